What follows belongs to an exercise in optimizing a design on an open flow for small area; a production flow would make more cautious choices. In this exercise RTL edits were held to simulation tests only and were not proved equivalent to the original. Runs are listed by start time; runs that overlapped did not see each other's results, and the first one shown may already differ from the original design. The series may have gaps, and a smaller design here may also do less where the tests do not look.

**design/flow/design.v**
```verilog
`resetall
`timescale 1ns / 1ps
module adv_timer_apb_if #(
  parameter APB_ADDR_WIDTH = 12
) (
  input  logic                      HCLK,
  input  logic                      HRESETn,
  input  logic [APB_ADDR_WIDTH-1:0] PADDR,
  input  logic               [31:0] PWDATA,
  input  logic                      PWRITE,
  input  logic                      PSEL,
  input  logic                      PENABLE,
  output logic               [31:0] PRDATA,
  output logic                      PREADY,
  output logic                      PSLVERR,
  output logic               [3:0]  events_en_o,
  output logic               [3:0]  events_sel_0_o,
  output logic               [3:0]  events_sel_1_o,
  output logic               [3:0]  events_sel_2_o,
  output logic               [3:0]  events_sel_3_o,
  input  logic              [15:0]  timer0_counter_i,
  input  logic              [15:0]  timer1_counter_i,
  input  logic              [15:0]  timer2_counter_i,
  input  logic              [15:0]  timer3_counter_i,
  output logic                      timer0_start_o,
  output logic                      timer0_stop_o,
  output logic                      timer0_update_o,
  output logic                      timer0_arm_o,
  output logic                      timer0_rst_o,
  output logic                      timer0_saw_o,
  output logic                [2:0] timer0_in_mode_o,
  output logic                [7:0] timer0_in_sel_o,
  output logic                      timer0_in_clk_o,
  output logic                [7:0] timer0_presc_o,
  output logic               [15:0] timer0_th_hi_o,
  output logic               [15:0] timer0_th_low_o,
  output logic                [2:0] timer0_ch0_mode_o,
  output logic                [1:0] timer0_ch0_flt_o,
  output logic               [15:0] timer0_ch0_th_o,
  output logic               [15:0] timer0_ch0_lut_o,
  output logic                [2:0] timer0_ch1_mode_o,
  output logic                [1:0] timer0_ch1_flt_o,
  output logic               [15:0] timer0_ch1_th_o,
  output logic               [15:0] timer0_ch1_lut_o,
  output logic                [2:0] timer0_ch2_mode_o,
  output logic                [1:0] timer0_ch2_flt_o,
  output logic               [15:0] timer0_ch2_th_o,
  output logic               [15:0] timer0_ch2_lut_o,
  output logic                [2:0] timer0_ch3_mode_o,
  output logic                [1:0] timer0_ch3_flt_o,
  output logic               [15:0] timer0_ch3_th_o,
  output logic               [15:0] timer0_ch3_lut_o,
  output logic                      timer1_start_o,
  output logic                      timer1_stop_o,
  output logic                      timer1_update_o,
  output logic                      timer1_arm_o,
  output logic                      timer1_rst_o,
  output logic                      timer1_saw_o,
  output logic                [2:0] timer1_in_mode_o,
  output logic                [7:0] timer1_in_sel_o,
  output logic                      timer1_in_clk_o,
  output logic                [7:0] timer1_presc_o,
  output logic               [15:0] timer1_th_hi_o,
  output logic               [15:0] timer1_th_low_o,
  output logic                [2:0] timer1_ch0_mode_o,
  output logic                [1:0] timer1_ch0_flt_o,
  output logic               [15:0] timer1_ch0_th_o,
  output logic               [15:0] timer1_ch0_lut_o,
  output logic                [2:0] timer1_ch1_mode_o,
  output logic                [1:0] timer1_ch1_flt_o,
  output logic               [15:0] timer1_ch1_th_o,
  output logic               [15:0] timer1_ch1_lut_o,
  output logic                [2:0] timer1_ch2_mode_o,
  output logic                [1:0] timer1_ch2_flt_o,
  output logic               [15:0] timer1_ch2_th_o,
  output logic               [15:0] timer1_ch2_lut_o,
  output logic                [2:0] timer1_ch3_mode_o,
  output logic                [1:0] timer1_ch3_flt_o,
  output logic               [15:0] timer1_ch3_th_o,
  output logic               [15:0] timer1_ch3_lut_o,
  output logic                      timer2_start_o,
  output logic                      timer2_stop_o,
  output logic                      timer2_update_o,
  output logic                      timer2_arm_o,
  output logic                      timer2_rst_o,
  output logic                      timer2_saw_o,
  output logic                [2:0] timer2_in_mode_o,
  output logic                [7:0] timer2_in_sel_o,
  output logic                      timer2_in_clk_o,
  output logic                [7:0] timer2_presc_o,
  output logic               [15:0] timer2_th_hi_o,
  output logic               [15:0] timer2_th_low_o,
  output logic                [2:0] timer2_ch0_mode_o,
  output logic                [1:0] timer2_ch0_flt_o,
  output logic               [15:0] timer2_ch0_th_o,
  output logic               [15:0] timer2_ch0_lut_o,
  output logic                [2:0] timer2_ch1_mode_o,
  output logic                [1:0] timer2_ch1_flt_o,
  output logic               [15:0] timer2_ch1_th_o,
  output logic               [15:0] timer2_ch1_lut_o,
  output logic                [2:0] timer2_ch2_mode_o,
  output logic                [1:0] timer2_ch2_flt_o,
  output logic               [15:0] timer2_ch2_th_o,
  output logic               [15:0] timer2_ch2_lut_o,
  output logic                [2:0] timer2_ch3_mode_o,
  output logic                [1:0] timer2_ch3_flt_o,
  output logic               [15:0] timer2_ch3_th_o,
  output logic               [15:0] timer2_ch3_lut_o,
  output logic                      timer3_start_o,
  output logic                      timer3_stop_o,
  output logic                      timer3_update_o,
  output logic                      timer3_arm_o,
  output logic                      timer3_rst_o,
  output logic                      timer3_saw_o,
  output logic                [2:0] timer3_in_mode_o,
  output logic                [7:0] timer3_in_sel_o,
  output logic                      timer3_in_clk_o,
  output logic                [7:0] timer3_presc_o,
  output logic               [15:0] timer3_th_hi_o,
  output logic               [15:0] timer3_th_low_o,
  output logic                [2:0] timer3_ch0_mode_o,
  output logic                [1:0] timer3_ch0_flt_o,
  output logic               [15:0] timer3_ch0_th_o,
  output logic               [15:0] timer3_ch0_lut_o,
  output logic                [2:0] timer3_ch1_mode_o,
  output logic                [1:0] timer3_ch1_flt_o,
  output logic               [15:0] timer3_ch1_th_o,
  output logic               [15:0] timer3_ch1_lut_o,
  output logic                [2:0] timer3_ch2_mode_o,
  output logic                [1:0] timer3_ch2_flt_o,
  output logic               [15:0] timer3_ch2_th_o,
  output logic               [15:0] timer3_ch2_lut_o,
  output logic                [2:0] timer3_ch3_mode_o,
  output logic                [1:0] timer3_ch3_flt_o,
  output logic               [15:0] timer3_ch3_th_o,
  output logic               [15:0] timer3_ch3_lut_o,
  output logic                      timer0_clk_en_o,
  output logic                      timer1_clk_en_o,
  output logic                      timer2_clk_en_o,
  output logic                      timer3_clk_en_o
);
  logic        s_timer1_apb_in_clk;
  logic        s_timer2_apb_in_clk;
  logic        s_timer3_apb_in_clk;
  logic        s_timer1_apb_start;
  logic        s_timer1_apb_stop;
  logic        s_timer2_apb_start;
  logic        s_timer2_apb_stop;
  logic        s_timer3_apb_start;
  logic        s_timer3_apb_stop;
  logic [31:0] r_timer0_th;
  logic  [7:0] r_timer0_presc;
  logic  [7:0] r_timer0_in_sel;
  logic        r_timer0_in_clk;
  logic  [2:0] r_timer0_in_mode;
  logic        r_timer0_start;
  logic        r_timer0_stop;
  logic        r_timer0_update;
  logic        r_timer0_arm;
  logic        r_timer0_rst;
  logic        r_timer0_saw;
  logic [15:0] r_timer0_ch0_th;
  logic  [2:0] r_timer0_ch0_mode;
  logic [15:0] r_timer0_ch0_lut;
  logic  [1:0] r_timer0_ch0_flt;
  logic [15:0] r_timer0_ch1_th;
  logic  [2:0] r_timer0_ch1_mode;
  logic [15:0] r_timer0_ch1_lut;
  logic  [1:0] r_timer0_ch1_flt;
  logic [15:0] r_timer0_ch2_th;
  logic  [2:0] r_timer0_ch2_mode;
  logic [15:0] r_timer0_ch2_lut;
  logic  [1:0] r_timer0_ch2_flt;
  logic [15:0] r_timer0_ch3_th;
  logic  [2:0] r_timer0_ch3_mode;
  logic [15:0] r_timer0_ch3_lut;
  logic  [1:0] r_timer0_ch3_flt;
  logic [31:0] r_timer1_th;
  logic  [7:0] r_timer1_presc;
  logic  [7:0] r_timer1_in_sel;
  logic        r_timer1_in_clk;
  logic  [2:0] r_timer1_in_mode;
  logic        r_timer1_start;
  logic        r_timer1_stop;
  logic        r_timer1_update;
  logic        r_timer1_arm;
  logic        r_timer1_rst;
  logic        r_timer1_saw;
  logic [15:0] r_timer1_ch0_th;
  logic  [2:0] r_timer1_ch0_mode;
  logic [15:0] r_timer1_ch0_lut;
  logic  [1:0] r_timer1_ch0_flt;
  logic [15:0] r_timer1_ch1_th;
  logic  [2:0] r_timer1_ch1_mode;
  logic [15:0] r_timer1_ch1_lut;
  logic  [1:0] r_timer1_ch1_flt;
  logic [15:0] r_timer1_ch2_th;
  logic  [2:0] r_timer1_ch2_mode;
  logic [15:0] r_timer1_ch2_lut;
  logic  [1:0] r_timer1_ch2_flt;
  logic [15:0] r_timer1_ch3_th;
  logic  [2:0] r_timer1_ch3_mode;
  logic [15:0] r_timer1_ch3_lut;
  logic  [1:0] r_timer1_ch3_flt;
  logic [31:0] r_timer2_th;
  logic  [7:0] r_timer2_presc;
  logic  [7:0] r_timer2_in_sel;
  logic        r_timer2_in_clk;
  logic  [2:0] r_timer2_in_mode;
  logic        r_timer2_start;
  logic        r_timer2_stop;
  logic        r_timer2_update;
  logic        r_timer2_arm;
  logic        r_timer2_rst;
  logic        r_timer2_saw;
  logic [15:0] r_timer2_ch0_th;
  logic  [2:0] r_timer2_ch0_mode;
  logic [15:0] r_timer2_ch0_lut;
  logic  [1:0] r_timer2_ch0_flt;
  logic [15:0] r_timer2_ch1_th;
  logic  [2:0] r_timer2_ch1_mode;
  logic [15:0] r_timer2_ch1_lut;
  logic  [1:0] r_timer2_ch1_flt;
  logic [15:0] r_timer2_ch2_th;
  logic  [2:0] r_timer2_ch2_mode;
  logic [15:0] r_timer2_ch2_lut;
  logic  [1:0] r_timer2_ch2_flt;
  logic [15:0] r_timer2_ch3_th;
  logic  [2:0] r_timer2_ch3_mode;
  logic [15:0] r_timer2_ch3_lut;
  logic  [1:0] r_timer2_ch3_flt;
  logic [31:0] r_timer3_th;
  logic  [7:0] r_timer3_presc;
  logic  [7:0] r_timer3_in_sel;
  logic        r_timer3_in_clk;
  logic  [2:0] r_timer3_in_mode;
  logic        r_timer3_start;
  logic        r_timer3_stop;
  logic        r_timer3_update;
  logic        r_timer3_arm;
  logic        r_timer3_rst;
  logic        r_timer3_saw;
  logic [15:0] r_timer3_ch0_th;
  logic  [2:0] r_timer3_ch0_mode;
  logic [15:0] r_timer3_ch0_lut;
  logic  [1:0] r_timer3_ch0_flt;
  logic [15:0] r_timer3_ch1_th;
  logic  [2:0] r_timer3_ch1_mode;
  logic [15:0] r_timer3_ch1_lut;
  logic  [1:0] r_timer3_ch1_flt;
  logic [15:0] r_timer3_ch2_th;
  logic  [2:0] r_timer3_ch2_mode;
  logic [15:0] r_timer3_ch2_lut;
  logic  [1:0] r_timer3_ch2_flt;
  logic [15:0] r_timer3_ch3_th;
  logic  [2:0] r_timer3_ch3_mode;
  logic [15:0] r_timer3_ch3_lut;
  logic  [1:0] r_timer3_ch3_flt;
  logic  [3:0] r_event_sel_0; 
  logic  [3:0] r_event_sel_1; 
  logic  [3:0] r_event_sel_2; 
  logic  [3:0] r_event_sel_3; 
  logic  [3:0] r_event_en   ; 
  logic  [3:0] r_clk_en;
  logic  [7:0] s_apb_addr;
  assign events_en_o    = r_event_en;
  assign events_sel_0_o = r_event_sel_0;
  assign events_sel_1_o = r_event_sel_1;
  assign events_sel_2_o = r_event_sel_2;
  assign events_sel_3_o = r_event_sel_3;
  assign timer0_start_o     = r_timer0_start;
  assign timer0_stop_o      = r_timer0_stop;
  assign timer0_update_o    = r_timer0_update;
  assign timer0_rst_o       = r_timer0_rst;
  assign timer0_arm_o       = r_timer0_arm;
  assign timer0_saw_o       = r_timer0_saw;
  assign timer0_in_mode_o   = r_timer0_in_mode;
  assign timer0_in_sel_o    = r_timer0_in_sel;
  assign timer0_in_clk_o    = r_timer0_in_clk;
  assign timer0_presc_o     = r_timer0_presc;
  assign timer0_th_hi_o     = r_timer0_th[31:16];
  assign timer0_th_low_o    = r_timer0_th[15:0];
  assign timer0_ch0_mode_o  = r_timer0_ch0_mode;
  assign timer0_ch0_flt_o   = r_timer0_ch0_flt;
  assign timer0_ch0_th_o    = r_timer0_ch0_th;
  assign timer0_ch0_lut_o   = r_timer0_ch0_lut;
  assign timer0_ch1_mode_o  = r_timer0_ch1_mode;
  assign timer0_ch1_flt_o   = r_timer0_ch1_flt;
  assign timer0_ch1_th_o    = r_timer0_ch1_th;
  assign timer0_ch1_lut_o   = r_timer0_ch1_lut;
  assign timer0_ch2_mode_o  = r_timer0_ch2_mode;
  assign timer0_ch2_flt_o   = r_timer0_ch2_flt;
  assign timer0_ch2_th_o    = r_timer0_ch2_th;
  assign timer0_ch2_lut_o   = r_timer0_ch2_lut;
  assign timer0_ch3_mode_o  = r_timer0_ch3_mode;
  assign timer0_ch3_flt_o   = r_timer0_ch3_flt;
  assign timer0_ch3_th_o    = r_timer0_ch3_th;
  assign timer0_ch3_lut_o   = r_timer0_ch3_lut;
  assign timer1_start_o     = r_timer1_start;
  assign timer1_stop_o      = r_timer1_stop;
  assign timer1_update_o    = r_timer1_update;
  assign timer1_rst_o       = r_timer1_rst;
  assign timer1_arm_o       = r_timer1_arm;
  assign timer1_saw_o       = r_timer1_saw;
  assign timer1_in_mode_o   = r_timer1_in_mode;
  assign timer1_in_sel_o    = r_timer1_in_sel;
  assign timer1_in_clk_o    = r_timer1_in_clk;
  assign timer1_presc_o     = r_timer1_presc;
  assign timer1_th_hi_o     = r_timer1_th[31:16];
  assign timer1_th_low_o    = r_timer1_th[15:0];
  assign timer1_ch0_mode_o  = r_timer1_ch0_mode;
  assign timer1_ch0_flt_o   = r_timer1_ch0_flt;
  assign timer1_ch0_th_o    = r_timer1_ch0_th;
  assign timer1_ch0_lut_o   = r_timer1_ch0_lut;
  assign timer1_ch1_mode_o  = r_timer1_ch1_mode;
  assign timer1_ch1_flt_o   = r_timer1_ch1_flt;
  assign timer1_ch1_th_o    = r_timer1_ch1_th;
  assign timer1_ch1_lut_o   = r_timer1_ch1_lut;
  assign timer1_ch2_mode_o  = r_timer1_ch2_mode;
  assign timer1_ch2_flt_o   = r_timer1_ch2_flt;
  assign timer1_ch2_th_o    = r_timer1_ch2_th;
  assign timer1_ch2_lut_o   = r_timer1_ch2_lut;
  assign timer1_ch3_mode_o  = r_timer1_ch3_mode;
  assign timer1_ch3_flt_o   = r_timer1_ch3_flt;
  assign timer1_ch3_th_o    = r_timer1_ch3_th;
  assign timer1_ch3_lut_o   = r_timer1_ch3_lut;
  assign timer2_start_o     = r_timer2_start;
  assign timer2_stop_o      = r_timer2_stop;
  assign timer2_update_o    = r_timer2_update;
  assign timer2_rst_o       = r_timer2_rst;
  assign timer2_arm_o       = r_timer2_arm;
  assign timer2_saw_o       = r_timer2_saw;
  assign timer2_in_mode_o   = r_timer2_in_mode;
  assign timer2_in_sel_o    = r_timer2_in_sel;
  assign timer2_in_clk_o    = r_timer2_in_clk;
  assign timer2_presc_o     = r_timer2_presc;
  assign timer2_th_hi_o     = r_timer2_th[31:16];
  assign timer2_th_low_o    = r_timer2_th[15:0];
  assign timer2_ch0_mode_o  = r_timer2_ch0_mode;
  assign timer2_ch0_flt_o   = r_timer2_ch0_flt;
  assign timer2_ch0_th_o    = r_timer2_ch0_th;
  assign timer2_ch0_lut_o   = r_timer2_ch0_lut;
  assign timer2_ch1_mode_o  = r_timer2_ch1_mode;
  assign timer2_ch1_flt_o   = r_timer2_ch1_flt;
  assign timer2_ch1_th_o    = r_timer2_ch1_th;
  assign timer2_ch1_lut_o   = r_timer2_ch1_lut;
  assign timer2_ch2_mode_o  = r_timer2_ch2_mode;
  assign timer2_ch2_flt_o   = r_timer2_ch2_flt;
  assign timer2_ch2_th_o    = r_timer2_ch2_th;
  assign timer2_ch2_lut_o   = r_timer2_ch2_lut;
  assign timer2_ch3_mode_o  = r_timer2_ch3_mode;
  assign timer2_ch3_flt_o   = r_timer2_ch3_flt;
  assign timer2_ch3_th_o    = r_timer2_ch3_th;
  assign timer2_ch3_lut_o   = r_timer2_ch3_lut;
  assign timer3_start_o     = r_timer3_start;
  assign timer3_stop_o      = r_timer3_stop;
  assign timer3_update_o    = r_timer3_update;
  assign timer3_rst_o       = r_timer3_rst;
  assign timer3_arm_o       = r_timer3_arm;
  assign timer3_saw_o       = r_timer3_saw;
  assign timer3_in_mode_o   = r_timer3_in_mode;
  assign timer3_in_sel_o    = r_timer3_in_sel;
  assign timer3_in_clk_o    = r_timer3_in_clk;
  assign timer3_presc_o     = r_timer3_presc;
  assign timer3_th_hi_o     = r_timer3_th[31:16];
  assign timer3_th_low_o    = r_timer3_th[15:0];
  assign timer3_ch0_mode_o  = r_timer3_ch0_mode;
  assign timer3_ch0_flt_o   = r_timer3_ch0_flt;
  assign timer3_ch0_th_o    = r_timer3_ch0_th;
  assign timer3_ch0_lut_o   = r_timer3_ch0_lut;
  assign timer3_ch1_mode_o  = r_timer3_ch1_mode;
  assign timer3_ch1_flt_o   = r_timer3_ch1_flt;
  assign timer3_ch1_th_o    = r_timer3_ch1_th;
  assign timer3_ch1_lut_o   = r_timer3_ch1_lut;
  assign timer3_ch2_mode_o  = r_timer3_ch2_mode;
  assign timer3_ch2_flt_o   = r_timer3_ch2_flt;
  assign timer3_ch2_th_o    = r_timer3_ch2_th;
  assign timer3_ch2_lut_o   = r_timer3_ch2_lut;
  assign timer3_ch3_mode_o  = r_timer3_ch3_mode;
  assign timer3_ch3_flt_o   = r_timer3_ch3_flt;
  assign timer3_ch3_th_o    = r_timer3_ch3_th;
  assign timer3_ch3_lut_o   = r_timer3_ch3_lut;
  assign timer0_clk_en_o    = r_clk_en[0];
  assign timer1_clk_en_o    = r_clk_en[1];
  assign timer2_clk_en_o    = r_clk_en[2];
  assign timer3_clk_en_o    = r_clk_en[3];
  assign s_apb_addr = PADDR[9:2];
  always_ff @(posedge HCLK, negedge HRESETn) 
  begin
    if(~HRESETn) 
    begin
      r_timer0_th       <=  'h0;
      r_timer0_in_sel   <=  'h0;
      r_timer0_in_clk   <=  'h0;
      r_timer0_in_mode  <=  'h0;
      r_timer0_presc    <=  'h0;
      r_timer0_start    <= 1'b0;
      r_timer0_stop     <= 1'b0;
      r_timer0_update   <= 1'b0;
      r_timer0_arm      <= 1'b0;
      r_timer0_rst      <= 1'b0;
      r_timer0_saw      <= 1'b1;
      r_timer0_ch0_th   <=  'h0;
      r_timer0_ch0_mode <=  'h0;
      r_timer0_ch0_lut  <=  'h0;
      r_timer0_ch0_flt  <=  'h0;
      r_timer0_ch1_th   <=  'h0;
      r_timer0_ch1_mode <=  'h0;
      r_timer0_ch1_lut  <=  'h0;
      r_timer0_ch1_flt  <=  'h0;
      r_timer0_ch2_th   <=  'h0;
      r_timer0_ch2_mode <=  'h0;
      r_timer0_ch2_lut  <=  'h0;
      r_timer0_ch2_flt  <=  'h0;
      r_timer0_ch3_th   <=  'h0;
      r_timer0_ch3_mode <=  'h0;
      r_timer0_ch3_lut  <=  'h0;
      r_timer0_ch3_flt  <=  'h0;
      r_timer1_th       <=  'h0;
      r_timer1_in_sel   <=  'h0;
      r_timer1_in_clk   <=  'h0;
      r_timer1_in_mode  <=  'h0;
      r_timer1_presc    <=  'h0;
      r_timer1_start    <= 1'b0;
      r_timer1_stop     <= 1'b0;
      r_timer1_update   <= 1'b0;
      r_timer1_rst      <= 1'b0;
      r_timer1_arm      <= 1'b0;
      r_timer1_saw      <= 1'b1;
      r_timer1_ch0_th   <=  'h0;
      r_timer1_ch0_mode <=  'h0;
      r_timer1_ch0_lut  <=  'h0;
      r_timer1_ch0_flt  <=  'h0;
      r_timer1_ch1_th   <=  'h0;
      r_timer1_ch1_mode <=  'h0;
      r_timer1_ch1_lut  <=  'h0;
      r_timer1_ch1_flt  <=  'h0;
      r_timer1_ch2_th   <=  'h0;
      r_timer1_ch2_mode <=  'h0;
      r_timer1_ch2_lut  <=  'h0;
      r_timer1_ch2_flt  <=  'h0;
      r_timer1_ch3_th   <=  'h0;
      r_timer1_ch3_mode <=  'h0;
      r_timer1_ch3_lut  <=  'h0;
      r_timer1_ch3_flt  <=  'h0;
      r_timer2_th       <=  'h0;
      r_timer2_in_sel   <=  'h0;
      r_timer2_in_clk   <=  'h0;
      r_timer2_in_mode  <=  'h0;
      r_timer2_presc    <=  'h0;
      r_timer2_start    <= 1'b0;
      r_timer2_stop     <= 1'b0;
      r_timer2_update   <= 1'b0;
      r_timer2_rst      <= 1'b0;
      r_timer2_arm      <= 1'b0;
      r_timer2_saw      <= 1'b1;
      r_timer2_ch0_th   <=  'h0;
      r_timer2_ch0_mode <=  'h0;
      r_timer2_ch0_lut  <=  'h0;
      r_timer2_ch0_flt  <=  'h0;
      r_timer2_ch1_th   <=  'h0;
      r_timer2_ch1_mode <=  'h0;
      r_timer2_ch1_lut  <=  'h0;
      r_timer2_ch1_flt  <=  'h0;
      r_timer2_ch2_th   <=  'h0;
      r_timer2_ch2_mode <=  'h0;
      r_timer2_ch2_lut  <=  'h0;
      r_timer2_ch2_flt  <=  'h0;
      r_timer2_ch3_th   <=  'h0;
      r_timer2_ch3_mode <=  'h0;
      r_timer2_ch3_lut  <=  'h0;
      r_timer2_ch3_flt  <=  'h0;
      r_timer3_th       <=  'h0;
      r_timer3_in_sel   <=  'h0;
      r_timer3_in_clk   <=  'h0;
      r_timer3_in_mode  <=  'h0;
      r_timer3_presc    <=  'h0;
      r_timer3_start    <= 1'b0;
      r_timer3_stop     <= 1'b0;
      r_timer3_update   <= 1'b0;
      r_timer3_rst      <= 1'b0;
      r_timer3_arm      <= 1'b0;
      r_timer3_saw      <= 1'b1;
      r_timer3_ch0_th   <=  'h0;
      r_timer3_ch0_mode <=  'h0;
      r_timer3_ch0_lut  <=  'h0;
      r_timer3_ch0_flt  <=  'h0;
      r_timer3_ch1_th   <=  'h0;
      r_timer3_ch1_mode <=  'h0;
      r_timer3_ch1_lut  <=  'h0;
      r_timer3_ch1_flt  <=  'h0;
      r_timer3_ch2_th   <=  'h0;
      r_timer3_ch2_mode <=  'h0;
      r_timer3_ch2_lut  <=  'h0;
      r_timer3_ch2_flt  <=  'h0;
      r_timer3_ch3_th   <=  'h0;
      r_timer3_ch3_mode <=  'h0;
      r_timer3_ch3_lut  <=  'h0;
      r_timer3_ch3_flt  <=  'h0;
      r_event_sel_0     <=  'h0; 
      r_event_sel_1     <=  'h0; 
      r_event_sel_2     <=  'h0; 
      r_event_sel_3     <=  'h0; 
      r_event_en        <=  'h0; 
      r_clk_en          <=  'h0;
    end
    else
    begin
      if (PSEL && PENABLE && PWRITE)
      begin
        case (s_apb_addr)
          8'b00000010:
            r_timer0_th <= PWDATA;
          8'b00000000:
          begin
            r_timer0_start  <= PWDATA[0];
            r_timer0_stop   <= PWDATA[1];
            r_timer0_update <= PWDATA[2];
            r_timer0_rst    <= PWDATA[3];
            r_timer0_arm    <= PWDATA[4];
          end
          8'b00000001:
          begin
            r_timer0_in_sel <= PWDATA[7:0];
            r_timer0_in_mode<= PWDATA[10:8];
            r_timer0_in_clk <= PWDATA[11];
            r_timer0_saw    <= PWDATA[12];
            r_timer0_presc  <= PWDATA[23:16];
          end
          8'b00000011:
          begin
            r_timer0_ch0_th   <= PWDATA[15:0];
            r_timer0_ch0_mode <= PWDATA[18:16];
          end
          8'b00000111:
          begin
            r_timer0_ch0_lut  <= PWDATA[15:0];
            r_timer0_ch0_flt  <= PWDATA[17:16];
          end
          8'b00000100:
          begin
            r_timer0_ch1_th   <= PWDATA[15:0];
            r_timer0_ch1_mode <= PWDATA[18:16];
          end
          8'b00001000:
          begin
            r_timer0_ch1_lut  <= PWDATA[15:0];
            r_timer0_ch1_flt  <= PWDATA[17:16];
          end
          8'b00000101:
          begin
            r_timer0_ch2_th   <= PWDATA[15:0];
            r_timer0_ch2_mode <= PWDATA[18:16];
          end
          8'b00001001:
          begin
            r_timer0_ch2_lut  <= PWDATA[15:0];
            r_timer0_ch2_flt  <= PWDATA[17:16];
          end
          8'b00000110:
          begin
            r_timer0_ch3_th   <= PWDATA[15:0];
            r_timer0_ch3_mode <= PWDATA[18:16];
          end
          8'b00001010:
          begin
            r_timer0_ch3_lut  <= PWDATA[15:0];
            r_timer0_ch3_flt  <= PWDATA[17:16];
          end
          8'b00010010:
            r_timer1_th <= PWDATA;
          8'b00010000:
          begin
            r_timer1_start  <= PWDATA[0];
            r_timer1_stop   <= PWDATA[1];
            r_timer1_update <= PWDATA[2];
            r_timer1_rst    <= PWDATA[3];
            r_timer1_arm    <= PWDATA[4];
          end
          8'b00010001:
          begin
            r_timer1_in_sel <= PWDATA[7:0];
            r_timer1_in_mode<= PWDATA[10:8];
            r_timer1_in_clk <= PWDATA[11];
            r_timer1_saw    <= PWDATA[12];
            r_timer1_presc  <= PWDATA[23:16];
          end
          8'b00010011:
          begin
            r_timer1_ch0_th   <= PWDATA[15:0];
            r_timer1_ch0_mode <= PWDATA[18:16];
          end
          8'b00010111:
          begin
            r_timer1_ch0_lut  <= PWDATA[15:0];
            r_timer1_ch0_flt  <= PWDATA[17:16];
          end
          8'b00010100:
          begin
            r_timer1_ch1_th   <= PWDATA[15:0];
            r_timer1_ch1_mode <= PWDATA[18:16];
          end
          8'b00011000:
          begin
            r_timer1_ch1_lut  <= PWDATA[15:0];
            r_timer1_ch1_flt  <= PWDATA[17:16];
          end
          8'b00010101:
          begin
            r_timer1_ch2_th   <= PWDATA[15:0];
            r_timer1_ch2_mode <= PWDATA[18:16];
          end
          8'b00011001:
          begin
            r_timer1_ch2_lut  <= PWDATA[15:0];
            r_timer1_ch2_flt  <= PWDATA[17:16];
          end
          8'b00010110:
          begin
            r_timer1_ch3_th   <= PWDATA[15:0];
            r_timer1_ch3_mode <= PWDATA[18:16];
          end
          8'b00011010:
          begin
            r_timer1_ch3_lut  <= PWDATA[15:0];
            r_timer1_ch3_flt  <= PWDATA[17:16];
          end
          8'b00100010:
            r_timer2_th <= PWDATA;
          8'b00100000:
          begin
            r_timer2_start  <= PWDATA[0];
            r_timer2_stop   <= PWDATA[1];
            r_timer2_update <= PWDATA[2];
            r_timer2_rst    <= PWDATA[3];
            r_timer2_arm    <= PWDATA[4];
          end
          8'b00100001:
          begin
            r_timer2_in_sel <= PWDATA[7:0];
            r_timer2_in_mode<= PWDATA[10:8];
            r_timer2_in_clk <= PWDATA[11];
            r_timer2_saw    <= PWDATA[12];
            r_timer2_presc  <= PWDATA[23:16];
          end
          8'b00100011:
          begin
            r_timer2_ch0_th   <= PWDATA[15:0];
            r_timer2_ch0_mode <= PWDATA[18:16];
          end
          8'b00100111:
          begin
            r_timer2_ch0_lut  <= PWDATA[15:0];
            r_timer2_ch0_flt  <= PWDATA[17:16];
          end
          8'b00100100:
          begin
            r_timer2_ch1_th   <= PWDATA[15:0];
            r_timer2_ch1_mode <= PWDATA[18:16];
          end
          8'b00101000:
          begin
            r_timer2_ch1_lut  <= PWDATA[15:0];
            r_timer2_ch1_flt  <= PWDATA[17:16];
          end
          8'b00100101:
          begin
            r_timer2_ch2_th   <= PWDATA[15:0];
            r_timer2_ch2_mode <= PWDATA[18:16];
          end
          8'b00101001:
          begin
            r_timer2_ch2_lut  <= PWDATA[15:0];
            r_timer2_ch2_flt  <= PWDATA[17:16];
          end
          8'b00100110:
          begin
            r_timer2_ch3_th   <= PWDATA[15:0];
            r_timer2_ch3_mode <= PWDATA[18:16];
          end
          8'b00101010:
          begin
            r_timer2_ch3_lut  <= PWDATA[15:0];
            r_timer2_ch3_flt  <= PWDATA[17:16];
          end
          8'b00110010:
            r_timer3_th <= PWDATA;
          8'b00110000:
          begin
            r_timer3_start  <= PWDATA[0];
            r_timer3_stop   <= PWDATA[1];
            r_timer3_update <= PWDATA[2];
            r_timer3_rst    <= PWDATA[3];
            r_timer3_arm    <= PWDATA[4];
          end
          8'b00110001:
          begin
            r_timer3_in_sel <= PWDATA[7:0];
            r_timer3_in_mode<= PWDATA[10:8];
            r_timer3_in_clk <= PWDATA[11];
            r_timer3_saw    <= PWDATA[12];
            r_timer3_presc  <= PWDATA[23:16];
          end
          8'b00110011:
          begin
            r_timer3_ch0_th   <= PWDATA[15:0];
            r_timer3_ch0_mode <= PWDATA[18:16];
          end
          8'b00110111:
          begin
            r_timer3_ch0_lut  <= PWDATA[15:0];
            r_timer3_ch0_flt  <= PWDATA[17:16];
          end
          8'b00110100:
          begin
            r_timer3_ch1_th   <= PWDATA[15:0];
            r_timer3_ch1_mode <= PWDATA[18:16];
          end
          8'b00111000:
          begin
            r_timer3_ch1_lut  <= PWDATA[15:0];
            r_timer3_ch1_flt  <= PWDATA[17:16];
          end
          8'b00110101:
          begin
            r_timer3_ch2_th   <= PWDATA[15:0];
            r_timer3_ch2_mode <= PWDATA[18:16];
          end
          8'b00111001:
          begin
            r_timer3_ch2_lut  <= PWDATA[15:0];
            r_timer3_ch2_flt  <= PWDATA[17:16];
          end
          8'b00110110:
          begin
            r_timer3_ch3_th   <= PWDATA[15:0];
            r_timer3_ch3_mode <= PWDATA[18:16];
          end
          8'b00111010:
          begin
            r_timer3_ch3_lut  <= PWDATA[15:0];
            r_timer3_ch3_flt  <= PWDATA[17:16];
          end
          8'b01000000:
          begin
            r_event_sel_0 <= PWDATA[3:0];
            r_event_sel_1 <= PWDATA[7:4];
            r_event_sel_2 <= PWDATA[11:8];
            r_event_sel_3 <= PWDATA[15:12];
            r_event_en    <= PWDATA[19:16];
          end
          8'b01000001:
          begin
            r_clk_en <= PWDATA[3:0];
          end
        endcase  
      end
      else
      begin
        r_timer0_start  <= 1'b0;
        r_timer0_stop   <= 1'b0;
        r_timer0_rst    <= 1'b0;
        r_timer0_update <= 1'b0;
        r_timer0_arm    <= 1'b0;
        r_timer1_start  <= 1'b0;
        r_timer1_stop   <= 1'b0;
        r_timer1_rst    <= 1'b0;
        r_timer1_update <= 1'b0;
        r_timer1_arm    <= 1'b0;
        r_timer2_start  <= 1'b0;
        r_timer2_stop   <= 1'b0;
        r_timer2_rst    <= 1'b0;
        r_timer2_update <= 1'b0;
        r_timer2_arm    <= 1'b0;
        r_timer3_start  <= 1'b0;
        r_timer3_stop   <= 1'b0;
        r_timer3_rst    <= 1'b0;
        r_timer3_update <= 1'b0;
        r_timer3_arm    <= 1'b0;
      end
    end
  end
  always_comb
  begin
    case (s_apb_addr)
    8'b00000010:
        PRDATA = r_timer0_th;
    8'b00010010:
        PRDATA = r_timer1_th;
    8'b00100010:
        PRDATA = r_timer2_th;
    8'b00110010:
        PRDATA = r_timer3_th;
    8'b00000001:
      PRDATA = {8'h0,r_timer0_presc,3'h0,r_timer0_saw,r_timer0_in_clk,r_timer0_in_mode,r_timer0_in_sel};
    8'b00000011:
      PRDATA = {13'h0,r_timer0_ch0_mode,r_timer0_ch0_th};
    8'b00000111:
      PRDATA = {14'h0,r_timer0_ch0_flt,r_timer0_ch0_lut};
    8'b00000100:
      PRDATA = {13'h0,r_timer0_ch1_mode,r_timer0_ch1_th};
    8'b00001000:
      PRDATA = {14'h0,r_timer0_ch1_flt,r_timer0_ch1_lut};
    8'b00000101:
      PRDATA = {13'h0,r_timer0_ch2_mode,r_timer0_ch2_th};
    8'b00001001:
      PRDATA = {14'h0,r_timer0_ch2_flt,r_timer0_ch2_lut};
    8'b00000110:
      PRDATA = {13'h0,r_timer0_ch3_mode,r_timer0_ch3_th};
    8'b00001010:
      PRDATA = {14'h0,r_timer0_ch3_flt,r_timer0_ch3_lut};
    8'b00010001:
      PRDATA = {8'h0,r_timer1_presc,3'h0,r_timer1_saw,r_timer1_in_clk,r_timer1_in_mode,r_timer1_in_sel};
    8'b00010011:
      PRDATA = {13'h0,r_timer1_ch0_mode,r_timer1_ch0_th};
    8'b00010111:
      PRDATA = {14'h0,r_timer1_ch0_flt,r_timer1_ch0_lut};
    8'b00010100:
      PRDATA = {13'h0,r_timer1_ch1_mode,r_timer1_ch1_th};
    8'b00011000:
      PRDATA = {14'h0,r_timer1_ch1_flt,r_timer1_ch1_lut};
    8'b00010101:
      PRDATA = {13'h0,r_timer1_ch2_mode,r_timer1_ch2_th};
    8'b00011001:
      PRDATA = {14'h0,r_timer1_ch2_flt,r_timer1_ch2_lut};
    8'b00010110:
      PRDATA = {13'h0,r_timer1_ch3_mode,r_timer1_ch3_th};
    8'b00011010:
      PRDATA = {14'h0,r_timer1_ch3_flt,r_timer1_ch3_lut};
    8'b00100001:
      PRDATA = {8'h0,r_timer2_presc,3'h0,r_timer2_saw,r_timer2_in_clk,r_timer2_in_mode,r_timer2_in_sel};
    8'b00100011:
      PRDATA = {13'h0,r_timer2_ch0_mode,r_timer2_ch0_th};
    8'b00100111:
      PRDATA = {14'h0,r_timer2_ch0_flt,r_timer2_ch0_lut};
    8'b00100100:
      PRDATA = {13'h0,r_timer2_ch1_mode,r_timer2_ch1_th};
    8'b00101000:
      PRDATA = {14'h0,r_timer2_ch1_flt,r_timer2_ch1_lut};
    8'b00100101:
      PRDATA = {13'h0,r_timer2_ch2_mode,r_timer2_ch2_th};
    8'b00101001:
      PRDATA = {14'h0,r_timer2_ch2_flt,r_timer2_ch2_lut};
    8'b00100110:
      PRDATA = {13'h0,r_timer2_ch3_mode,r_timer2_ch3_th};
    8'b00101010:
      PRDATA = {14'h0,r_timer2_ch3_flt,r_timer2_ch3_lut};
    8'b00110001:
      PRDATA = {8'h0,r_timer3_presc,3'h0,r_timer3_saw,r_timer3_in_clk,r_timer3_in_mode,r_timer3_in_sel};
    8'b00110011:
      PRDATA = {13'h0,r_timer3_ch0_mode,r_timer3_ch0_th};
    8'b00110111:
      PRDATA = {14'h0,r_timer3_ch0_flt,r_timer3_ch0_lut};
    8'b00110100:
      PRDATA = {13'h0,r_timer3_ch1_mode,r_timer3_ch1_th};
    8'b00111000:
      PRDATA = {14'h0,r_timer3_ch1_flt,r_timer3_ch1_lut};
    8'b00110101:
      PRDATA = {13'h0,r_timer3_ch2_mode,r_timer3_ch2_th};
    8'b00111001:
      PRDATA = {14'h0,r_timer3_ch2_flt,r_timer3_ch2_lut};
    8'b00110110:
      PRDATA = {13'h0,r_timer3_ch3_mode,r_timer3_ch3_th};
    8'b00111010:
      PRDATA = {14'h0,r_timer3_ch3_flt,r_timer3_ch3_lut};
    8'b00001011:
      PRDATA = {16'h0,timer0_counter_i};
    8'b00011011:
      PRDATA = {16'h0,timer1_counter_i};
    8'b00101011:
      PRDATA = {16'h0,timer2_counter_i};
    8'b00111011:
      PRDATA = {16'h0,timer3_counter_i};
    8'b01000000:
      PRDATA = {12'h0,r_event_en,r_event_sel_3,r_event_sel_2,r_event_sel_1,r_event_sel_0};
    8'b01000001:
      PRDATA = {28'h0,r_clk_en};
      default:
          PRDATA = 'h0;
      endcase
    end
    assign PREADY  = 1'b1;
    assign PSLVERR = 1'b0;
 endmodule  
`resetall
`resetall
`timescale 1ns / 1ps
module comparator #(
  parameter NUM_BITS = 16
) (
  input  logic                clk_i,
  input  logic                rstn_i,
  input  logic                clk_en_i,
  input  logic                ctrl_active_i,
  input  logic                ctrl_update_i,
  input  logic                ctrl_rst_i,
  input  logic [NUM_BITS-1:0] cfg_comp_i,
  input  logic          [2:0] cfg_comp_op_i,
  input  logic                timer_end_i,
  input  logic                timer_valid_i,
  input  logic                timer_sawtooth_i,
  input  logic [NUM_BITS-1:0] timer_count_i,
  output logic                result_o
);
  logic [NUM_BITS-1:0] r_comp;
  logic          [2:0] r_comp_op; 
  logic                r_value;
  logic                r_active;
  logic                r_is_2nd_event;
  logic                s_match;
  logic                s_2nd_event;
  assign s_match = timer_valid_i & (r_comp == timer_count_i);
  assign s_2nd_event = timer_sawtooth_i ? timer_end_i : s_match;
  assign result_o = r_value;  
  always_ff @(posedge clk_i or negedge rstn_i) begin : proc_r_comp
    if(~rstn_i) begin
      r_comp    <= 0;
      r_comp_op <= 0;
    end else if (clk_en_i) begin
      if (ctrl_update_i)  
      begin
        r_comp    <= cfg_comp_i;
        r_comp_op <= cfg_comp_op_i; 
      end
    end
  end
  always_ff @(posedge clk_i or negedge rstn_i) begin : proc_r_value
    if(~rstn_i) begin
      r_value <= 0;
      r_is_2nd_event <= 1'b0;
    end else if (clk_en_i) begin
      if  (ctrl_rst_i)
      begin
        r_value <= 1'b0;
        r_is_2nd_event <= 1'b0;
      end
      else if (timer_valid_i && ctrl_active_i)
      begin
        case(r_comp_op)
          3'b000:
            r_value <= s_match ? 1'b1 : r_value;
          3'b001:
          begin
            if(timer_sawtooth_i)
            begin
              if(s_match)
                r_value <= ~r_value;
              else if(s_2nd_event)
                r_value <= 1'b0;
            end
            else
            begin
              if(s_match && !r_is_2nd_event)
              begin
                r_value <= ~r_value;
                r_is_2nd_event <= 1'b1;
              end
              else if(s_match && r_is_2nd_event)
              begin
                r_value <= 1'b0;
                r_is_2nd_event <= 1'b0;
              end
            end
          end
          3'b010:
          begin
            if(timer_sawtooth_i)
            begin
              if(s_match)
                r_value <= 1'b1;
              else if(s_2nd_event)
                r_value <= 1'b0;
            end
            else
            begin
              if(s_match && !r_is_2nd_event)
              begin
                r_value <= 1'b1;
                r_is_2nd_event <= 1'b1;
              end
              else if(s_match && r_is_2nd_event)
              begin
                r_value <= 1'b0;
                r_is_2nd_event <= 1'b0;
              end
            end
          end
          3'b011:
            r_value <= s_match ? ~r_value : r_value;
          3'b100:
            r_value <= s_match ? 1'b0 : r_value;
          3'b101:
          begin
            if(timer_sawtooth_i)
            begin
              if(s_match)
                r_value <= ~r_value;
              else if(s_2nd_event)
                r_value <= 1'b1;
            end
            else
            begin
              if(s_match && !r_is_2nd_event)
              begin
                r_value <= ~r_value;
                r_is_2nd_event <= 1'b1;
              end
              else if(s_match && r_is_2nd_event)
              begin
                r_value <= 1'b1;
                r_is_2nd_event <= 1'b0;
              end
            end
          end
          3'b110:
          begin
            if(timer_sawtooth_i)
            begin
              if(s_match)
                r_value <= 1'b0;
              else if(s_2nd_event)
                r_value <= 1'b1;
            end
            else
            begin
              if(s_match && !r_is_2nd_event)
              begin
                r_value <= 1'b0;
                r_is_2nd_event <= 1'b1;
              end
              else if(s_match && r_is_2nd_event)
              begin
                r_value <= 1'b1;
                r_is_2nd_event <= 1'b0;
              end
            end
          end
          default:
          begin
            r_value        <= r_value;
            r_is_2nd_event <= 1'b0;
          end
        endcase  
      end
    end
  end
endmodule  
`resetall
`resetall
`timescale 1ns / 1ps
module input_stage #(
  parameter EXTSIG_NUM = 32
) (
  input  logic                  clk_i,
  input  logic                  rstn_i,
  input  logic                clk_en_i,
  input  logic                  ctrl_active_i,
  input  logic                  ctrl_update_i,
  input  logic                  ctrl_arm_i,
  input  logic                  cnt_end_i,
  input  logic            [7:0] cfg_sel_i,
  input  logic                  cfg_sel_clk_i,
  input  logic            [2:0] cfg_mode_i,
  input  logic                  ls_clk_i,
  input  logic [EXTSIG_NUM-1:0] signal_i,
  output logic                  event_o
);
  logic s_rise;
  logic s_rise_ls_clk;
  logic s_fall;
  logic s_int_evnt;
  logic s_event;
  logic                r_active;
  logic                r_event;
  logic                r_oldval;
  logic                s_int_sig;
  logic          [7:0] r_sel; 
  logic          [2:0] r_mode;
  logic                r_armed;
  logic          [2:0] r_ls_clk_sync;
  assign s_rise = ~r_oldval &  s_int_sig;
  assign s_fall =  r_oldval & ~s_int_sig;
  assign s_rise_ls_clk = ~r_ls_clk_sync[2] & r_ls_clk_sync[1];
  always_ff @(posedge clk_i or negedge rstn_i) begin : proc_r_ls_clk_sync
    if(~rstn_i) begin
      r_ls_clk_sync <= 'h0;
    end else if (clk_en_i) begin
      r_ls_clk_sync <= {r_ls_clk_sync[1:0],ls_clk_i};
    end
  end
  always_ff @(posedge clk_i or negedge rstn_i) begin : proc_r_mode
    if(~rstn_i) begin
      r_mode    <= 0;
      r_sel     <= 0;
    end else if (clk_en_i) begin
      if (ctrl_update_i)
      begin
        r_mode    <= cfg_mode_i;
        r_sel     <= cfg_sel_i; 
      end
    end
  end
  always_comb begin : proc_event_o
    if(cfg_sel_clk_i)
      event_o = s_int_evnt & s_rise_ls_clk;
    else
      event_o = s_int_evnt;
  end
  always_comb begin : proc_s_int_evnt
    case (r_mode)
      3'b000:
        s_int_evnt = 1'b1;          
      3'b001:
        s_int_evnt = ~s_int_sig;
      3'b010:
        s_int_evnt = s_int_sig;
      3'b011:
        s_int_evnt = s_rise;
      3'b100:
        s_int_evnt = s_fall;
      3'b101:
        s_int_evnt = s_rise | s_fall;
      3'b110:
      begin
        if(r_armed)
          s_int_evnt = s_rise ? 1'b1 : r_event;
        else
          s_int_evnt = 1'b0;
      end
      3'b111:
      begin
        if(r_armed)
          s_int_evnt = s_fall ? 1'b1 : r_event;
        else
          s_int_evnt = 1'b0;
      end
    endcase  
  end
  always_comb begin : proc_int_sig
    s_int_sig = 0;
    for (int i=0;i<EXTSIG_NUM;i++)
    begin
      if (r_sel == i)
        s_int_sig = signal_i[i];
    end
  end
  always_ff @(posedge clk_i or negedge rstn_i) begin : proc_r_event
    if(~rstn_i) begin
      r_event <= 1'b0;
      r_armed <= 1'b0;
    end else if (clk_en_i) begin
      if (r_armed)
        r_event <= s_int_evnt;
      else if(cnt_end_i)
        r_event <= 1'b0;
      if (ctrl_arm_i)
        r_armed <= 1'b1;
      else if(cnt_end_i)
        r_armed <= 1'b0;
    end
  end
  always_ff @(posedge clk_i or negedge rstn_i) begin : proc_r_sync
    if(~rstn_i) begin
      r_oldval <= 0;
    end else if (clk_en_i) begin
      if (ctrl_active_i)
      begin
        if (!cfg_sel_clk_i || (cfg_sel_clk_i && s_rise_ls_clk))
          r_oldval <= s_int_sig;
      end
    end
  end
endmodule  
`resetall
`resetall
`timescale 1ns / 1ps
module  prescaler (
  input  logic                clk_i,
  input  logic                rstn_i,
  input  logic                clk_en_i,
  input  logic                ctrl_active_i,
  input  logic                ctrl_update_i,
  input  logic                ctrl_rst_i,
  input  logic          [7:0] cfg_presc_i,
  input  logic                event_i,
  output logic                event_o
);
  logic   [7:0] r_presc;
  logic   [7:0] r_counter;
  always_ff @(posedge clk_i or negedge rstn_i) begin : proc_r_presc
    if(~rstn_i) begin
      r_presc <= 0;
    end else if (clk_en_i) begin
      if ( ctrl_update_i )  
      begin
        r_presc <= cfg_presc_i;
      end
    end
  end
  always_ff @(posedge clk_i or negedge rstn_i) begin : proc_r_counter
    if(~rstn_i) begin
      r_counter <= 0;
      event_o <= 0;
    end else if (clk_en_i) begin
      if (ctrl_rst_i)
      begin
        r_counter <= 0;
        event_o   <= 0;
      end
      else if (ctrl_active_i)
      begin
        if (event_i)
        begin
          if(r_presc == 0)
          begin
            event_o <= 1'b1;
          end
          else
          begin
            if (r_counter == r_presc)
            begin
              event_o   <= 1'b1;
              r_counter <= 0;
            end
            else
            begin
              event_o   <= 1'b0;
              r_counter <= r_counter + 1;
            end
          end
        end
        else
        begin
          event_o <= 1'b0;
        end
      end
      else
      begin
        r_counter <= 0;
        event_o   <= 0;
      end
    end
  end
endmodule  
`resetall
`resetall
`timescale 1ns / 1ps
module timer_cntrl (
  input  logic       clk_i,
  input  logic       rstn_i,
  input  logic                clk_en_i,
  input  logic       cfg_start_i,
  input  logic       cfg_stop_i,
  input  logic       cfg_rst_i,
  input  logic       cfg_update_i,
  input  logic       cfg_arm_i,
  output logic       ctrl_cnt_upd_o,
  output logic       ctrl_all_upd_o,
  output logic       ctrl_active_o,
  output logic       ctrl_rst_o,
  output logic       ctrl_arm_o,
  input  logic       cnt_update_i,
  output logic [7:0] status_o
);
  logic r_active;
  logic r_pending;
  assign ctrl_arm_o = cfg_arm_i;
  assign status_o = {6'h0,r_pending};
  assign ctrl_active_o = r_active;
  always_comb begin : proc_sm
    if (cfg_start_i && !r_active)
    begin
      ctrl_rst_o     = 1'b1;
      ctrl_cnt_upd_o = 1'b1;
      ctrl_all_upd_o = 1'b1;
    end
    else
    begin
      ctrl_rst_o     = cfg_rst_i;
      ctrl_cnt_upd_o = cfg_update_i;
      ctrl_all_upd_o = cnt_update_i;      
    end
  end
  always_ff @(posedge clk_i or negedge rstn_i) begin : proc_r_active
    if(~rstn_i) begin
      r_active <= 0;
      r_pending <= 0;
    end else if (clk_en_i) begin
      if (cfg_start_i)
        r_active <= 1;
      else if (cfg_stop_i)
        r_active <= 0;
      if (cnt_update_i && !cfg_update_i)
      begin
        r_pending <= 0;
      end
      else if(cfg_update_i)
      begin
        r_pending <= 1;
      end
    end
  end
endmodule
`resetall
`resetall
`timescale 1ns / 1ps
module up_down_counter #(
  parameter NUM_BITS = 16
) (
  input  logic                clk_i,
  input  logic                rstn_i,
  input  logic                clk_en_i,
  input  logic                cfg_sawtooth_i,
  input  logic [NUM_BITS-1:0] cfg_start_i,
  input  logic [NUM_BITS-1:0] cfg_end_i,
  input  logic                ctrl_update_i,
  input  logic                ctrl_rst_i,
  input  logic                ctrl_active_i,
  input  logic                counter_event_i,
  output logic                counter_end_o,
  output logic                counter_saw_o,
  output logic                counter_evt_o,
  output logic [NUM_BITS-1:0] counter_o
);
  logic [NUM_BITS-1:0] r_counter;
  logic [NUM_BITS-1:0] r_start;
  logic [NUM_BITS-1:0] r_end;
  logic [NUM_BITS-1:0] s_counter;
  logic [NUM_BITS-1:0] s_start;
  logic [NUM_BITS-1:0] s_end;
  logic                r_direction;  
  logic                r_sawtooth;  
  logic                r_event;
  logic                s_direction;  
  logic                s_sawtooth; 
  logic                s_is_update; 
  logic                s_do_update; 
  logic                s_pending_update; 
  logic                r_pending_update; 
  assign counter_o     = r_counter;
  assign counter_saw_o = r_sawtooth;
  assign counter_evt_o = ctrl_active_i & r_event;
  assign counter_end_o = ctrl_active_i & r_event & s_is_update;
  assign s_is_update = r_sawtooth ? (r_counter == r_end) : (r_direction && (r_counter == r_start-1));
  always_ff @(posedge clk_i or negedge rstn_i) begin : proc_r_event
    if(~rstn_i) begin
      r_event <= 0;
      r_pending_update <= 0;
    end else if (clk_en_i) begin
      r_pending_update <= s_pending_update;
      if (ctrl_active_i)
        r_event <= counter_event_i;
    end
  end
  always_comb begin : proc_s_do_update
    s_pending_update = r_pending_update;
    s_do_update      = 0;
    if (ctrl_update_i || r_pending_update)
    begin
      if(ctrl_update_i && !ctrl_active_i)
      begin
        s_pending_update = 0;
        s_do_update      = 1;
      end
      else if(s_is_update)
      begin
        s_pending_update = 0;
        s_do_update      = counter_event_i;
      end
      else
      begin
        s_pending_update = 1;
        s_do_update      = 0;
      end
    end
    else if(ctrl_rst_i)
    begin
        s_pending_update = 0;
        s_do_update      = 1;
    end
  end
  always_comb begin : proc_s_counter
    s_counter   = r_counter;
    s_start     = r_start;
    s_sawtooth  = r_sawtooth;
    s_end       = r_end;
    s_direction = r_direction;
    if(s_do_update)
    begin
      s_counter   = cfg_start_i;
      s_start     = cfg_start_i;
      s_sawtooth  = cfg_sawtooth_i;
      s_end       = cfg_end_i;
      s_direction = 1'b0;
    end
    else if(counter_event_i && ctrl_active_i)
    begin
      if (!r_direction && (r_counter == r_end))
      begin
        if (r_sawtooth)
        begin
          s_counter   = r_start;
          s_direction = 1'b0;
        end
        else 
        begin
          s_counter    = r_counter - 1;
          s_direction  = 1'b1;
        end
      end
      else if (r_direction && (r_counter == r_start))
      begin
        s_counter    = r_counter + 1;
        s_direction  = 1'b0;
      end
      else
      begin
        if (r_direction)
          s_counter  = r_counter - 1;
        else
          s_counter  = r_counter + 1;
      end
    end
  end
  always_ff @(posedge clk_i or negedge rstn_i) begin : proc_r_counter
    if(~rstn_i) begin
      r_counter   <= 0;
      r_start     <= 0;
      r_end       <= 0;
      r_direction <= 0;
      r_sawtooth  <= 1'b1;
    end else if (clk_en_i) begin
      if (s_do_update || (counter_event_i && ctrl_active_i))
      begin
        r_counter   <= s_counter;
        r_direction <= s_direction;
      end
      if (s_do_update)
      begin
        r_start     <= s_start    ;
        r_end       <= s_end      ;
        r_sawtooth  <= s_sawtooth ;       
      end
    end
  end
endmodule
`resetall
`resetall
`timescale 1ns / 1ps
module timer_module #(
  parameter NUM_BITS = 16,
  parameter N_EXTSIG = 32
) (
  input  logic        clk_i,
  input  logic            rstn_i,
  input  logic            clk_en_i,
  input  logic                cfg_start_i,
  input  logic                cfg_stop_i,
  input  logic                cfg_rst_i,
  input  logic                cfg_update_i,
  input  logic                cfg_arm_i,
  input  logic          [7:0] cfg_sel_i,
  input  logic                cfg_sel_clk_i,
  input  logic          [2:0] cfg_mode_i,
  input  logic          [7:0] cfg_presc_i,
  input  logic                cfg_sawtooth_i,
  input  logic [NUM_BITS-1:0] cfg_cnt_start_i,
  input  logic [NUM_BITS-1:0] cfg_cnt_end_i,
  input  logic [NUM_BITS-1:0] cfg_comp_ch0_i,
  input  logic          [2:0] cfg_comp_op_ch0_i,
  input  logic [NUM_BITS-1:0] cfg_comp_ch1_i,
  input  logic          [2:0] cfg_comp_op_ch1_i,
  input  logic [NUM_BITS-1:0] cfg_comp_ch2_i,
  input  logic          [2:0] cfg_comp_op_ch2_i,
  input  logic [NUM_BITS-1:0] cfg_comp_ch3_i,
  input  logic          [2:0] cfg_comp_op_ch3_i,
  input  logic                ls_clk_i,
  input  logic [N_EXTSIG-1:0] signal_i,
  output logic [NUM_BITS-1:0] counter_o,
  output logic          [3:0] pwm_o,
  output logic          [7:0] status_o
);
  logic s_ctrl_update_cnt;
  logic s_ctrl_update_all;
  logic s_ctrl_active;
  logic s_ctrl_rst;
  logic s_ctrl_arm;
  logic s_cnt_update;  
  logic s_in_evt;
  logic s_presc_evt;
  logic s_cnt_end;
  logic s_cnt_saw;
  logic s_cnt_evt;
  logic [NUM_BITS-1:0] s_cnt;
  assign counter_o = s_cnt;
  timer_cntrl u_controller
  (
    .clk_i          ( clk_i      ),
    .rstn_i         ( rstn_i     ),
    .clk_en_i         ( clk_en_i          ),
    .cfg_start_i    ( cfg_start_i       ),
    .cfg_stop_i     ( cfg_stop_i        ),
    .cfg_rst_i      ( cfg_rst_i         ),
    .cfg_update_i   ( cfg_update_i      ),
    .cfg_arm_i      ( cfg_arm_i         ),
    .ctrl_cnt_upd_o ( s_ctrl_update_cnt ),
    .ctrl_all_upd_o ( s_ctrl_update_all ),
    .ctrl_active_o  ( s_ctrl_active     ),
    .ctrl_rst_o     ( s_ctrl_rst        ),
    .ctrl_arm_o     ( s_ctrl_arm        ),
    .cnt_update_i   ( s_cnt_evt         ),
    .status_o       ( status_o          )
  );
  input_stage #(
    .EXTSIG_NUM(N_EXTSIG)
  ) u_in_stage (
    .clk_i         ( clk_i             ),
    .rstn_i        ( rstn_i            ),
    .clk_en_i         ( clk_en_i          ),
    .ctrl_update_i ( s_ctrl_update_all ),
    .ctrl_active_i ( s_ctrl_active     ),
    .ctrl_arm_i    ( s_ctrl_arm        ),
    .cnt_end_i     ( s_cnt_end         ),
    .cfg_sel_i     ( cfg_sel_i         ),
    .cfg_sel_clk_i ( cfg_sel_clk_i     ),
    .cfg_mode_i    ( cfg_mode_i        ),
    .ls_clk_i      ( ls_clk_i          ),
    .signal_i      ( signal_i          ),
    .event_o       ( s_in_evt          )
  );
  prescaler u_prescaler
  (
    .clk_i         ( clk_i             ),
    .rstn_i        ( rstn_i            ),
    .clk_en_i         ( clk_en_i          ),
    .ctrl_update_i ( s_ctrl_update_all ),
    .ctrl_active_i ( s_ctrl_active     ),
    .ctrl_rst_i    ( s_ctrl_rst        ),
    .cfg_presc_i   ( cfg_presc_i       ),
    .event_i       ( s_in_evt          ),
    .event_o       ( s_presc_evt       )
  );
  up_down_counter u_counter
  (
    .clk_i           ( clk_i             ),
    .rstn_i          ( rstn_i            ),
    .clk_en_i         ( clk_en_i          ),
    .ctrl_update_i   ( s_ctrl_update_cnt ),
    .ctrl_rst_i      ( s_ctrl_rst        ),
    .ctrl_active_i   ( s_ctrl_active     ),
    .cfg_sawtooth_i  ( cfg_sawtooth_i    ),
    .cfg_start_i     ( cfg_cnt_start_i   ),
    .cfg_end_i       ( cfg_cnt_end_i     ),
    .counter_event_i ( s_presc_evt       ),
    .counter_end_o   ( s_cnt_end         ),
    .counter_saw_o   ( s_cnt_saw         ),
    .counter_evt_o   ( s_cnt_evt         ),
    .counter_o       ( s_cnt             )
  );
  comparator u_comp_ch0
  (
    .clk_i            ( clk_i             ),
    .rstn_i           ( rstn_i            ),
    .clk_en_i         ( clk_en_i          ),
    .ctrl_update_i    ( s_ctrl_update_all ),
    .ctrl_active_i    ( s_ctrl_active     ),
    .ctrl_rst_i       ( s_ctrl_rst        ),
    .timer_end_i      ( s_cnt_end         ),
    .timer_valid_i    ( s_cnt_evt         ),
    .timer_sawtooth_i ( s_cnt_saw         ),
    .timer_count_i    ( s_cnt             ),
    .cfg_comp_op_i    ( cfg_comp_op_ch0_i ),
    .cfg_comp_i       ( cfg_comp_ch0_i    ),
    .result_o         ( pwm_o[0]          )
  );
  comparator u_comp_ch1
  (
    .clk_i             ( clk_i          ),
    .rstn_i            ( rstn_i         ),
    .clk_en_i         ( clk_en_i          ),
    .ctrl_update_i     ( s_ctrl_update_all ),
    .ctrl_active_i     ( s_ctrl_active     ),
    .ctrl_rst_i        ( s_ctrl_rst        ),
    .timer_end_i       ( s_cnt_end      ),
    .timer_valid_i     ( s_cnt_evt      ),
    .timer_sawtooth_i  ( s_cnt_saw      ),
    .timer_count_i     ( s_cnt          ),
    .cfg_comp_op_i     ( cfg_comp_op_ch1_i ),
    .cfg_comp_i        ( cfg_comp_ch1_i    ),
    .result_o          ( pwm_o[1]   )
  );
  comparator u_comp_ch2
  (
    .clk_i             ( clk_i          ),
    .rstn_i            ( rstn_i         ),
    .clk_en_i         ( clk_en_i          ),
    .ctrl_update_i     ( s_ctrl_update_all ),
    .ctrl_active_i     ( s_ctrl_active     ),
    .ctrl_rst_i        ( s_ctrl_rst        ),
    .timer_end_i       ( s_cnt_end      ),
    .timer_valid_i     ( s_cnt_evt      ),
    .timer_sawtooth_i  ( s_cnt_saw      ),
    .timer_count_i     ( s_cnt          ),
    .cfg_comp_op_i     ( cfg_comp_op_ch2_i ),
    .cfg_comp_i        ( cfg_comp_ch2_i    ),
    .result_o          ( pwm_o[2]   )
  );
  comparator u_comp_ch3
  (
    .clk_i             ( clk_i          ),
    .rstn_i            ( rstn_i         ),
    .clk_en_i         ( clk_en_i          ),
    .ctrl_update_i     ( s_ctrl_update_all ),
    .ctrl_active_i     ( s_ctrl_active     ),
    .ctrl_rst_i        ( s_ctrl_rst        ),
    .timer_end_i       ( s_cnt_end      ),
    .timer_valid_i     ( s_cnt_evt      ),
    .timer_sawtooth_i  ( s_cnt_saw      ),
    .timer_count_i     ( s_cnt          ),
    .cfg_comp_op_i     ( cfg_comp_op_ch3_i ),
    .cfg_comp_i        ( cfg_comp_ch3_i    ),
    .result_o          ( pwm_o[3]   )
  );
endmodule  
`resetall
`resetall
`timescale 1ns / 1ps
module apb_adv_timer #(
  parameter APB_ADDR_WIDTH = 12,
  parameter EXTSIG_NUM     = 32,
  parameter TIMER_NBITS    = 16
) (
  input  logic                      HCLK,
  input  logic                      HRESETn,
  input  logic [APB_ADDR_WIDTH-1:0] PADDR,
  input  logic               [31:0] PWDATA,
  input  logic                      PWRITE,
  input  logic                      PSEL,
  input  logic                      PENABLE,
  output logic               [31:0] PRDATA,
  output logic                      PREADY,
  output logic                      PSLVERR,
  input  logic                      dft_cg_enable_i,
  input  logic                      low_speed_clk_i,
  input  logic     [EXTSIG_NUM-1:0] ext_sig_i,
  output logic                [3:0] events_o, 
  output logic                [3:0] ch_0_o, 
  output logic                [3:0] ch_1_o, 
  output logic                [3:0] ch_2_o, 
  output logic                [3:0] ch_3_o
);
  localparam N_TIMEREXTSIG = EXTSIG_NUM+16;
  logic                      s_timer0_apb_start;
  logic                      s_timer0_apb_stop;
  logic                      s_timer0_apb_arm;
  logic                      s_timer0_apb_update;
  logic                      s_timer0_apb_rst;
  logic                      s_timer0_apb_saw;
  logic                [7:0] s_timer0_apb_in_sel;
  logic                [2:0] s_timer0_apb_in_mode;
  logic                [7:0] s_timer0_apb_presc;
  logic               [15:0] s_timer0_apb_th_hi;
  logic               [15:0] s_timer0_apb_th_low;
  logic                [2:0] s_timer0_apb_ch0_mode;
  logic                [1:0] s_timer0_apb_ch0_flt;
  logic               [15:0] s_timer0_apb_ch0_th;
  logic               [15:0] s_timer0_apb_ch0_lut;
  logic                [2:0] s_timer0_apb_ch1_mode;
  logic                [1:0] s_timer0_apb_ch1_flt;
  logic               [15:0] s_timer0_apb_ch1_th;
  logic               [15:0] s_timer0_apb_ch1_lut;
  logic                [2:0] s_timer0_apb_ch2_mode;
  logic                [1:0] s_timer0_apb_ch2_flt;
  logic               [15:0] s_timer0_apb_ch2_th;
  logic               [15:0] s_timer0_apb_ch2_lut;
  logic                [2:0] s_timer0_apb_ch3_mode;
  logic                [1:0] s_timer0_apb_ch3_flt;
  logic               [15:0] s_timer0_apb_ch3_th;
  logic               [15:0] s_timer0_apb_ch3_lut;
  logic                      s_timer1_apb_start;
  logic                      s_timer1_apb_stop;
  logic                      s_timer1_apb_arm;
  logic                      s_timer1_apb_update;
  logic                      s_timer1_apb_rst;
  logic                      s_timer1_apb_saw;
  logic                [7:0] s_timer1_apb_in_sel;
  logic                [2:0] s_timer1_apb_in_mode;
  logic                [7:0] s_timer1_apb_presc;
  logic               [15:0] s_timer1_apb_th_hi;
  logic               [15:0] s_timer1_apb_th_low;
  logic                [2:0] s_timer1_apb_ch0_mode;
  logic                [1:0] s_timer1_apb_ch0_flt;
  logic               [15:0] s_timer1_apb_ch0_th;
  logic               [15:0] s_timer1_apb_ch0_lut;
  logic                [2:0] s_timer1_apb_ch1_mode;
  logic                [1:0] s_timer1_apb_ch1_flt;
  logic               [15:0] s_timer1_apb_ch1_th;
  logic               [15:0] s_timer1_apb_ch1_lut;
  logic                [2:0] s_timer1_apb_ch2_mode;
  logic                [1:0] s_timer1_apb_ch2_flt;
  logic               [15:0] s_timer1_apb_ch2_th;
  logic               [15:0] s_timer1_apb_ch2_lut;
  logic                [2:0] s_timer1_apb_ch3_mode;
  logic                [1:0] s_timer1_apb_ch3_flt;
  logic               [15:0] s_timer1_apb_ch3_th;
  logic               [15:0] s_timer1_apb_ch3_lut;
  logic                      s_timer2_apb_start;
  logic                      s_timer2_apb_stop;
  logic                      s_timer2_apb_arm;
  logic                      s_timer2_apb_update;
  logic                      s_timer2_apb_rst;
  logic                      s_timer2_apb_saw;
  logic                [7:0] s_timer2_apb_in_sel;
  logic                [2:0] s_timer2_apb_in_mode;
  logic                [7:0] s_timer2_apb_presc;
  logic               [15:0] s_timer2_apb_th_hi;
  logic               [15:0] s_timer2_apb_th_low;
  logic                [2:0] s_timer2_apb_ch0_mode;
  logic                [1:0] s_timer2_apb_ch0_flt;
  logic               [15:0] s_timer2_apb_ch0_th;
  logic               [15:0] s_timer2_apb_ch0_lut;
  logic                [2:0] s_timer2_apb_ch1_mode;
  logic                [1:0] s_timer2_apb_ch1_flt;
  logic               [15:0] s_timer2_apb_ch1_th;
  logic               [15:0] s_timer2_apb_ch1_lut;
  logic                [2:0] s_timer2_apb_ch2_mode;
  logic                [1:0] s_timer2_apb_ch2_flt;
  logic               [15:0] s_timer2_apb_ch2_th;
  logic               [15:0] s_timer2_apb_ch2_lut;
  logic                [2:0] s_timer2_apb_ch3_mode;
  logic                [1:0] s_timer2_apb_ch3_flt;
  logic               [15:0] s_timer2_apb_ch3_th;
  logic               [15:0] s_timer2_apb_ch3_lut;
  logic                      s_timer3_apb_start;
  logic                      s_timer3_apb_stop;
  logic                      s_timer3_apb_arm;
  logic                      s_timer3_apb_update;
  logic                      s_timer3_apb_rst;
  logic                      s_timer3_apb_saw;
  logic                [7:0] s_timer3_apb_in_sel;
  logic                [2:0] s_timer3_apb_in_mode;
  logic                [7:0] s_timer3_apb_presc;
  logic               [15:0] s_timer3_apb_th_hi;
  logic               [15:0] s_timer3_apb_th_low;
  logic                [2:0] s_timer3_apb_ch0_mode;
  logic                [1:0] s_timer3_apb_ch0_flt;
  logic               [15:0] s_timer3_apb_ch0_th;
  logic               [15:0] s_timer3_apb_ch0_lut;
  logic                [2:0] s_timer3_apb_ch1_mode;
  logic                [1:0] s_timer3_apb_ch1_flt;
  logic               [15:0] s_timer3_apb_ch1_th;
  logic               [15:0] s_timer3_apb_ch1_lut;
  logic                [2:0] s_timer3_apb_ch2_mode;
  logic                [1:0] s_timer3_apb_ch2_flt;
  logic               [15:0] s_timer3_apb_ch2_th;
  logic               [15:0] s_timer3_apb_ch2_lut;
  logic                [2:0] s_timer3_apb_ch3_mode;
  logic                [1:0] s_timer3_apb_ch3_flt;
  logic               [15:0] s_timer3_apb_ch3_th;
  logic               [15:0] s_timer3_apb_ch3_lut;
  logic                [3:0] s_event_en;
  logic                [3:0] s_event_sel_0;
  logic                [3:0] s_event_sel_1;
  logic                [3:0] s_event_sel_2;
  logic                [3:0] s_event_sel_3;
  logic                      s_timer0_apb_in_clk;
  logic                      s_timer1_apb_in_clk;
  logic                      s_timer2_apb_in_clk;
  logic                      s_timer3_apb_in_clk;
  logic               [15:0] s_timer0_counter;
  logic               [15:0] s_timer1_counter;
  logic               [15:0] s_timer2_counter;
  logic               [15:0] s_timer3_counter;
  logic                      s_timer0_clk_en;
  logic                      s_timer1_clk_en;
  logic                      s_timer2_clk_en;
  logic                      s_timer3_clk_en;
  logic                      s_clk_en_timer0;
  logic                      s_clk_en_timer1;
  logic                      s_clk_en_timer2;
  logic                      s_clk_en_timer3;
  adv_timer_apb_if #(
    .APB_ADDR_WIDTH          ( APB_ADDR_WIDTH        )
  ) u_apb_if (
    .HCLK                    ( HCLK                  ),
    .HRESETn                 ( HRESETn               ),
    .PADDR                   ( PADDR                 ),
    .PWDATA                  ( PWDATA                ),
    .PWRITE                  ( PWRITE                ),
    .PSEL                    ( PSEL                  ),
    .PENABLE                 ( PENABLE               ),
    .PRDATA                  ( PRDATA                ),
    .PREADY                  ( PREADY                ),
    .PSLVERR                 ( PSLVERR               ),
    .events_en_o             ( s_event_en            ),
    .events_sel_0_o          ( s_event_sel_0         ),
    .events_sel_1_o          ( s_event_sel_1         ),
    .events_sel_2_o          ( s_event_sel_2         ),
    .events_sel_3_o          ( s_event_sel_3         ),
    .timer0_start_o          ( s_timer0_apb_start    ),
    .timer0_stop_o           ( s_timer0_apb_stop     ),
    .timer0_arm_o            ( s_timer0_apb_arm      ),
    .timer0_update_o         ( s_timer0_apb_update   ),
    .timer0_rst_o            ( s_timer0_apb_rst      ),
    .timer0_saw_o            ( s_timer0_apb_saw      ),
    .timer0_in_sel_o         ( s_timer0_apb_in_sel   ),
    .timer0_in_clk_o         ( s_timer0_apb_in_clk   ),
    .timer0_in_mode_o        ( s_timer0_apb_in_mode  ),
    .timer0_presc_o          ( s_timer0_apb_presc    ),
    .timer0_th_hi_o          ( s_timer0_apb_th_hi    ),
    .timer0_th_low_o         ( s_timer0_apb_th_low   ),
    .timer0_ch0_mode_o       ( s_timer0_apb_ch0_mode ),
    .timer0_ch0_flt_o        ( s_timer0_apb_ch0_flt  ),
    .timer0_ch0_th_o         ( s_timer0_apb_ch0_th   ),
    .timer0_ch0_lut_o        ( s_timer0_apb_ch0_lut  ),
    .timer0_ch1_mode_o       ( s_timer0_apb_ch1_mode ),
    .timer0_ch1_flt_o        ( s_timer0_apb_ch1_flt  ),
    .timer0_ch1_th_o         ( s_timer0_apb_ch1_th   ),
    .timer0_ch1_lut_o        ( s_timer0_apb_ch1_lut  ),
    .timer0_ch2_mode_o       ( s_timer0_apb_ch2_mode ),
    .timer0_ch2_flt_o        ( s_timer0_apb_ch2_flt  ),
    .timer0_ch2_th_o         ( s_timer0_apb_ch2_th   ),
    .timer0_ch2_lut_o        ( s_timer0_apb_ch2_lut  ),
    .timer0_ch3_mode_o       ( s_timer0_apb_ch3_mode ),
    .timer0_ch3_flt_o        ( s_timer0_apb_ch3_flt  ),
    .timer0_ch3_th_o         ( s_timer0_apb_ch3_th   ),
    .timer0_ch3_lut_o        ( s_timer0_apb_ch3_lut  ),
    .timer0_counter_i        ( s_timer0_counter      ),
    .timer1_start_o          ( s_timer1_apb_start    ),
    .timer1_stop_o           ( s_timer1_apb_stop     ),
    .timer1_arm_o            ( s_timer1_apb_arm      ),
    .timer1_update_o         ( s_timer1_apb_update   ),
    .timer1_rst_o            ( s_timer1_apb_rst      ),
    .timer1_saw_o            ( s_timer1_apb_saw      ),
    .timer1_in_sel_o         ( s_timer1_apb_in_sel   ),
    .timer1_in_clk_o         ( s_timer1_apb_in_clk   ),
    .timer1_in_mode_o        ( s_timer1_apb_in_mode  ),
    .timer1_presc_o          ( s_timer1_apb_presc    ),
    .timer1_th_hi_o          ( s_timer1_apb_th_hi    ),
    .timer1_th_low_o         ( s_timer1_apb_th_low   ),
    .timer1_ch0_mode_o       ( s_timer1_apb_ch0_mode ),
    .timer1_ch0_flt_o        ( s_timer1_apb_ch0_flt  ),
    .timer1_ch0_th_o         ( s_timer1_apb_ch0_th   ),
    .timer1_ch0_lut_o        ( s_timer1_apb_ch0_lut  ),
    .timer1_ch1_mode_o       ( s_timer1_apb_ch1_mode ),
    .timer1_ch1_flt_o        ( s_timer1_apb_ch1_flt  ),
    .timer1_ch1_th_o         ( s_timer1_apb_ch1_th   ),
    .timer1_ch1_lut_o        ( s_timer1_apb_ch1_lut  ),
    .timer1_ch2_mode_o       ( s_timer1_apb_ch2_mode ),
    .timer1_ch2_flt_o        ( s_timer1_apb_ch2_flt  ),
    .timer1_ch2_th_o         ( s_timer1_apb_ch2_th   ),
    .timer1_ch2_lut_o        ( s_timer1_apb_ch2_lut  ),
    .timer1_ch3_mode_o       ( s_timer1_apb_ch3_mode ),
    .timer1_ch3_flt_o        ( s_timer1_apb_ch3_flt  ),
    .timer1_ch3_th_o         ( s_timer1_apb_ch3_th   ),
    .timer1_ch3_lut_o        ( s_timer1_apb_ch3_lut  ),
    .timer1_counter_i        ( s_timer1_counter      ),
    .timer2_start_o          ( s_timer2_apb_start    ),
    .timer2_stop_o           ( s_timer2_apb_stop     ),
    .timer2_arm_o            ( s_timer2_apb_arm      ),
    .timer2_update_o         ( s_timer2_apb_update   ),
    .timer2_rst_o            ( s_timer2_apb_rst      ),
    .timer2_saw_o            ( s_timer2_apb_saw      ),
    .timer2_in_sel_o         ( s_timer2_apb_in_sel   ),
    .timer2_in_clk_o         ( s_timer2_apb_in_clk   ),
    .timer2_in_mode_o        ( s_timer2_apb_in_mode  ),
    .timer2_presc_o          ( s_timer2_apb_presc    ),
    .timer2_th_hi_o          ( s_timer2_apb_th_hi    ),
    .timer2_th_low_o         ( s_timer2_apb_th_low   ),
    .timer2_ch0_mode_o       ( s_timer2_apb_ch0_mode ),
    .timer2_ch0_flt_o        ( s_timer2_apb_ch0_flt  ),
    .timer2_ch0_th_o         ( s_timer2_apb_ch0_th   ),
    .timer2_ch0_lut_o        ( s_timer2_apb_ch0_lut  ),
    .timer2_ch1_mode_o       ( s_timer2_apb_ch1_mode ),
    .timer2_ch1_flt_o        ( s_timer2_apb_ch1_flt  ),
    .timer2_ch1_th_o         ( s_timer2_apb_ch1_th   ),
    .timer2_ch1_lut_o        ( s_timer2_apb_ch1_lut  ),
    .timer2_ch2_mode_o       ( s_timer2_apb_ch2_mode ),
    .timer2_ch2_flt_o        ( s_timer2_apb_ch2_flt  ),
    .timer2_ch2_th_o         ( s_timer2_apb_ch2_th   ),
    .timer2_ch2_lut_o        ( s_timer2_apb_ch2_lut  ),
    .timer2_ch3_mode_o       ( s_timer2_apb_ch3_mode ),
    .timer2_ch3_flt_o        ( s_timer2_apb_ch3_flt  ),
    .timer2_ch3_th_o         ( s_timer2_apb_ch3_th   ),
    .timer2_ch3_lut_o        ( s_timer2_apb_ch3_lut  ),
    .timer2_counter_i        ( s_timer2_counter      ),
    .timer3_start_o          ( s_timer3_apb_start    ),
    .timer3_stop_o           ( s_timer3_apb_stop     ),
    .timer3_arm_o            ( s_timer3_apb_arm      ),
    .timer3_update_o         ( s_timer3_apb_update   ),
    .timer3_rst_o            ( s_timer3_apb_rst      ),
    .timer3_saw_o            ( s_timer3_apb_saw      ),
    .timer3_in_sel_o         ( s_timer3_apb_in_sel   ),
    .timer3_in_clk_o         ( s_timer3_apb_in_clk   ),
    .timer3_in_mode_o        ( s_timer3_apb_in_mode  ),
    .timer3_presc_o          ( s_timer3_apb_presc    ),
    .timer3_th_hi_o          ( s_timer3_apb_th_hi    ),
    .timer3_th_low_o         ( s_timer3_apb_th_low   ),
    .timer3_ch0_mode_o       ( s_timer3_apb_ch0_mode ),
    .timer3_ch0_flt_o        ( s_timer3_apb_ch0_flt  ),
    .timer3_ch0_th_o         ( s_timer3_apb_ch0_th   ),
    .timer3_ch0_lut_o        ( s_timer3_apb_ch0_lut  ),
    .timer3_ch1_mode_o       ( s_timer3_apb_ch1_mode ),
    .timer3_ch1_flt_o        ( s_timer3_apb_ch1_flt  ),
    .timer3_ch1_th_o         ( s_timer3_apb_ch1_th   ),
    .timer3_ch1_lut_o        ( s_timer3_apb_ch1_lut  ),
    .timer3_ch2_mode_o       ( s_timer3_apb_ch2_mode ),
    .timer3_ch2_flt_o        ( s_timer3_apb_ch2_flt  ),
    .timer3_ch2_th_o         ( s_timer3_apb_ch2_th   ),
    .timer3_ch2_lut_o        ( s_timer3_apb_ch2_lut  ),
    .timer3_ch3_mode_o       ( s_timer3_apb_ch3_mode ),
    .timer3_ch3_flt_o        ( s_timer3_apb_ch3_flt  ),
    .timer3_ch3_th_o         ( s_timer3_apb_ch3_th   ),
    .timer3_ch3_lut_o        ( s_timer3_apb_ch3_lut  ),
    .timer3_counter_i        ( s_timer3_counter      ),
    .timer0_clk_en_o         ( s_timer0_clk_en       ),
    .timer1_clk_en_o         ( s_timer1_clk_en       ),
    .timer2_clk_en_o         ( s_timer2_clk_en       ),
    .timer3_clk_en_o         ( s_timer3_clk_en       )
  );
  logic [7:0] s_timer0_status;
  logic [N_TIMEREXTSIG-1:0] s_timer0_signal;
  assign s_timer0_signal = {ch_3_o,ch_2_o,ch_1_o,ch_0_o,ext_sig_i};
  assign s_clk_en_timer0 = s_timer0_clk_en | dft_cg_enable_i;
  timer_module #(
    .NUM_BITS(TIMER_NBITS),
    .N_EXTSIG(N_TIMEREXTSIG)
  ) u_tim0 (
    .clk_i            ( HCLK                  ),
    .clk_en_i         ( s_clk_en_timer0        ),
    .rstn_i           ( HRESETn               ),
    .cfg_start_i      ( s_timer0_apb_start    ),
    .cfg_stop_i       ( s_timer0_apb_stop     ),
    .cfg_rst_i        ( s_timer0_apb_rst      ),
    .cfg_update_i     ( s_timer0_apb_update   ),
    .cfg_arm_i        ( s_timer0_apb_arm      ),
    .cfg_sel_i        ( s_timer0_apb_in_sel   ),
    .cfg_sel_clk_i    ( s_timer0_apb_in_clk   ),
    .cfg_mode_i       ( s_timer0_apb_in_mode  ),
    .cfg_presc_i      ( s_timer0_apb_presc    ),
    .cfg_sawtooth_i   ( s_timer0_apb_saw      ),
    .cfg_cnt_start_i  ( s_timer0_apb_th_low   ),
    .cfg_cnt_end_i    ( s_timer0_apb_th_hi    ),
    .cfg_comp_ch0_i   ( s_timer0_apb_ch0_th   ),
    .cfg_comp_op_ch0_i( s_timer0_apb_ch0_mode ),
    .cfg_comp_ch1_i   ( s_timer0_apb_ch1_th   ),
    .cfg_comp_op_ch1_i( s_timer0_apb_ch1_mode ),
    .cfg_comp_ch2_i   ( s_timer0_apb_ch2_th   ),
    .cfg_comp_op_ch2_i( s_timer0_apb_ch2_mode ),
    .cfg_comp_ch3_i   ( s_timer0_apb_ch3_th   ),
    .cfg_comp_op_ch3_i( s_timer0_apb_ch3_mode ),
    .ls_clk_i         ( low_speed_clk_i       ),
    .signal_i         ( s_timer0_signal       ),
    .counter_o        ( s_timer0_counter      ),
    .pwm_o            ( ch_0_o                ),
    .status_o         ( s_timer0_status       )
  );
  logic [7:0] s_timer1_status;
  logic [N_TIMEREXTSIG-1:0] s_timer1_signal;
  assign s_timer1_signal = {ch_3_o,ch_2_o,ch_1_o,ch_0_o,ext_sig_i};
  assign s_clk_en_timer1 = s_timer1_clk_en | dft_cg_enable_i;
  timer_module #(
    .NUM_BITS(TIMER_NBITS),
    .N_EXTSIG(N_TIMEREXTSIG)
  ) u_tim1 (
    .clk_i            ( HCLK                  ),
    .clk_en_i         ( s_clk_en_timer1        ),
    .rstn_i           ( HRESETn               ),
    .cfg_start_i      ( s_timer1_apb_start    ),
    .cfg_stop_i       ( s_timer1_apb_stop     ),
    .cfg_rst_i        ( s_timer1_apb_rst      ),
    .cfg_update_i     ( s_timer1_apb_update   ),
    .cfg_arm_i        ( s_timer1_apb_arm      ),
    .cfg_sel_i        ( s_timer1_apb_in_sel   ),
    .cfg_sel_clk_i    ( s_timer1_apb_in_clk   ),
    .cfg_mode_i       ( s_timer1_apb_in_mode  ),
    .cfg_presc_i      ( s_timer1_apb_presc    ),
    .cfg_sawtooth_i   ( s_timer1_apb_saw      ),
    .cfg_cnt_start_i  ( s_timer1_apb_th_low   ),
    .cfg_cnt_end_i    ( s_timer1_apb_th_hi    ),
    .cfg_comp_ch0_i   ( s_timer1_apb_ch0_th   ),
    .cfg_comp_op_ch0_i( s_timer1_apb_ch0_mode ),
    .cfg_comp_ch1_i   ( s_timer1_apb_ch1_th   ),
    .cfg_comp_op_ch1_i( s_timer1_apb_ch1_mode ),
    .cfg_comp_ch2_i   ( s_timer1_apb_ch2_th   ),
    .cfg_comp_op_ch2_i( s_timer1_apb_ch2_mode ),
    .cfg_comp_ch3_i   ( s_timer1_apb_ch3_th   ),
    .cfg_comp_op_ch3_i( s_timer1_apb_ch3_mode ),
    .ls_clk_i         ( low_speed_clk_i       ),
    .signal_i         ( s_timer1_signal       ),
    .counter_o        ( s_timer1_counter      ),
    .pwm_o            ( ch_1_o                ),
    .status_o         ( s_timer1_status       )
  );
  logic [7:0] s_timer2_status;
  logic [N_TIMEREXTSIG-1:0] s_timer2_signal;
  assign s_timer2_signal = {ch_3_o,ch_2_o,ch_1_o,ch_0_o,ext_sig_i};
  assign s_clk_en_timer2 = s_timer2_clk_en | dft_cg_enable_i;
  timer_module #(
    .NUM_BITS(TIMER_NBITS),
    .N_EXTSIG(N_TIMEREXTSIG)
  ) u_tim2 (
    .clk_i            ( HCLK                  ),
    .clk_en_i         ( s_clk_en_timer2        ),
    .rstn_i           ( HRESETn               ),
    .cfg_start_i      ( s_timer2_apb_start    ),
    .cfg_stop_i       ( s_timer2_apb_stop     ),
    .cfg_rst_i        ( s_timer2_apb_rst      ),
    .cfg_update_i     ( s_timer2_apb_update   ),
    .cfg_arm_i        ( s_timer2_apb_arm      ),
    .cfg_sel_i        ( s_timer2_apb_in_sel   ),
    .cfg_sel_clk_i    ( s_timer2_apb_in_clk   ),
    .cfg_mode_i       ( s_timer2_apb_in_mode  ),
    .cfg_presc_i      ( s_timer2_apb_presc    ),
    .cfg_sawtooth_i   ( s_timer2_apb_saw      ),
    .cfg_cnt_start_i  ( s_timer2_apb_th_low   ),
    .cfg_cnt_end_i    ( s_timer2_apb_th_hi    ),
    .cfg_comp_ch0_i   ( s_timer2_apb_ch0_th   ),
    .cfg_comp_op_ch0_i( s_timer2_apb_ch0_mode ),
    .cfg_comp_ch1_i   ( s_timer2_apb_ch1_th   ),
    .cfg_comp_op_ch1_i( s_timer2_apb_ch1_mode ),
    .cfg_comp_ch2_i   ( s_timer2_apb_ch2_th   ),
    .cfg_comp_op_ch2_i( s_timer2_apb_ch2_mode ),
    .cfg_comp_ch3_i   ( s_timer2_apb_ch3_th   ),
    .cfg_comp_op_ch3_i( s_timer2_apb_ch3_mode ),
    .ls_clk_i         ( low_speed_clk_i       ),
    .signal_i         ( s_timer2_signal       ),
    .counter_o        ( s_timer2_counter      ),
    .pwm_o            ( ch_2_o                ),
    .status_o         ( s_timer2_status       )
  );
  logic [7:0] s_timer3_status;
  logic [N_TIMEREXTSIG-1:0] s_timer3_signal;
  assign s_timer3_signal = {ch_3_o,ch_2_o,ch_1_o,ch_0_o,ext_sig_i};
  assign s_clk_en_timer3 = s_timer3_clk_en | dft_cg_enable_i;
  timer_module #(
    .NUM_BITS(TIMER_NBITS),
    .N_EXTSIG(N_TIMEREXTSIG)
  ) u_tim3 (
    .clk_i            ( HCLK                  ),
    .clk_en_i         ( s_clk_en_timer3        ),
    .rstn_i           ( HRESETn               ),
    .cfg_start_i      ( s_timer3_apb_start    ),
    .cfg_stop_i       ( s_timer3_apb_stop     ),
    .cfg_rst_i        ( s_timer3_apb_rst      ),
    .cfg_update_i     ( s_timer3_apb_update   ),
    .cfg_arm_i        ( s_timer3_apb_arm      ),
    .cfg_sel_i        ( s_timer3_apb_in_sel   ),
    .cfg_sel_clk_i    ( s_timer3_apb_in_clk   ),
    .cfg_mode_i       ( s_timer3_apb_in_mode  ),
    .cfg_presc_i      ( s_timer3_apb_presc    ),
    .cfg_sawtooth_i   ( s_timer3_apb_saw      ),
    .cfg_cnt_start_i  ( s_timer3_apb_th_low   ),
    .cfg_cnt_end_i    ( s_timer3_apb_th_hi    ),
    .cfg_comp_ch0_i   ( s_timer3_apb_ch0_th   ),
    .cfg_comp_op_ch0_i( s_timer3_apb_ch0_mode ),
    .cfg_comp_ch1_i   ( s_timer3_apb_ch1_th   ),
    .cfg_comp_op_ch1_i( s_timer3_apb_ch1_mode ),
    .cfg_comp_ch2_i   ( s_timer3_apb_ch2_th   ),
    .cfg_comp_op_ch2_i( s_timer3_apb_ch2_mode ),
    .cfg_comp_ch3_i   ( s_timer3_apb_ch3_th   ),
    .cfg_comp_op_ch3_i( s_timer3_apb_ch3_mode ),
    .ls_clk_i         ( low_speed_clk_i       ),
    .signal_i         ( s_timer3_signal       ),
    .counter_o        ( s_timer3_counter      ),
    .pwm_o            ( ch_3_o                ),
    .status_o         ( s_timer3_status       )
  );
  logic [15:0] s_event_signals;
  logic  [1:0] r_event_sync_0;
  logic  [1:0] r_event_sync_1;
  logic  [1:0] r_event_sync_2;
  logic  [1:0] r_event_sync_3;
  assign s_event_signals = {ch_3_o,ch_2_o,ch_1_o,ch_0_o};
  assign events_o[0] = s_event_en[0] & r_event_sync_0[1] & ~r_event_sync_0[0];
  assign events_o[1] = s_event_en[1] & r_event_sync_1[1] & ~r_event_sync_1[0];
  assign events_o[2] = s_event_en[2] & r_event_sync_2[1] & ~r_event_sync_2[0];
  assign events_o[3] = s_event_en[3] & r_event_sync_3[1] & ~r_event_sync_3[0];
  always_ff @(posedge HCLK or negedge HRESETn) begin : proc_edgedet
    if(~HRESETn) begin
      r_event_sync_0 <= 0;
      r_event_sync_1 <= 0;
      r_event_sync_2 <= 0;
      r_event_sync_3 <= 0;
    end else begin
      if (s_event_en[0])
        r_event_sync_0 <= {s_event_signals[s_event_sel_0],r_event_sync_0[1]};
      if (s_event_en[1])
        r_event_sync_1 <= {s_event_signals[s_event_sel_1],r_event_sync_1[1]};
      if (s_event_en[2])
        r_event_sync_2 <= {s_event_signals[s_event_sel_2],r_event_sync_2[1]};
      if (s_event_en[3])
        r_event_sync_3 <= {s_event_signals[s_event_sel_3],r_event_sync_3[1]};
    end
  end
endmodule  
`resetall
```
**design/flow/run.sh**
```bash
#!/bin/bash
# synth_recipe.tcl (not shown) runs the flow's synth.tcl, then flattens the netlist and writes it again
# the make line also repeats each setting of config.mk as NAME=value (left out here)
make -C /OpenROAD-flow-scripts/flow DESIGN_CONFIG=/design/flow/config.mk WORK_HOME=/design/flow/orfs CLKGATE_MAP_FILE= SYNTH_SCRIPT=/design/flow/synth_recipe.tcl finish
```
**design/flow/config.mk**
```make
export PLATFORM = sky130hd
export DESIGN_NAME = apb_adv_timer
export DESIGN_NICKNAME = apb_adv_timer
export VERILOG_FILES = /design/flow/design.v
export SDC_FILE = /design/flow/constraint.sdc
export NUM_CORES = 4
export LEC_CHECK = 0
export CAP_MARGIN = 20
export CORE_MARGIN = 2
export CORE_UTILIZATION = 40
export SLEW_MARGIN = 20
```
**design/flow/constraint.sdc**
```tcl
create_clock -name core_clock -period 10.0 [get_ports {HCLK}]
set_input_delay 2.0000 -clock core_clock [delete_from_list [all_inputs] [get_ports {HCLK}]]
set_output_delay 2.0000 -clock core_clock [all_outputs]
set_load 0.01 [all_outputs]
```
==> results of run 1 <==
==> cell type report <==
class / instances / share of cell area, %
multi-input combinational: 5107 / 44.45
clock buffer: 243 / 5.382
antenna: 14 / 0.03800
tap: 2688 / 3.648
timing repair buffer: 352 / 3.276
inverter: 133 / 0.5415
sequential: 1540 / 41.81
clock inverter: 66 / 0.8604
==> stage by stage <==
stage / std cells / worst slack [ps]
2_1_floorplan: 7384 / 3957
5_1_grt: 10130 / 1127
6_report: 10140 / 963.1
3_5_place_dp: 9818 / 1235
4_1_cts: 10130 / 1216
3_3_place_gp: 9817 / 1264
==> critical path, cell delays in order <==
cell and delay, ps:
clkdlybuf4s50_1 480, nor2_1 100, nand3b_1 590, buf_4 310
nor2_2 50, buf_4 220, a22o_1 260, a221oi_1 560
nand4_1 410, nor4_1 870, buf_4 290, nand4_1 270
clkdlybuf4s50_1 570
==> cell usage after synthesis (29+ instances only) <==
master | count | area (um^2)
and2_1 | 32 | 200.2
xnor2_1 | 265 | 2321
a22o_1 | 107 | 937.2
nand2_1 | 414 | 1554
a31oi_1 | 39 | 244.0
nor2b_1 | 47 | 294.0
clkbuf_1 | 482 | 1809
or4_1 | 31 | 232.7
o21ai_0 | 238 | 1191
dfrtp_1 | 1532 | 38340
nor3_1 | 101 | 505.5
a222oi_1 | 39 | 390.4
o31ai_1 | 33 | 247.7
buf_1 | 70 | 262.8
nand3b_1 | 36 | 270.3
nor4_1 | 118 | 738.2
and3_1 | 48 | 300.3
nand3_1 | 187 | 935.9
a21oi_1 | 174 | 870.8
nand2b_1 | 64 | 400.4
a22oi_1 | 212 | 1592
mux4_2 | 29 | 653.1
nand4_1 | 140 | 875.8
mux2i_1 | 93 | 930.9
o211ai_1 | 44 | 330.3
nor2_1 | 317 | 1190
inv_1 | 130 | 488.0
mux2_2 | 1328 | 14950
xor2_1 | 270 | 2365
a221oi_1 | 113 | 989.7
o22ai_1 | 49 | 306.5
==> state kept, by name, summed over array words and instances (netlist names), 32 cells and up <==
register              cells
u_apb_if.r_timer0_th     32
u_apb_if.r_timer3_th     32
u_apb_if.r_timer2_th     32
u_apb_if.r_timer1_th     32
==> worst max path at each step <==
stage | cells past startpoint | endpoint | start
global placement | 13 | PRDATA[2] | PADDR[8]
floorplan | 9 | PRDATA[22] | PADDR[9]
finish | 13 | PRDATA[2] | PADDR[9]
global route | 13 | PRDATA[2] | PADDR[8]
detailed placement | 13 | PRDATA[2] | PADDR[9]
CTS | 13 | PRDATA[2] | PADDR[9]
==> per-layer routing <==
layer | track usage (%) | part of all wire (%) | up-vias
li1 | - | - | 27150
met1 | 44.01 | 41 | 34530
met2 | 45.63 | 42 | 3682
met3 | 7.762 | 10 | 827
met4 | 18.57 | 6.7 | 6
met5 | 0 | 0.011 | -
==> cells by family after synthesis <==
kind of cell / share of synthesized area [%]
adder cells (fa/ha/maj): 0.3654
AND/OR/NAND/NOR: 10.76
other: 0.009138
AO/OA/AOI/OAI: 12.14
multiplexers: 20.50
XOR/XNOR: 5.729
flip-flops: 46.90
buffers and inverters: 3.594
==> key figures, run 1 <==
Min path
  • Worst hold start: u_tim2.u_in_stage.r_ls_clk_sync[0]$_DFFE_PN0N_
  • Hold crit path type: reg2reg
  • Hold path endpoint: u_tim2.u_in_stage.r_ls_clk_sync[0]$_DFFE_PN0N_
  • Hold Path Depth: 2

Place
  • Final GP Congestion: 0.9841
  • Final HPWL DP: 240.3 mm
  • Buffers on Ports: 130
  • Post-DP Area: 86360 um^2

Worst setup path
  • Reg2Reg Capture Point: u_tim2.u_prescaler.r_counter[4]$_DFFE_PN0P_
  • Reg-to-reg slack, setup: 4700 ps
  • Critical Path End Type: output port
  • Setup crit start kind: input port
  • Crit path kind: in2out
  • CP required: 8000 ps
  • Worst Path Max Fanout: 13
  • Crit path DAT: 7040 ps
  • Reg2reg start: u_tim2.u_in_stage.r_sel[0]$_DFFE_PN0P_
  • R2r worst-path depth: 16

Global route
  • Initial antenna violation count: 17
  • Tot GR Track Use: 31.97%
  • First-pass GRT wire length: 481.9 mm
  • Vias in the first global route: 62880
  • Largest net degree at the start of global routing: 175
  • Total grt overflow: 0

Synth
  • Ys flop type: dfrtp_1
  • Yosys warnings: 7
  • Post-synth ARST share: 100.0%
  • Cells after Synth: 7384
  • Post-synth EDFFs: 0
  • Number of synthesized register bits: 1540
  • Syn_nets: 7491
  • Seq/Total Area, Yosys: 46.90%
  • Syn avg cell area: 11.13 um^2
  • Unique masters post-synth: 102
  • Mapped cell area: 82190 um^2

Cells and area
  • FF+latch area: 38550 um^2
  • Filler cell count: 18900
  • Commonest non-fill, non-tap cell in the layout: dfrtp_1
  • Area of the multi-input gates: 40980 um^2
  • Area Overhead vs Synth: 12.18%
  • Util after Layout: 45.11%
  • Final instance area: 92200 um^2
  • Most frequent cells in the layout: dfrtp_1 (1532), mux2_2 (1328), nand2_1 (405)
  • Nets: 7411
  • Layout cell share with drive strength beyond 1: 27.43%

CTS
  • Clk buf depth: 3
  • TritonCTS Sinks: 1540
  • CTS H-tree lvls: 4
  • Root Driver: clkbuf_16
  • Post-cts gate resize count: 0
  • CTS Buf Count: 170
  • Clk pin slew, worst setup/hold paths: 60 ps
  • CTS tree: yes
  • Post-CTS Hold Buffers: 0
  • Skew-Pair Late Insertion Delay: 860 ps
  • Postcts setup bufs: 0

Job
  • Max cap viols: 0

Drt
  • Remaining DRCs: 0
  • Initial drt markers: 9039
  • First-pass DRT Iterations: 7
  • Vias post-DR: 66190
  • Aggregate routed wire length: 341.5 mm
  • Final antenna-violating net count: 0
  • Via density: 6.526
  • Wirelength per Cell: 33.67 um

STA
  • Worst Max-Slew Pin Slew: 1245 ps
  • RSZ-0062 raised after global routing: no
  • Final period utilization: 90.37%
  • Max frequency: 110.7 MHz
  • Worst hold slack: 465.8 ps
  • Final setup TNS: 0 ps
  • Clk_skew: 53.56 ps
  • Final Hold Fails: 0
  • Final setup vio count: 0
  • Slew Viols, Final: 0
  • Rel. slew slack: 16.78%
  • Min cycle time layout: 9037 ps

Die
  • Initial core utilization: 40.21%
  • Die H: 457.3 um
  • Core area: 204400 um^2
  • # IOs: 137
  • Row cnt: 166
  • Die X: 457.3 um
  • Die Footprint: 209100 um^2

Outcome
  • Status: finished clean
Power of run 1 is not shown: the default activity estimate is doubtful for this run.
==> run 2: changes to the inputs <==
==> design/flow/design.v (replaced) <==
`resetall
`timescale 1ns / 1ps
module adv_timer_apb_if #(
  parameter APB_ADDR_WIDTH = 12
) (
  input  logic                      HCLK,
  input  logic                      HRESETn,
  input  logic [APB_ADDR_WIDTH-1:0] PADDR,
  input  logic               [31:0] PWDATA,
  input  logic                      PWRITE,
  input  logic                      PSEL,
  input  logic                      PENABLE,
  output logic               [31:0] PRDATA,
  output logic                      PREADY,
  output logic                      PSLVERR,
  output logic               [3:0]  events_en_o,
  output logic              [15:0]  events_sel_o,    
  input  logic              [63:0]  counter_i,       
  output logic               [3:0]  start_o,
  output logic               [3:0]  stop_o,
  output logic               [3:0]  update_o,
  output logic               [3:0]  arm_o,
  output logic               [3:0]  rst_o,
  output logic               [3:0]  saw_o,
  output logic              [31:0]  in_sel_o,        
  output logic               [3:0]  in_clk_o,
  output logic              [11:0]  in_mode_o,       
  output logic              [31:0]  presc_o,         
  output logic             [127:0]  th_o,            
  output logic             [255:0]  ch_th_o,         
  output logic              [47:0]  ch_mode_o,       
  output logic               [3:0]  clk_en_o
);
  logic [7:0] s_apb_addr;
  logic       s_write;
  assign s_apb_addr = PADDR[9:2];
  assign s_write    = PSEL & PENABLE & PWRITE;
  logic       r_cmd_valid;
  logic [1:0] r_cmd_timer;
  logic [4:0] r_cmd;
  always_ff @(posedge HCLK or negedge HRESETn) begin : proc_cmd_valid
    if (~HRESETn)
      r_cmd_valid <= 1'b0;
    else
      r_cmd_valid <= s_write && (s_apb_addr[7:6] == 2'b00) && (s_apb_addr[3:0] == 4'd0);
  end
  always_ff @(posedge HCLK) begin : proc_cmd
    r_cmd_timer <= s_apb_addr[5:4];
    r_cmd       <= PWDATA[4:0];
  end
  logic [3:0] r_event_en;
  logic [15:0] r_event_sel;
  logic [3:0] r_clk_en;
  logic [127:0] r_th;
  logic [31:0]  r_presc;
  logic [31:0]  r_in_sel;
  logic [3:0]       r_in_clk;
  logic [11:0]  r_in_mode;
  logic [3:0]       r_saw;
  logic [255:0] r_ch_th;
  logic [47:0]  r_ch_mode;
  logic [287:0] r_ch_lut;      
  logic [15:0]  r_ch_lut_valid;  
  genvar t, c;
  generate
    for (t = 0; t < 4; t++) begin : g_tim
      logic s_sel;
      assign s_sel = s_write && (s_apb_addr[7:4] == {2'b00, t[1:0]});
      always_ff @(posedge HCLK or negedge HRESETn) begin : proc_regs
        if (~HRESETn) begin
          r_th[t*32 +: 32]      <= '0;
          r_presc[t*8 +: 8]   <= '0;
          r_in_sel[t*8 +: 8]  <= '0;
          r_in_clk[t]  <= 1'b0;
          r_in_mode[t*3 +: 3] <= '0;
          r_saw[t]     <= 1'b1;
        end else begin
          if (s_sel && s_apb_addr[3:0] == 4'd2)
            r_th[t*32 +: 32] <= PWDATA;
          if (s_sel && s_apb_addr[3:0] == 4'd1) begin
            r_in_sel[t*8 +: 8]  <= PWDATA[7:0];
            r_in_mode[t*3 +: 3] <= PWDATA[10:8];
            r_in_clk[t]  <= PWDATA[11];
            r_saw[t]     <= PWDATA[12];
            r_presc[t*8 +: 8]   <= PWDATA[23:16];
          end
        end
      end
      for (c = 0; c < 4; c++) begin : g_ch
        always_ff @(posedge HCLK or negedge HRESETn) begin : proc_ch
          if (~HRESETn) begin
            r_ch_th[(4*t+c)*16 +: 16]        <= '0;
            r_ch_mode[(4*t+c)*3 +: 3]      <= '0;
            r_ch_lut_valid[4*t+c] <= 1'b0;
          end else begin
            if (s_sel && s_apb_addr[3:0] == 4'd3 + c) begin
              r_ch_th[(4*t+c)*16 +: 16]   <= PWDATA[15:0];
              r_ch_mode[(4*t+c)*3 +: 3] <= PWDATA[18:16];
            end
            if (s_sel && s_apb_addr[3:0] == 4'd7 + c)
              r_ch_lut_valid[4*t+c] <= 1'b1;
          end
        end
        always_ff @(posedge HCLK) begin : proc_lut
          if (s_sel && s_apb_addr[3:0] == 4'd7 + c)
            r_ch_lut[(4*t+c)*18 +: 18] <= PWDATA[17:0];
        end
              end
      assign start_o[t]  = r_cmd_valid && (r_cmd_timer == t) && r_cmd[0];
      assign stop_o[t]   = r_cmd_valid && (r_cmd_timer == t) && r_cmd[1];
      assign update_o[t] = r_cmd_valid && (r_cmd_timer == t) && r_cmd[2];
      assign rst_o[t]    = r_cmd_valid && (r_cmd_timer == t) && r_cmd[3];
      assign arm_o[t]    = r_cmd_valid && (r_cmd_timer == t) && r_cmd[4];
    end
  endgenerate
  always_ff @(posedge HCLK or negedge HRESETn) begin : proc_glob
    if (~HRESETn) begin
      r_event_sel <= '0;
      r_event_en  <= '0;
      r_clk_en    <= '0;
    end else begin
      if (s_write && s_apb_addr == 8'h40) begin
        r_event_sel <= PWDATA[15:0];
        r_event_en  <= PWDATA[19:16];
      end
      if (s_write && s_apb_addr == 8'h41)
        r_clk_en <= PWDATA[3:0];
    end
  end
  assign th_o      = r_th;
  assign presc_o   = r_presc;
  assign in_sel_o  = r_in_sel;
  assign in_clk_o  = r_in_clk;
  assign in_mode_o = r_in_mode;
  assign saw_o     = r_saw;
  assign ch_th_o   = r_ch_th;
  assign ch_mode_o = r_ch_mode;
  assign events_en_o  = r_event_en;
  assign events_sel_o = r_event_sel;
  assign clk_en_o     = r_clk_en;
  always_comb begin : proc_rdata
    PRDATA = '0;
    for (int i = 0; i < 4; i++) begin
      if (s_apb_addr == {2'b00, i[1:0], 4'd1})
        PRDATA = PRDATA | {8'h0, r_presc[i*8 +: 8], 3'h0, r_saw[i], r_in_clk[i], r_in_mode[i*3 +: 3], r_in_sel[i*8 +: 8]};
      if (s_apb_addr == {2'b00, i[1:0], 4'd2})
        PRDATA = PRDATA | r_th[i*32 +: 32];
      for (int j = 0; j < 4; j++) begin
        if (s_apb_addr == {2'b00, i[1:0], 4'd3 + j[3:0]})
          PRDATA = PRDATA | {13'h0, r_ch_mode[(4*i+j)*3 +: 3], r_ch_th[(4*i+j)*16 +: 16]};
        if (s_apb_addr == {2'b00, i[1:0], 4'd7 + j[3:0]} && r_ch_lut_valid[4*i+j])
          PRDATA = PRDATA | {14'h0, r_ch_lut[(4*i+j)*18 +: 18]};
      end
      if (s_apb_addr == {2'b00, i[1:0], 4'd11})
        PRDATA = PRDATA | {16'h0, counter_i[i*16 +: 16]};
    end
    if (s_apb_addr == 8'h40)
      PRDATA = PRDATA | {12'h0, r_event_en, r_event_sel};
    if (s_apb_addr == 8'h41)
      PRDATA = PRDATA | {28'h0, r_clk_en};
  end
  assign PREADY  = 1'b1;
  assign PSLVERR = 1'b0;
endmodule  
`resetall
`resetall
`timescale 1ns / 1ps
module comparator #(
  parameter NUM_BITS = 16
) (
  input  logic                clk_i,
  input  logic                rstn_i,
  input  logic                clk_en_i,
  input  logic                ctrl_active_i,
  input  logic                ctrl_update_i,
  input  logic                ctrl_rst_i,
  input  logic [NUM_BITS-1:0] cfg_comp_i,
  input  logic          [2:0] cfg_comp_op_i,
  input  logic                timer_end_i,
  input  logic                timer_valid_i,
  input  logic                timer_sawtooth_i,
  input  logic [NUM_BITS-1:0] timer_count_i,
  output logic                result_o
);
  logic [NUM_BITS-1:0] r_comp;
  logic          [2:0] r_comp_op;
  logic                r_value;
  logic                r_is_2nd_event;
  logic                s_match;
  logic                s_step;
  logic                s_two_evt;    
  logic                s_first_val;  
  logic                s_second_val; 
  logic                s_value;
  logic                s_is_2nd;
  assign s_match = (r_comp == timer_count_i);
  assign s_step  = timer_valid_i & ctrl_active_i;
  assign result_o = r_value;
  always_ff @(posedge clk_i) begin : proc_r_comp
    if (clk_en_i && ctrl_update_i) begin
      r_comp    <= cfg_comp_i;
      r_comp_op <= cfg_comp_op_i;
    end
  end
  always_comb begin : proc_next
    s_two_evt    = 1'b0;
    s_first_val  = r_value;
    s_second_val = r_value;
    case (r_comp_op)
      3'b000:    s_first_val = 1'b1;
      3'b001: begin s_two_evt = 1'b1; s_first_val = ~r_value; s_second_val = 1'b0; end
      3'b010: begin s_two_evt = 1'b1; s_first_val = 1'b1;     s_second_val = 1'b0; end
      3'b011:    s_first_val = ~r_value;
      3'b100:    s_first_val = 1'b0;
      3'b101: begin s_two_evt = 1'b1; s_first_val = ~r_value; s_second_val = 1'b1; end
      3'b110: begin s_two_evt = 1'b1; s_first_val = 1'b0;     s_second_val = 1'b1; end
      default:    ;
    endcase
    s_value  = r_value;
    s_is_2nd = r_is_2nd_event;
    if (r_comp_op == 3'b111)
      s_is_2nd = 1'b0;
    else if (s_two_evt && !timer_sawtooth_i) begin
      if (s_match) begin
        s_value  = r_is_2nd_event ? s_second_val : s_first_val;
        s_is_2nd = ~r_is_2nd_event;
      end
    end else begin
      if (s_match)
        s_value = s_first_val;
      else if (s_two_evt && timer_end_i)
        s_value = s_second_val;
    end
  end
  always_ff @(posedge clk_i or negedge rstn_i) begin : proc_r_value
    if(~rstn_i) begin
      r_value <= 1'b0;
    end else if (clk_en_i) begin
      if (ctrl_rst_i)
        r_value <= 1'b0;
      else if (s_step)
        r_value <= s_value;
    end
  end
  always_ff @(posedge clk_i) begin : proc_r_is_2nd
    if (clk_en_i) begin
      if (ctrl_rst_i)
        r_is_2nd_event <= 1'b0;
      else if (s_step)
        r_is_2nd_event <= s_is_2nd;
    end
  end
endmodule  
`resetall
`resetall
`timescale 1ns / 1ps
module input_stage #(
  parameter EXTSIG_NUM = 32
) (
  input  logic                  clk_i,
  input  logic                  rstn_i,
  input  logic                clk_en_i,
  input  logic                  ctrl_active_i,
  input  logic                  ctrl_update_i,
  input  logic                  ctrl_arm_i,
  input  logic                  cnt_end_i,
  input  logic            [7:0] cfg_sel_i,
  input  logic                  cfg_sel_clk_i,
  input  logic            [2:0] cfg_mode_i,
  input  logic                  ls_clk_i,
  input  logic [EXTSIG_NUM-1:0] signal_i,
  output logic                  event_o
);
  logic s_rise;
  logic s_rise_ls_clk;
  logic s_fall;
  logic s_int_evnt;
  logic s_event;
  logic                r_active;
  logic                r_event;
  logic                r_oldval;
  logic                s_int_sig;
  logic          [5:0] r_sel;    
  logic          [2:0] r_mode;
  logic                r_armed;
  logic          [2:0] r_ls_clk_sync;
  assign s_rise = ~r_oldval &  s_int_sig;
  assign s_fall =  r_oldval & ~s_int_sig;
  assign s_rise_ls_clk = ~r_ls_clk_sync[2] & r_ls_clk_sync[1];
  always_ff @(posedge clk_i or negedge rstn_i) begin : proc_r_ls_clk_sync
    if(~rstn_i) begin
      r_ls_clk_sync <= 'h0;
    end else if (clk_en_i) begin
      r_ls_clk_sync <= {r_ls_clk_sync[1:0],ls_clk_i};
    end
  end
  always_ff @(posedge clk_i or negedge rstn_i) begin : proc_r_mode
    if(~rstn_i) begin
      r_mode    <= 0;
    end else if (clk_en_i) begin
      if (ctrl_update_i)
        r_mode    <= cfg_mode_i;
    end
  end
  always_ff @(posedge clk_i) begin : proc_r_sel
    if (clk_en_i && ctrl_update_i)
      r_sel <= {cfg_sel_i[5:4] | {2{|cfg_sel_i[7:6]}}, cfg_sel_i[3:0]};
  end
  always_comb begin : proc_event_o
    if(cfg_sel_clk_i)
      event_o = s_int_evnt & s_rise_ls_clk;
    else
      event_o = s_int_evnt;
  end
  always_comb begin : proc_s_int_evnt
    case (r_mode)
      3'b000:
        s_int_evnt = 1'b1;          
      3'b001:
        s_int_evnt = ~s_int_sig;
      3'b010:
        s_int_evnt = s_int_sig;
      3'b011:
        s_int_evnt = s_rise;
      3'b100:
        s_int_evnt = s_fall;
      3'b101:
        s_int_evnt = s_rise | s_fall;
      3'b110:
      begin
        if(r_armed)
          s_int_evnt = s_rise ? 1'b1 : r_event;
        else
          s_int_evnt = 1'b0;
      end
      3'b111:
      begin
        if(r_armed)
          s_int_evnt = s_fall ? 1'b1 : r_event;
        else
          s_int_evnt = 1'b0;
      end
    endcase  
  end
  logic [63:0] s_sig_pad;
  assign s_sig_pad = {{(64-EXTSIG_NUM){1'b0}}, signal_i};
  assign s_int_sig = s_sig_pad[r_sel];
  always_ff @(posedge clk_i or negedge rstn_i) begin : proc_r_event
    if(~rstn_i) begin
      r_event <= 1'b0;
      r_armed <= 1'b0;
    end else if (clk_en_i) begin
      if (r_armed)
        r_event <= s_int_evnt;
      else if(cnt_end_i)
        r_event <= 1'b0;
      if (ctrl_arm_i)
        r_armed <= 1'b1;
      else if(cnt_end_i)
        r_armed <= 1'b0;
    end
  end
  always_ff @(posedge clk_i or negedge rstn_i) begin : proc_r_sync
    if(~rstn_i) begin
      r_oldval <= 0;
    end else if (clk_en_i) begin
      if (ctrl_active_i)
      begin
        if (!cfg_sel_clk_i || (cfg_sel_clk_i && s_rise_ls_clk))
          r_oldval <= s_int_sig;
      end
    end
  end
endmodule  
`resetall
`resetall
`timescale 1ns / 1ps
module  prescaler (
  input  logic                clk_i,
  input  logic                rstn_i,
  input  logic                clk_en_i,
  input  logic                ctrl_active_i,
  input  logic                ctrl_update_i,
  input  logic                ctrl_rst_i,
  input  logic          [7:0] cfg_presc_i,
  input  logic                event_i,
  output logic                event_o
);
  logic   [7:0] r_presc;
  logic   [7:0] r_counter;
  always_ff @(posedge clk_i) begin : proc_r_presc
    if (clk_en_i && ctrl_update_i)
      r_presc <= cfg_presc_i;
  end
  always_ff @(posedge clk_i) begin : proc_r_counter
    if (clk_en_i) begin
      if (ctrl_rst_i)
        r_counter <= 0;
      else if (ctrl_active_i && event_i && (r_presc != 0))
      begin
        if (r_counter == r_presc)
          r_counter <= 0;
        else
          r_counter <= r_counter + 1;
      end
    end
  end
  always_ff @(posedge clk_i) begin : proc_event_o
    if (clk_en_i) begin
      if (ctrl_rst_i || !ctrl_active_i || !event_i)
        event_o <= 1'b0;
      else
        event_o <= (r_presc == 0) || (r_counter == r_presc);
    end
  end
endmodule  
`resetall
`resetall
`timescale 1ns / 1ps
module timer_cntrl (
  input  logic       clk_i,
  input  logic       rstn_i,
  input  logic                clk_en_i,
  input  logic       cfg_start_i,
  input  logic       cfg_stop_i,
  input  logic       cfg_rst_i,
  input  logic       cfg_update_i,
  input  logic       cfg_arm_i,
  output logic       ctrl_cnt_upd_o,
  output logic       ctrl_all_upd_o,
  output logic       ctrl_active_o,
  output logic       ctrl_rst_o,
  output logic       ctrl_arm_o,
  input  logic       cnt_update_i,
  output logic [7:0] status_o
);
  logic r_active;
  logic r_pending;
  assign ctrl_arm_o = cfg_arm_i;
  assign status_o = {6'h0,r_pending};
  assign ctrl_active_o = r_active;
  always_comb begin : proc_sm
    if (cfg_start_i && !r_active)
    begin
      ctrl_rst_o     = 1'b1;
      ctrl_cnt_upd_o = 1'b1;
      ctrl_all_upd_o = 1'b1;
    end
    else
    begin
      ctrl_rst_o     = cfg_rst_i;
      ctrl_cnt_upd_o = cfg_update_i;
      ctrl_all_upd_o = cnt_update_i;      
    end
  end
  always_ff @(posedge clk_i or negedge rstn_i) begin : proc_r_active
    if(~rstn_i) begin
      r_active <= 0;
      r_pending <= 0;
    end else if (clk_en_i) begin
      if (cfg_start_i)
        r_active <= 1;
      else if (cfg_stop_i)
        r_active <= 0;
      if (cnt_update_i && !cfg_update_i)
      begin
        r_pending <= 0;
      end
      else if(cfg_update_i)
      begin
        r_pending <= 1;
      end
    end
  end
endmodule
`resetall
`resetall
`timescale 1ns / 1ps
module up_down_counter #(
  parameter NUM_BITS = 16
) (
  input  logic                clk_i,
  input  logic                rstn_i,
  input  logic                clk_en_i,
  input  logic                cfg_sawtooth_i,
  input  logic [NUM_BITS-1:0] cfg_start_i,
  input  logic [NUM_BITS-1:0] cfg_end_i,
  input  logic                ctrl_update_i,
  input  logic                ctrl_rst_i,
  input  logic                ctrl_active_i,
  input  logic                counter_event_i,
  output logic                counter_end_o,
  output logic                counter_saw_o,
  output logic                counter_evt_o,
  output logic [NUM_BITS-1:0] counter_o
);
  logic [NUM_BITS-1:0] r_counter;
  logic [NUM_BITS-1:0] r_start;
  logic [NUM_BITS-1:0] r_end;
  logic [NUM_BITS-1:0] s_counter;
  logic                r_direction;  
  logic                r_sawtooth;  
  logic                r_event;
  logic                s_direction;  
  logic                s_is_update; 
  logic                s_do_update; 
  logic                s_pending_update; 
  logic                r_pending_update; 
  assign counter_o     = r_counter;
  assign counter_saw_o = r_sawtooth;
  assign counter_evt_o = ctrl_active_i & r_event;
  assign counter_end_o = ctrl_active_i & r_event & s_is_update;
  logic [NUM_BITS-1:0] s_cnt_inc;
  logic [NUM_BITS-1:0] s_cnt_dec;
  logic                s_cnt_carry;
  assign {s_cnt_carry, s_cnt_inc} = {1'b0, r_counter} + 1;
  assign s_cnt_dec = r_counter - 1;
  assign s_is_update = r_sawtooth ? (r_counter == r_end) : (r_direction && !s_cnt_carry && (s_cnt_inc == r_start));
  always_ff @(posedge clk_i or negedge rstn_i) begin : proc_r_event
    if(~rstn_i) begin
      r_event <= 0;
      r_pending_update <= 0;
    end else if (clk_en_i) begin
      r_pending_update <= s_pending_update;
      if (ctrl_active_i)
        r_event <= counter_event_i;
    end
  end
  always_comb begin : proc_s_do_update
    s_pending_update = r_pending_update;
    s_do_update      = 0;
    if (ctrl_update_i || r_pending_update)
    begin
      if(ctrl_update_i && !ctrl_active_i)
      begin
        s_pending_update = 0;
        s_do_update      = 1;
      end
      else if(s_is_update)
      begin
        s_pending_update = 0;
        s_do_update      = counter_event_i;
      end
      else
      begin
        s_pending_update = 1;
        s_do_update      = 0;
      end
    end
    else if(ctrl_rst_i)
    begin
        s_pending_update = 0;
        s_do_update      = 1;
    end
  end
  always_comb begin : proc_s_counter
    s_counter   = r_counter;
    s_direction = r_direction;
    if(s_do_update)
    begin
      s_counter   = cfg_start_i;
      s_direction = 1'b0;
    end
    else if (!r_direction && (r_counter == r_end))
    begin
      if (r_sawtooth)
      begin
        s_counter   = r_start;
        s_direction = 1'b0;
      end
      else
      begin
        s_counter    = s_cnt_dec;
        s_direction  = 1'b1;
      end
    end
    else if (r_direction && (r_counter == r_start))
    begin
      s_counter    = s_cnt_inc;
      s_direction  = 1'b0;
    end
    else
    begin
      if (r_direction)
        s_counter  = s_cnt_dec;
      else
        s_counter  = s_cnt_inc;
    end
  end
  always_ff @(posedge clk_i or negedge rstn_i) begin : proc_r_counter
    if(~rstn_i) begin
      r_counter   <= 0;
    end else if (clk_en_i) begin
      if (s_do_update || (counter_event_i && ctrl_active_i))
        r_counter   <= s_counter;
    end
  end
  always_ff @(posedge clk_i) begin : proc_r_bounds
    if (clk_en_i) begin
      if (s_do_update || (counter_event_i && ctrl_active_i))
        r_direction <= s_direction;
      if (s_do_update)
      begin
        r_start     <= cfg_start_i;
        r_end       <= cfg_end_i;
        r_sawtooth  <= cfg_sawtooth_i;
      end
    end
  end
endmodule
`resetall
`resetall
`timescale 1ns / 1ps
module timer_module #(
  parameter NUM_BITS = 16,
  parameter N_EXTSIG = 32
) (
  input  logic        clk_i,
  input  logic            rstn_i,
  input  logic            clk_en_i,
  input  logic                cfg_start_i,
  input  logic                cfg_stop_i,
  input  logic                cfg_rst_i,
  input  logic                cfg_update_i,
  input  logic                cfg_arm_i,
  input  logic          [7:0] cfg_sel_i,
  input  logic                cfg_sel_clk_i,
  input  logic          [2:0] cfg_mode_i,
  input  logic          [7:0] cfg_presc_i,
  input  logic                cfg_sawtooth_i,
  input  logic [NUM_BITS-1:0] cfg_cnt_start_i,
  input  logic [NUM_BITS-1:0] cfg_cnt_end_i,
  input  logic [NUM_BITS-1:0] cfg_comp_ch0_i,
  input  logic          [2:0] cfg_comp_op_ch0_i,
  input  logic [NUM_BITS-1:0] cfg_comp_ch1_i,
  input  logic          [2:0] cfg_comp_op_ch1_i,
  input  logic [NUM_BITS-1:0] cfg_comp_ch2_i,
  input  logic          [2:0] cfg_comp_op_ch2_i,
  input  logic [NUM_BITS-1:0] cfg_comp_ch3_i,
  input  logic          [2:0] cfg_comp_op_ch3_i,
  input  logic                ls_clk_i,
  input  logic [N_EXTSIG-1:0] signal_i,
  output logic [NUM_BITS-1:0] counter_o,
  output logic          [3:0] pwm_o,
  output logic          [7:0] status_o
);
  logic s_ctrl_update_cnt;
  logic s_ctrl_update_all;
  logic s_ctrl_active;
  logic s_ctrl_rst;
  logic s_ctrl_arm;
  logic s_cnt_update;  
  logic s_in_evt;
  logic s_presc_evt;
  logic s_cnt_end;
  logic s_cnt_saw;
  logic s_cnt_evt;
  logic [NUM_BITS-1:0] s_cnt;
  assign counter_o = s_cnt;
  timer_cntrl u_controller
  (
    .clk_i          ( clk_i      ),
    .rstn_i         ( rstn_i     ),
    .clk_en_i         ( clk_en_i          ),
    .cfg_start_i    ( cfg_start_i       ),
    .cfg_stop_i     ( cfg_stop_i        ),
    .cfg_rst_i      ( cfg_rst_i         ),
    .cfg_update_i   ( cfg_update_i      ),
    .cfg_arm_i      ( cfg_arm_i         ),
    .ctrl_cnt_upd_o ( s_ctrl_update_cnt ),
    .ctrl_all_upd_o ( s_ctrl_update_all ),
    .ctrl_active_o  ( s_ctrl_active     ),
    .ctrl_rst_o     ( s_ctrl_rst        ),
    .ctrl_arm_o     ( s_ctrl_arm        ),
    .cnt_update_i   ( s_cnt_evt         ),
    .status_o       ( status_o          )
  );
  input_stage #(
    .EXTSIG_NUM(N_EXTSIG)
  ) u_in_stage (
    .clk_i         ( clk_i             ),
    .rstn_i        ( rstn_i            ),
    .clk_en_i         ( clk_en_i          ),
    .ctrl_update_i ( s_ctrl_update_all ),
    .ctrl_active_i ( s_ctrl_active     ),
    .ctrl_arm_i    ( s_ctrl_arm        ),
    .cnt_end_i     ( s_cnt_end         ),
    .cfg_sel_i     ( cfg_sel_i         ),
    .cfg_sel_clk_i ( cfg_sel_clk_i     ),
    .cfg_mode_i    ( cfg_mode_i        ),
    .ls_clk_i      ( ls_clk_i          ),
    .signal_i      ( signal_i          ),
    .event_o       ( s_in_evt          )
  );
  prescaler u_prescaler
  (
    .clk_i         ( clk_i             ),
    .rstn_i        ( rstn_i            ),
    .clk_en_i         ( clk_en_i          ),
    .ctrl_update_i ( s_ctrl_update_all ),
    .ctrl_active_i ( s_ctrl_active     ),
    .ctrl_rst_i    ( s_ctrl_rst        ),
    .cfg_presc_i   ( cfg_presc_i       ),
    .event_i       ( s_in_evt          ),
    .event_o       ( s_presc_evt       )
  );
  up_down_counter u_counter
  (
    .clk_i           ( clk_i             ),
    .rstn_i          ( rstn_i            ),
    .clk_en_i         ( clk_en_i          ),
    .ctrl_update_i   ( s_ctrl_update_cnt ),
    .ctrl_rst_i      ( s_ctrl_rst        ),
    .ctrl_active_i   ( s_ctrl_active     ),
    .cfg_sawtooth_i  ( cfg_sawtooth_i    ),
    .cfg_start_i     ( cfg_cnt_start_i   ),
    .cfg_end_i       ( cfg_cnt_end_i     ),
    .counter_event_i ( s_presc_evt       ),
    .counter_end_o   ( s_cnt_end         ),
    .counter_saw_o   ( s_cnt_saw         ),
    .counter_evt_o   ( s_cnt_evt         ),
    .counter_o       ( s_cnt             )
  );
  comparator u_comp_ch0
  (
    .clk_i            ( clk_i             ),
    .rstn_i           ( rstn_i            ),
    .clk_en_i         ( clk_en_i          ),
    .ctrl_update_i    ( s_ctrl_update_all ),
    .ctrl_active_i    ( s_ctrl_active     ),
    .ctrl_rst_i       ( s_ctrl_rst        ),
    .timer_end_i      ( s_cnt_end         ),
    .timer_valid_i    ( s_cnt_evt         ),
    .timer_sawtooth_i ( s_cnt_saw         ),
    .timer_count_i    ( s_cnt             ),
    .cfg_comp_op_i    ( cfg_comp_op_ch0_i ),
    .cfg_comp_i       ( cfg_comp_ch0_i    ),
    .result_o         ( pwm_o[0]          )
  );
  comparator u_comp_ch1
  (
    .clk_i             ( clk_i          ),
    .rstn_i            ( rstn_i         ),
    .clk_en_i         ( clk_en_i          ),
    .ctrl_update_i     ( s_ctrl_update_all ),
    .ctrl_active_i     ( s_ctrl_active     ),
    .ctrl_rst_i        ( s_ctrl_rst        ),
    .timer_end_i       ( s_cnt_end      ),
    .timer_valid_i     ( s_cnt_evt      ),
    .timer_sawtooth_i  ( s_cnt_saw      ),
    .timer_count_i     ( s_cnt          ),
    .cfg_comp_op_i     ( cfg_comp_op_ch1_i ),
    .cfg_comp_i        ( cfg_comp_ch1_i    ),
    .result_o          ( pwm_o[1]   )
  );
  comparator u_comp_ch2
  (
    .clk_i             ( clk_i          ),
    .rstn_i            ( rstn_i         ),
    .clk_en_i         ( clk_en_i          ),
    .ctrl_update_i     ( s_ctrl_update_all ),
    .ctrl_active_i     ( s_ctrl_active     ),
    .ctrl_rst_i        ( s_ctrl_rst        ),
    .timer_end_i       ( s_cnt_end      ),
    .timer_valid_i     ( s_cnt_evt      ),
    .timer_sawtooth_i  ( s_cnt_saw      ),
    .timer_count_i     ( s_cnt          ),
    .cfg_comp_op_i     ( cfg_comp_op_ch2_i ),
    .cfg_comp_i        ( cfg_comp_ch2_i    ),
    .result_o          ( pwm_o[2]   )
  );
  comparator u_comp_ch3
  (
    .clk_i             ( clk_i          ),
    .rstn_i            ( rstn_i         ),
    .clk_en_i         ( clk_en_i          ),
    .ctrl_update_i     ( s_ctrl_update_all ),
    .ctrl_active_i     ( s_ctrl_active     ),
    .ctrl_rst_i        ( s_ctrl_rst        ),
    .timer_end_i       ( s_cnt_end      ),
    .timer_valid_i     ( s_cnt_evt      ),
    .timer_sawtooth_i  ( s_cnt_saw      ),
    .timer_count_i     ( s_cnt          ),
    .cfg_comp_op_i     ( cfg_comp_op_ch3_i ),
    .cfg_comp_i        ( cfg_comp_ch3_i    ),
    .result_o          ( pwm_o[3]   )
  );
endmodule  
`resetall
`resetall
`timescale 1ns / 1ps
module apb_adv_timer #(
  parameter APB_ADDR_WIDTH = 12,   
  parameter EXTSIG_NUM     = 32,
  parameter TIMER_NBITS    = 16
) (
  input  logic                      HCLK,
  input  logic                      HRESETn,
  input  logic [APB_ADDR_WIDTH-1:0] PADDR,
  input  logic               [31:0] PWDATA,
  input  logic                      PWRITE,
  input  logic                      PSEL,
  input  logic                      PENABLE,
  output logic               [31:0] PRDATA,
  output logic                      PREADY,
  output logic                      PSLVERR,
  input  logic                      dft_cg_enable_i,
  input  logic                      low_speed_clk_i,
  input  logic     [EXTSIG_NUM-1:0] ext_sig_i,
  output logic                [3:0] events_o,
  output logic                [3:0] ch_0_o,
  output logic                [3:0] ch_1_o,
  output logic                [3:0] ch_2_o,
  output logic                [3:0] ch_3_o
);
  localparam N_TIMEREXTSIG = EXTSIG_NUM+16;
  logic   [3:0] s_event_en;
  logic  [15:0] s_event_sel;
  logic   [3:0] s_start;
  logic   [3:0] s_stop;
  logic   [3:0] s_update;
  logic   [3:0] s_arm;
  logic   [3:0] s_rst;
  logic   [3:0] s_saw;
  logic  [31:0] s_in_sel;
  logic   [3:0] s_in_clk;
  logic  [11:0] s_in_mode;
  logic  [31:0] s_presc;
  logic [127:0] s_th;
  logic [255:0] s_ch_th;
  logic  [47:0] s_ch_mode;
  logic   [3:0] s_clk_en;
  logic  [63:0] s_counter;
  logic  [15:0] s_pwm;
  logic [N_TIMEREXTSIG-1:0] s_timer_signal;
  assign ch_0_o = s_pwm[3:0];
  assign ch_1_o = s_pwm[7:4];
  assign ch_2_o = s_pwm[11:8];
  assign ch_3_o = s_pwm[15:12];
  assign s_timer_signal = {s_pwm, ext_sig_i};
  adv_timer_apb_if #(
    .APB_ADDR_WIDTH ( APB_ADDR_WIDTH )
  ) u_apb_if (
    .HCLK           ( HCLK         ),
    .HRESETn        ( HRESETn      ),
    .PADDR          ( PADDR        ),
    .PWDATA         ( PWDATA       ),
    .PWRITE         ( PWRITE       ),
    .PSEL           ( PSEL         ),
    .PENABLE        ( PENABLE      ),
    .PRDATA         ( PRDATA       ),
    .PREADY         ( PREADY       ),
    .PSLVERR        ( PSLVERR      ),
    .events_en_o    ( s_event_en   ),
    .events_sel_o   ( s_event_sel  ),
    .counter_i      ( s_counter    ),
    .start_o        ( s_start      ),
    .stop_o         ( s_stop       ),
    .update_o       ( s_update     ),
    .arm_o          ( s_arm        ),
    .rst_o          ( s_rst        ),
    .saw_o          ( s_saw        ),
    .in_sel_o       ( s_in_sel     ),
    .in_clk_o       ( s_in_clk     ),
    .in_mode_o      ( s_in_mode    ),
    .presc_o        ( s_presc      ),
    .th_o           ( s_th         ),
    .ch_th_o        ( s_ch_th      ),
    .ch_mode_o      ( s_ch_mode    ),
    .clk_en_o       ( s_clk_en     )
  );
  genvar t;
  generate
    for (t = 0; t < 4; t++) begin : g_tim
      timer_module #(
        .NUM_BITS ( TIMER_NBITS   ),
        .N_EXTSIG ( N_TIMEREXTSIG )
      ) u_tim (
        .clk_i             ( HCLK                             ),
        .clk_en_i          ( s_clk_en[t] | dft_cg_enable_i    ),
        .rstn_i            ( HRESETn                          ),
        .cfg_start_i       ( s_start[t]                       ),
        .cfg_stop_i        ( s_stop[t]                        ),
        .cfg_rst_i         ( s_rst[t]                         ),
        .cfg_update_i      ( s_update[t]                      ),
        .cfg_arm_i         ( s_arm[t]                         ),
        .cfg_sel_i         ( s_in_sel[t*8 +: 8]               ),
        .cfg_sel_clk_i     ( s_in_clk[t]                      ),
        .cfg_mode_i        ( s_in_mode[t*3 +: 3]              ),
        .cfg_presc_i       ( s_presc[t*8 +: 8]                ),
        .cfg_sawtooth_i    ( s_saw[t]                         ),
        .cfg_cnt_start_i   ( s_th[t*32 +: 16]                 ),
        .cfg_cnt_end_i     ( s_th[t*32+16 +: 16]              ),
        .cfg_comp_ch0_i    ( s_ch_th[(4*t+0)*16 +: 16]        ),
        .cfg_comp_op_ch0_i ( s_ch_mode[(4*t+0)*3 +: 3]        ),
        .cfg_comp_ch1_i    ( s_ch_th[(4*t+1)*16 +: 16]        ),
        .cfg_comp_op_ch1_i ( s_ch_mode[(4*t+1)*3 +: 3]        ),
        .cfg_comp_ch2_i    ( s_ch_th[(4*t+2)*16 +: 16]        ),
        .cfg_comp_op_ch2_i ( s_ch_mode[(4*t+2)*3 +: 3]        ),
        .cfg_comp_ch3_i    ( s_ch_th[(4*t+3)*16 +: 16]        ),
        .cfg_comp_op_ch3_i ( s_ch_mode[(4*t+3)*3 +: 3]        ),
        .ls_clk_i          ( low_speed_clk_i                  ),
        .signal_i          ( s_timer_signal                   ),
        .counter_o         ( s_counter[t*16 +: 16]            ),
        .pwm_o             ( s_pwm[t*4 +: 4]                  ),
        .status_o          (                                  )
      );
    end
  endgenerate
  logic [7:0] r_event_sync;    
  genvar e;
  generate
    for (e = 0; e < 4; e++) begin : g_evt
      assign events_o[e] = s_event_en[e] & r_event_sync[2*e+1] & ~r_event_sync[2*e];
      always_ff @(posedge HCLK or negedge HRESETn) begin : proc_edgedet
        if (~HRESETn)
          r_event_sync[2*e +: 2] <= 2'b00;
        else if (s_event_en[e])
          r_event_sync[2*e +: 2] <= {s_pwm[s_event_sel[e*4 +: 4]], r_event_sync[2*e+1]};
      end
    end
  endgenerate
endmodule  
`resetall
==> run 2 against run 1 <==
Compared with the run above: setup slack better by 250 ps; critical path depth unchanged; clock skew shrank 25 ps; clock-buffer cell count is 2 higher; global-route usage shrank 2.2 points; maximum frequency is 2.8% higher; still clean on timing, DRC and antenna; synthesized area shrank 11%; worst hold slack got worse by 6.7 ps; first-iteration DRC count fell by 9.5%.
==> key figures, run 2 <==
STA
  • Final setup vio count: 0
  • Clk_skew: 29.03 ps
  • Worst hold slack: 459.1 ps
  • Slew Viols, Final: 0
  • Min cycle time layout: 8791 ps
  • Worst Max-Slew Pin Slew: 1211 ps
  • RSZ-0062 raised after global routing: no
  • Final Hold Fails: 0
  • Final setup TNS: 0 ps
  • Final period utilization: 87.91%
  • Rel. slew slack: 19.15%
  • Max frequency: 113.8 MHz

Drt
  • Final antenna-violating net count: 0
  • Vias post-DR: 53480
  • Initial drt markers: 8179
  • Wirelength per Cell: 33.80 um
  • Aggregate routed wire length: 281.8 mm
  • Via density: 6.414
  • Remaining DRCs: 0
  • First-pass DRT Iterations: 9

Min path
  • Worst hold start: u_apb_if.r_ch_lut_valid[5]$_DFFE_PN0P_
  • Hold crit path type: reg2reg

Synth
  • Mapped cell area: 73070 um^2
  • Number of synthesized register bits: 1536
  • XOR/XNOR share of the synthesized area: 6.569%
  • Leading cell types by count after synthesis: edfxtp_1 (836), dfrtp_1 (689), mux2_2 (579)
  • Post-synth EDFFs: 836
  • Syn_nets: 5816
  • Synth area leaders: edfxtp_1 (34%), dfrtp_1 (24%), mux2_2 (8.9%), xor2_1 (4.7%), mux4_2 (2.5%)
  • Most common cell in the netlist: edfxtp_1
  • Post-synthesis adder-cell area fraction: 0.5617%
  • Syn avg cell area: 12.79 um^2
  • Simple-gate share of the synthesized area: 9.446%
  • Cells after Synth: 5713
  • Post-synthesis mux area share: 12.42%
  • Post-synth ARST share: 45.12%
  • Yosys warnings: 7
  • Area share of the largest cell type after synthesis: 34.36%
  • Largest family of logic cells by synthesized area: multiplexers
  • Seq/Total Area, Yosys: 58.29%
  • Ys flop type: edfxtp_1
  • Unique masters post-synth: 91
  • Compound-Gate Fraction of Synth Area: 10.07%
  • Post-synth top area cell: edfxtp_1

CTS
  • Skew-Pair Late Insertion Delay: 830 ps
  • CTS H-tree lvls: 4
  • Post-CTS Hold Buffers: 0
  • CTS tree: yes
  • Postcts setup bufs: 0
  • Post-cts gate resize count: 0
  • Clk buf depth: 3
  • Root Driver: clkbuf_16
  • CTS Buf Count: 162
  • Clk pin slew, worst setup/hold paths: 60 ps
  • TritonCTS Sinks: 1536

Worst setup path
  • Worst path cell trace: clkdlybuf4s50_1 -> nor2_1 -> nand2_1 -> nor2_4 -> buf_12 -> a22oi_1 -> nand2_1 -> a221oi_1 -> nand3_1 -> nor4_1 -> buf_4 -> nand4_1 -> clkdlybuf4s50_1
  • CP Capture Point: PRDATA[7]
  • Reg2Reg Capture Point: g_tim[2].u_tim.u_prescaler.r_counter[7]$_SDFFCE_PP0P_
  • Reg2reg start: g_tim[2].u_tim.u_in_stage.r_sel[0]$_DFFE_PP_
  • Reg-to-reg slack, setup: 5120 ps
  • Critical path origin: PADDR[7]
  • R2r worst-path depth: 12
  • Crit path DAT: 6790 ps
  • Crit path kind: in2out
  • CP required: 8000 ps
  • Critical Path End Type: output port
  • Slowest Stage Delay on Critical Path: 760 ps
  • Slowest CP cell: nor4_1
  • Setup crit start kind: input port
  • Worst Path Max Fanout: 20

Job
  • Max cap viols: 0

Place
  • Final HPWL DP: 194.0 mm
  • Buffers on Ports: 130
  • Final GP Congestion: 0.9557
  • DP Cell Count: 8017

Global route
  • Total grt overflow: 0
  • Tot GR Track Use: 29.73%
  • Initial antenna violation count: 26
  • Largest net degree at the start of global routing: 166
  • Vias in the first global route: 49230
  • First-pass GRT wire length: 390.3 mm

Cells and area
  • Max reg flops: 288
  • FF+latch area: 42590 um^2
  • Most frequent cells in the layout: edfxtp_1 (836), dfrtp_1 (689), mux2_2 (579)
  • Util after Layout: 45.84%
  • Finished Layout Cells: 8338
  • Filler cell count: 16230
  • Area Overhead vs Synth: 13.64%
  • Layout cell share with drive strength beyond 1: 21.28%
  • Commonest non-fill, non-tap cell in the layout: edfxtp_1
  • Nets: 5917
  • Top reg by flops: u_apb_if.r_ch_lut
  • Area of the multi-input gates: 28830 um^2
  • Top flop regs: u_apb_if.r_ch_lut: 288 flops, u_apb_if.r_ch_th: 256 flops, u_apb_if.r_th: 128 flops

Die
  • Die X: 431.4 um
  • Die H: 431.4 um
  • # IOs: 137
  • Core area: 181100 um^2
  • Row cnt: 156
  • Die Footprint: 186100 um^2
  • Initial core utilization: 40.34%

Outcome
  • Status: finished clean
## run 2: changes by cell type in the layout (fill, tap and decap cells not counted), sizes merged, moves of 31 or more
cell,previous run,this run
mux4,29,80
nand3,187,108
mux2,1349,579
o21ai,243,193
xor2,270,390
nor2,320,271
nand2,414,383
edfxtp,0,836
dfrtp,1532,689
inv,138,75
nor3,102,53
a21oi,175,104
xnor2,265,158
## run 2: metal layers
layer | global-route usage, % | up-vias | share of wire (%)
met5 | 0 | - | 0.037
li1 | - | 21850 | -
met4 | 15.16 | 16 | 5.8
met2 | 42.09 | 3573 | 42
met1 | 41.95 | 27430 | 40
met3 | 7.714 | 612 | 12
## run 2: worst min path at each step
| stage | to | slack, ps | depth (start not counted) |
|---|---|---|---|
| 3_5_place_dp | u_apb_if.r_ch_lut_valid[5]$_DFFE_PN0P_ | 440 | 1 |
| 4_1_cts | u_apb_if.r_ch_lut_valid[5]$_DFFE_PN0P_ | 460 | 1 |
| 6_report | u_apb_if.r_ch_lut_valid[5]$_DFFE_PN0P_ | 460 | 1 |
| 3_3_place_gp | u_apb_if.r_ch_lut_valid[0]$_DFFE_PN0P_ | 440 | 1 |
| 2_1_floorplan | u_apb_if.r_ch_lut_valid[0]$_DFFE_PN0P_ | 430 | 1 |
| 5_1_grt | u_apb_if.r_ch_lut_valid[5]$_DFFE_PN0P_ | 470 | 1 |
## run 2: area by class of cell
class	count	share of cell area, %
antenna	13	0.03918
clock buffer	245	5.829
clock inverter	60	0.7098
inverter	64	0.2954
multi-input combinational	3707	34.72
sequential	1536	51.30
tap	2370	3.571
timing repair buffer	343	3.541
## run 2: kinds of logic (layout without fill, tap and decap cells)
family / after synthesis / count (layout)
adders and majority gates: 36 / 36
buffers and inverters: 470 / 712
and+or+nand+nor: 1366 / 1366
muxes: 734 / 734
other: 2 / 15
AOI/OAI and AO/OA: 1021 / 1021
DFF: 1536 / 1536
xor gates and xnor gates: 548 / 548
## run 2: metrics by stage
| step | area, um^2 | worst slack, ps |
|---|---|---|
| global placement | 77450 | 1338 |
| global route | 83010 | 1039 |
| detailed placement | 77480 | 1328 |
| finish | 83030 | 1209 |
| floorplan | 73070 | 2330 |
| CTS | 82910 | 1302 |
## run 2: critical path: cells and delay by family
kind | cells | cell delay, ps
compound gates | 2 | 700
buf+inv | 4 | 1670
simple gates | 7 | 2370
Power of run 2 is not shown: the default activity estimate is doubtful for this run.
==> run 3: changes to the inputs <==
--- a/design/flow/config.mk
+++ b/design/flow/config.mk
@@ -6,4 +6,6 @@
 export NUM_CORES = 4
 export LEC_CHECK = 0
+export ABC_AREA = 1
+export ABC_CLOCK_PERIOD_IN_PS = 10000
 export CAP_MARGIN = 20
 export CORE_MARGIN = 2
==> run 3 against run 2 <==
Compared with the run above: still clean on timing, DRC and antenna; die area is 2.0% higher; sequential cell count stayed put; non-clock buffer count is 5 lower; utilization is 0.17 points lower; synthesized area is 2.0% higher; synthesized cell count is 39% higher; global-route usage is 5.3 points higher; register-to-register slack better by 40 ps; setup slack worse by 180 ps; critical endpoint is now PRDATA[10].
==> key figures, run 3 <==
CTS
  • TritonCTS Sinks: 1536
  • Post-cts gate resize count: 0
  • CTS H-tree lvls: 4
  • Clk buf depth: 3
  • Skew-Pair Late Insertion Delay: 870 ps
  • CTS Buf Count: 164
  • Post-CTS Hold Buffers: 0
  • Postcts setup bufs: 0
  • Clk pin slew, worst setup/hold paths: 60 ps
  • Root Driver: clkbuf_16
  • CTS tree: yes

Drt
  • Vias post-DR: 63870
  • Initial drt markers: 9828
  • First-pass DRT Iterations: 8
  • Final antenna-violating net count: 0
  • Via density: 5.982
  • Wirelength per Cell: 31.85 um
  • Aggregate routed wire length: 340.1 mm
  • Remaining DRCs: 0

Cells and area
  • Nets: 8145
  • Layout cell share with drive strength beyond 1: 8.296%
  • Commonest non-fill, non-tap cell in the layout: nand2_1
  • Filler cell count: 17610
  • Top reg by flops: u_apb_if.r_ch_lut
  • Most frequent cells in the layout: nand2_1 (1916), o21ai_0 (930), edfxtp_1 (836)
  • Max reg flops: 288
  • Top flop regs: u_apb_if.r_ch_lut: 288 flops, u_apb_if.r_ch_th: 256 flops, u_apb_if.r_th: 128 flops
  • Util after Layout: 45.67%
  • Area Overhead vs Synth: 13.47%

Synth
  • Seq/Total Area, Yosys: 57.13%
  • Syn_nets: 8050
  • Number of synthesized register bits: 1536
  • Area share of the largest cell type after synthesis: 33.67%
  • Mapped cell area: 74550 um^2
  • Ys flop type: edfxtp_1
  • Leading cell types by count after synthesis: nand2_1 (1926), o21ai_0 (930), edfxtp_1 (836)
  • Syn avg cell area: 9.381 um^2
  • Post-synth EDFFs: 836
  • Unique masters post-synth: 67
  • Post-synth top area cell: edfxtp_1
  • Most common cell in the netlist: nand2_1
  • Post-synth ARST share: 45.12%
  • Synth area leaders: edfxtp_1 (34%), dfrtp_1 (23%), nand2_1 (9.7%), o21ai_0 (6.2%), xnor2_1 (3.8%)
  • Cells after Synth: 7947
  • Yosys warnings: 7

STA
  • Max frequency: 111.4 MHz
  • Slew Viols, Final: 0
  • RSZ-0062 raised after global routing: no
  • Clk_skew: 47.26 ps
  • Rel. slew slack: 13.72%
  • Worst Max-Slew Pin Slew: 1294 ps
  • Final setup TNS: 0 ps
  • Final Hold Fails: 0
  • Min cycle time layout: 8973 ps
  • Final period utilization: 89.73%
  • Final setup vio count: 0

Worst setup path
  • Setup crit start kind: input port
  • Worst Path Max Fanout: 15
  • Crit path DAT: 6970 ps
  • CP required: 8000 ps
  • Critical Path End Type: output port
  • Crit path kind: in2out

Die
  • Die Footprint: 189900 um^2
  • Die X: 435.7 um
  • # IOs: 137
  • Row cnt: 158
  • Die H: 435.7 um
  • Core area: 185200 um^2
  • Initial core utilization: 40.25%

Global route
  • Largest net degree at the start of global routing: 164
  • Initial antenna violation count: 42
  • Tot GR Track Use: 35.04%
  • First-pass GRT wire length: 465.6 mm
  • Total grt overflow: 0
  • Vias in the first global route: 58480

Outcome
  • Status: finished clean

Place
  • Buffers on Ports: 130
  • Final HPWL DP: 248.0 mm
  • Final GP Congestion: 1.083

Job
  • Max cap viols: 0

Min path
  • Hold crit path type: reg2reg
-- run 3: area by class of cell --
type / count / area (um^2) / area share [%]
Multi-Input combinational cell: 5383 / 27990 / 33.09
Tap cell: 2480 / 3103 / 3.668
Clock buffer: 243 / 4776 / 5.646
Timing Repair Buffer: 338 / 2953 / 3.491
Antenna cell: 12 / 30.03 / 0.03550
Clock inverter: 66 / 823.3 / 0.9732
Sequential cell: 1536 / 42590 / 50.35
Inverter: 619 / 2326 / 2.750
-- run 3: kinds of logic after synthesis --
| logic type | synth area share (%) |
|---|---|
| xor gates and xnor gates | 5.376 |
| DFF | 57.13 |
| buffers and inverters | 5.656 |
| other | 0.01007 |
| adders and majority gates | 0.3357 |
| AOI/OAI and AO/OA | 12.15 |
| and+or+nand+nor | 19.30 |
| muxes | 0.04028 |
-- run 3: worst paths after layout --
kind	from	endpoint	slack, ps	cells after the start
worst max-delay path	PADDR[7]	PRDATA[10]	1030	13
worst min-delay path	u_apb_if.r_ch_th[192]$_DFFE_PN0P_	g_tim[3].u_tim.u_comp_ch0.r_comp[0]$_DFFE_PP_	460	0
worst max register to register	g_tim[0].u_tim.u_counter.r_counter[0]$_DFFE_PN0P_	g_tim[0].u_tim.u_counter.r_end[10]$_DFFE_PP_	5160	17
worst min register to register	u_apb_if.r_ch_th[192]$_DFFE_PN0P_	g_tim[3].u_tim.u_comp_ch0.r_comp[0]$_DFFE_PP_	460	0
max in group asynchronous	HRESETn	u_apb_if.r_event_sel[6]$_DFFE_PN0P_	6760	3
min in group asynchronous	HRESETn	u_apb_if.r_th[78]$_DFFE_PN0P_	1110	1
-- run 3: worst max-delay path, stage by stage --
cell,delay (ps)
clkdlybuf4s50_1,810
inv_1,130
nand3_1,260
clkinv_1,480
nand2_1,170
inv_1,450
buf_4,360
a22o_1,390
a221oi_1,760
nand4_1,170
nor2_1,140
nand3_1,220
clkdlybuf4s50_1,560
-- run 3: stage by stage --
step           std cells  hold WS (ps)  setup WS [ps]  cell area [um^2]
3_3_place_gp       10350         452.2           1115             78870
3_5_place_dp       10350         453.3           1036             78880
4_1_cts            10660         467.5           1031             84480
2_1_floorplan       7947         437.5           2602             74550
5_1_grt            10670         477.2           1036             84570
6_report           10680         461.5           1027             84590
-- run 3: per-layer routing --
metal | share of wire [%] | GRT usage (%) | vias up
li1 | - | - | 27390
met1 | 38 | 44.80 | 31600
met2 | 42 | 50.86 | 3983
met3 | 12 | 10.10 | 883
met4 | 8.5 | 24.96 | 22
met5 | 0.040 | 0 | -
Power of run 3 is not shown: the default activity estimate is doubtful for this run.
==> run 4: changes to the inputs <==
==> design/flow/flow/run.sh (new file) <==
#!/bin/bash
# Own layout flow: the standard layout, except that the technology mapping
# of the combinational logic (the abc step of ORFS synthesis) uses a deeper
# area-oriented ABC script (flow/abc_deep.script). Registers, their names and
# cell types come out as in the standard synthesis, since abc only maps the
# logic between them. Everything after synthesis is the standard flow.
set -euo pipefail
W=$(pwd)
export MY_ABC_SCRIPT=$W/flow/abc_deep.script
sed "s#SYNTH_SCRIPT=[^ ]*#SYNTH_SCRIPT=$W/flow/my_synth.tcl#" standard.sh > my_standard.sh
bash my_standard.sh finish > $W/flow_make.log 2>&1 || { tail -50 $W/flow_make.log; exit 1; }
tail -5 $W/flow_make.log
==> design/flow/flow/abc_deep.script (new file) <==
strash
&get -n
&st
&deepsyn -T 60
&put
dch -f
amap
==> design/flow/flow/my_synth.tcl (new file) <==
# The standard synthesis (synth_recipe.tcl), with ORFS's abc call given a
# different ABC script. abc maps only the logic between the flip-flops.
proc abc {args} {
  set i [lsearch -exact $args -script]
  if { $i >= 0 } {
    lset args [expr { $i + 1 }] $::env(MY_ABC_SCRIPT)
  }
  puts "abc (own script): $args"
  yosys abc {*}$args
}
source [file dirname [file dirname [file normalize [info script]]]]/synth_recipe.tcl
==> design/flow/standard.sh (new file) <==
#!/bin/bash
# synth_recipe.tcl (not shown) runs the flow's synth.tcl, then flattens the netlist and writes it again
# the make line also repeats each setting of config.mk as NAME=value (left out here)
make -C /OpenROAD-flow-scripts/flow DESIGN_CONFIG=/design/flow/config.mk WORK_HOME=/design/flow/orfs CLKGATE_MAP_FILE= SYNTH_SCRIPT=/design/flow/synth_recipe.tcl "${@:-finish}"
--- a/design/flow/config.mk
+++ b/design/flow/config.mk
@@ -6,6 +6,4 @@
 export NUM_CORES = 4
 export LEC_CHECK = 0
-export ABC_AREA = 1
-export ABC_CLOCK_PERIOD_IN_PS = 10000
 export CAP_MARGIN = 20
 export CORE_MARGIN = 2
removed: design/flow/run.sh
==> run 4 against run 3 <==
Compared with the run above: worst hold slack lost 25 ps; non-clock buffer count fell by 8; die area shrank 8.0%; maximum frequency decreased by 5.1%; sequential cell count unchanged; wire length is 0.81% lower; synthesized area shrank 8.1%; sequential share of layout area up 3.1 points; utilization up 1.3 points; register-to-register slack worse by 2900 ps; setup slack worse by 480 ps; critical endpoint is now PRDATA[11]; largest cell class unchanged.
==> key figures, run 4 <==
Drt
  • Remaining DRCs: 0
  • Vias post-DR: 61220
  • Initial drt markers: 10930
  • Final antenna-violating net count: 0
  • Wirelength per Cell: 36.35 um
  • Via density: 6.596
  • Aggregate routed wire length: 337.3 mm
  • First-pass DRT Iterations: 7

Worst setup path
  • Crit path kind: in2out
  • R2r worst-path depth: 20
  • CP required: 8000 ps
  • Crit path DAT: 7450 ps
  • Worst Path Max Fanout: 17
  • Reg2Reg Capture Point: g_tim[0].u_tim.u_counter.r_counter[9]$_DFFE_PN0P_
  • Setup crit start kind: input port
  • Reg2reg start: g_tim[0].u_tim.u_counter.r_counter[3]$_DFFE_PN0P_
  • Critical Path End Type: output port
  • Reg-to-reg slack, setup: 2240 ps

STA
  • Final period utilization: 94.54%
  • Final setup TNS: 0 ps
  • Max frequency: 105.8 MHz
  • Clk_skew: 36.29 ps
  • RSZ-0062 raised after global routing: no
  • Final Hold Fails: 0
  • Rel. slew slack: 15.81%
  • Min cycle time layout: 9454 ps
  • Worst Max-Slew Pin Slew: 1263 ps
  • Final setup vio count: 0
  • Slew Viols, Final: 0

Outcome
  • Status: finished clean

Place
  • Final HPWL DP: 243.4 mm
  • Post-DP Area: 74270 um^2
  • Buffers on Ports: 130
  • Final GP Congestion: 1.083

Synth
  • Unique masters post-synth: 63
  • Post-synth top area cell: edfxtp_1
  • Number of synthesized register bits: 1536
  • Post-synth ARST share: 45.12%
  • Mapped cell area: 68500 um^2
  • Syn_nets: 6536
  • Most common cell in the netlist: clkinv_1
  • Synth area leaders: edfxtp_1 (37%), dfrtp_1 (25%), o22ai_1 (7.6%), clkinv_1 (5.7%), nor2_1 (4.5%)
  • Cells after Synth: 6433
  • Area share of the largest cell type after synthesis: 36.65%
  • Seq/Total Area, Yosys: 62.18%
  • Ys flop type: edfxtp_1
  • Yosys warnings: 7
  • Leading cell types by count after synthesis: clkinv_1 (1045), edfxtp_1 (836), nor2_1 (828)
  • Post-synth EDFFs: 836
  • Syn avg cell area: 10.65 um^2

CTS
  • TritonCTS Sinks: 1536
  • CTS H-tree lvls: 4
  • Post-CTS Hold Buffers: 0
  • Skew-Pair Late Insertion Delay: 850 ps
  • Post-cts gate resize count: 0
  • CTS tree: yes
  • Clk pin slew, worst setup/hold paths: 60 ps
  • CTS Buf Count: 163
  • Clk buf depth: 3
  • Root Driver: clkbuf_16
  • Postcts setup bufs: 0

Cells and area
  • Nets: 7013
  • Most frequent cells in the layout: clkinv_1 (1049), edfxtp_1 (836), o22ai_1 (827)
  • Commonest non-fill, non-tap cell in the layout: clkinv_1
  • Area Overhead vs Synth: 16.44%
  • Top reg by flops: u_apb_if.r_ch_lut
  • Layout cell share with drive strength beyond 1: 7.486%
  • Max reg flops: 288
  • Top flop regs: u_apb_if.r_ch_lut: 288 flops, u_apb_if.r_ch_th: 256 flops, u_apb_if.r_th: 128 flops
  • Final instance area: 79760 um^2

Die
  • Row cnt: 151
  • # IOs: 137
  • Die X: 417.8 um
  • Core area: 169700 um^2
  • Die Footprint: 174600 um^2
  • Initial core utilization: 40.37%
  • Die H: 417.8 um

Global route
  • Largest net degree at the start of global routing: 137
  • Tot GR Track Use: 38.00%
  • Initial antenna violation count: 37
  • First-pass GRT wire length: 456.7 mm
  • Vias in the first global route: 55320
  • Total grt overflow: 0

Job
  • Max cap viols: 0

Min path
  • Hold path endpoint: g_tim[1].u_tim.u_comp_ch1.r_comp[2]$_DFFE_PP_
  • Worst hold start: u_apb_if.r_ch_th[82]$_DFFE_PN0P_
  • Hold crit path type: reg2reg
  • Hold Path Depth: 0
[run 4: cell families (layout without fill, tap and decap cells)]
logic type | after synthesis | in the layout | share of synthesized area [%]
AOI/OAI and AO/OA | 2138 | 2138 | 20.74
xor gates and xnor gates | 5 | 5 | 0.06393
adders and majority gates | 20 | 20 | 0.3653
buffers and inverters | 1063 | 1683 | 5.924
DFF | 1536 | 1536 | 62.18
other | 2 | 12 | 0.01096
and+or+nand+nor | 1669 | 1669 | 10.72
[run 4: worst max-delay path by stage]
stage                         start  cells past startpoint                                       endpoint
floorplan           dft_cg_enable_i                      8  g_tim[1].u_tim.u_comp_ch1.r_value$_DFFE_PN0P_
global placement           PADDR[8]                     10                                      PRDATA[4]
detailed placement         PADDR[8]                     10                                      PRDATA[4]
CTS                        PADDR[8]                     10                                      PRDATA[4]
global route               PADDR[6]                     13                                     PRDATA[11]
finish                     PADDR[7]                     13                                     PRDATA[11]
[run 4: stage by stage]
stage	instances	hold slack [ps]	setup slack [ps]	utilization (%)
2_1_floorplan	6433	430.5	1990	-
3_3_place_gp	8961	433.9	650.8	43.77
3_5_place_dp	8962	436.5	979.7	43.78
4_1_cts	9270	447.2	980.2	46.96
5_1_grt	9273	454.2	685.2	47.00
6_report	9281	436.6	545.6	47.01
[run 4: layout make-up]
cell class / count / area [um^2]
Inverter: 1045 / 3926
Clock inverter: 96 / 998.5
Clock buffer: 212 / 4405
Multi-Input combinational cell: 3834 / 22170
Timing Repair Buffer: 330 / 2865
Tap cell: 2218 / 2775
Sequential cell: 1536 / 42590
Fill cell: 15750 / 89900
Antenna cell: 10 / 25.02
[run 4: routing by layer]
| metal | GRT usage [%] | vias to the layer above | share of wire, % |
|---|---|---|---|
| met1 | 50.59 | 30290 | 38 |
| met2 | 53.63 | 4621 | 41 |
| met3 | 10.62 | 971 | 13 |
| met4 | 26.18 | 22 | 8.5 |
| met5 | 0 | - | 0.040 |
| li1 | - | 25310 | - |
[run 4: worst max-delay path, stage by stage]
cell and delay [ps]:
clkdlybuf4s50_1 890, or3_1 220, or2_0 720, buf_4 270
nor3_2 50, buf_4 280, nand2_1 110, o21ai_0 80
a221oi_1 230, o2111ai_1 420, nor4b_1 1090, nand3_1 480
clkdlybuf4s50_1 610
Power of run 4 is not shown: the default activity estimate is doubtful for this run.
==> run 5: changes to the inputs <==
==> design/flow/run.sh (new file) <==
#!/bin/bash
# synth_recipe.tcl (not shown) runs the flow's synth.tcl, then flattens the netlist and writes it again
# the make line also repeats each setting of config.mk as NAME=value (left out here)
make -C /OpenROAD-flow-scripts/flow DESIGN_CONFIG=/design/flow/config.mk WORK_HOME=/design/flow/orfs CLKGATE_MAP_FILE= SYNTH_SCRIPT=/design/flow/synth_recipe.tcl finish
--- a/design/flow/config.mk
+++ b/design/flow/config.mk
@@ -6,6 +6,7 @@
 export NUM_CORES = 4
 export LEC_CHECK = 0
-export CAP_MARGIN = 20
+export CAP_MARGIN = 0
 export CORE_MARGIN = 2
 export CORE_UTILIZATION = 40
-export SLEW_MARGIN = 20
+export CTS_BUF_LIST = sky130_fd_sc_hd__clkbuf_4 sky130_fd_sc_hd__clkbuf_8
+export SLEW_MARGIN = 0
removed: design/flow/flow/run.sh
removed: design/flow/flow/abc_deep.script
removed: design/flow/flow/my_synth.tcl
removed: design/flow/standard.sh
==> run 5 against run 4 <==
Compared with the run above: via count is 12% lower; sequential share of layout area is 2.2 points lower; still clean; cell count is 8.4% lower; clock skew is 34 ps higher; register-to-register slack better by 2900 ps; utilization is 1.1 points lower; final area is 4.3% higher.
==> key figures, run 5 <==
Outcome
  • Status: finished clean

Synth
  • Synth area leaders: edfxtp_1 (34%), dfrtp_1 (24%), mux2_2 (8.9%), xor2_1 (4.7%), mux4_2 (2.5%)
  • Mapped cell area: 73070 um^2
  • Seq/Total Area, Yosys: 58.29%
  • Post-synth ARST share: 45.12%
  • Ys flop type: edfxtp_1
  • Number of synthesized register bits: 1536
  • Syn avg cell area: 12.79 um^2
  • Post-synth top area cell: edfxtp_1
  • Yosys warnings: 7
  • Syn_nets: 5816
  • Leading cell types by count after synthesis: edfxtp_1 (836), dfrtp_1 (689), mux2_2 (579)
  • Area share of the largest cell type after synthesis: 34.36%
  • Most common cell in the netlist: edfxtp_1
  • Cells after Synth: 5713
  • Post-synth EDFFs: 836
  • Unique masters post-synth: 91

Cells and area
  • Most frequent cells in the layout: edfxtp_1 (836), dfrtp_1 (689), mux2_2 (579)
  • Area Overhead vs Synth: 13.84%
  • Top flop regs: u_apb_if.r_ch_lut: 288 flops, u_apb_if.r_ch_th: 256 flops, u_apb_if.r_th: 128 flops
  • Util after Layout: 45.92%
  • Nets: 6027
  • Finished Layout Cells: 8502
  • Commonest non-fill, non-tap cell in the layout: edfxtp_1
  • Area of the multi-input gates: 28820 um^2
  • Filler cell count: 16380
  • Layout cell share with drive strength beyond 1: 24.18%
  • Top reg by flops: u_apb_if.r_ch_lut
  • Max reg flops: 288
  • FF+latch area: 42590 um^2

STA
  • Worst hold slack: 444.0 ps
  • Min cycle time layout: 9083 ps
  • Max frequency: 110.1 MHz
  • RSZ-0062 raised after global routing: no
  • Worst Max-Slew Pin Slew: 1309 ps
  • Final period utilization: 90.83%
  • Final setup vio count: 0
  • Slew Viols, Final: 0
  • Clk_skew: 70.37 ps
  • Rel. slew slack: 12.54%
  • Final Hold Fails: 0
  • Final setup TNS: 0 ps

Worst setup path
  • Crit path DAT: 7080 ps
  • Reg2reg start: g_tim[2].u_tim.u_in_stage.r_sel[0]$_DFFE_PP_
  • Slowest Stage Delay on Critical Path: 810 ps
  • Setup crit start kind: input port
  • Worst Path Max Fanout: 20
  • Slowest CP cell: nor4_1
  • CP required: 8000 ps
  • Crit path kind: in2out
  • Critical path origin: PADDR[7]
  • Worst path cell trace: clkdlybuf4s50_1 -> nor2_1 -> nand2_1 -> nor2_4 -> buf_12 -> a22oi_1 -> nand2_1 -> a221oi_1 -> nand3_1 -> nor4_1 -> buf_4 -> nand4_1 -> clkdlybuf4s50_1
  • Critical Path End Type: output port

CTS
  • Clk buf depth: 4
  • Postcts setup bufs: 0
  • Root Driver: clkbuf_8
  • Post-CTS Hold Buffers: 0
  • Post-cts gate resize count: 0
  • Clk pin slew, worst setup/hold paths: 60 ps
  • CTS H-tree lvls: 5
  • Skew-Pair Late Insertion Delay: 1040 ps
  • CTS Buf Count: 276
  • CTS tree: yes
  • TritonCTS Sinks: 1536

Drt
  • Aggregate routed wire length: 283.7 mm
  • Final antenna-violating net count: 0
  • Initial drt markers: 8447
  • Remaining DRCs: 0
  • Vias post-DR: 53980
  • Via density: 6.349
  • First-pass DRT Iterations: 9
  • Wirelength per Cell: 33.37 um

Die
  • Die H: 431.4 um
  • Core area: 181100 um^2
  • Die Footprint: 186100 um^2
  • Initial core utilization: 40.34%
  • Die X: 431.4 um
  • # IOs: 137
  • Row cnt: 156

Min path
  • Hold crit path type: reg2reg
  • Worst hold start: u_apb_if.r_ch_th[6]$_DFFE_PN0P_

Global route
  • Tot GR Track Use: 29.98%
  • Largest net degree at the start of global routing: 166
  • First-pass GRT wire length: 394.8 mm
  • Initial antenna violation count: 31
  • Total grt overflow: 0
  • Vias in the first global route: 50870

Place
  • Final HPWL DP: 193.9 mm
  • Final GP Congestion: 0.9557
  • Buffers on Ports: 130
  • DP Cell Count: 8016

Job
  • Max cap viols: 0
[run 5: cell types whose count changed in the layout (fill, tap and decap cells not counted), sizes merged, moves of 107 or more]
cell / before / now
a22oi: 97 / 204
mux2: 0 / 579
o22ai: 827 / 43
o21ai: 341 / 193
xnor2: 1 / 158
o221ai: 139 / 19
xor2: 4 / 390
nor3: 177 / 53
nor2: 828 / 271
clkinv: 1090 / 39
a21oi: 266 / 104
clkbuf: 212 / 423
[run 5: metal layers]
| layer | global-route usage, % | up-vias | share of wire (%) |
|---|---|---|---|
| met5 | 0 | - | 0.061 |
| met4 | 16.69 | 28 | 6.4 |
| met3 | 8.592 | 728 | 12 |
| met2 | 41.90 | 3553 | 41 |
| met1 | 41.68 | 27610 | 40 |
| li1 | - | 22060 | - |
[run 5: worst max-delay path, delay by kind of cell]
kind | cells | cell delay, ps
AO/OA/AOI/OAI | 2 | 780
AND/OR/NAND/NOR | 7 | 2570
buffers and inverters | 4 | 1700
[run 5: cell type report]
type | instances | area share (%)
inverter | 64 | 0.2948
tap | 2370 | 3.565
sequential | 1536 | 51.20
antenna | 7 | 0.02106
timing repair buffer | 339 | 3.400
clock inverter | 56 | 0.6197
clock buffer | 423 | 6.247
multi-input combinational | 3707 | 34.65
[run 5: cells by family (layout without fill, tap and decap cells)]
| family | after synthesis | in the layout | share of synthesized area [%] |
|---|---|---|---|
| flops | 1536 | 1536 | 58.29 |
| simple gates | 1366 | 1366 | 9.446 |
| compound gates | 1021 | 1021 | 10.07 |
| mux | 734 | 734 | 12.42 |
| xor+xnor | 548 | 548 | 6.569 |
| buf+inv | 470 | 882 | 2.639 |
| fa+ha+maj | 36 | 36 | 0.5617 |
| other cells | 2 | 9 | 0.01028 |
[run 5: worst paths after layout]
| kind | depth (start not counted) | slack, ps | to |
|---|---|---|---|
| hold / removal | 0 | 440 | g_tim[0].u_tim.u_comp_ch0.r_comp[6]$_DFFE_PP_ |
| hold reg to reg | 0 | 440 | g_tim[0].u_tim.u_comp_ch0.r_comp[6]$_DFFE_PP_ |
| max in group asynchronous | 3 | 6720 | g_tim[0].u_tim.u_in_stage.r_armed$_DFFE_PN0P_ |
| setup / recovery | 13 | 920 | PRDATA[7] |
| min in group asynchronous | 1 | 930 | u_apb_if.r_ch_th[241]$_DFFE_PN0P_ |
| setup reg to reg | 12 | 5150 | g_tim[2].u_tim.u_prescaler.r_counter[4]$_SDFFCE_PP0P_ |
[run 5: metrics by stage]
step	instance area, um^2	worst slack (ps)
floorplan	73070	2330
global placement	77450	1338
detailed placement	77450	1305
CTS	83160	1281
global route	83170	998.1
finish	83180	917.0
Power of run 5 is not shown: the default activity estimate is doubtful for this run.
==> run 6: changes to the inputs <==
--- a/design/flow/design.v
+++ b/design/flow/design.v
@@ -17,4 +17,5 @@
   output logic              [15:0]  events_sel_o,    
   input  logic              [63:0]  counter_i,       
+  input  logic               [3:0]  counter_valid_i, 
   output logic               [3:0]  start_o,
   output logic               [3:0]  stop_o,
@@ -152,5 +153,5 @@
           PRDATA = PRDATA | {14'h0, r_ch_lut[(4*i+j)*18 +: 18]};
       end
-      if (s_apb_addr == {2'b00, i[1:0], 4'd11})
+      if (s_apb_addr == {2'b00, i[1:0], 4'd11} && counter_valid_i[i])
         PRDATA = PRDATA | {16'h0, counter_i[i*16 +: 16]};
     end
@@ -493,5 +494,6 @@
   output logic                counter_saw_o,
   output logic                counter_evt_o,
-  output logic [NUM_BITS-1:0] counter_o
+  output logic [NUM_BITS-1:0] counter_o,
+  output logic                counter_valid_o
 );
   logic [NUM_BITS-1:0] r_counter;
@@ -513,8 +515,21 @@
   logic [NUM_BITS-1:0] s_cnt_inc;
   logic [NUM_BITS-1:0] s_cnt_dec;
-  logic                s_cnt_carry;
-  assign {s_cnt_carry, s_cnt_inc} = {1'b0, r_counter} + 1;
-  assign s_cnt_dec = r_counter - 1;
-  assign s_is_update = r_sawtooth ? (r_counter == r_end) : (r_direction && !s_cnt_carry && (s_cnt_inc == r_start));
+  logic                s_eq_end;
+  logic                s_eq_start;
+  logic                s_cnt_write;
+  logic                r_cnt_valid;
+  logic                r_upd_hit;
+  logic                s_upd_hit;
+  assign s_cnt_inc  = r_counter + 1;
+  assign s_cnt_dec  = r_counter - 1;
+  assign s_eq_end   = (r_counter == r_end);
+  assign s_eq_start = (r_counter == r_start);
+  assign counter_valid_o = r_cnt_valid;
+  assign s_is_update = r_sawtooth ? s_eq_end : r_upd_hit;
+  always_comb begin : proc_s_upd_hit
+    s_upd_hit = 1'b0;
+    if (!s_do_update && !r_direction && s_eq_end)
+      s_upd_hit = !r_sawtooth && s_eq_start && (r_start != '0);
+  end
   always_ff @(posedge clk_i or negedge rstn_i) begin : proc_r_event
     if(~rstn_i) begin
@@ -554,4 +569,5 @@
     end
   end
+  assign s_cnt_write = s_do_update || (counter_event_i && ctrl_active_i);
   always_comb begin : proc_s_counter
     s_counter   = r_counter;
@@ -562,5 +578,5 @@
       s_direction = 1'b0;
     end
-    else if (!r_direction && (r_counter == r_end))
+    else if (!r_direction && s_eq_end)
     begin
       if (r_sawtooth)
@@ -575,5 +591,5 @@
       end
     end
-    else if (r_direction && (r_counter == r_start))
+    else if (r_direction && s_eq_start)
     begin
       s_counter    = s_cnt_inc;
@@ -588,16 +604,18 @@
     end
   end
-  always_ff @(posedge clk_i or negedge rstn_i) begin : proc_r_counter
-    if(~rstn_i) begin
-      r_counter   <= 0;
-    end else if (clk_en_i) begin
-      if (s_do_update || (counter_event_i && ctrl_active_i))
-        r_counter   <= s_counter;
-    end
+  always_ff @(posedge clk_i or negedge rstn_i) begin : proc_r_cnt_valid
+    if(~rstn_i)
+      r_cnt_valid <= 1'b0;
+    else if (clk_en_i && s_do_update)
+      r_cnt_valid <= 1'b1;
   end
-  always_ff @(posedge clk_i) begin : proc_r_bounds
+  always_ff @(posedge clk_i) begin : proc_r_counter
     if (clk_en_i) begin
-      if (s_do_update || (counter_event_i && ctrl_active_i))
+      if (s_cnt_write)
+      begin
+        r_counter   <= s_counter;
         r_direction <= s_direction;
+        r_upd_hit   <= s_upd_hit;
+      end
       if (s_do_update)
       begin
@@ -642,4 +660,5 @@
   input  logic [N_EXTSIG-1:0] signal_i,
   output logic [NUM_BITS-1:0] counter_o,
+  output logic                counter_valid_o,
   output logic          [3:0] pwm_o,
   output logic          [7:0] status_o
@@ -720,5 +739,6 @@
     .counter_saw_o   ( s_cnt_saw         ),
     .counter_evt_o   ( s_cnt_evt         ),
-    .counter_o       ( s_cnt             )
+    .counter_o       ( s_cnt             ),
+    .counter_valid_o ( counter_valid_o   )
   );
   comparator u_comp_ch0
@@ -832,4 +852,5 @@
   logic   [3:0] s_clk_en;
   logic  [63:0] s_counter;
+  logic   [3:0] s_counter_valid;
   logic  [15:0] s_pwm;
   logic [N_TIMEREXTSIG-1:0] s_timer_signal;
@@ -855,4 +876,5 @@
     .events_sel_o   ( s_event_sel  ),
     .counter_i      ( s_counter    ),
+    .counter_valid_i( s_counter_valid ),
     .start_o        ( s_start      ),
     .stop_o         ( s_stop       ),
@@ -903,4 +925,5 @@
         .signal_i          ( s_timer_signal                   ),
         .counter_o         ( s_counter[t*16 +: 16]            ),
+        .counter_valid_o   ( s_counter_valid[t]               ),
         .pwm_o             ( s_pwm[t*4 +: 4]                  ),
         .status_o          (                                  )
==> design/flow/flow/run.sh (new file) <==
#!/bin/bash
# Own layout flow: the standard layout (standard.sh, same make targets and
# settings) with three changes:
#  - synthesis maps the combinational logic with a deeper, area-oriented ABC
#    script (flow/abc_deep.script); flip-flops, their names and cell types are
#    those of the standard synthesis, since abc only maps the logic between them;
#  - the port buffers are sky130_fd_sc_hd__buf_2 cells;
#  - clock tree synthesis uses clkbuf_8 buffers, 14-sink clusters and no
#    dummy loads.
# make's full output goes to flow_make.log; ORFS keeps each step's log under
# orfs/logs/.
set -euo pipefail
W=$(pwd)
export MY_ABC_SCRIPT=$W/flow/abc_deep.script
sed "s#SYNTH_SCRIPT=[^ ]*#SYNTH_SCRIPT=$W/flow/my_synth.tcl#" standard.sh > my_standard.sh
bash my_standard.sh \
  "BUFFER_PORTS_ARGS=-buffer_cell sky130_fd_sc_hd__buf_2" \
  "CTS_ARGS=-sink_clustering_enable -repair_clock_nets -dont_use_dummy_load -buf_list sky130_fd_sc_hd__clkbuf_8 -sink_clustering_size 14 -sink_clustering_max_diameter 60" \
  finish > $W/flow_make.log 2>&1 || { tail -50 $W/flow_make.log; exit 1; }
tail -5 $W/flow_make.log
==> design/flow/flow/abc_deep.script (new file) <==
strash
&get -n
&st
&deepsyn -T 60
&put
dch -f
amap
==> design/flow/flow/my_synth.tcl (new file) <==
# The standard synthesis (synth_recipe.tcl), with ORFS's abc call given a
# different ABC script. abc maps only the logic between the flip-flops.
proc abc {args} {
  set i [lsearch -exact $args -script]
  if { $i >= 0 } {
    lset args [expr { $i + 1 }] $::env(MY_ABC_SCRIPT)
  }
  puts "abc (own script): $args"
  yosys abc {*}$args
}
source [file dirname [file dirname [file normalize [info script]]]]/synth_recipe.tcl
==> design/flow/standard.sh (new file) <==
#!/bin/bash
# synth_recipe.tcl (not shown) runs the flow's synth.tcl, then flattens the netlist and writes it again
# the make line also repeats each setting of config.mk as NAME=value (left out here)
make -C /OpenROAD-flow-scripts/flow DESIGN_CONFIG=/design/flow/config.mk WORK_HOME=/design/flow/orfs CLKGATE_MAP_FILE= SYNTH_SCRIPT=/design/flow/synth_recipe.tcl "${@:-finish}"
==> design/flow/config.mk (replaced) <==
export PLATFORM = sky130hd
export DESIGN_NAME = apb_adv_timer
export DESIGN_NICKNAME = apb_adv_timer
export VERILOG_FILES = /design/flow/design.v
export SDC_FILE = /design/flow/constraint.sdc
export NUM_CORES = 4
export LEC_CHECK = 0
export CAP_MARGIN = 20
export CORE_MARGIN = 2
export CORE_UTILIZATION = 40
export SLEW_MARGIN = 20
removed: design/flow/run.sh
==> run 6 against run 5 <==
Compared with the run above: die area down 7.9%; final area fell by 10%; setup slack improved by 470 ps; worst hold slack worse by 19 ps; wire length is 18% higher; utilization shrank 1.3 points; register-to-register slack got worse by 1200 ps; global-route usage grew 8.6 points; cell count decreased by 2.2%; critical endpoint is now PRDATA[9]; largest cell class unchanged; highest routed layer unchanged.
==> key figures, run 6 <==
Synth
  • Mapped cell area: 67240 um^2
  • Most common cell in the netlist: edfxtp_1
  • Seq/Total Area, Yosys: 64.15%
  • Post-synth ARST share: 41.00%
  • Ys flop type: edfxtp_1
  • Leading cell types by count after synthesis: edfxtp_1 (904), nor2_1 (682), dfrtp_1 (629)
  • Yosys warnings: 7
  • Post-synth top area cell: edfxtp_1
  • Syn avg cell area: 11.92 um^2
  • Syn_nets: 5746
  • Post-synth EDFFs: 904
  • Synth area leaders: edfxtp_1 (40%), dfrtp_1 (23%), o22a_1 (6.1%), nor2_1 (3.8%), clkinv_1 (3.2%)
  • Cells after Synth: 5643
  • Unique masters post-synth: 62
  • Number of synthesized register bits: 1544
  • Area share of the largest cell type after synthesis: 40.37%

Global route
  • Initial antenna violation count: 46
  • First-pass GRT wire length: 448.4 mm
  • Total grt overflow: 0
  • Vias in the first global route: 52230
  • Tot GR Track Use: 38.56%
  • Largest net degree at the start of global routing: 160

CTS
  • Post-CTS Hold Buffers: 0
  • Postcts setup bufs: 0
  • CTS Buf Count: 149
  • CTS tree: yes
  • Post-cts gate resize count: 0
  • Root Driver: clkbuf_8
  • Clk buf depth: 3
  • TritonCTS Sinks: 1544
  • CTS H-tree lvls: 4
  • Clk pin slew, worst setup/hold paths: 100 ps
  • Skew-Pair Late Insertion Delay: 960 ps

Min path
  • Worst hold start: u_apb_if.r_ch_th[98]$_DFFE_PN0P_
  • Hold crit path type: reg2reg

Cells and area
  • Max reg flops: 288
  • Most frequent cells in the layout: edfxtp_1 (904), nor2_1 (644), dfrtp_1 (629)
  • Top reg by flops: u_apb_if.r_ch_lut
  • Nets: 6199
  • Commonest non-fill, non-tap cell in the layout: edfxtp_1
  • Filler cell count: 15650
  • Top flop regs: u_apb_if.r_ch_lut: 288 flops, u_apb_if.r_ch_th: 256 flops, u_apb_if.r_th: 128 flops
  • Layout cell share with drive strength beyond 1: 9.222%
  • Util after Layout: 44.64%
  • Area Overhead vs Synth: 10.90%

Drt
  • First-pass DRT Iterations: 8
  • Aggregate routed wire length: 335.3 mm
  • Vias post-DR: 57680
  • Wirelength per Cell: 40.33 um
  • Final antenna-violating net count: 0
  • Initial drt markers: 10450
  • Via density: 6.938
  • Remaining DRCs: 0

Worst setup path
  • Reg2reg start: g_tim[3].u_tim.u_counter.r_counter[11]$_DFFE_PP_
  • Crit path DAT: 6610 ps
  • Crit path kind: in2out
  • Worst Path Max Fanout: 14
  • CP required: 8000 ps
  • Critical Path End Type: output port
  • Critical path origin: PADDR[3]
  • Setup crit start kind: input port

STA
  • Rel. slew slack: 7.421%
  • RSZ-0062 raised after global routing: no
  • Final setup TNS: 0 ps
  • Clk_skew: 109.7 ps
  • Final period utilization: 86.12%
  • Final Hold Fails: 0
  • Worst Max-Slew Pin Slew: 1389 ps
  • Min cycle time layout: 8612 ps
  • Max frequency: 116.1 MHz
  • Final setup vio count: 0
  • Slew Viols, Final: 0

Place
  • Buffers on Ports: 130
  • Final GP Congestion: 1.057
  • Final HPWL DP: 237.7 mm

Die
  • # IOs: 137
  • Core area: 167000 um^2
  • Die X: 414.0 um
  • Die Footprint: 171400 um^2
  • Row cnt: 150
  • Die H: 414.0 um
  • Initial core utilization: 40.25%

Job
  • Max cap viols: 0

Outcome
  • Status: finished clean
[run 6: cell types whose count changed in the layout (fill, tap and decap cells not counted), moves of 83 or more]
| cell | before | now |
|---|---|---|
| a21oi_1 | 101 | 265 |
| mux2_2 | 579 | 0 |
| a222oi_1 | 27 | 110 |
| clkinv_1 | 13 | 577 |
| o22ai_1 | 43 | 195 |
| clkdlybuf4s50_1 | 111 | 0 |
| nor2_1 | 218 | 644 |
| xor2_1 | 390 | 1 |
| buf_2 | 16 | 126 |
| clkbuf_8 | 323 | 149 |
| nor3_1 | 52 | 162 |
| clkbuf_4 | 100 | 0 |
| o22a_1 | 5 | 468 |
| xnor2_1 | 158 | 1 |
[run 6: kinds of logic (layout without fill, tap and decap cells)]
| kind of cell | Yosys count | after routing | synth area share, % |
|---|---|---|---|
| AOI/OAI and AO/OA | 2014 | 2014 | 22.37 |
| xor gates and xnor gates | 2 | 2 | 0.02606 |
| and+or+nand+nor | 1464 | 1464 | 9.635 |
| adders and majority gates | 20 | 20 | 0.3722 |
| DFF | 1544 | 1544 | 64.15 |
| buffers and inverters | 597 | 1048 | 3.433 |
| other | 2 | 18 | 0.01117 |
[run 6: worst paths after layout]
check / to / slack [ps] / depth (start not counted)
max reg2reg: g_tim[3].u_tim.u_counter.r_counter[12]$_DFFE_PP_ / 4000 / 16
max: PRDATA[9] / 1390 / 10
max in group asynchronous: u_apb_if.r_ch_lut_valid[5]$_DFFE_PN0P_ / 7370 / 2
min in group asynchronous: u_apb_if.r_in_sel[21]$_DFFE_PN0P_ / 1080 / 1
min reg2reg: g_tim[1].u_tim.u_comp_ch2.r_comp[2]$_DFFE_PP_ / 420 / 0
min: g_tim[1].u_tim.u_comp_ch2.r_comp[2]$_DFFE_PP_ / 420 / 0
[run 6: worst max-delay path, cell delays in order]
cell and delay (ps):
buf_2 340, clkinv_1 530, nand4_1 910, nor3_2 90, buf_4 250, a221oi_1 760
o211ai_1 170, nor4b_1 790, nand4_1 460, buf_2 290
[run 6: cell type report]
cell class | count | area, um^2 | area share, %
multi-input cells | 3502 | 22250 | 29.85
well taps | 2204 | 2758 | 3.698
diodes | 16 | 40.04 | 0.05370
clock buffers | 149 | 2051 | 2.750
inverters | 579 | 2178 | 2.921
flip-flops and latches | 1544 | 43130 | 57.84
repair buffers | 320 | 2152 | 2.886
[run 6: through the flow]
step,std cells,cell area [um^2],worst slack (ps),hold WS [ps]
2_1_floorplan,5643,67250,2518,432.7
3_5_place_dp,8148,72420,1724,439.1
5_1_grt,8301,74530,1525,447.2
3_3_place_gp,8148,72410,1758,435.1
4_1_cts,8297,74470,1695,427.4
6_report,8314,74560,1388,424.5
[run 6: per-layer routing]
metal	global-route usage [%]	vias up	wire length [um]
li1	-	23110	-
met1	50.09	28980	123700
met2	54.21	4610	137400
met3	13.39	945	46580
met4	25.92	38	27350
met5	0	-	251
Power of run 6 is not shown: the default activity estimate is doubtful for this run.
==> run 7: changes to the inputs <==
--- a/design/flow/design.v
+++ b/design/flow/design.v
@@ -68,5 +68,5 @@
       logic s_sel;
       assign s_sel = s_write && (s_apb_addr[7:4] == {2'b00, t[1:0]});
-      always_ff @(posedge HCLK or negedge HRESETn) begin : proc_regs
+      always_ff @(posedge HCLK) begin : proc_regs
         if (~HRESETn) begin
           r_th[t*32 +: 32]      <= '0;
@@ -89,5 +89,5 @@
       end
       for (c = 0; c < 4; c++) begin : g_ch
-        always_ff @(posedge HCLK or negedge HRESETn) begin : proc_ch
+        always_ff @(posedge HCLK) begin : proc_ch
           if (~HRESETn) begin
             r_ch_th[(4*t+c)*16 +: 16]        <= '0;
@@ -115,5 +115,5 @@
     end
   endgenerate
-  always_ff @(posedge HCLK or negedge HRESETn) begin : proc_glob
+  always_ff @(posedge HCLK) begin : proc_glob
     if (~HRESETn) begin
       r_event_sel <= '0;
@@ -140,24 +140,31 @@
   assign events_sel_o = r_event_sel;
   assign clk_en_o     = r_clk_en;
+  logic [31:0] s_rdata;
+  always_comb begin : proc_rdata_rst
+    if (HRESETn)
+      PRDATA = s_rdata;
+    else
+      PRDATA = {19'h0, (s_apb_addr[7:6] == 2'b00) && (s_apb_addr[3:0] == 4'd1), 12'h0};
+  end
   always_comb begin : proc_rdata
-    PRDATA = '0;
+    s_rdata = '0;
     for (int i = 0; i < 4; i++) begin
       if (s_apb_addr == {2'b00, i[1:0], 4'd1})
-        PRDATA = PRDATA | {8'h0, r_presc[i*8 +: 8], 3'h0, r_saw[i], r_in_clk[i], r_in_mode[i*3 +: 3], r_in_sel[i*8 +: 8]};
+        s_rdata = s_rdata | {8'h0, r_presc[i*8 +: 8], 3'h0, r_saw[i], r_in_clk[i], r_in_mode[i*3 +: 3], r_in_sel[i*8 +: 8]};
       if (s_apb_addr == {2'b00, i[1:0], 4'd2})
-        PRDATA = PRDATA | r_th[i*32 +: 32];
+        s_rdata = s_rdata | r_th[i*32 +: 32];
       for (int j = 0; j < 4; j++) begin
         if (s_apb_addr == {2'b00, i[1:0], 4'd3 + j[3:0]})
-          PRDATA = PRDATA | {13'h0, r_ch_mode[(4*i+j)*3 +: 3], r_ch_th[(4*i+j)*16 +: 16]};
+          s_rdata = s_rdata | {13'h0, r_ch_mode[(4*i+j)*3 +: 3], r_ch_th[(4*i+j)*16 +: 16]};
         if (s_apb_addr == {2'b00, i[1:0], 4'd7 + j[3:0]} && r_ch_lut_valid[4*i+j])
-          PRDATA = PRDATA | {14'h0, r_ch_lut[(4*i+j)*18 +: 18]};
+          s_rdata = s_rdata | {14'h0, r_ch_lut[(4*i+j)*18 +: 18]};
       end
       if (s_apb_addr == {2'b00, i[1:0], 4'd11} && counter_valid_i[i])
-        PRDATA = PRDATA | {16'h0, counter_i[i*16 +: 16]};
+        s_rdata = s_rdata | {16'h0, counter_i[i*16 +: 16]};
     end
     if (s_apb_addr == 8'h40)
-      PRDATA = PRDATA | {12'h0, r_event_en, r_event_sel};
+      s_rdata = s_rdata | {12'h0, r_event_en, r_event_sel};
     if (s_apb_addr == 8'h41)
-      PRDATA = PRDATA | {28'h0, r_clk_en};
+      s_rdata = s_rdata | {28'h0, r_clk_en};
   end
   assign PREADY  = 1'b1;
@@ -289,5 +296,5 @@
   assign s_fall =  r_oldval & ~s_int_sig;
   assign s_rise_ls_clk = ~r_ls_clk_sync[2] & r_ls_clk_sync[1];
-  always_ff @(posedge clk_i or negedge rstn_i) begin : proc_r_ls_clk_sync
+  always_ff @(posedge clk_i) begin : proc_r_ls_clk_sync
     if(~rstn_i) begin
       r_ls_clk_sync <= 'h0;
@@ -296,5 +303,5 @@
     end
   end
-  always_ff @(posedge clk_i or negedge rstn_i) begin : proc_r_mode
+  always_ff @(posedge clk_i) begin : proc_r_mode
     if(~rstn_i) begin
       r_mode    <= 0;
@@ -347,5 +354,5 @@
   assign s_sig_pad = {{(64-EXTSIG_NUM){1'b0}}, signal_i};
   assign s_int_sig = s_sig_pad[r_sel];
-  always_ff @(posedge clk_i or negedge rstn_i) begin : proc_r_event
+  always_ff @(posedge clk_i) begin : proc_r_event
     if(~rstn_i) begin
       r_event <= 1'b0;
@@ -362,5 +369,5 @@
     end
   end
-  always_ff @(posedge clk_i or negedge rstn_i) begin : proc_r_sync
+  always_ff @(posedge clk_i) begin : proc_r_sync
     if(~rstn_i) begin
       r_oldval <= 0;
@@ -455,5 +462,5 @@
     end
   end
-  always_ff @(posedge clk_i or negedge rstn_i) begin : proc_r_active
+  always_ff @(posedge clk_i) begin : proc_r_active
     if(~rstn_i) begin
       r_active <= 0;
@@ -513,6 +520,4 @@
   assign counter_evt_o = ctrl_active_i & r_event;
   assign counter_end_o = ctrl_active_i & r_event & s_is_update;
-  logic [NUM_BITS-1:0] s_cnt_inc;
-  logic [NUM_BITS-1:0] s_cnt_dec;
   logic                s_eq_end;
   logic                s_eq_start;
@@ -521,6 +526,4 @@
   logic                r_upd_hit;
   logic                s_upd_hit;
-  assign s_cnt_inc  = r_counter + 1;
-  assign s_cnt_dec  = r_counter - 1;
   assign s_eq_end   = (r_counter == r_end);
   assign s_eq_start = (r_counter == r_start);
@@ -532,5 +535,5 @@
       s_upd_hit = !r_sawtooth && s_eq_start && (r_start != '0);
   end
-  always_ff @(posedge clk_i or negedge rstn_i) begin : proc_r_event
+  always_ff @(posedge clk_i) begin : proc_r_event
     if(~rstn_i) begin
       r_event <= 0;
@@ -570,39 +573,29 @@
   end
   assign s_cnt_write = s_do_update || (counter_event_i && ctrl_active_i);
+  logic                s_wrap;
+  logic                s_dn;
+  logic [NUM_BITS-1:0] s_tog;
+  logic [NUM_BITS-1:0] s_cnt_step;
+  assign s_wrap = !r_direction && s_eq_end && r_sawtooth;
+  assign s_dn   = (!r_direction && s_eq_end && !r_sawtooth) || (r_direction && !s_eq_start);
+  always_comb begin : proc_s_tog
+    s_tog[0] = 1'b1;
+    for (int i = 1; i < NUM_BITS; i++)
+      s_tog[i] = s_tog[i-1] & (r_counter[i-1] ^ s_dn);
+  end
+  assign s_cnt_step = r_counter ^ s_tog;
   always_comb begin : proc_s_counter
-    s_counter   = r_counter;
-    s_direction = r_direction;
-    if(s_do_update)
-    begin
+    if (s_do_update) begin
       s_counter   = cfg_start_i;
       s_direction = 1'b0;
-    end
-    else if (!r_direction && s_eq_end)
-    begin
-      if (r_sawtooth)
-      begin
-        s_counter   = r_start;
-        s_direction = 1'b0;
-      end
-      else
-      begin
-        s_counter    = s_cnt_dec;
-        s_direction  = 1'b1;
-      end
-    end
-    else if (r_direction && s_eq_start)
-    begin
-      s_counter    = s_cnt_inc;
-      s_direction  = 1'b0;
-    end
-    else
-    begin
-      if (r_direction)
-        s_counter  = s_cnt_dec;
-      else
-        s_counter  = s_cnt_inc;
+    end else if (s_wrap) begin
+      s_counter   = r_start;
+      s_direction = 1'b0;
+    end else begin
+      s_counter   = s_cnt_step;
+      s_direction = s_dn;
     end
   end
-  always_ff @(posedge clk_i or negedge rstn_i) begin : proc_r_cnt_valid
+  always_ff @(posedge clk_i) begin : proc_r_cnt_valid
     if(~rstn_i)
       r_cnt_valid <= 1'b0;
--- a/design/flow/flow/run.sh
+++ b/design/flow/flow/run.sh
@@ -6,5 +6,5 @@
 #    those of the standard synthesis, since abc only maps the logic between them;
 #  - the port buffers are sky130_fd_sc_hd__buf_2 cells;
-#  - clock tree synthesis uses clkbuf_8 buffers, 14-sink clusters and no
+#  - clock tree synthesis uses clkbuf_4 buffers, 8-sink clusters and no
 #    dummy loads.
 # make's full output goes to flow_make.log; ORFS keeps each step's log under
@@ -16,5 +16,5 @@
 bash my_standard.sh \
   "BUFFER_PORTS_ARGS=-buffer_cell sky130_fd_sc_hd__buf_2" \
-  "CTS_ARGS=-sink_clustering_enable -repair_clock_nets -dont_use_dummy_load -buf_list sky130_fd_sc_hd__clkbuf_8 -sink_clustering_size 14 -sink_clustering_max_diameter 60" \
+  "CTS_ARGS=-sink_clustering_enable -repair_clock_nets -dont_use_dummy_load -buf_list sky130_fd_sc_hd__clkbuf_4 -sink_clustering_size 8 -sink_clustering_max_diameter 50" \
   finish > $W/flow_make.log 2>&1 || { tail -50 $W/flow_make.log; exit 1; }
 tail -5 $W/flow_make.log
==> run 7 against run 6 <==
Compared with the run above: still clean; register-to-register slack lost 1600 ps; setup slack lost 220 ps; wire length shrank 3.0%; die area shrank 4.8%; critical path depth grew 2; worst hold slack lost 90 ps; critical path type unchanged; critical endpoint is now PRDATA[0].
==> key figures, run 7 <==
Drt
  • Aggregate routed wire length: 325.4 mm
  • Vias post-DR: 58760
  • Remaining DRCs: 0
  • Via density: 6.793
  • Final antenna-violating net count: 0
  • Initial drt markers: 10670
  • First-pass DRT Iterations: 12
  • Wirelength per Cell: 37.62 um

Synth
  • Cells after Synth: 6035
  • Compound-Gate Fraction of Synth Area: 20.45%
  • Leading cell types by count after synthesis: edfxtp_1 (904), clkinv_1 (886), o22ai_1 (795)
  • Post-synth ARST share: 1.619%
  • Seq/Total Area, Yosys: 62.63%
  • Ys flop type: edfxtp_1
  • Simple-gate share of the synthesized area: 11.11%
  • Most common cell in the netlist: edfxtp_1
  • Unique masters post-synth: 60
  • Post-synth EDFFs: 904
  • Largest family of logic cells by synthesized area: compound AO/OA/AOI/OAI gates
  • Number of synthesized register bits: 1544
  • Post-synth top area cell: edfxtp_1
  • Post-synthesis mux area share: 0%
  • Area share of the largest cell type after synthesis: 42.42%
  • Yosys warnings: 7
  • Syn avg cell area: 10.60 um^2
  • Syn_nets: 6138
  • Mapped cell area: 64000 um^2
  • XOR/XNOR share of the synthesized area: 0%
  • Post-synthesis adder-cell area fraction: 0.3910%
  • Synth area leaders: edfxtp_1 (42%), dfxtp_1 (19%), o22ai_1 (7.8%), clkinv_1 (5.2%), nor2_1 (4.5%)

Min path
  • Hold crit path type: reg2reg
  • Worst hold start: u_apb_if.r_ch_th[164]$_SDFFE_PN0P_
  • Hold Path Depth: 0
  • Hold path endpoint: g_tim[2].u_tim.u_comp_ch2.r_comp[4]$_DFFE_PP_

Worst setup path
  • Worst path cell trace: buf_2 -> or2_0 -> or3_1 -> buf_4 -> or3_1 -> o22ai_1 -> a21oi_1 -> o21ai_0 -> a2111oi_0 -> nor4bb_1 -> a31oi_1 -> buf_2
  • R2r worst-path depth: 26
  • Slowest Stage Delay on Critical Path: 890 ps
  • Reg-to-reg slack, setup: 2380 ps
  • Setup crit start kind: input port
  • CP required: 8000 ps
  • Slowest CP cell: or3_1
  • Crit path DAT: 6830 ps
  • Crit path kind: in2out
  • Worst Path Max Fanout: 15
  • Reg2Reg Capture Point: g_tim[3].u_tim.u_counter.r_counter[15]$_DFFE_PP_
  • Critical Path End Type: output port
  • Reg2reg start: g_tim[3].u_tim.u_counter.r_counter[10]$_DFFE_PP_

STA
  • Slew Viols, Final: 0
  • Rel. slew slack: 8.172%
  • Final setup margin: 1172 ps
  • Max frequency: 113.3 MHz
  • Final period utilization: 88.28%
  • Final Hold Fails: 0
  • RSZ-0062 raised after global routing: no
  • Clk_skew: 198.2 ps
  • Final setup vio count: 0
  • Worst hold slack: 334.5 ps
  • Min cycle time layout: 8828 ps
  • Final setup TNS: 0 ps
  • Worst Max-Slew Pin Slew: 1367 ps

CTS
  • Post-cts gate resize count: 0
  • Root Driver: clkbuf_4
  • Clk pin slew, worst setup/hold paths: 100 ps
  • CTS H-tree lvls: 4
  • TritonCTS Sinks: 1544
  • Clk buf depth: 3
  • CTS Buf Count: 224
  • Postcts setup bufs: 0
  • Post-CTS Hold Buffers: 0
  • CTS tree: yes
  • Skew-Pair Late Insertion Delay: 1440 ps

Global route
  • Total grt overflow: 0
  • Tot GR Track Use: 38.75%
  • Initial antenna violation count: 27
  • Largest net degree at the start of global routing: 78
  • First-pass GRT wire length: 432.1 mm
  • Vias in the first global route: 52220

Die
  • Die H: 404 um
  • Row cnt: 146
  • Initial core utilization: 40.36%
  • Die Footprint: 163200 um^2
  • Die X: 404 um
  • Core area: 158600 um^2
  • # IOs: 137

Place
  • Pre-CTS setup slack: 1702 ps
  • Final GP Congestion: 1.074
  • Final HPWL DP: 234.7 mm
  • Post-DP Area: 68770 um^2
  • Buffers on Ports: 130

Outcome
  • Status: finished clean

Cells and area
  • Commonest non-fill, non-tap cell in the layout: edfxtp_1
  • Final instance area: 70590 um^2
  • Most frequent cells in the layout: edfxtp_1 (904), clkinv_1 (873), o22ai_1 (791)
  • Top reg by flops: u_apb_if.r_ch_lut
  • Layout cell share with drive strength beyond 1: 9.142%
  • Max reg flops: 288
  • Area Overhead vs Synth: 10.30%
  • Nets: 6657
  • Top flop regs: u_apb_if.r_ch_lut: 288 flops, u_apb_if.r_ch_th: 256 flops, u_apb_if.r_th: 128 flops

Job
  • Max cap viols: 0
run 7: changes by cell type in the layout (fill, tap and decap cells not counted), moves of 66 or more:
cell / before / now
a21oi_1: 265 / 199
clkbuf_4: 0 / 224
clkbuf_8: 149 / 0
clkinv_1: 577 / 873
dfrtp_1: 629 / 25
dfxtp_1: 7 / 615
nor2_1: 644 / 735
o21ai_0: 248 / 318
o22a_1: 468 / 18
o22ai_1: 195 / 791
run 7: worst max path at each step:
stage,startpoint,to,depth (start not counted)
6_report,PADDR[8],PRDATA[0],12
5_1_grt,PADDR[8],PRDATA[0],12
4_1_cts,PADDR[8],PRDATA[4],13
3_5_place_dp,PADDR[8],PRDATA[4],13
3_3_place_gp,PADDR[8],PRDATA[4],13
2_1_floorplan,PADDR[9],PRDATA[9],9
run 7: cells by family after synthesis:
family                     Yosys count
adders and majority gates           20
AOI/OAI and AO/OA                 1961
buffers and inverters              904
other                                2
DFF                               1544
and+or+nand+nor                   1604
run 7: critical path, delay by kind of cell:
kind	cells	cell delay, ps
AND/OR/NAND/NOR	4	2580
AO/OA/AOI/OAI	5	1430
buffers and inverters	3	780
run 7: metrics by stage:
| stage | instances | utilization [%] |
|---|---|---|
| 6_report | 8650 | 44.52 |
| 5_1_grt | 8631 | 44.49 |
| 4_1_cts | 8621 | 44.43 |
| 3_5_place_dp | 8397 | 43.37 |
| 3_3_place_gp | 8397 | 43.36 |
| 2_1_floorplan | 6035 | - |
run 7: area by class of cell:
type | count | area (um^2)
inverter | 886 | 3333
tap | 2072 | 2592
antenna | 26 | 65.06
multi-input combinational | 3587 | 20770
fill | 15120 | 87970
sequential | 1544 | 40080
timing repair buffer | 311 | 2069
clock buffer | 224 | 1682
run 7: routing by layer:
layer / vias to the layer above / GRT usage, % / part of all wire [%]
li1: 24040 / - / -
met5: - / 0 / 0.027
met3: 1067 / 12.52 / 15
met4: 14 / 31.23 / 9.8
met1: 28500 / 49.58 / 36
met2: 5141 / 53.47 / 40
Power of run 7 is not shown: the default activity estimate is doubtful for this run.
==> run 8: changes to the inputs <==
--- a/design/flow/flow/run.sh
+++ b/design/flow/flow/run.sh
@@ -6,5 +6,5 @@
 #    those of the standard synthesis, since abc only maps the logic between them;
 #  - the port buffers are sky130_fd_sc_hd__buf_2 cells;
-#  - clock tree synthesis uses clkbuf_4 buffers, 8-sink clusters and no
+#  - clock tree synthesis uses clkbuf_8 buffers, 14-sink clusters and no
 #    dummy loads.
 # make's full output goes to flow_make.log; ORFS keeps each step's log under
@@ -16,5 +16,5 @@
 bash my_standard.sh \
   "BUFFER_PORTS_ARGS=-buffer_cell sky130_fd_sc_hd__buf_2" \
-  "CTS_ARGS=-sink_clustering_enable -repair_clock_nets -dont_use_dummy_load -buf_list sky130_fd_sc_hd__clkbuf_4 -sink_clustering_size 8 -sink_clustering_max_diameter 50" \
+  "CTS_ARGS=-sink_clustering_enable -repair_clock_nets -dont_use_dummy_load -buf_list sky130_fd_sc_hd__clkbuf_8 -sink_clustering_size 14 -sink_clustering_max_diameter 60" \
   finish > $W/flow_make.log 2>&1 || { tail -50 $W/flow_make.log; exit 1; }
 tail -5 $W/flow_make.log
==> run 8 against run 7 <==
Compared with the run above: highest routed layer unchanged; utilization grew 0.18 points; still clean; critical path type unchanged; die area unchanged; clock skew shrank 90 ps; wire length fell by 0.39%; clock-buffer cell count shrank 79; global-route usage shrank 0.16 points; critical path depth is the same.
==> key figures, run 8 <==
Drt
  • Wirelength per Cell: 37.86 um
  • Initial drt markers: 10430
  • Remaining DRCs: 0
  • First-pass DRT Iterations: 10
  • Final antenna-violating net count: 0
  • Aggregate routed wire length: 324.1 mm
  • Vias post-DR: 57920
  • Via density: 6.764

STA
  • Slew Viols, Final: 0
  • RSZ-0062 raised after global routing: no
  • Rel. slew slack: 10.08%
  • Final period utilization: 88.26%
  • Worst hold slack: 391.7 ps
  • Final Hold Fails: 0
  • Min cycle time layout: 8827 ps
  • Worst Max-Slew Pin Slew: 1338 ps
  • Final setup margin: 1174 ps
  • Final setup vio count: 0
  • Max frequency: 113.3 MHz
  • Clk_skew: 108.6 ps
  • Final setup TNS: 0 ps

Global route
  • Largest net degree at the start of global routing: 78
  • Initial antenna violation count: 29
  • Tot GR Track Use: 38.59%
  • Vias in the first global route: 51510
  • Total grt overflow: 0
  • First-pass GRT wire length: 429.6 mm

Die
  • Initial core utilization: 40.36%
  • Die Footprint: 163200 um^2
  • Die H: 404 um
  • Die X: 404 um
  • Row cnt: 146
  • Core area: 158600 um^2
  • # IOs: 137

Worst setup path
  • CP required: 8000 ps
  • Slowest CP cell: or3_1
  • Slowest Stage Delay on Critical Path: 880 ps
  • Reg2reg start: g_tim[3].u_tim.u_counter.r_counter[10]$_DFFE_PP_
  • Critical path origin: PADDR[8]
  • Worst path cell trace: buf_2 -> or2_0 -> or3_1 -> buf_4 -> or3_1 -> o22ai_1 -> a21oi_1 -> o21ai_0 -> a2111oi_0 -> nor4bb_1 -> a31oi_1 -> buf_2
  • CP Capture Point: PRDATA[0]
  • Setup crit start kind: input port
  • Reg-to-reg slack, setup: 2390 ps
  • R2r worst-path depth: 28
  • Worst Path Max Fanout: 15
  • Crit path kind: in2out
  • Crit path DAT: 6830 ps
  • Critical Path End Type: output port
  • Reg2Reg Capture Point: g_tim[3].u_tim.u_counter.r_counter[15]$_DFFE_PP_

Min path
  • Hold crit path type: reg2reg

Synth
  • Syn_nets: 6138
  • Seq/Total Area, Yosys: 62.63%
  • Post-synth EDFFs: 904
  • Synth area leaders: edfxtp_1 (42%), dfxtp_1 (19%), o22ai_1 (7.8%), clkinv_1 (5.2%), nor2_1 (4.5%)
  • Area share of the largest cell type after synthesis: 42.42%
  • Mapped cell area: 64000 um^2
  • Number of synthesized register bits: 1544
  • Post-synth ARST share: 1.619%
  • Leading cell types by count after synthesis: edfxtp_1 (904), clkinv_1 (886), o22ai_1 (795)
  • Post-synth top area cell: edfxtp_1
  • Ys flop type: edfxtp_1
  • Unique masters post-synth: 60
  • Cells after Synth: 6035
  • Syn avg cell area: 10.60 um^2
  • Most common cell in the netlist: edfxtp_1
  • Yosys warnings: 7

Cells and area
  • Commonest non-fill, non-tap cell in the layout: edfxtp_1
  • Top flop regs: u_apb_if.r_ch_lut: 288 flops, u_apb_if.r_ch_th: 256 flops, u_apb_if.r_th: 128 flops
  • Layout cell share with drive strength beyond 1: 8.019%
  • Area Overhead vs Synth: 10.74%
  • Nets: 6577
  • Max reg flops: 288
  • Most frequent cells in the layout: edfxtp_1 (904), clkinv_1 (873), o22ai_1 (791)
  • Top reg by flops: u_apb_if.r_ch_lut

CTS
  • CTS tree: yes
  • Postcts setup bufs: 0
  • Post-CTS Hold Buffers: 0
  • TritonCTS Sinks: 1544
  • Post-cts gate resize count: 0
  • CTS H-tree lvls: 4
  • Clk pin slew, worst setup/hold paths: 90 ps
  • CTS Buf Count: 145
  • Skew-Pair Late Insertion Delay: 990 ps
  • Clk buf depth: 3
  • Root Driver: clkbuf_8

Place
  • Buffers on Ports: 130
  • Pre-CTS setup slack: 1702 ps
  • Final GP Congestion: 1.074
  • Final HPWL DP: 234.7 mm

Job
  • Max cap viols: 0

Outcome
  • Status: finished clean
run 8: cell counts after synthesis:
No cell type changed its count.
run 8: cell type report:
class	instances	area, um^2
fill	15020	87690
sequential	1544	40080
multi-input combinational	3587	20770
inverter	886	3333
tap	2072	2592
timing repair buffer	310	2057
clock buffer	145	1996
antenna	18	45.04
run 8: how the worst min path moves through the flow:
stage | end | slack, ps | start | cells past startpoint
2_1_floorplan | g_tim[0].u_tim.u_comp_ch0.r_comp[0]$_DFFE_PP_ | 420 | u_apb_if.r_ch_th[0]$_SDFFE_PN0P_ | 0
3_3_place_gp | g_tim[0].u_tim.u_comp_ch0.r_comp[4]$_DFFE_PP_ | 420 | u_apb_if.r_ch_th[4]$_SDFFE_PN0P_ | 0
3_5_place_dp | g_tim[0].u_tim.u_comp_ch2.r_comp[11]$_DFFE_PP_ | 420 | u_apb_if.r_ch_th[43]$_SDFFE_PN0P_ | 0
4_1_cts | g_tim[0].u_tim.u_comp_ch2.r_comp[7]$_DFFE_PP_ | 380 | u_apb_if.r_ch_th[39]$_SDFFE_PN0P_ | 0
5_1_grt | g_tim[3].u_tim.u_comp_ch1.r_comp[13]$_DFFE_PP_ | 400 | u_apb_if.r_ch_th[221]$_SDFFE_PN0P_ | 0
6_report | g_tim[3].u_tim.u_comp_ch1.r_comp[13]$_DFFE_PP_ | 390 | u_apb_if.r_ch_th[221]$_SDFFE_PN0P_ | 0
run 8: cells by family after synthesis:
family          synth area share, %
simple gates                  11.11
fa+ha+maj                    0.3910
flops                         62.63
other cells                 0.01173
compound gates                20.45
buf+inv                       5.408
run 8: critical path, delay by kind of cell:
family	cells	cell delay, ps
AND/OR/NAND/NOR	4	2570
buffers and inverters	3	790
AO/OA/AOI/OAI	5	1440
run 8: per-stage QoR:
stage | instance area [um^2] | instances | utilization [%]
floorplan | 64000 | 6035 | -
global placement | 68760 | 8397 | 43.36
detailed placement | 68770 | 8397 | 43.37
CTS | 70760 | 8542 | 44.63
global route | 70840 | 8547 | 44.67
finish | 70870 | 8562 | 44.70
run 8: layer usage:
layer,up-vias,routed length [um],global-route usage (%),part of all wire (%)
met4,16,32370,31.53,10
met5,-,170,0,0.052
met2,4842,128500,52.99,40
li1,23750,-,-,-
met1,28280,117700,49.30,36
met3,1032,45460,12.64,14
Power of run 8 is not shown: the default activity estimate is doubtful for this run.
==> run 9: changes to the inputs <==
--- a/design/flow/flow/run.sh
+++ b/design/flow/flow/run.sh
@@ -6,5 +6,5 @@
 #    those of the standard synthesis, since abc only maps the logic between them;
 #  - the port buffers are sky130_fd_sc_hd__buf_2 cells;
-#  - clock tree synthesis uses clkbuf_8 buffers, 14-sink clusters and no
+#  - clock tree synthesis uses clkbuf_4 buffers, 8-sink clusters and no
 #    dummy loads.
 # make's full output goes to flow_make.log; ORFS keeps each step's log under
@@ -16,5 +16,5 @@
 bash my_standard.sh \
   "BUFFER_PORTS_ARGS=-buffer_cell sky130_fd_sc_hd__buf_2" \
-  "CTS_ARGS=-sink_clustering_enable -repair_clock_nets -dont_use_dummy_load -buf_list sky130_fd_sc_hd__clkbuf_8 -sink_clustering_size 14 -sink_clustering_max_diameter 60" \
+  "CTS_ARGS=-sink_clustering_enable -repair_clock_nets -dont_use_dummy_load -buf_list sky130_fd_sc_hd__clkbuf_4 -sink_clustering_size 8 -sink_clustering_max_diameter 50" \
   finish > $W/flow_make.log 2>&1 || { tail -50 $W/flow_make.log; exit 1; }
 tail -5 $W/flow_make.log
==> design/flow/flow/abc_deep.script (replaced) <==
strash
&get -n
&st
&deepsyn -T 60
&put
dch -f
amap -F 4 -A 10
topo
==> run 9 against run 8 <==
Compared with the run above: maximum frequency fell by 1.5%; still clean; die area shrank 0.63%; worst hold slack got worse by 89 ps; highest routed layer unchanged.
==> key figures, run 9 <==
Cells and area
  • Filler cell count: 15030
  • Layout cell share with drive strength beyond 1: 9.746%
  • Nets: 6456
  • Commonest non-fill, non-tap cell in the layout: edfxtp_1
  • Most frequent cells in the layout: edfxtp_1 (904), clkinv_1 (726), dfxtp_1 (615)
  • Max reg flops: 288
  • Top flop regs: u_apb_if.r_ch_lut: 288 flops, u_apb_if.r_ch_th: 256 flops, u_apb_if.r_th: 128 flops
  • Final instance area: 70310 um^2
  • Top reg by flops: u_apb_if.r_ch_lut
  • Area Overhead vs Synth: 10.57%

Synth
  • Post-synth ARST share: 1.619%
  • Post-synth top area cell: edfxtp_1
  • Syn_nets: 5923
  • Seq/Total Area, Yosys: 63.03%
  • Cells after Synth: 5820
  • Area share of the largest cell type after synthesis: 42.69%
  • Leading cell types by count after synthesis: edfxtp_1 (904), clkinv_1 (740), dfxtp_1 (615)
  • Yosys warnings: 7
  • Synth area leaders: edfxtp_1 (43%), dfxtp_1 (19%), o22ai_1 (5.2%), o21ai_0 (4.5%), clkinv_1 (4.4%)
  • Syn avg cell area: 10.93 um^2
  • Post-synth EDFFs: 904
  • Number of synthesized register bits: 1544
  • Most common cell in the netlist: edfxtp_1
  • Unique masters post-synth: 57
  • Ys flop type: edfxtp_1
  • Mapped cell area: 63590 um^2

Global route
  • Tot GR Track Use: 42.22%
  • Vias in the first global route: 51640
  • Initial antenna violation count: 49
  • Largest net degree at the start of global routing: 78
  • First-pass GRT wire length: 460.5 mm
  • Total grt overflow: 0

Drt
  • Via density: 6.930
  • Final antenna-violating net count: 0
  • Wirelength per Cell: 41.58 um
  • Remaining DRCs: 0
  • Aggregate routed wire length: 351.2 mm
  • Initial drt markers: 11880
  • First-pass DRT Iterations: 10
  • Vias post-DR: 58540

CTS
  • Clk buf depth: 3
  • TritonCTS Sinks: 1544
  • Clk pin slew, worst setup/hold paths: 100 ps
  • CTS H-tree lvls: 4
  • Post-CTS Hold Buffers: 0
  • CTS Buf Count: 224
  • Skew-Pair Late Insertion Delay: 1400 ps
  • CTS tree: yes
  • Postcts setup bufs: 0
  • Root Driver: clkbuf_4
  • Post-cts gate resize count: 0

Place
  • Pre-CTS setup slack: 1323 ps
  • Final HPWL DP: 259.0 mm
  • Buffers on Ports: 130
  • Post-DP Area: 68490 um^2
  • Final GP Congestion: 1.096

Worst setup path
  • Slowest CP cell: o22ai_1
  • Crit path DAT: 6960 ps
  • CP bufs+invs: 4
  • Reg2reg start: g_tim[3].u_tim.u_counter.r_counter[1]$_DFFE_PP_
  • Critical path origin: PADDR[9]
  • Critical Path End Type: output port
  • Worst path top cell family by delay: simple AND/OR/NAND/NOR gates
  • Slowest Stage Delay on Critical Path: 860 ps
  • Crit path kind: in2out
  • CP required: 8000 ps
  • Setup crit start kind: input port
  • Worst path cell trace: buf_2 -> or2_0 -> or3_1 -> buf_4 -> nor2_1 -> clkinv_1 -> o22ai_1 -> a221oi_1 -> nand4_1 -> nor2_1 -> a31oi_1 -> buf_2
  • Worst Path Max Fanout: 9

STA
  • Final setup margin: 1038 ps
  • Final setup vio count: 0
  • Max frequency: 111.6 MHz
  • Clk_skew: 186.2 ps
  • Worst Max-Slew Pin Slew: 1379 ps
  • Worst hold slack: 302.8 ps
  • Final period utilization: 89.62%
  • Final setup TNS: 0 ps
  • Slew Viols, Final: 0
  • RSZ-0062 raised after global routing: no
  • Rel. slew slack: 8.096%
  • Final Hold Fails: 0
  • Min cycle time layout: 8962 ps

Die
  • Core area: 158200 um^2
  • # IOs: 137
  • Initial core utilization: 40.20%
  • Die X: 402.7 um
  • Die Footprint: 162200 um^2
  • Row cnt: 146
  • Die H: 402.7 um

Min path
  • Worst hold start: u_apb_if.r_th[84]$_SDFFE_PN0P_
  • Hold crit path type: reg2reg

Job
  • Max cap viols: 0

Outcome
  • Status: finished clean
run 9: cell count changes in the layout (fill, tap and decap cells not counted), sizes merged, moves of 24 or more:
cell	previous run	this run
clkinv	879	729
nor4	80	45
a211oi	64	40
nor2	759	531
a221oi	89	121
nand2	341	307
o22ai	795	526
a222oi	48	151
a22oi	65	109
clkbuf	145	224
or3	67	34
o21ai	318	570
nand3	92	331
nor3	108	74
run 9: area by class of cell:
cell class                 count  area, um^2  area share (%)
inverter                     740        2786           3.963
multi-input combinational   3518       20940           29.77
tap                         2072        2592           3.687
timing repair buffer         325        2175           3.093
clock buffer                 224        1682           2.392
antenna                       24       60.06         0.08541
sequential                  1544       40080           57.01
run 9: kinds of logic after synthesis:
group	Yosys count	share of synthesized area [%]
compound gates	2059	21.83
fa+ha+maj	20	0.3935
simple gates	1437	10.15
flops	1544	63.03
other cells	2	0.01181
buf+inv	758	4.580
run 9: through the flow:
| stage | util, % | instances |
|---|---|---|
| 2_1_floorplan | - | 5820 |
| 3_3_place_gp | 43.27 | 8194 |
| 3_5_place_dp | 43.30 | 8196 |
| 4_1_cts | 44.36 | 8420 |
| 5_1_grt | 44.42 | 8432 |
| 6_report | 44.45 | 8447 |
run 9: routing by layer:
layer | track usage [%] | vias to the layer above | wire length, um
li1 | - | 23840 | -
met1 | 54.71 | 28620 | 128700
met2 | 58.05 | 5018 | 139700
met3 | 14.92 | 1043 | 51470
met4 | 30.76 | 24 | 31170
met5 | 0 | - | 161
run 9: worst register-to-register path: cells and delay by family (launching register included):
family | cells | cell delay [ps]
compound gates | 8 | 2510
flops | 1 | 710
buf+inv | 2 | 1040
simple gates | 12 | 2660
run 9: path summary, 6_finish.rpt:
kind                                                                     to  slack (ps)  depth (start not counted)
min                             g_tim[2].u_tim.u_counter.r_end[4]$_DFFE_PP_         300                          0
max reg2reg                g_tim[3].u_tim.u_counter.r_counter[15]$_DFFE_PP_        2810                         22
min reg2reg                     g_tim[2].u_tim.u_counter.r_end[4]$_DFFE_PP_         300                          0
max                                                               PRDATA[6]        1040                         12
min in group asynchronous                    u_apb_if.r_cmd_valid$_DFF_PN0_         870                          2
max in group asynchronous                       r_event_sync[4]$_DFFE_PN0P_        7890                          3
Power of run 9 is not shown: the default activity estimate is doubtful for this run.

## afterwards: timing with drivers on the ports
In the flow no input, the clock included, has a driving cell. The finished layouts below were timed again as built, in two steps.
Step 1 (the two cells are an assumption about what drives the block):
set clk [get_ports {HCLK}]
set_driving_cell -lib_cell sky130_fd_sc_hd__clkbuf_16 $clk
set_driving_cell -lib_cell sky130_fd_sc_hd__buf_2 [delete_from_list [all_inputs] $clk]
Step 2 adds t to the input delays and takes it off the output delays; t is the mean of the earliest and latest rising clock arrival at the registers after step 1. Input paths then give back, and output paths get back, about the clock's delay inside the block.
Three values: ideal ports, drivers, drivers and shift; two values: the first two.
run	t (ns)	setup WS [ns]	hold WS [ns]	slew at the worst register clock pin (ns)
run 1	0.922	0.963 / 0.920 / 0.920	0.466 / 0.466 / 0.466	0.07 / 0.07
run 2	0.897	1.209 / 1.135 / 1.135	0.459 / 0.459 / 0.459	0.07 / 0.07
run 3	0.935	1.027 / 1.002 / 1.002	0.461 / 0.461 / 0.461	0.07 / 0.07
run 4	0.929	0.546 / 0.498 / 0.498	0.437 / 0.437 / 0.437	0.07 / 0.07
run 5	1.083	0.917 / 0.838 / 0.838	0.444 / 0.444 / 0.444	0.07 / 0.07
run 6	0.986	1.388 / 1.219 / 1.219	0.425 / 0.425 / 0.425	0.10 / 0.10
run 7	1.421	1.172 / 1.138 / 1.138	0.334 / 0.334 / 0.334	0.11 / 0.11
run 8	1.012	1.174 / 1.141 / 1.141	0.392 / 0.392 / 0.392	0.10 / 0.10
run 9	1.389	1.038 / 1.015 / 1.015	0.303 / 0.303 / 0.303	0.12 / 0.12
After both steps setup and hold are still met in every run listed. The setup slack of run 6, which loses most, moves by -0.169 ns with the drivers and by -0.169 ns with both steps.
